Source: an optimization exercise on an open RTL-to-GDS flow (aim: small area). Production flows keep margins and buffers that such runs may drop.
Function was checked by simulation only, so behaviour that the tests miss may differ from the original.
Runs are listed by start time; runs that overlapped did not see each other's results, and the first one shown may already differ from the original design.
Not every run is shown, and edits may drop behaviour that the tests do not exercise. The clock port is modelled as an ideal driver; clocking choices that lean on that would not hold on a real chip.

[design.v]
module cfar_detector #(
    parameter DATA_WIDTH = 16,
    parameter GUARD_CELLS = 4,
    parameter REFERENCE_CELLS = 16
)(
    input wire clk,
    input wire rst_n,
    input wire enable,
    input wire [DATA_WIDTH-1:0] data_in,
    input wire data_valid,
    input wire [15:0] threshold_scale,
    output reg [15:0] detected_range,
    output reg [15:0] detected_velocity,
    output reg target_detected
);
localparam LAST_CELL = GUARD_CELLS*2+REFERENCE_CELLS*2;
localparam SUM_WIDTH = DATA_WIDTH + $clog2(REFERENCE_CELLS*2);
reg [DATA_WIDTH-1:0] cfar_window [0:LAST_CELL];
reg [SUM_WIDTH-1:0] reference_sum;
reg [SUM_WIDTH-1:0] reference_sum_next;
reg [DATA_WIDTH+15:0] threshold;
reg [DATA_WIDTH-1:0] cell_under_test;
reg [DATA_WIDTH-1:0] cell_under_test_d;
reg [15:0] range_counter;
reg [15:0] velocity_counter;
integer i;
always @(*) begin
    reference_sum_next = 0;
    for (i = 0; i < REFERENCE_CELLS; i = i + 1) begin
        reference_sum_next = reference_sum_next + cfar_window[i];
    end
    for (i = GUARD_CELLS*2+REFERENCE_CELLS+1; i <= LAST_CELL; i = i + 1) begin
        reference_sum_next = reference_sum_next + cfar_window[i];
    end
end
always @(posedge clk or negedge rst_n) begin
    if (!rst_n) begin
        for (i = 0; i <= LAST_CELL; i = i + 1) begin
            cfar_window[i] <= 0;
        end
        reference_sum <= 0;
        threshold <= 0;
        cell_under_test <= 0;
        cell_under_test_d <= 0;
        target_detected <= 0;
        detected_range <= 0;
        detected_velocity <= 0;
        range_counter <= 0;
        velocity_counter <= 0;
    end else if (enable && data_valid) begin
        for (i = LAST_CELL; i > 0; i = i - 1) begin
            cfar_window[i] <= cfar_window[i-1];
        end
        cfar_window[0] <= data_in;
        reference_sum <= reference_sum_next;
        threshold <= (reference_sum >> $clog2(REFERENCE_CELLS*2)) * threshold_scale;
        cell_under_test <= cfar_window[GUARD_CELLS+REFERENCE_CELLS];
        cell_under_test_d <= cell_under_test;
        if (cell_under_test_d > threshold) begin
            target_detected <= 1;
            detected_range <= range_counter;
            detected_velocity <= velocity_counter;
        end else begin
            target_detected <= 0;
        end
        range_counter <= range_counter + 1;
        if (range_counter == 1023) begin  
            range_counter <= 0;
            velocity_counter <= velocity_counter + 1;
            if (velocity_counter == 63) begin  
                velocity_counter <= 0;
            end
        end
    end
end
endmodule
[config.mk]
export PLATFORM = sky130hd
export DESIGN_NAME = cfar_detector
export DESIGN_NICKNAME = cfar_detector
export VERILOG_FILES = /design/flow/design.v
export SDC_FILE = /design/flow/constraint.sdc
export NUM_CORES = 4
export LEC_CHECK = 0
export CAP_MARGIN = 20
export CORE_MARGIN = 2
export CORE_UTILIZATION = 40
export SLEW_MARGIN = 20
[run.sh]
#!/bin/bash
# synth_recipe.tcl (not shown) runs the flow's synth.tcl, then flattens the netlist and writes it again
# the make line also repeats each setting of config.mk as NAME=value (left out here)
make -C /OpenROAD-flow-scripts/flow DESIGN_CONFIG=/design/flow/config.mk WORK_HOME=/design/flow/orfs CLKGATE_MAP_FILE= SYNTH_SCRIPT=/design/flow/synth_recipe.tcl finish
[constraint.sdc]
create_clock -name core_clock -period 10.0 [get_ports {clk}]
set_input_delay 2.0000 -clock core_clock [delete_from_list [all_inputs] [get_ports {clk}]]
set_output_delay 2.0000 -clock core_clock [all_outputs]
set_load 0.01 [all_outputs]
==> impl_metrics.tcl, run 1 <==
set metrics [dict create \
    status "finished clean" \
    max_cap_violations 0 \
    track_usage_pct 16.7 \
    crit_path_max_incr_delay_ns 0.95 \
    synth_cells 5325 \
    initial_core_util_pct 40.3 \
    antenna_found_initial 0 \
    path_cells "clkdlybuf4s50_1 -> nand2_1 -> fa_1 -> inv_1 -> fa_1 -> inv_1 -> fa_1 -> fa_1 -> inv_1 -> fa_1 -> inv_1 -> fa_1 -> inv_1 -> ha_1 -> a21oi_1 -> o21ai_1 -> a2111oi_2 -> nor3_1 -> o21a_1 -> a21o_1 -> a211oi_1 -> o31ai_1" \
    slew_headroom_pct 27.2 \
    rsz0062_at_grt "false" \
    ys_async_sr_fraction_pct 100 \
    synth_ff_type "dfrtp_1" \
    cts_resized 0 \
    hold_buffers 0 \
    routed_via_density 4.73 \
    synth.distinct_cells 57 \
    finalWeightedCongestion 0.843 \
    max_freq_mhz 125 \
    ios 69 \
    cts_tree "yes" \
    critical_path.startpoint_type "primary input" \
    slowest_stage "clkdlybuf4s50_1" \
    ant_nets 0 \
    grt.overflow.total 0 \
    critPathKind "in2reg" \
    row_count 130 \
    finalClockSkew_ns 0.0320 \
    ys_seq_area_share_pct 38.0 \
    drt-total-wl_mm 102 \
    core_area_sq_um 126000 \
    hold_path_depth 2 \
    drv_slew 0 \
    die-height_um 360 \
    fin_crit_ns 7.97 \
    firstDrtPassIters 7 \
    clk_pin_slew_ns 0.06 \
    place.detailed.hpwl_mm 71.7 \
    root_buffer "clkbuf_16" \
    n_antenna_cell 0 \
    vias 33100 \
    setup_viol 0 \
    crit_arrival_ns 8.47 \
    drc 0 \
    die_w_um 360 \
    crit_buf_inv 6 \
    clock_latency_ns 0.68 \
    final_layout_size_suffix_gt1_share_pct 3.41 \
    worstRegToRegCells 23 \
    port_buffers 68 \
    cts_buffer_depth 3 \
    post-cts-setup-buffers 0 \
    worst_pin_slew_ns 1.09 \
    syn2layout_area_growth_pct 10.2 \
    grt_pass1_vias 35700 \
    hold_path_class "reg2reg" \
    path_common_cell "fa_1" \
    path_max_fanout 16 \
    htreeDepth 3 \
    required_ns 10.50 \
    fin_crit_sh_pct 79.7 \
    drtIter0Drc 1972 \
    finalHoldViolCount 0 \
    finalSetupTns_ns 0 \
    yosysWarningCount 2 \
    end_kind "register" \
    grt_pass1_wl_mm 180 \
    die-area_sq_um 129000 \
    synth_edf_count 0 \
    grt_max_degree 251 \
    timing.critical_path.max_delay_family "adder cells" \
    wire_per_inst_um 14.5 \
    syn-cell-area_sq_um 50600 \
    cts_buffers 87 \
    synth-seq-cells 769 \
    synth_area_per_cell_sq_um 9.50 \
    critical_path_cell_count 22 \
    fin_nets 6148 \
    cts_sinks 769 \
]
-- worst register-to-register path, stage by stage (launching register included) --
cell      delay (ns)
dfrtp_1         0.34
inv_1           0.07
fa_1            0.53
inv_1           0.05
fa_1            0.52
inv_1           0.05
fa_1            0.51
fa_1            0.53
inv_1           0.06
fa_1            0.51
fa_1            0.51
inv_1           0.05
fa_1            0.49
inv_1           0.05
fa_1            0.36
ha_1            0.31
a41o_1          0.24
a21oi_1         0.30
o21bai_1        0.25
a21oi_1         0.69
o21ai_0         0.28
o221ai_1        0.37
xor2_1          0.29
o21ai_0         0.11
-- placed cells by master, fill, tap and decap left out, types with 38 or more instances in the layout --
| cell type | n |
|---|---|
| nand2_1 | 1734 |
| inv_1 | 884 |
| dfrtp_1 | 769 |
| fa_1 | 667 |
| o21ai_0 | 302 |
| ha_1 | 164 |
| and2_1 | 90 |
| clkbuf_16 | 88 |
| clkdlybuf4s50_1 | 67 |
| nand3_1 | 47 |
| nand4_1 | 43 |
| nor2_1 | 41 |
| nor2b_1 | 40 |
| a21oi_1 | 38 |
| o211ai_1 | 38 |
-- layer usage --
metal	wire length [um]	global-route usage (%)
met3	2770	2.36
met4	2560	4.50
met2	51500	28.9
met5	0	0
met1	44700	22.1
-- worst paths after layout --
kind,start,to,slack (ns)
max reg2reg,cfar_window[30][2],reference_sum[19],2.35
min in group asynchronous,rst_n,cfar_window[40][0],1.33
max in group asynchronous,rst_n,cfar_window[3][11],6.56
min reg2reg,cfar_window[16][1],cfar_window[17][1],0.45
min,cfar_window[16][1],cfar_window[17][1],0.45
max,threshold_scale[2],threshold[26],2.03
-- flip-flops by register name, summed over array words and instances (netlist names) --
register,flops
detected_range,16
threshold,32
reference_sum,16
velocity_counter,16
range_counter,16
cell_under_test,16
target_detected,1
cfar_window,640
detected_velocity,16
-- cells by family (layout without fill, tap and decap cells) --
| kind of cell | count (synthesis) | in the layout | share of synthesized area [%] |
|---|---|---|---|
| AO/OA/AOI/OAI | 500 | 500 | 5.65 |
| AND/OR/NAND/NOR | 2056 | 2056 | 16.6 |
| XOR/XNOR | 54 | 54 | 0.935 |
| adder cells (fa/ha/maj) | 831 | 831 | 30.5 |
| buffers and inverters | 1115 | 1133 | 8.28 |
| flip-flops | 769 | 769 | 38.0 |
-- layout make-up --
type | instances | area [sq um]
timing repair buffer | 97 | 1020
sequential | 769 | 19200
tap | 1650 | 2060
fill | 12000 | 69800
clock inverter | 27 | 349
inverter | 885 | 3320
clock buffer | 124 | 2570
multi-input combinational | 3441 | 27200
-- synthesized netlist by cell type, types with 3 or more instances --
cell,number,area (sq um)
o21a_1,8,60.1
or3_1,4,25.0
o21ai_0,302,1510
xnor2_1,31,272
ha_1,164,2050
nor3b_1,3,22.5
clkbuf_1,210,788
or4_1,3,22.5
nand3_1,47,235
nor4_1,7,43.8
buf_2,3,15.0
a21o_1,24,180
and2_1,91,569
o211ai_1,38,285
xor2_1,23,201
o31ai_1,8,60.1
nor3_1,9,45.0
fa_1,667,13400
o21ai_1,12,60.1
o311ai_1,3,26.3
buf_1,17,63.8
a21oi_1,39,195
inv_1,885,3320
nor2_1,42,158
nand4_1,43,269
a31oi_1,37,231
nand2b_1,4,25.0
nand3b_1,3,22.5
a211oi_1,8,60.1
dfrtp_1,769,19200
nor2b_1,40,250
nand2_1,1735,6510
and3_1,15,93.8
-- metrics by stage --
stage,area (sq um),worst slack [ns],cells,utilization (%),hold slack [ns]
after floorplan,50600,2.50,5325,-,0.439
after global placement,52800,1.43,6840,42.0,0.447
after detailed placement,52800,1.43,6840,42.0,0.451
after CTS,55700,2.13,6991,44.3,0.454
after global routing,55700,1.65,6993,44.4,0.484
final,55700,2.03,6993,44.4,0.455
Power of run 1 is not shown: default switching activity piles up to over one toggle a cycle in this logic, so the estimate is an artifact.
==> run 2: changes to the inputs <==
==> design.v (replaced) <==
module cfar_detector #(
    parameter DATA_WIDTH = 16,
    parameter GUARD_CELLS = 4,
    parameter REFERENCE_CELLS = 16
)(
    input wire clk,
    input wire rst_n,
    input wire enable,
    input wire [DATA_WIDTH-1:0] data_in,
    input wire data_valid,
    input wire [15:0] threshold_scale,
    output reg [15:0] detected_range,
    output reg [15:0] detected_velocity,
    output reg target_detected
);
wire acc = enable & data_valid;
reg [15:0] dly [1:41];           
reg [20:0] rsum;                 
reg [15:0] cnt;                  
reg        warm;                 
reg        p1, p2;               
integer i;
always @(posedge clk) begin
    if (acc) begin
        dly[1] <= data_in;
        for (i = 2; i <= 41; i = i + 1)
            dly[i] <= dly[i-1];
    end
end
wire [5:0] c6 = cnt[5:0];
wire v16 = warm | (c6 >= 6'd16);
wire v21 = warm | (c6 >= 6'd21);
wire v25 = warm | (c6 >= 6'd25);
wire v41 = warm | (c6 >= 6'd41);
wire [15:0] t16 = dly[16] & {16{v16}};
wire [15:0] t25 = dly[25] & {16{v25}};
wire [15:0] t41 = dly[41] & {16{v41}};
wire [20:0] rsum_next = rsum + data_in - t16 + t25 - t41;
wire [15:0] mean = rsum[20:5];
wire [16:0] tlow = mean * threshold_scale;
reg hi;
always @(*) begin
    hi = 1'b0;
    for (i = 1; i < 16; i = i + 1)
        hi = hi | (threshold_scale[i] & (|(mean >> (16 - i))));
end
wire [15:0] cut = dly[21];
wire det_next = v21 & ~hi & ~tlow[16] & (cut > tlow[15:0]);
always @(posedge clk or negedge rst_n) begin
    if (!rst_n) begin
        rsum <= 0;
        cnt <= 0;
        warm <= 0;
        p1 <= 0;
        p2 <= 0;
        target_detected <= 0;
        detected_range <= 0;
        detected_velocity <= 0;
    end else if (acc) begin
        rsum <= rsum_next;
        cnt <= cnt + 1'b1;
        if (&c6)
            warm <= 1'b1;
        p1 <= det_next;
        p2 <= p1;
        target_detected <= p2;
        if (p2) begin
            detected_range <= {6'd0, cnt[9:0]};
            detected_velocity <= {10'd0, cnt[15:10]};
        end
    end
end
endmodule
==> run 2 against run 1 <==
Effect of this change: synthesized cell count decreased by 68%; maximum frequency decreased by 3.6%; register-to-register slack improved by 0.84 ns; clock-buffer cell count decreased by 40; routed wire length decreased by 51%; critical endpoint is now p1.
==> impl_metrics.tcl, run 2 <==
set metrics [dict create \
    status "finished clean" \
    regMostFlops "dly" \
    hold_path_class "reg2reg" \
    synth.area.top_cells "edfxtp_1, fa_1, dfrtp_1, ha_1, nand2_1" \
    crit_arrival_ns 8.78 \
    grt_max_degree 226 \
    firstDrtPassIters 5 \
    drc 0 \
    path_common_cell "fa_1" \
    ant_nets 0 \
    final_cell_mix "edfxtp_1, nand2_1, inv_1, fa_1, ha_1" \
    synth_top_area_share_pct 67.1 \
    yosysWarningCount 2 \
    post-cts-setup-buffers 0 \
    setup_viol 0 \
    path_cells "clkdlybuf4s50_1 -> nand2_1 -> fa_1 -> fa_1 -> fa_1 -> inv_1 -> fa_1 -> fa_1 -> inv_1 -> fa_1 -> inv_1 -> ha_1 -> or3_1 -> or3_1 -> a31oi_1 -> xor2_1 -> ha_1 -> nand4_1 -> nor2_1 -> a21oi_1 -> nand4_1 -> o41ai_2" \
    cts_resized 0 \
    largest_register_ffs 656 \
    slowest_stage "clkdlybuf4s50_1" \
    initial_core_util_pct 40.3 \
    synth_edf_count 656 \
    finalClockSkew_ns 0.0270 \
    syn2layout_area_growth_pct 13.4 \
    synth-seq-cells 713 \
    slew_headroom_pct 34.9 \
    required_ns 10.51 \
    final_layout_size_suffix_gt1_share_pct 7.76 \
    finalHoldViolCount 0 \
    reg_top3 "dly (656), rsum (21), cnt (16)" \
    drv_slew 0 \
    cts_sinks 713 \
    syn-cell-area_sq_um 29400 \
    antenna_found_initial 2 \
    wire_per_inst_um 17.6 \
    track_usage_pct 13.7 \
    crit_path_max_incr_delay_ns 1.01 \
    fin_crit_ns 8.27 \
    yosys-mux-area-fraction_pct 0.537 \
    vias 13400 \
    worst_pin_slew_ns 0.977 \
    place.detailed.hpwl_mm 31.2 \
    dpl.cell_count 2697 \
    die-height_um 275 \
    synth_top_family_by_area "adder cells" \
    synth_ff_type "edfxtp_1" \
    synth_fa_ha_area_share_pct 13.8 \
    rsz0062_at_grt "false" \
    postPlaceCellArea_sq_um 30900 \
    critical_path.startpoint_type "primary input" \
    hold_path.startpoint "dly[30][11]" \
    cts_buffer_depth 3 \
    ys_async_sr_fraction_pct 7.99 \
    grt_pass1_vias 14200 \
    grt.overflow.total 0 \
    finalWeightedCongestion 0.796 \
    ys_seq_area_share_pct 72.0 \
    mostFrequentLayoutCell "edfxtp_1" \
    clk_pin_slew_ns 0.06 \
    worstReg2RegStart "rsum[10]" \
    synth_top_area_cell "edfxtp_1" \
    max_cap_violations 0 \
    fin_nets 2086 \
    cts_tree "yes" \
    root_buffer "clkbuf_16" \
    die_w_um 275 \
    die-area_sq_um 75600 \
    fin_util_pct 45.7 \
    clock_latency_ns 0.62 \
    nFillCells 6306 \
    port_buffers 52 \
    ff2ff_setup_slack_ns 3.19 \
    synth_xor_area_share_pct 2.03 \
    synth_area_per_cell_sq_um 17.1 \
    worstSetupStartpoint "threshold_scale[3]" \
    htreeDepth 3 \
    fin_crit_sh_pct 82.7 \
    yosysMostFrequentCell "edfxtp_1" \
    ios 69 \
    drtIter0Drc 954 \
    synth-simple-area-share_pct 5.69 \
    grt_pass1_wl_mm 79.5 \
    critPathKind "in2reg" \
    synth.distinct_cells 63 \
    stdcell_area_sq_um 33300 \
    core_area_sq_um 72800 \
    path_max_fanout 16 \
    max_freq_mhz 121 \
    routed_via_density 4.74 \
    fin_cells 2829 \
    row_count 99 \
    synth-compound-area-share_pct 2.78 \
    finalSetupTns_ns 0 \
    synth_common_cells "edfxtp_1, nand2_1, inv_1" \
    drt-total-wl_mm 49.9 \
    synth_cells 1713 \
    hold_buffers 0 \
    end_kind "register" \
    cts_buffers 70 \
]
[run 2: cell families after synthesis]
kind of cell / Yosys count
and+or+nand+nor: 345
adders and majority gates: 239
AOI/OAI and AO/OA: 120
DFF: 713
buffers and inverters: 213
muxes: 14
other: 1
xor gates and xnor gates: 68
[run 2: final cells by class]
type | instances | area [sq um] | area share, %
Antenna cell | 1 | 2.50 | 0.00752
Clock buffer | 84 | 1810 | 5.45
Clock inverter | 46 | 527 | 1.58
Inverter | 162 | 616 | 1.85
Multi-Input combinational cell | 802 | 7360 | 22.1
Sequential cell | 713 | 21100 | 63.5
Tap cell | 959 | 1200 | 3.60
Timing Repair Buffer | 62 | 639 | 1.92
[run 2: worst paths after layout]
kind	endpoint	cells after the start
max reg2reg	p1	22
min in group asynchronous	target_detected	2
min reg2reg	dly[31][11]	0
max in group asynchronous	rsum[0]	2
min	dly[31][11]	0
max	p1	22
[run 2: through the flow]
step,hold slack (ns),worst slack (ns)
after floorplan,0.400,2.29
after global placement,0.401,1.33
after detailed placement,0.405,1.14
after CTS,0.399,1.77
after global routing,0.412,1.39
final,0.396,1.73
[run 2: routing by layer]
layer,track usage [%],up-vias,wire length [um]
li1,-,6206,-
met1,19.3,6914,23500
met2,21.5,200,23400
met3,2.42,89,1580
met4,4.68,0,1410
met5,0,-,0
[run 2: worst max-delay path, delay by kind of cell]
family | cells | cell delay [ns]
buffers and inverters | 4 | 1.15
AOI/OAI and AO/OA | 3 | 0.66
adders and majority gates | 8 | 3.59
and+or+nand+nor | 6 | 1.14
xor gates and xnor gates | 1 | 0.21
Power of run 2 is left out for the same reason.
==> run 3: changes to the inputs <==
--- a/config.mk
+++ b/config.mk
@@ -9,3 +9,5 @@
 export CORE_MARGIN = 2
-export CORE_UTILIZATION = 40
+export CORE_UTILIZATION = 60
+export CTS_BUF_LIST = sky130_fd_sc_hd__clkbuf_8
+export CTS_CLUSTER_SIZE = 30
 export SLEW_MARGIN = 20
==> run 3 against run 2 <==
Effect of this change: still clean on timing, DRC and antenna; flip-flop and latch count unchanged; maximum frequency increased by 3.4%; die area decreased by 33%; clock skew decreased by 0.0019 ns; synthesized cell count unchanged; non-clock buffer count unchanged; core utilization increased by 21 points.
==> impl_metrics.tcl, run 3 <==
set metrics [dict create \
    status "finished clean" \
    ys_seq_area_share_pct 72.0 \
    die_w_um 225 \
    vias 13600 \
    whs_ns 0.399 \
    grt_pass1_wl_mm 75.2 \
    finalClockSkew_ns 0.0251 \
    rsz0062_at_grt "false" \
    routed_via_density 5.31 \
    drc 0 \
    initial_core_util_pct 60.3 \
    firstDrtPassIters 5 \
    antenna_found_initial 0 \
    port_buffers 52 \
    synth-simple-area-share_pct 5.69 \
    grt_pass1_vias 13800 \
    synth_edf_count 656 \
    fin_crit_sh_pct 80.0 \
    clock_latency_ns 0.68 \
    top_usage_layer "met2" \
    finalSetupTns_ns 0 \
    synth_common_cells "edfxtp_1, nand2_1, inv_1" \
    synth_fa_ha_area_share_pct 13.8 \
    gr-usage-met1_pct 28.2 \
    crit_arrival_ns 8.57 \
    critical_path.startpoint_type "primary input" \
    row_count 81 \
    worst_pin_slew_ns 1.12 \
    synth_ff_type "edfxtp_1" \
    setup_viol 0 \
    cts_sinks 713 \
    cts_buffer_depth 3 \
    place.detailed.hpwl_mm 30.2 \
    regMostFlops "dly" \
    yosys-mux-area-fraction_pct 0.537 \
    cts_tree "yes" \
    hold_path_class "reg2reg" \
    clk_pin_slew_ns 0.07 \
    max_freq_mhz 125 \
    final_cell_mix "edfxtp_1, inv_1, nand2_1, fa_1, clkbuf_8" \
    core_area_sq_um 48600 \
    grt.overflow.total 0 \
    final_layout_size_suffix_gt1_share_pct 9.00 \
    nFillCells 3376 \
    multi_input_area_sq_um 7360 \
    end_kind "register" \
    synth_top_family_by_area "adder cells" \
    die-height_um 225 \
    post-cts-setup-buffers 0 \
    htreeDepth 3 \
    ys_async_sr_fraction_pct 7.99 \
    synth-seq-cells 713 \
    synth-compound-area-share_pct 2.78 \
    fin_cells 2555 \
    drv_slew 0 \
    mostFrequentLayoutCell "edfxtp_1" \
    finalWeightedCongestion 0.847 \
    drt-total-wl_mm 48.4 \
    synth_xor_area_share_pct 2.03 \
    wire_per_inst_um 19.0 \
    syn-cell-area_sq_um 29400 \
    required_ns 10.57 \
    dpl.cell_count 2361 \
    finalHoldViolCount 0 \
    synth_cells 1713 \
    path_max_fanout 16 \
    largest_register_ffs 656 \
    track_usage_pct 19.8 \
    grt_max_degree 204 \
    cts_buffers 107 \
    hold_buffers 0 \
    drtIter0Drc 768 \
    n_antenna_cell 0 \
    synth_area_per_cell_sq_um 17.1 \
    ant_nets 0 \
    fin_nets 2123 \
    seqCellArea_sq_um 21100 \
    max_cap_violations 0 \
    gr-usage-met3_pct 4.11 \
    syn2layout_area_growth_pct 10.7 \
    yosysWarningCount 2 \
    cts_resized 0 \
    synth_top_area_cell "edfxtp_1" \
    reg_top3 "dly (656), rsum (21), cnt (16)" \
    synth_top_area_share_pct 67.1 \
    synth.area.top_cells "edfxtp_1, fa_1, dfrtp_1, ha_1, nand2_1" \
    die-area_sq_um 50700 \
    root_buffer "clkbuf_8" \
    fin_crit_ns 8.00 \
    ios 69 \
    grt_util_met2_pct 30.8 \
    yosysMostFrequentCell "edfxtp_1" \
    synth.distinct_cells 63 \
    slew_headroom_pct 25.2 \
    critPathKind "in2reg" \
]
[run 3: cell counts after synthesis]
No cell type changed its count.
[run 3: worst paths after layout]
path                            slack (ns)                from                 to  cells past startpoint
worst max register to register        3.27            rsum[10]                 p1                     22
max in group asynchronous             7.99               rst_n            rsum[2]                      2
min in group asynchronous             1.50               rst_n  detected_range[6]                      2
worst max-delay path                  2.00  threshold_scale[3]                 p1                     22
worst min register to register        0.40         dly[23][14]        dly[24][14]                      0
worst min-delay path                  0.40         dly[23][14]        dly[24][14]                      0
[run 3: cell families (layout without fill, tap and decap cells)]
group	after synthesis	after routing
buf+inv	213	418
compound gates	120	120
flops	713	713
fa+ha+maj	239	239
other cells	1	16
xor+xnor	68	68
simple gates	345	345
mux	14	14
[run 3: critical path: stages]
cell and delay [ns]:
clkdlybuf4s50_1 0.90, nand2_1 0.17, fa_1 0.58, fa_1 0.43
fa_1 0.51, inv_1 0.05, fa_1 0.47, fa_1 0.54
inv_1 0.05, fa_1 0.52, inv_1 0.04, ha_1 0.25
or3_1 0.37, or3_1 0.34, a31oi_1 0.20, xor2_1 0.18
ha_1 0.28, nand4_1 0.10, nor2_1 0.06, a21oi_1 0.12
nand4_1 0.10, o41ai_2 0.29
[run 3: per-stage QoR]
stage                     utilization (%)  cell area (sq um)  setup slack (ns)
after floorplan                         -              29400              2.29
after global placement               62.7              30500              1.45
after detailed placement             62.7              30500              1.35
after CTS                            66.8              32500              2.06
after global routing                 66.8              32500              1.59
final                                66.8              32500              2.00
[run 3: cell type report]
class | count | area share, %
Inverter | 162 | 1.90
Multi-Input combinational cell | 802 | 22.7
Tap cell | 622 | 2.40
Clock inverter | 83 | 1.41
Sequential cell | 713 | 65.0
Timing Repair Buffer | 62 | 1.90
Clock buffer | 111 | 4.70
[run 3: layer usage]
| layer | share of wire (%) | wire (um) | vias up |
|---|---|---|---|
| li1 | - | - | 6294 |
| met1 | 46 | 22300 | 6915 |
| met2 | 47 | 22800 | 261 |
| met3 | 4.3 | 2090 | 103 |
| met4 | 2.6 | 1280 | 0 |
| met5 | 0 | 0 | - |
Power of run 3 is left out for the same reason.
==> run 4: changes to the inputs <==
--- a/config.mk
+++ b/config.mk
@@ -9,5 +9,4 @@
 export CORE_MARGIN = 2
-export CORE_UTILIZATION = 60
-export CTS_BUF_LIST = sky130_fd_sc_hd__clkbuf_8
-export CTS_CLUSTER_SIZE = 30
+export CORE_UTILIZATION = 40
+export CTS_BUF_LIST = sky130_fd_sc_hd__clkbuf_4
 export SLEW_MARGIN = 20
==> run 4 against run 3 <==
Effect of this change: still clean; via count is 3.4% higher; hold slack got worse by 0.027 ns; first-iteration DRC count rose by 23%; global-route usage fell by 5.7 points; core utilization decreased by 21 points; die area up 49%; sequential share of layout area shrank 1.0 points; non-clock buffer count is the same; clock skew grew 0.038 ns; flip-flop and latch count unchanged; final area is 1.6% higher; critical endpoint unchanged.
==> impl_metrics.tcl, run 4 <==
set metrics [dict create \
    hold_path_depth 0 \
    ff2ff_setup_slack_ns 3.23 \
    critPathKind "in2reg" \
    yosys-mux-area-fraction_pct 0.537 \
    yosysMostFrequentCell "edfxtp_1" \
    cts_buffers 170 \
    synth_cells 1713 \
    routed_via_density 4.70 \
    port_buffers 52 \
    crit_path_max_incr_delay_ns 1.02 \
    finalSetupTns_ns 0 \
    status "finished clean" \
    ant_nets 0 \
    initial_core_util_pct 40.3 \
    synth_fa_ha_area_share_pct 13.8 \
    synth-simple-area-share_pct 5.69 \
    worstRegToRegCells 22 \
    setup_viol 0 \
    die_w_um 275 \
    cts_tree "yes" \
    die-height_um 275 \
    antenna_found_initial 3 \
    fin_nets 2186 \
    synth_top_area_cell "edfxtp_1" \
    largest_register_ffs 656 \
    finalHoldViolCount 0 \
    htreeDepth 4 \
    final_layout_size_suffix_gt1_share_pct 14.6 \
    synth.area.top_cells "edfxtp_1, fa_1, dfrtp_1, ha_1, nand2_1" \
    grt_pass1_vias 15000 \
    crit_buf_inv 4 \
    slowest_stage "clkdlybuf4s50_1" \
    finalClockSkew_ns 0.0636 \
    grt.overflow.total 0 \
    synth_edf_count 656 \
    firstDrtPassIters 5 \
    r2r_end "p1" \
    mostFrequentLayoutCell "edfxtp_1" \
    synth-seq-cells 713 \
    ys_async_sr_fraction_pct 7.99 \
    drt-total-wl_mm 51.1 \
    fin_crit_sh_pct 79.1 \
    reg_top3 "dly (656), rsum (21), cnt (16)" \
    worst_pin_slew_ns 1.00 \
    syn2layout_area_growth_pct 12.4 \
    timing.critical_path.max_delay_family "adder cells" \
    drc 0 \
    slew_headroom_pct 33.3 \
    syn-cell-area_sq_um 29400 \
    rsz0062_at_grt "false" \
    crit_arrival_ns 8.77 \
    worstReg2RegStart "rsum[10]" \
    clk_pin_slew_ns 0.07 \
    clock_latency_ns 0.97 \
    cts_buffer_depth 3 \
    place.detailed.hpwl_mm 31.2 \
    synth.distinct_cells 63 \
    synth-compound-area-share_pct 2.78 \
    vias 14000 \
    hold_buffers 0 \
    synth_common_cells "edfxtp_1, nand2_1, inv_1" \
    synth_xor_area_share_pct 2.03 \
    path_cells "clkdlybuf4s50_1 -> nand2_1 -> fa_1 -> fa_1 -> fa_1 -> inv_1 -> fa_1 -> fa_1 -> inv_1 -> fa_1 -> inv_1 -> ha_1 -> or3_1 -> or3_1 -> a31oi_1 -> xor2_1 -> ha_1 -> nand4_1 -> nor2_1 -> a21oi_1 -> nand4_1 -> o41ai_2" \
    die-area_sq_um 75600 \
    hold_path_class "reg2reg" \
    final_cell_mix "edfxtp_1, clkbuf_4, nand2_1, inv_1, fa_1" \
    wire_per_inst_um 17.1 \
    grt_max_degree 226 \
    synth_area_per_cell_sq_um 17.1 \
    cts_sinks 713 \
    track_usage_pct 14.1 \
    grt_pass1_wl_mm 81.7 \
    required_ns 10.86 \
    ys_seq_area_share_pct 72.0 \
    hold_path.startpoint "dly[7][14]" \
    critical_path.startpoint_type "primary input" \
    post-cts-setup-buffers 0 \
    drv_slew 0 \
    max_cap_violations 0 \
    fin_crit_ns 7.91 \
    end_kind "register" \
    synth_ff_type "edfxtp_1" \
    core_area_sq_um 72800 \
    drtIter0Drc 945 \
    root_buffer "clkbuf_4" \
    synth_top_area_share_pct 67.1 \
    path_max_fanout 16 \
    hold_end "dly[8][14]" \
    max_freq_mhz 126 \
    ios 69 \
    row_count 99 \
    synth_top_family_by_area "adder cells" \
    path_common_cell "fa_1" \
    finalWeightedCongestion 0.796 \
    regMostFlops "dly" \
    yosysWarningCount 2 \
    cts_resized 0 \
]
## run 4: worst max path at each step
stage                  startpoint  endpoint  cells past startpoint
6_report       threshold_scale[3]        p1                     22
5_1_grt        threshold_scale[3]        p1                     22
4_1_cts        threshold_scale[3]        p1                     22
3_5_place_dp   threshold_scale[3]        p1                     22
3_3_place_gp   threshold_scale[3]        p1                     22
2_1_floorplan  threshold_scale[6]        p1                     23
## run 4: area by class of cell
class | instances | area, sq um
Fill cell | 6451 | 39800
Sequential cell | 713 | 21100
Multi-Input combinational cell | 802 | 7360
Clock buffer | 238 | 1790
Tap cell | 959 | 1200
Timing Repair Buffer | 62 | 639
Inverter | 162 | 616
Clock inverter | 48 | 267
Antenna cell | 2 | 5.00
## run 4: cells by family after synthesis
family / after synthesis
other: 1
xor gates and xnor gates: 68
DFF: 713
buffers and inverters: 213
muxes: 14
and+or+nand+nor: 345
AOI/OAI and AO/OA: 120
adders and majority gates: 239
## run 4: per-stage QoR
| step | setup WS [ns] | hold WS, ns | instances | utilization [%] | area (sq um) |
|---|---|---|---|---|---|
| 3_3_place_gp | 1.33 | 0.401 | 2697 | 42.4 | 30900 |
| 6_report | 2.09 | 0.372 | 2986 | 45.3 | 33000 |
| 2_1_floorplan | 2.29 | 0.400 | 1728 | - | 29400 |
| 5_1_grt | 1.81 | 0.373 | 2986 | 45.3 | 33000 |
| 4_1_cts | 2.23 | 0.366 | 2983 | 45.3 | 33000 |
| 3_5_place_dp | 1.14 | 0.405 | 2697 | 42.4 | 30900 |
## run 4: per-layer routing
| layer | vias up | share of wire (%) | GRT usage [%] |
|---|---|---|---|
| met5 | - | 0 | 0 |
| met4 | 0 | 2.6 | 6.26 |
| met3 | 83 | 3.9 | 3.52 |
| met2 | 280 | 47 | 21.3 |
| met1 | 7157 | 47 | 19.5 |
| li1 | 6514 | - | - |
Power of run 4 is left out for the same reason.
==> run 5: changes to the inputs <==
==> flow/run.sh (new file) <==
#!/bin/bash
# Standard ORFS layout with two changes: input/output port buffers use the
# smallest buffer cell, and clock tree synthesis uses small clock buffers
# without dummy loads.
set -euo pipefail
export BUFFER_PORTS_ARGS="-buffer_cell sky130_fd_sc_hd__buf_1"
export CTS_ARGS="-sink_clustering_enable -repair_clock_nets -dont_use_dummy_load -buf_list sky130_fd_sc_hd__clkbuf_4 ${CTS_EXTRA:-}"
bash standard.sh finish > standard_make.log 2>&1
==> standard.sh (new file) <==
#!/bin/bash
# synth_recipe.tcl (not shown) runs the flow's synth.tcl, then flattens the netlist and writes it again
# the make line also repeats each setting of config.mk as NAME=value (left out here)
make -C /OpenROAD-flow-scripts/flow DESIGN_CONFIG=/design/flow/config.mk WORK_HOME=/design/flow/orfs CLKGATE_MAP_FILE= SYNTH_SCRIPT=/design/flow/synth_recipe.tcl "${@:-finish}"
--- a/config.mk
+++ b/config.mk
@@ -9,4 +9,3 @@
 export CORE_MARGIN = 2
-export CORE_UTILIZATION = 40
-export CTS_BUF_LIST = sky130_fd_sc_hd__clkbuf_4
+export CORE_UTILIZATION = 60
 export SLEW_MARGIN = 20
removed: run.sh
==> run 5 against run 4 <==
Effect of this change: clock skew rose by 0.038 ns; setup slack better by 0.37 ns; routed wire length fell by 4.7%; non-clock buffer count up 1; synthesized cell count unchanged; register-to-register slack improved by 0.10 ns; critical path depth is the same; largest cell class unchanged.
==> impl_metrics.tcl, run 5 <==
set metrics [dict create \
    crit_arrival_ns 8.36 \
    crit_buf_inv 4 \
    syn2layout_area_growth_pct 7.32 \
    synth-compound-area-share_pct 2.78 \
    required_ns 10.82 \
    slew_headroom_pct 24.6 \
    yosys-mux-area-fraction_pct 0.537 \
    post-cts-setup-buffers 0 \
    synth_ff_type "edfxtp_1" \
    root_buffer "clkbuf_4" \
    path_cells "buf_1 -> nand2_1 -> fa_1 -> fa_1 -> fa_1 -> fa_1 -> inv_1 -> fa_1 -> inv_1 -> fa_1 -> inv_1 -> ha_1 -> or3_1 -> or3_1 -> a31oi_1 -> xor2_1 -> ha_1 -> nand4_1 -> nor2_1 -> a21oi_1 -> nand4_1 -> o41ai_2" \
    multi_input_area_sq_um 7360 \
    seqCellArea_sq_um 21100 \
    port_buffers 52 \
    cts_sinks 713 \
    synth_common_cells "edfxtp_1, nand2_1, inv_1" \
    final_cell_mix "edfxtp_1, clkbuf_4, nand2_1, inv_1, fa_1" \
    ys_seq_area_share_pct 72.0 \
    place.detailed.hpwl_mm 30.1 \
    ant_nets 0 \
    routed_via_density 5.38 \
    cts_tree "yes" \
    timing.critical_path.max_delay_family "adder cells" \
    cts_buffers 174 \
    hold_path_class "reg2reg" \
    path_common_cell "fa_1" \
    synth_xor_area_share_pct 2.03 \
    ios 69 \
    max_freq_mhz 133 \
    drv_slew 0 \
    die_w_um 225 \
    fin_ws_ns 2.46 \
    final_layout_size_suffix_gt1_share_pct 11.3 \
    finalSetupTns_ns 0 \
    synth-seq-cells 713 \
    place_ws_ns 1.56 \
    ff2ff_setup_slack_ns 3.33 \
    path_max_fanout 16 \
    core_area_sq_um 48600 \
    die-height_um 225 \
    setup_viol 0 \
    htreeDepth 4 \
    max_cap_violations 0 \
    reg_top3 "dly (656), rsum (21), cnt (16)" \
    syn-cell-area_sq_um 29400 \
    crit_path_max_incr_delay_ns 0.71 \
    drc 0 \
    end_kind "register" \
    synth-simple-area-share_pct 5.69 \
    grt.overflow.total 0 \
    fin_crit_sh_pct 75.4 \
    nFillCells 3509 \
    synth_fa_ha_area_share_pct 13.8 \
    fin_crit_ns 7.54 \
    slowest_stage "buf_1" \
    synth_top_area_cell "edfxtp_1" \
    synth.distinct_cells 63 \
    grt_max_degree 190 \
    status "finished clean" \
    yosysWarningCount 2 \
    largest_register_ffs 656 \
    worst_pin_slew_ns 1.13 \
    synth_cells 1713 \
    critPathKind "in2reg" \
    cts_resized 0 \
    row_count 81 \
    ys_async_sr_fraction_pct 7.99 \
    hold_buffers 0 \
    drtIter0Drc 884 \
    vias 13700 \
    firstDrtPassIters 5 \
    rsz0062_at_grt "false" \
    wire_per_inst_um 19.2 \
    yosysMostFrequentCell "edfxtp_1" \
    fin_nets 2191 \
    synth.area.top_cells "edfxtp_1, fa_1, dfrtp_1, ha_1, nand2_1" \
    finalHoldViolCount 0 \
    regMostFlops "dly" \
    antenna_found_initial 2 \
    clock_latency_ns 0.94 \
    grt_pass1_wl_mm 76.9 \
    cts_buffer_depth 3 \
    finalClockSkew_ns 0.101 \
    initial_core_util_pct 60.3 \
    track_usage_pct 20.5 \
    grt_pass1_vias 14300 \
    finalWeightedCongestion 0.837 \
    mostFrequentLayoutCell "edfxtp_1" \
    drt-total-wl_mm 48.7 \
    synth_edf_count 656 \
    synth_top_family_by_area "adder cells" \
    clk_pin_slew_ns 0.06 \
    critical_path.startpoint_type "primary input" \
    synth_top_area_share_pct 67.1 \
    fin_util_pct 64.8 \
    die-area_sq_um 50700 \
    synth_area_per_cell_sq_um 17.1 \
]
-- run 5: worst register-to-register path, stage by stage (launching register included) --
cell	delay (ns)
dfrtp_1	0.69
and2_1	0.35
fa_1	0.53
inv_1	0.06
fa_1	0.57
fa_1	0.44
fa_1	0.50
inv_1	0.06
fa_1	0.52
inv_1	0.05
fa_1	0.53
inv_1	0.04
ha_1	0.22
or3_1	0.36
or3_1	0.34
a31oi_1	0.21
xor2_1	0.17
ha_1	0.26
nand4_1	0.10
nor2_1	0.06
a21oi_1	0.14
nand4_1	0.12
o41ai_2	0.30
-- run 5: through the flow --
step | cells | cell area (sq um) | hold slack (ns)
floorplan | 1728 | 29400 | 0.400
detailed placement | 2362 | 30200 | 0.405
CTS | 2536 | 31500 | 0.333
global placement | 2362 | 30200 | 0.400
finish | 2539 | 31500 | 0.344
global route | 2539 | 31500 | 0.342
-- run 5: cells by family after synthesis --
group	after synthesis
DFF	713
adders and majority gates	239
and+or+nand+nor	345
other	1
xor gates and xnor gates	68
muxes	14
buffers and inverters	213
AOI/OAI and AO/OA	120
-- run 5: final cells by class --
cell class | instances | share of cell area, %
Multi-Input combinational cell | 802 | 23.4
Clock buffer | 174 | 4.15
Tap cell | 622 | 2.47
Inverter | 162 | 1.95
Antenna cell | 3 | 0.0238
Sequential cell | 713 | 67.1
Timing Repair Buffer | 63 | 0.977
-- run 5: worst paths after layout --
kind / start / endpoint / cells after the start
max reg2reg: rsum[10] / p1 / 22
min reg2reg: dly[23][13] / dly[24][13] / 0
min: dly[23][13] / dly[24][13] / 0
max in group asynchronous: rst_n / rsum[16] / 2
min in group asynchronous: rst_n / detected_velocity[5] / 2
max: threshold_scale[2] / p1 / 22
-- run 5: per-layer routing --
| metal | GRT usage (%) | vias up | part of all wire [%] |
|---|---|---|---|
| li1 | - | 6397 | - |
| met1 | 28.7 | 6881 | 46 |
| met2 | 30.7 | 297 | 47 |
| met3 | 5.07 | 91 | 4.2 |
| met4 | 9.96 | 0 | 3.0 |
| met5 | 0 | - | 0 |
Power of run 5 is left out for the same reason.
==> run 6: changes to the inputs <==
--- a/flow/run.sh
+++ b/flow/run.sh
@@ -6,3 +6,3 @@
 export BUFFER_PORTS_ARGS="-buffer_cell sky130_fd_sc_hd__buf_1"
-export CTS_ARGS="-sink_clustering_enable -repair_clock_nets -dont_use_dummy_load -buf_list sky130_fd_sc_hd__clkbuf_4 ${CTS_EXTRA:-}"
+export CTS_ARGS="-sink_clustering_enable -repair_clock_nets -dont_use_dummy_load -buf_list sky130_fd_sc_hd__clkbuf_8 -sink_clustering_size 20 -sink_clustering_max_diameter 80"
 bash standard.sh finish > standard_make.log 2>&1
==> run 6 against run 5 <==
Effect of this change: critical path depth is the same; first-iteration DRC count decreased by 12%; highest routed layer unchanged; critical path type unchanged; hold slack improved by 0.0021 ns; clock-buffer cell count down 130; synthesized cell count did not move.
==> impl_metrics.tcl, run 6 <==
set metrics [dict create \
    status "finished clean" \
    clock_latency_ns 0.65 \
    finalWeightedCongestion 0.837 \
    core_area_sq_um 48600 \
    cts_tree "yes" \
    synth_top_area_cell "edfxtp_1" \
    critPathKind "in2reg" \
    initial_core_util_pct 60.3 \
    final_cell_mix "edfxtp_1, nand2_1, inv_1, fa_1, ha_1" \
    drc 0 \
    drtIter0Drc 781 \
    rsz0062_at_grt "false" \
    regMostFlops "dly" \
    vias 12900 \
    die-area_sq_um 50700 \
    grt_util_met2_pct 30.7 \
    grt_pass1_vias 13200 \
    synth.distinct_cells 63 \
    path_max_fanout 16 \
    end_kind "register" \
    cts_buffer_depth 3 \
    required_ns 10.50 \
    wire_per_inst_um 19.5 \
    synth.area.top_cells "edfxtp_1, fa_1, dfrtp_1, ha_1, nand2_1" \
    yosysWarningCount 2 \
    hold_path_depth 0 \
    grt_pass1_wl_mm 73.7 \
    max_cap_violations 0 \
    place.detailed.hpwl_mm 30.1 \
    fin_nets 2061 \
    syn-cell-area_sq_um 29400 \
    gr-usage-met1_pct 28.2 \
    syn2layout_area_growth_pct 4.91 \
    largest_register_ffs 656 \
    path_cells "buf_1 -> nand2_1 -> fa_1 -> fa_1 -> fa_1 -> fa_1 -> inv_1 -> fa_1 -> inv_1 -> fa_1 -> inv_1 -> ha_1 -> or3_1 -> or3_1 -> a31oi_1 -> xor2_1 -> ha_1 -> nand4_1 -> nor2_1 -> a21oi_1 -> nand4_1 -> o41ai_2" \
    post-cts-setup-buffers 0 \
    htreeDepth 2 \
    slew_headroom_pct 31.1 \
    yosysMostFrequentCell "edfxtp_1" \
    critical_path_cell_count 22 \
    finalSetupTns_ns 0 \
    synth_top_area_share_pct 67.1 \
    grt_max_degree 190 \
    ys_seq_area_share_pct 72.0 \
    crit_path_max_incr_delay_ns 0.70 \
    setup_viol 0 \
    max_freq_mhz 127 \
    worst_pin_slew_ns 1.03 \
    crit_buf_inv 4 \
    fin_crit_ns 7.85 \
    synth_ff_type "edfxtp_1" \
    synth_common_cells "edfxtp_1, nand2_1, inv_1" \
    synth_edf_count 656 \
    critical_path.startpoint_type "primary input" \
    firstDrtPassIters 5 \
    row_count 81 \
    ys_async_sr_fraction_pct 7.99 \
    die_w_um 225 \
    drv_slew 0 \
    ant_nets 0 \
    drt-total-wl_mm 47.0 \
    synth-seq-cells 713 \
    reg_top3 "dly (656), rsum (21), cnt (16)" \
    port_buffers 52 \
    synth_area_per_cell_sq_um 17.1 \
    gr-usage-met3_pct 2.84 \
    crit_arrival_ns 8.35 \
    final_layout_size_suffix_gt1_share_pct 4.88 \
    cts_sinks 713 \
    top_usage_layer "met2" \
    postPlaceCellArea_sq_um 30200 \
    path_common_cell "fa_1" \
    track_usage_pct 19.3 \
    cts_buffers 44 \
    routed_via_density 5.37 \
    fin_crit_sh_pct 78.5 \
    finalHoldViolCount 0 \
    ios 69 \
    n_antenna_cell 0 \
    antenna_found_initial 0 \
    clk_pin_slew_ns 0.11 \
    worstRegToRegCells 22 \
    cts_resized 0 \
    stdcell_area_sq_um 30800 \
    grt.overflow.total 0 \
    root_buffer "clkbuf_8" \
    mostFrequentLayoutCell "edfxtp_1" \
    timing.critical_path.max_delay_family "adder cells" \
    slowest_stage "buf_1" \
    synth_cells 1713 \
    finalClockSkew_ns 0.0716 \
    die-height_um 225 \
    hold_buffers 0 \
    hold_path_class "reg2reg" \
]
==> run 6: cell counts after synthesis <==
No cell type changed its count.
==> run 6: layout make-up <==
class | count | area [sq um]
timing repair buffer | 63 | 308
fill | 3525 | 17900
clock buffer | 44 | 606
inverter | 162 | 616
multi-input combinational | 802 | 7360
tap | 622 | 778
sequential | 713 | 21100
==> run 6: metrics by stage <==
step                      util [%]  hold slack (ns)  instances  setup slack [ns]
after floorplan                  -            0.400       1728              2.29
after global placement        62.0            0.400       2362              1.71
after detailed placement      62.1            0.405       2362              1.56
after CTS                     63.3            0.346       2406              2.23
after global routing          63.3            0.341       2406              1.92
final                         63.3            0.346       2406              2.15
==> run 6: kinds of logic (layout without fill, tap and decap cells) <==
| group | after synthesis | after routing | share of synthesized area (%) |
|---|---|---|---|
| AO/OA/AOI/OAI | 120 | 120 | 2.78 |
| adder cells (fa/ha/maj) | 239 | 239 | 13.8 |
| XOR/XNOR | 68 | 68 | 2.03 |
| buffers and inverters | 213 | 269 | 3.16 |
| AND/OR/NAND/NOR | 345 | 345 | 5.69 |
| multiplexers | 14 | 14 | 0.537 |
| flip-flops | 713 | 713 | 72.0 |
| other | 1 | 16 | 0.0128 |
==> run 6: final timing paths <==
path | end | slack [ns] | from
worst max-delay path | p1 | 2.15 | threshold_scale[2]
worst min-delay path | dly[24][5] | 0.35 | dly[23][5]
worst max register to register | p1 | 3.21 | rsum[10]
worst min register to register | dly[24][5] | 0.35 | dly[23][5]
max in group asynchronous | rsum[5] | 7.92 | rst_n
min in group asynchronous | rsum[11] | 1.51 | rst_n
==> run 6: metal layers <==
metal  vias to the layer above  part of all wire (%)
met5                         -                     0
met4                         0                   2.4
met2                       194                    48
li1                       6085                     -
met1                      6582                    46
met3                        61                   3.4
Power of run 6 is left out for the same reason.
==> run 7: changes to the inputs <==
--- a/design.v
+++ b/design.v
@@ -39,3 +39,4 @@
 wire [15:0] mean = rsum[20:5];
-wire [16:0] tlow = mean * threshold_scale;
+wire [15:0] scale = threshold_scale;
+wire [15:0] cut_n = ~dly[21];
 reg hi;
@@ -44,6 +45,274 @@
     for (i = 1; i < 16; i = i + 1)
-        hi = hi | (threshold_scale[i] & (|(mean >> (16 - i))));
+        hi = hi | (scale[i] & (|(mean >> (16 - i))));
 end
-wire [15:0] cut = dly[21];
-wire det_next = v21 & ~hi & ~tlow[16] & (cut > tlow[15:0]);
+wire [15:0] pp [0:15];
+genvar gi;
+generate
+    for (gi = 0; gi < 16; gi = gi + 1) begin : g_pp
+        assign pp[gi] = scale & {16{mean[gi]}};
+    end
+endgenerate
+wire ms1 = pp[0][0] ^ cut_n[0] ^ 1'b1;
+wire mc2 = (pp[0][0] & cut_n[0]) | (pp[0][0] & 1'b1) | (cut_n[0] & 1'b1);
+wire ms3 = pp[0][1] ^ pp[1][0] ^ cut_n[1];
+wire mc4 = (pp[0][1] & pp[1][0]) | (pp[0][1] & cut_n[1]) | (pp[1][0] & cut_n[1]);
+wire ms5 = pp[0][2] ^ pp[1][1] ^ pp[2][0];
+wire mc6 = (pp[0][2] & pp[1][1]) | (pp[0][2] & pp[2][0]) | (pp[1][1] & pp[2][0]);
+wire ms7 = cut_n[2] ^ mc4 ^ ms5;
+wire mc8 = (cut_n[2] & mc4) | (cut_n[2] & ms5) | (mc4 & ms5);
+wire ms9 = pp[0][3] ^ pp[1][2] ^ pp[2][1];
+wire mc10 = (pp[0][3] & pp[1][2]) | (pp[0][3] & pp[2][1]) | (pp[1][2] & pp[2][1]);
+wire ms11 = pp[3][0] ^ cut_n[3] ^ mc6;
+wire mc12 = (pp[3][0] & cut_n[3]) | (pp[3][0] & mc6) | (cut_n[3] & mc6);
+wire ms13 = ms9 ^ mc8 ^ ms11;
+wire mc14 = (ms9 & mc8) | (ms9 & ms11) | (mc8 & ms11);
+wire ms15 = pp[0][4] ^ pp[1][3] ^ pp[2][2];
+wire mc16 = (pp[0][4] & pp[1][3]) | (pp[0][4] & pp[2][2]) | (pp[1][3] & pp[2][2]);
+wire ms17 = pp[3][1] ^ pp[4][0] ^ cut_n[4];
+wire mc18 = (pp[3][1] & pp[4][0]) | (pp[3][1] & cut_n[4]) | (pp[4][0] & cut_n[4]);
+wire ms19 = mc10 ^ ms15 ^ ms17;
+wire mc20 = (mc10 & ms15) | (mc10 & ms17) | (ms15 & ms17);
+wire ms21 = mc12 ^ ms19 ^ mc14;
+wire mc22 = (mc12 & ms19) | (mc12 & mc14) | (ms19 & mc14);
+wire ms23 = pp[0][5] ^ pp[1][4] ^ pp[2][3];
+wire mc24 = (pp[0][5] & pp[1][4]) | (pp[0][5] & pp[2][3]) | (pp[1][4] & pp[2][3]);
+wire ms25 = pp[3][2] ^ pp[4][1] ^ pp[5][0];
+wire mc26 = (pp[3][2] & pp[4][1]) | (pp[3][2] & pp[5][0]) | (pp[4][1] & pp[5][0]);
+wire ms27 = cut_n[5] ^ mc16 ^ mc18;
+wire mc28 = (cut_n[5] & mc16) | (cut_n[5] & mc18) | (mc16 & mc18);
+wire ms29 = ms23 ^ ms25 ^ mc20;
+wire mc30 = (ms23 & ms25) | (ms23 & mc20) | (ms25 & mc20);
+wire ms31 = ms27 ^ ms29 ^ mc22;
+wire mc32 = (ms27 & ms29) | (ms27 & mc22) | (ms29 & mc22);
+wire ms33 = pp[0][6] ^ pp[1][5] ^ pp[2][4];
+wire mc34 = (pp[0][6] & pp[1][5]) | (pp[0][6] & pp[2][4]) | (pp[1][5] & pp[2][4]);
+wire ms35 = pp[3][3] ^ pp[4][2] ^ pp[5][1];
+wire mc36 = (pp[3][3] & pp[4][2]) | (pp[3][3] & pp[5][1]) | (pp[4][2] & pp[5][1]);
+wire ms37 = pp[6][0] ^ cut_n[6] ^ mc24;
+wire mc38 = (pp[6][0] & cut_n[6]) | (pp[6][0] & mc24) | (cut_n[6] & mc24);
+wire ms39 = mc26 ^ ms33 ^ ms35;
+wire mc40 = (mc26 & ms33) | (mc26 & ms35) | (ms33 & ms35);
+wire ms41 = mc28 ^ ms37 ^ ms39;
+wire mc42 = (mc28 & ms37) | (mc28 & ms39) | (ms37 & ms39);
+wire ms43 = mc30 ^ ms41 ^ mc32;
+wire mc44 = (mc30 & ms41) | (mc30 & mc32) | (ms41 & mc32);
+wire ms45 = pp[0][7] ^ pp[1][6] ^ pp[2][5];
+wire mc46 = (pp[0][7] & pp[1][6]) | (pp[0][7] & pp[2][5]) | (pp[1][6] & pp[2][5]);
+wire ms47 = pp[3][4] ^ pp[4][3] ^ pp[5][2];
+wire mc48 = (pp[3][4] & pp[4][3]) | (pp[3][4] & pp[5][2]) | (pp[4][3] & pp[5][2]);
+wire ms49 = pp[6][1] ^ pp[7][0] ^ cut_n[7];
+wire mc50 = (pp[6][1] & pp[7][0]) | (pp[6][1] & cut_n[7]) | (pp[7][0] & cut_n[7]);
+wire ms51 = mc34 ^ mc36 ^ ms45;
+wire mc52 = (mc34 & mc36) | (mc34 & ms45) | (mc36 & ms45);
+wire ms53 = ms47 ^ ms49 ^ mc38;
+wire mc54 = (ms47 & ms49) | (ms47 & mc38) | (ms49 & mc38);
+wire ms55 = mc40 ^ ms51 ^ mc42;
+wire mc56 = (mc40 & ms51) | (mc40 & mc42) | (ms51 & mc42);
+wire ms57 = ms53 ^ ms55 ^ mc44;
+wire mc58 = (ms53 & ms55) | (ms53 & mc44) | (ms55 & mc44);
+wire ms59 = pp[0][8] ^ pp[1][7] ^ pp[2][6];
+wire mc60 = (pp[0][8] & pp[1][7]) | (pp[0][8] & pp[2][6]) | (pp[1][7] & pp[2][6]);
+wire ms61 = pp[3][5] ^ pp[4][4] ^ pp[5][3];
+wire mc62 = (pp[3][5] & pp[4][4]) | (pp[3][5] & pp[5][3]) | (pp[4][4] & pp[5][3]);
+wire ms63 = pp[6][2] ^ pp[7][1] ^ pp[8][0];
+wire mc64 = (pp[6][2] & pp[7][1]) | (pp[6][2] & pp[8][0]) | (pp[7][1] & pp[8][0]);
+wire ms65 = cut_n[8] ^ mc46 ^ mc48;
+wire mc66 = (cut_n[8] & mc46) | (cut_n[8] & mc48) | (mc46 & mc48);
+wire ms67 = mc50 ^ ms59 ^ ms61;
+wire mc68 = (mc50 & ms59) | (mc50 & ms61) | (ms59 & ms61);
+wire ms69 = ms63 ^ mc52 ^ ms65;
+wire mc70 = (ms63 & mc52) | (ms63 & ms65) | (mc52 & ms65);
+wire ms71 = ms67 ^ mc54 ^ ms69;
+wire mc72 = (ms67 & mc54) | (ms67 & ms69) | (mc54 & ms69);
+wire ms73 = mc56 ^ ms71 ^ mc58;
+wire mc74 = (mc56 & ms71) | (mc56 & mc58) | (ms71 & mc58);
+wire ms75 = pp[0][9] ^ pp[1][8] ^ pp[2][7];
+wire mc76 = (pp[0][9] & pp[1][8]) | (pp[0][9] & pp[2][7]) | (pp[1][8] & pp[2][7]);
+wire ms77 = pp[3][6] ^ pp[4][5] ^ pp[5][4];
+wire mc78 = (pp[3][6] & pp[4][5]) | (pp[3][6] & pp[5][4]) | (pp[4][5] & pp[5][4]);
+wire ms79 = pp[6][3] ^ pp[7][2] ^ pp[8][1];
+wire mc80 = (pp[6][3] & pp[7][2]) | (pp[6][3] & pp[8][1]) | (pp[7][2] & pp[8][1]);
+wire ms81 = pp[9][0] ^ cut_n[9] ^ mc60;
+wire mc82 = (pp[9][0] & cut_n[9]) | (pp[9][0] & mc60) | (cut_n[9] & mc60);
+wire ms83 = mc62 ^ mc64 ^ ms75;
+wire mc84 = (mc62 & mc64) | (mc62 & ms75) | (mc64 & ms75);
+wire ms85 = ms77 ^ ms79 ^ mc66;
+wire mc86 = (ms77 & ms79) | (ms77 & mc66) | (ms79 & mc66);
+wire ms87 = mc68 ^ ms81 ^ ms83;
+wire mc88 = (mc68 & ms81) | (mc68 & ms83) | (ms81 & ms83);
+wire ms89 = mc70 ^ ms85 ^ ms87;
+wire mc90 = (mc70 & ms85) | (mc70 & ms87) | (ms85 & ms87);
+wire ms91 = mc72 ^ ms89 ^ mc74;
+wire mc92 = (mc72 & ms89) | (mc72 & mc74) | (ms89 & mc74);
+wire ms93 = pp[0][10] ^ pp[1][9] ^ pp[2][8];
+wire mc94 = (pp[0][10] & pp[1][9]) | (pp[0][10] & pp[2][8]) | (pp[1][9] & pp[2][8]);
+wire ms95 = pp[3][7] ^ pp[4][6] ^ pp[5][5];
+wire mc96 = (pp[3][7] & pp[4][6]) | (pp[3][7] & pp[5][5]) | (pp[4][6] & pp[5][5]);
+wire ms97 = pp[6][4] ^ pp[7][3] ^ pp[8][2];
+wire mc98 = (pp[6][4] & pp[7][3]) | (pp[6][4] & pp[8][2]) | (pp[7][3] & pp[8][2]);
+wire ms99 = pp[9][1] ^ pp[10][0] ^ cut_n[10];
+wire mc100 = (pp[9][1] & pp[10][0]) | (pp[9][1] & cut_n[10]) | (pp[10][0] & cut_n[10]);
+wire ms101 = mc76 ^ mc78 ^ mc80;
+wire mc102 = (mc76 & mc78) | (mc76 & mc80) | (mc78 & mc80);
+wire ms103 = ms93 ^ ms95 ^ ms97;
+wire mc104 = (ms93 & ms95) | (ms93 & ms97) | (ms95 & ms97);
+wire ms105 = ms99 ^ mc82 ^ mc84;
+wire mc106 = (ms99 & mc82) | (ms99 & mc84) | (mc82 & mc84);
+wire ms107 = ms101 ^ ms103 ^ mc86;
+wire mc108 = (ms101 & ms103) | (ms101 & mc86) | (ms103 & mc86);
+wire ms109 = mc88 ^ ms105 ^ mc90;
+wire mc110 = (mc88 & ms105) | (mc88 & mc90) | (ms105 & mc90);
+wire ms111 = ms107 ^ ms109 ^ mc92;
+wire mc112 = (ms107 & ms109) | (ms107 & mc92) | (ms109 & mc92);
+wire ms113 = pp[0][11] ^ pp[1][10] ^ pp[2][9];
+wire mc114 = (pp[0][11] & pp[1][10]) | (pp[0][11] & pp[2][9]) | (pp[1][10] & pp[2][9]);
+wire ms115 = pp[3][8] ^ pp[4][7] ^ pp[5][6];
+wire mc116 = (pp[3][8] & pp[4][7]) | (pp[3][8] & pp[5][6]) | (pp[4][7] & pp[5][6]);
+wire ms117 = pp[6][5] ^ pp[7][4] ^ pp[8][3];
+wire mc118 = (pp[6][5] & pp[7][4]) | (pp[6][5] & pp[8][3]) | (pp[7][4] & pp[8][3]);
+wire ms119 = pp[9][2] ^ pp[10][1] ^ pp[11][0];
+wire mc120 = (pp[9][2] & pp[10][1]) | (pp[9][2] & pp[11][0]) | (pp[10][1] & pp[11][0]);
+wire ms121 = cut_n[11] ^ mc94 ^ mc96;
+wire mc122 = (cut_n[11] & mc94) | (cut_n[11] & mc96) | (mc94 & mc96);
+wire ms123 = mc98 ^ mc100 ^ ms113;
+wire mc124 = (mc98 & mc100) | (mc98 & ms113) | (mc100 & ms113);
+wire ms125 = ms115 ^ ms117 ^ ms119;
+wire mc126 = (ms115 & ms117) | (ms115 & ms119) | (ms117 & ms119);
+wire ms127 = mc102 ^ mc104 ^ ms121;
+wire mc128 = (mc102 & mc104) | (mc102 & ms121) | (mc104 & ms121);
+wire ms129 = ms123 ^ ms125 ^ mc106;
+wire mc130 = (ms123 & ms125) | (ms123 & mc106) | (ms125 & mc106);
+wire ms131 = ms127 ^ mc108 ^ ms129;
+wire mc132 = (ms127 & mc108) | (ms127 & ms129) | (mc108 & ms129);
+wire ms133 = mc110 ^ ms131 ^ mc112;
+wire mc134 = (mc110 & ms131) | (mc110 & mc112) | (ms131 & mc112);
+wire ms135 = pp[0][12] ^ pp[1][11] ^ pp[2][10];
+wire mc136 = (pp[0][12] & pp[1][11]) | (pp[0][12] & pp[2][10]) | (pp[1][11] & pp[2][10]);
+wire ms137 = pp[3][9] ^ pp[4][8] ^ pp[5][7];
+wire mc138 = (pp[3][9] & pp[4][8]) | (pp[3][9] & pp[5][7]) | (pp[4][8] & pp[5][7]);
+wire ms139 = pp[6][6] ^ pp[7][5] ^ pp[8][4];
+wire mc140 = (pp[6][6] & pp[7][5]) | (pp[6][6] & pp[8][4]) | (pp[7][5] & pp[8][4]);
+wire ms141 = pp[9][3] ^ pp[10][2] ^ pp[11][1];
+wire mc142 = (pp[9][3] & pp[10][2]) | (pp[9][3] & pp[11][1]) | (pp[10][2] & pp[11][1]);
+wire ms143 = pp[12][0] ^ cut_n[12] ^ mc114;
+wire mc144 = (pp[12][0] & cut_n[12]) | (pp[12][0] & mc114) | (cut_n[12] & mc114);
+wire ms145 = mc116 ^ mc118 ^ mc120;
+wire mc146 = (mc116 & mc118) | (mc116 & mc120) | (mc118 & mc120);
+wire ms147 = ms135 ^ ms137 ^ ms139;
+wire mc148 = (ms135 & ms137) | (ms135 & ms139) | (ms137 & ms139);
+wire ms149 = ms141 ^ mc122 ^ mc124;
+wire mc150 = (ms141 & mc122) | (ms141 & mc124) | (mc122 & mc124);
+wire ms151 = mc126 ^ ms143 ^ ms145;
+wire mc152 = (mc126 & ms143) | (mc126 & ms145) | (ms143 & ms145);
+wire ms153 = ms147 ^ mc128 ^ ms149;
+wire mc154 = (ms147 & mc128) | (ms147 & ms149) | (mc128 & ms149);
+wire ms155 = ms151 ^ mc130 ^ ms153;
+wire mc156 = (ms151 & mc130) | (ms151 & ms153) | (mc130 & ms153);
+wire ms157 = mc132 ^ ms155 ^ mc134;
+wire mc158 = (mc132 & ms155) | (mc132 & mc134) | (ms155 & mc134);
+wire ms159 = pp[0][13] ^ pp[1][12] ^ pp[2][11];
+wire mc160 = (pp[0][13] & pp[1][12]) | (pp[0][13] & pp[2][11]) | (pp[1][12] & pp[2][11]);
+wire ms161 = pp[3][10] ^ pp[4][9] ^ pp[5][8];
+wire mc162 = (pp[3][10] & pp[4][9]) | (pp[3][10] & pp[5][8]) | (pp[4][9] & pp[5][8]);
+wire ms163 = pp[6][7] ^ pp[7][6] ^ pp[8][5];
+wire mc164 = (pp[6][7] & pp[7][6]) | (pp[6][7] & pp[8][5]) | (pp[7][6] & pp[8][5]);
+wire ms165 = pp[9][4] ^ pp[10][3] ^ pp[11][2];
+wire mc166 = (pp[9][4] & pp[10][3]) | (pp[9][4] & pp[11][2]) | (pp[10][3] & pp[11][2]);
+wire ms167 = pp[12][1] ^ pp[13][0] ^ cut_n[13];
+wire mc168 = (pp[12][1] & pp[13][0]) | (pp[12][1] & cut_n[13]) | (pp[13][0] & cut_n[13]);
+wire ms169 = mc136 ^ mc138 ^ mc140;
+wire mc170 = (mc136 & mc138) | (mc136 & mc140) | (mc138 & mc140);
+wire ms171 = mc142 ^ ms159 ^ ms161;
+wire mc172 = (mc142 & ms159) | (mc142 & ms161) | (ms159 & ms161);
+wire ms173 = ms163 ^ ms165 ^ ms167;
+wire mc174 = (ms163 & ms165) | (ms163 & ms167) | (ms165 & ms167);
+wire ms175 = mc144 ^ mc146 ^ mc148;
+wire mc176 = (mc144 & mc146) | (mc144 & mc148) | (mc146 & mc148);
+wire ms177 = ms169 ^ ms171 ^ ms173;
+wire mc178 = (ms169 & ms171) | (ms169 & ms173) | (ms171 & ms173);
+wire ms179 = mc150 ^ mc152 ^ ms175;
+wire mc180 = (mc150 & mc152) | (mc150 & ms175) | (mc152 & ms175);
+wire ms181 = ms177 ^ mc154 ^ ms179;
+wire mc182 = (ms177 & mc154) | (ms177 & ms179) | (mc154 & ms179);
+wire ms183 = mc156 ^ ms181 ^ mc158;
+wire mc184 = (mc156 & ms181) | (mc156 & mc158) | (ms181 & mc158);
+wire ms185 = pp[0][14] ^ pp[1][13] ^ pp[2][12];
+wire mc186 = (pp[0][14] & pp[1][13]) | (pp[0][14] & pp[2][12]) | (pp[1][13] & pp[2][12]);
+wire ms187 = pp[3][11] ^ pp[4][10] ^ pp[5][9];
+wire mc188 = (pp[3][11] & pp[4][10]) | (pp[3][11] & pp[5][9]) | (pp[4][10] & pp[5][9]);
+wire ms189 = pp[6][8] ^ pp[7][7] ^ pp[8][6];
+wire mc190 = (pp[6][8] & pp[7][7]) | (pp[6][8] & pp[8][6]) | (pp[7][7] & pp[8][6]);
+wire ms191 = pp[9][5] ^ pp[10][4] ^ pp[11][3];
+wire mc192 = (pp[9][5] & pp[10][4]) | (pp[9][5] & pp[11][3]) | (pp[10][4] & pp[11][3]);
+wire ms193 = pp[12][2] ^ pp[13][1] ^ pp[14][0];
+wire mc194 = (pp[12][2] & pp[13][1]) | (pp[12][2] & pp[14][0]) | (pp[13][1] & pp[14][0]);
+wire ms195 = cut_n[14] ^ mc160 ^ mc162;
+wire mc196 = (cut_n[14] & mc160) | (cut_n[14] & mc162) | (mc160 & mc162);
+wire ms197 = mc164 ^ mc166 ^ mc168;
+wire mc198 = (mc164 & mc166) | (mc164 & mc168) | (mc166 & mc168);
+wire ms199 = ms185 ^ ms187 ^ ms189;
+wire mc200 = (ms185 & ms187) | (ms185 & ms189) | (ms187 & ms189);
+wire ms201 = ms191 ^ ms193 ^ mc170;
+wire mc202 = (ms191 & ms193) | (ms191 & mc170) | (ms193 & mc170);
+wire ms203 = mc172 ^ mc174 ^ ms195;
+wire mc204 = (mc172 & mc174) | (mc172 & ms195) | (mc174 & ms195);
+wire ms205 = ms197 ^ ms199 ^ mc176;
+wire mc206 = (ms197 & ms199) | (ms197 & mc176) | (ms199 & mc176);
+wire ms207 = mc178 ^ ms201 ^ ms203;
+wire mc208 = (mc178 & ms201) | (mc178 & ms203) | (ms201 & ms203);
+wire ms209 = mc180 ^ ms205 ^ ms207;
+wire mc210 = (mc180 & ms205) | (mc180 & ms207) | (ms205 & ms207);
+wire ms211 = mc182 ^ ms209 ^ mc184;
+wire mc212 = (mc182 & ms209) | (mc182 & mc184) | (ms209 & mc184);
+wire ms213 = pp[0][15] ^ pp[1][14] ^ pp[2][13];
+wire mc214 = (pp[0][15] & pp[1][14]) | (pp[0][15] & pp[2][13]) | (pp[1][14] & pp[2][13]);
+wire ms215 = pp[3][12] ^ pp[4][11] ^ pp[5][10];
+wire mc216 = (pp[3][12] & pp[4][11]) | (pp[3][12] & pp[5][10]) | (pp[4][11] & pp[5][10]);
+wire ms217 = pp[6][9] ^ pp[7][8] ^ pp[8][7];
+wire mc218 = (pp[6][9] & pp[7][8]) | (pp[6][9] & pp[8][7]) | (pp[7][8] & pp[8][7]);
+wire ms219 = pp[9][6] ^ pp[10][5] ^ pp[11][4];
+wire mc220 = (pp[9][6] & pp[10][5]) | (pp[9][6] & pp[11][4]) | (pp[10][5] & pp[11][4]);
+wire ms221 = pp[12][3] ^ pp[13][2] ^ pp[14][1];
+wire mc222 = (pp[12][3] & pp[13][2]) | (pp[12][3] & pp[14][1]) | (pp[13][2] & pp[14][1]);
+wire ms223 = pp[15][0] ^ cut_n[15] ^ mc186;
+wire mc224 = (pp[15][0] & cut_n[15]) | (pp[15][0] & mc186) | (cut_n[15] & mc186);
+wire ms225 = mc188 ^ mc190 ^ mc192;
+wire mc226 = (mc188 & mc190) | (mc188 & mc192) | (mc190 & mc192);
+wire ms227 = mc194 ^ ms213 ^ ms215;
+wire mc228 = (mc194 & ms213) | (mc194 & ms215) | (ms213 & ms215);
+wire ms229 = ms217 ^ ms219 ^ ms221;
+wire mc230 = (ms217 & ms219) | (ms217 & ms221) | (ms219 & ms221);
+wire ms231 = mc196 ^ mc198 ^ mc200;
+wire mc232 = (mc196 & mc198) | (mc196 & mc200) | (mc198 & mc200);
+wire ms233 = ms223 ^ ms225 ^ ms227;
+wire mc234 = (ms223 & ms225) | (ms223 & ms227) | (ms225 & ms227);
+wire ms235 = ms229 ^ mc202 ^ mc204;
+wire mc236 = (ms229 & mc202) | (ms229 & mc204) | (mc202 & mc204);
+wire ms237 = ms231 ^ ms233 ^ mc206;
+wire mc238 = (ms231 & ms233) | (ms231 & mc206) | (ms233 & mc206);
+wire ms239 = mc208 ^ ms235 ^ mc210;
+wire mc240 = (mc208 & ms235) | (mc208 & mc210) | (ms235 & mc210);
+wire ms241 = ms237 ^ ms239 ^ mc212;
+wire mc242 = (ms237 & ms239) | (ms237 & mc212) | (ms239 & mc212);
+wire ms243 = mc214 ^ mc216 ^ mc218;
+wire mc244 = (mc214 & mc216) | (mc214 & mc218) | (mc216 & mc218);
+wire ms245 = mc220 ^ mc222 ^ mc224;
+wire mc246 = (mc220 & mc222) | (mc220 & mc224) | (mc222 & mc224);
+wire ms247 = mc226 ^ mc228 ^ mc230;
+wire mc248 = (mc226 & mc228) | (mc226 & mc230) | (mc228 & mc230);
+wire ms249 = ms243 ^ mc232 ^ mc234;
+wire mc250 = (ms243 & mc232) | (ms243 & mc234) | (mc232 & mc234);
+wire ms251 = ms245 ^ ms247 ^ mc236;
+wire mc252 = (ms245 & ms247) | (ms245 & mc236) | (ms247 & mc236);
+wire ms253 = ms249 ^ mc238 ^ ms251;
+wire mc254 = (ms249 & mc238) | (ms249 & ms251) | (mc238 & ms251);
+wire ms255 = mc240 ^ ms253 ^ mc242;
+wire mc256 = (mc240 & ms253) | (mc240 & mc242) | (ms253 & mc242);
+wire ms257 = mc244 ^ mc246 ^ mc248;
+wire ms258 = mc250 ^ ms257 ^ mc252;
+wire ms259 = mc254 ^ ms258 ^ mc256;
+wire [17:0] mra = {ms259, ms255, ms241, ms211, ms183, ms157, ms133, ms111, ms91, ms73, ms57, ms43, ms31, ms21, ms13, ms7, mc2, ms1};
+wire [17:0] mrb = {1'b0, 1'b0, 1'b0, 1'b0, 1'b0, 1'b0, 1'b0, 1'b0, 1'b0, 1'b0, 1'b0, 1'b0, 1'b0, 1'b0, 1'b0, 1'b0, ms3, 1'b0};
+wire [17:0] w = mra + mrb;
+wire det_next = v21 & ~hi & ~w[17] & ~w[16];
 always @(posedge clk or negedge rst_n) begin
==> flow/run.sh (replaced) <==
#!/bin/bash
# Standard ORFS layout with two changes: input/output port buffers use the
# smallest buffer cell, and clock tree synthesis uses small clock buffers
# without dummy loads.
set -euo pipefail
export BUFFER_PORTS_ARGS="-buffer_cell sky130_fd_sc_hd__buf_1"
export CTS_ARGS="-sink_clustering_enable -repair_clock_nets -dont_use_dummy_load -buf_list sky130_fd_sc_hd__clkbuf_8 -sink_clustering_size 18 -sink_clustering_max_diameter 60"
bash standard.sh finish > standard_make.log 2>&1
==> run 7 against run 6 <==
Effect of this change: hold slack gained 0.027 ns; sequential share of layout area grew 1.6 points; clock skew grew 0.0025 ns; register-to-register slack lost 0.97 ns; core utilization grew 1.2 points; clock-buffer cell count grew 6; final cell count shrank 6.1%; synthesized area shrank 3.0%; global-route usage shrank 0.11 points; setup slack lost 0.96 ns; die area shrank 2.9%; critical endpoint unchanged; highest routed layer unchanged.
==> impl_metrics.tcl, run 7 <==
set metrics [dict create \
    status "finished clean" \
    die-area_sq_um 49200 \
    die-height_um 222 \
    finalHoldViolCount 0 \
    cts_buffer_depth 3 \
    reg_top3 "dly (656), rsum (21), cnt (16)" \
    setup_viol 0 \
    drc 0 \
    n_antenna_cell 0 \
    htreeDepth 2 \
    ant_nets 0 \
    synth_top_area_cell "edfxtp_1" \
    ff2ff_setup_slack_ns 2.24 \
    syn2layout_area_growth_pct 5.64 \
    fin_crit_sh_pct 88.1 \
    root_buffer "clkbuf_8" \
    drt-total-wl_mm 45.2 \
    cts_resized 0 \
    ios 69 \
    vias 12100 \
    crit_buf_inv 9 \
    fin_nets 1896 \
    cts_sinks 713 \
    mostFrequentLayoutCell "edfxtp_1" \
    synth_common_cells "edfxtp_1, fa_1, inv_1" \
    post-cts-setup-buffers 0 \
    required_ns 10.47 \
    clock_latency_ns 0.66 \
    path_max_fanout 16 \
    fin_crit_ns 8.81 \
    final_cell_mix "edfxtp_1, fa_1, inv_1, nand2_1, and2_1" \
    r2r_end "p1" \
    hold_path_class "reg2reg" \
    port_buffers 52 \
    row_count 79 \
    timing.critical_path.max_delay_family "adder cells" \
    end_kind "register" \
    grt_pass1_vias 12600 \
    synth_ff_type "edfxtp_1" \
    grt_pass1_wl_mm 71.3 \
    routed_via_density 5.35 \
    critPathKind "in2reg" \
    die_w_um 222 \
    finalClockSkew_ns 0.0741 \
    synth.area.top_cells "edfxtp_1, fa_1, dfrtp_1, and2_1, inv_1" \
    max_freq_mhz 113 \
    crit_arrival_ns 9.28 \
    worstRegToRegCells 30 \
    syn-cell-area_sq_um 28500 \
    crit_path_max_incr_delay_ns 0.52 \
    firstDrtPassIters 5 \
    grt_max_degree 209 \
    track_usage_pct 19.2 \
    finalSetupTns_ns 0 \
    antenna_found_initial 0 \
    clk_pin_slew_ns 0.11 \
    initial_core_util_pct 61.0 \
    synth_cells 1572 \
    rsz0062_at_grt "false" \
    regMostFlops "dly" \
    cp-endpoint "p1" \
    ys_seq_area_share_pct 74.2 \
    worstReg2RegStart "rsum[6]" \
    place.detailed.hpwl_mm 29.1 \
    worst_pin_slew_ns 1.07 \
    largest_register_ffs 656 \
    slowest_stage "buf_1" \
    yosysWarningCount 2 \
    finalWeightedCongestion 0.866 \
    path_common_cell "fa_1" \
    drv_slew 0 \
    core_area_sq_um 46700 \
    ys_async_sr_fraction_pct 7.99 \
    worstSetupStartpoint "threshold_scale[0]" \
    max_cap_violations 0 \
    synth.distinct_cells 50 \
    synth_area_per_cell_sq_um 18.1 \
    cts_tree "yes" \
    synth-seq-cells 713 \
    wire_per_inst_um 20.0 \
    cts_buffers 50 \
    hold_buffers 0 \
    synth_edf_count 656 \
    critical_path.startpoint_type "primary input" \
    critical_path_cell_count 31 \
    drtIter0Drc 962 \
    grt.overflow.total 0 \
    final_layout_size_suffix_gt1_share_pct 5.33 \
    slew_headroom_pct 28.6 \
    synth_top_area_share_pct 69.2 \
    yosysMostFrequentCell "edfxtp_1" \
]
-- run 7: per-layer routing --
metal  vias up  GRT usage [%]  part of all wire [%]
met2       230           28.6                    46
met4         0           6.84                   3.1
met1      6201           29.4                    47
li1       5577              -                     -
met5         -              0                     0
met3        72           3.14                   4.1
-- run 7: worst min path at each step --
stage	from	to	slack (ns)	cells after the start
after detailed placement	dly[9][11]	dly[10][11]	0.40	0
after global placement	dly[24][12]	dly[25][12]	0.40	0
after floorplan	dly[9][0]	dly[10][0]	0.40	0
final	dly[29][4]	dly[30][4]	0.37	0
after CTS	dly[29][4]	dly[30][4]	0.37	0
after global routing	dly[29][4]	dly[30][4]	0.36	0
-- run 7: cell families after synthesis --
kind of cell    share of synthesized area [%]
compound gates                           2.06
xor+xnor                                 1.02
fa+ha+maj                                13.7
buf+inv                                  2.92
flops                                    74.2
mux                                     0.514
other cells                            0.0132
simple gates                             5.63
-- run 7: layout make-up --
| class | instances | area, sq um |
|---|---|---|
| flip-flops and latches | 713 | 21100 |
| fillers | 3295 | 16600 |
| multi-input cells | 669 | 6580 |
| well taps | 607 | 759 |
| clock buffers | 50 | 688 |
| inverters | 153 | 582 |
| repair buffers | 67 | 345 |
-- run 7: stage by stage --
stage | utilization [%] | hold WS (ns) | cell area, sq um | cells | setup WS, ns
3_5_place_dp | 62.9 | 0.405 | 29400 | 2208 | 0.587
5_1_grt | 64.5 | 0.357 | 30100 | 2259 | 0.791
4_1_cts | 64.4 | 0.366 | 30000 | 2258 | 1.25
6_report | 64.5 | 0.373 | 30100 | 2259 | 1.19
2_1_floorplan | - | 0.400 | 28500 | 1587 | 1.37
3_3_place_gp | 62.9 | 0.401 | 29400 | 2208 | 0.834
Power of run 7 is not shown: the default activity estimate is doubtful for this run.
==> run 8: changes to the inputs <==
==> flow/run.sh (replaced) <==
#!/bin/bash
# Standard ORFS layout with two changes: input/output port buffers use the
# smallest buffer cell, and clock tree synthesis uses small clock buffers
# without dummy loads.
set -euo pipefail
export BUFFER_PORTS_ARGS="-buffer_cell sky130_fd_sc_hd__buf_1"
export CTS_ARGS="-sink_clustering_enable -repair_clock_nets -dont_use_dummy_load -buf_list sky130_fd_sc_hd__clkbuf_8 -sink_clustering_size 16 -sink_clustering_max_diameter 60"
bash standard.sh finish > standard_make.log 2>&1
==> run 8 against run 7 <==
Effect of this change: clock-buffer cell count is 5 higher; synthesized area stayed put; critical path depth stayed put; hold slack better by 0.0060 ns; sequential share of layout area is 0.16 points lower; die area stayed put; setup slack better by 0.046 ns; routed wire length is 0.52% higher; non-clock buffer count stayed put; via count hardly changed; critical path type unchanged.
==> impl_metrics.tcl, run 8 <==
set metrics [dict create \
    critPathKind "in2reg" \
    worstRegToRegCells 30 \
    firstDrtPassIters 7 \
    synth_ff_type "edfxtp_1" \
    die-area_sq_um 49200 \
    synth_edf_count 656 \
    hold_path.startpoint "dly[12][2]" \
    hold_path_depth 0 \
    core_area_sq_um 46700 \
    rsz0062_at_grt "false" \
    synth_top_area_share_pct 69.2 \
    slew_headroom_pct 30.1 \
    synth_cells 1572 \
    drt-total-wl_mm 45.4 \
    antenna_found_initial 0 \
    fin_nets 1901 \
    nFillCells 3285 \
    synth_fa_ha_area_share_pct 13.7 \
    hold_path_class "reg2reg" \
    place_ws_ns 0.587 \
    row_count 79 \
    hold_end "dly[13][2]" \
    initial_core_util_pct 61.0 \
    synth_area_per_cell_sq_um 18.1 \
    cts_buffers 55 \
    fin_ws_ns 1.23 \
    yosysWarningCount 2 \
    fin_cells 2264 \
    fin_crit_sh_pct 87.7 \
    ys_seq_area_share_pct 74.2 \
    port_buffers 52 \
    finalWeightedCongestion 0.866 \
    root_buffer "clkbuf_8" \
    drv_slew 0 \
    fin_crit_ns 8.77 \
    yosysMostFrequentCell "edfxtp_1" \
    routed_via_density 5.34 \
    ios 69 \
    grt.overflow.total 0 \
    synth-simple-area-share_pct 5.63 \
    max_cap_violations 0 \
    mostFrequentLayoutCell "edfxtp_1" \
    synth_xor_area_share_pct 1.02 \
    ys_async_sr_fraction_pct 7.99 \
    synth-compound-area-share_pct 2.06 \
    max_freq_mhz 114 \
    fin_util_pct 64.6 \
    die-height_um 222 \
    n_antenna_cell 0 \
    ff2ff_setup_slack_ns 2.23 \
    cts_resized 0 \
    place.detailed.hpwl_mm 29.1 \
    required_ns 10.51 \
    finalHoldViolCount 0 \
    status "finished clean" \
    cts_buffer_depth 3 \
    final_cell_mix "edfxtp_1, fa_1, inv_1, nand2_1, and2_1" \
    hold_buffers 0 \
    worst_pin_slew_ns 1.05 \
    syn-cell-area_sq_um 28500 \
    synth_top_area_cell "edfxtp_1" \
    worstReg2RegStart "rsum[6]" \
    grt_pass1_vias 12600 \
    synth.distinct_cells 50 \
    drtIter0Drc 1008 \
    crit_arrival_ns 9.27 \
    grt_max_degree 209 \
    vias 12100 \
    setup_viol 0 \
    finalClockSkew_ns 0.0760 \
    finalSetupTns_ns 0 \
    drc 0 \
    end_kind "register" \
    yosys-mux-area-fraction_pct 0.514 \
    synth.area.top_cells "edfxtp_1, fa_1, dfrtp_1, and2_1, inv_1" \
    cts_sinks 713 \
    path_common_cell "fa_1" \
    post-cts-setup-buffers 0 \
    path_max_fanout 16 \
    dpl.cell_count 2208 \
    clk_pin_slew_ns 0.09 \
    die_w_um 222 \
    track_usage_pct 19.2 \
    reg_top3 "dly (656), rsum (21), cnt (16)" \
    clock_latency_ns 0.68 \
    htreeDepth 2 \
    synth_common_cells "edfxtp_1, fa_1, inv_1" \
    slowest_stage "buf_1" \
    cts_tree "yes" \
    critical_path.startpoint_type "primary input" \
    wire_per_inst_um 20.1 \
    r2r_end "p1" \
    syn2layout_area_growth_pct 5.88 \
    synth_top_family_by_area "adder cells" \
    crit_path_max_incr_delay_ns 0.51 \
    synth-seq-cells 713 \
    regMostFlops "dly" \
    largest_register_ffs 656 \
    grt_pass1_wl_mm 71.3 \
    ant_nets 0 \
    final_layout_size_suffix_gt1_share_pct 5.61 \
]
## run 8: cell counts after synthesis
No cell type changed its count.
## run 8: worst max-delay path by stage
stage,start,endpoint,slack [ns],depth (start not counted)
after floorplan,threshold_scale[1],p1,1.37,31
after global placement,threshold_scale[1],p1,0.83,31
after detailed placement,threshold_scale[0],p1,0.59,31
after CTS,threshold_scale[0],p1,1.29,31
after global routing,threshold_scale[1],p1,0.83,31
final,threshold_scale[0],p1,1.23,31
## run 8: final cells by class
type,instances,area (sq um),share of cell area [%]
multi-input cells,669,6580,21.8
clock buffers,55,757,2.51
well taps,607,759,2.52
repair buffers,67,345,1.15
flip-flops and latches,713,21100,70.1
inverters,153,582,1.93
## run 8: metrics by stage
stage               cell area (sq um)  hold slack, ns
global route                    30100           0.375
CTS                             30100           0.382
finish                          30100           0.379
detailed placement              29400           0.405
global placement                29400           0.401
floorplan                       28500           0.400
## run 8: layer usage
layer	share of wire, %	vias up	GRT usage [%]
li1	-	5574	-
met3	3.8	81	3.45
met5	0	-	0
met4	3.1	0	6.45
met1	47	6218	29.3
met2	46	215	28.8
## run 8: kinds of logic (layout without fill, tap and decap cells)
family,count (synthesis),in the layout
simple gates,308,308
fa+ha+maj,206,206
xor+xnor,33,33
buf+inv,205,275
mux,13,13
compound gates,93,93
other cells,1,16
flops,713,713
## run 8: worst max-delay path, delay by kind of cell
kind	cells	cell delay [ns]
simple gates	4	0.67
buf+inv	9	0.99
fa+ha+maj	15	4.99
compound gates	3	0.61
Power of run 8 is not shown: the default activity estimate is doubtful for this run.
==> run 9: changes to the inputs <==
==> flow/run.sh (replaced) <==
#!/bin/bash
# Standard ORFS layout with two changes: input/output port buffers use the
# smallest buffer cell, and clock tree synthesis uses small clock buffers
# without dummy loads.
set -euo pipefail
export BUFFER_PORTS_ARGS="-buffer_cell sky130_fd_sc_hd__buf_1"
export CTS_ARGS="-sink_clustering_enable -repair_clock_nets -dont_use_dummy_load -buf_list sky130_fd_sc_hd__clkbuf_16 -sink_clustering_size 36 -sink_clustering_max_diameter 90"
bash standard.sh finish > standard_make.log 2>&1
==> run 9 against run 8 <==
Effect of this change: still clean; global-route usage shrank 0.54 points; first-iteration DRC count shrank 4.6%; routed wire length shrank 1.8%; clock-buffer cell count shrank 29; final cell count shrank 1.3%; via count shrank 1.0%; sequential share of layout area grew 0.25 points; hold slack lost 0.0013 ns.
==> impl_metrics.tcl, run 9 <==
set metrics [dict create \
    reg_top3 "dly (656), rsum (21), cnt (16)" \
    yosysMostFrequentCell "edfxtp_1" \
    grt_pass1_vias 12300 \
    die_w_um 222 \
    hold_path_class "reg2reg" \
    port_buffers 52 \
    place_ws_ns 0.587 \
    die-area_sq_um 49200 \
    end_kind "register" \
    finalSetupTns_ns 0 \
    clk_pin_slew_ns 0.12 \
    n_antenna_cell 0 \
    rsz0062_at_grt "false" \
    ant_nets 0 \
    fin_cells 2235 \
    cts_resized 0 \
    fin_ws_ns 1.19 \
    mostFrequentLayoutCell "edfxtp_1" \
    setup_viol 0 \
    hold_buffers 0 \
    regMostFlops "dly" \
    slew_headroom_pct 29.0 \
    core_area_sq_um 46700 \
    place.detailed.hpwl_mm 29.1 \
    synth-seq-cells 713 \
    final_cell_mix "edfxtp_1, fa_1, inv_1, nand2_1, and2_1" \
    required_ns 10.46 \
    fin_crit_sh_pct 88.1 \
    synth_edf_count 656 \
    clock_latency_ns 0.61 \
    max_freq_mhz 114 \
    synth.area.top_cells "edfxtp_1, fa_1, dfrtp_1, and2_1, inv_1" \
    yosysWarningCount 2 \
    synth.distinct_cells 50 \
    fin_crit_ns 8.81 \
    synth_top_area_share_pct 69.2 \
    synth_area_per_cell_sq_um 18.1 \
    wire_per_inst_um 20.0 \
    largest_register_ffs 656 \
    synth_cells 1572 \
    firstDrtPassIters 5 \
    finalWeightedCongestion 0.866 \
    drtIter0Drc 962 \
    syn2layout_area_growth_pct 5.51 \
    cts_sinks 713 \
    path_max_fanout 16 \
    grt_pass1_wl_mm 70.2 \
    drc 0 \
    finalHoldViolCount 0 \
    worst_pin_slew_ns 1.06 \
    drv_slew 0 \
    synth_ff_type "edfxtp_1" \
    cts_buffers 26 \
    synth_top_area_cell "edfxtp_1" \
    ios 69 \
    grt_max_degree 209 \
    vias 12000 \
    cts_buffer_depth 3 \
    post-cts-setup-buffers 0 \
    root_buffer "clkbuf_16" \
    ys_async_sr_fraction_pct 7.99 \
    postPlaceCellArea_sq_um 29400 \
    htreeDepth 1 \
    crit_path_max_incr_delay_ns 0.51 \
    ff2ff_setup_slack_ns 2.23 \
    ys_seq_area_share_pct 74.2 \
    cts_tree "yes" \
    critPathKind "in2reg" \
    max_cap_violations 0 \
    routed_via_density 5.35 \
    row_count 79 \
    critical_path.startpoint_type "primary input" \
    crit_arrival_ns 9.27 \
    slowest_stage "buf_1" \
    finalClockSkew_ns 0.0769 \
    syn-cell-area_sq_um 28500 \
    initial_core_util_pct 61.0 \
    synth_common_cells "edfxtp_1, fa_1, inv_1" \
    fin_nets 1872 \
    dpl.cell_count 2208 \
    grt.overflow.total 0 \
    antenna_found_initial 0 \
    status "finished clean" \
    final_layout_size_suffix_gt1_share_pct 3.93 \
    drt-total-wl_mm 44.6 \
    path_common_cell "fa_1" \
    track_usage_pct 18.7 \
    die-height_um 222 \
    stdcell_area_sq_um 30000 \
]
## run 9: cell counts after synthesis
No cell type changed its count.
## run 9: layout make-up
type	count	area, sq um
inverters	153	582
repair buffers	67	345
multi-input cells	669	6580
fillers	3296	16600
clock buffers	26	651
flip-flops and latches	713	21100
well taps	607	759
## run 9: metrics by stage
| stage | utilization, % | hold WS [ns] |
|---|---|---|
| 6_report | 64.4 | 0.378 |
| 2_1_floorplan | - | 0.400 |
| 3_5_place_dp | 62.9 | 0.405 |
| 5_1_grt | 64.4 | 0.375 |
| 4_1_cts | 64.3 | 0.377 |
| 3_3_place_gp | 62.9 | 0.401 |
## run 9: final timing paths
| kind | cells past startpoint | to | start |
|---|---|---|---|
| setup / recovery | 31 | p1 | threshold_scale[0] |
| hold / removal | 0 | dly[40][11] | dly[39][11] |
| setup reg to reg | 30 | p1 | rsum[6] |
| hold reg to reg | 0 | dly[40][11] | dly[39][11] |
| max in group asynchronous | 2 | rsum[3] | rst_n |
| min in group asynchronous | 2 | cnt[12] | rst_n |
## run 9: kinds of logic (layout without fill, tap and decap cells)
family / Yosys count / count (layout) / share of synthesized area (%)
DFF: 713 / 713 / 74.2
and+or+nand+nor: 308 / 308 / 5.63
adders and majority gates: 206 / 206 / 13.7
buffers and inverters: 205 / 246 / 2.92
AOI/OAI and AO/OA: 93 / 93 / 2.06
xor gates and xnor gates: 33 / 33 / 1.02
muxes: 13 / 13 / 0.514
other: 1 / 16 / 0.0132
## run 9: critical path, delay by kind of cell
kind	cells	cell delay, ns
adders and majority gates	15	4.99
buffers and inverters	9	0.99
and+or+nand+nor	4	0.66
AOI/OAI and AO/OA	3	0.61
## run 9: layer usage
metal | GRT usage [%] | up-vias | routed length, um
met3 | 2.20 | 65 | 1550
met4 | 5.60 | 0 | 1320
met1 | 29.1 | 6210 | 21100
li1 | - | 5525 | -
met2 | 28.6 | 162 | 20600
met5 | 0 | - | 0
Power of run 9 is not shown: the default activity estimate is doubtful for this run.
==> run 10: changes to the inputs <==
==> flow/run.sh (replaced) <==
#!/bin/bash
# Standard ORFS layout with two changes: input/output port buffers use the
# smallest buffer cell, and clock tree synthesis uses small clock buffers
# without dummy loads.
set -euo pipefail
export BUFFER_PORTS_ARGS="-buffer_cell sky130_fd_sc_hd__buf_1"
export CTS_ARGS="-sink_clustering_enable -repair_clock_nets -dont_use_dummy_load -buf_list sky130_fd_sc_hd__clkbuf_16 -sink_clustering_size 28 -sink_clustering_max_diameter 70"
bash standard.sh finish > standard_make.log 2>&1
==> run 10 against run 9 <==
Effect of this change: still clean; maximum frequency decreased by 1.0%; sequential share of layout area decreased by 0.82 points; flip-flop and latch count unchanged; critical endpoint unchanged.
==> impl_metrics.tcl, run 10 <==
set metrics [dict create \
    fin_crit_sh_pct 89.0 \
    fin_nets 1886 \
    ys_seq_area_share_pct 74.2 \
    worst_pin_slew_ns 0.901 \
    crit_path_max_incr_delay_ns 0.52 \
    regMostFlops "dly" \
    row_count 79 \
    routed_via_density 5.35 \
    wire_per_inst_um 20.0 \
    yosysMostFrequentCell "edfxtp_1" \
    post-cts-setup-buffers 0 \
    cts_buffer_depth 3 \
    crit_arrival_ns 9.28 \
    vias 12000 \
    antenna_found_initial 0 \
    synth-seq-cells 713 \
    track_usage_pct 19.1 \
    mostFrequentLayoutCell "edfxtp_1" \
    yosysWarningCount 2 \
    grt.overflow.total 0 \
    reg_top3 "dly (656), rsum (21), cnt (16)" \
    die_w_um 222 \
    cts_tree "yes" \
    end_kind "register" \
    drv_slew 0 \
    synth.area.top_cells "edfxtp_1, fa_1, dfrtp_1, and2_1, inv_1" \
    slowest_stage "buf_1" \
    max_freq_mhz 112 \
    hold_buffers 0 \
    ios 69 \
    slew_headroom_pct 40.0 \
    nFillCells 3254 \
    grt_pass1_vias 12500 \
    critical_path.startpoint_type "primary input" \
    synth_cells 1572 \
    grt_max_degree 209 \
    syn2layout_area_growth_pct 6.75 \
    cts_resized 0 \
    finalHoldViolCount 0 \
    die-height_um 222 \
    synth.distinct_cells 50 \
    required_ns 10.38 \
    htreeDepth 2 \
    synth_top_area_share_pct 69.2 \
    critPathKind "in2reg" \
    initial_core_util_pct 61.0 \
    largest_register_ffs 656 \
    drtIter0Drc 911 \
    place.detailed.hpwl_mm 29.1 \
    root_buffer "clkbuf_16" \
    path_common_cell "fa_1" \
    synth_edf_count 656 \
    port_buffers 52 \
    path_max_fanout 16 \
    die-area_sq_um 49200 \
    finalSetupTns_ns 0 \
    setup_viol 0 \
    firstDrtPassIters 5 \
    final_layout_size_suffix_gt1_share_pct 4.75 \
    cts_sinks 713 \
    finalClockSkew_ns 0.0641 \
    fin_crit_ns 8.90 \
    synth_common_cells "edfxtp_1, fa_1, inv_1" \
    seqCellArea_sq_um 21100 \
    final_cell_mix "edfxtp_1, fa_1, inv_1, nand2_1, and2_1" \
    synth_top_area_cell "edfxtp_1" \
    cts_buffers 38 \
    core_area_sq_um 46700 \
    synth_area_per_cell_sq_um 18.1 \
    multi_input_area_sq_um 6580 \
    finalWeightedCongestion 0.866 \
    syn-cell-area_sq_um 28500 \
    clk_pin_slew_ns 0.08 \
    clock_latency_ns 0.57 \
    n_antenna_cell 0 \
    drt-total-wl_mm 45.0 \
    synth_ff_type "edfxtp_1" \
    ant_nets 0 \
    ys_async_sr_fraction_pct 7.99 \
    grt_pass1_wl_mm 70.9 \
    drc 0 \
    status "finished clean" \
    max_cap_violations 0 \
    hold_path_class "reg2reg" \
    rsz0062_at_grt "false" \
]
-- run 10: kinds of logic (layout without fill, tap and decap cells) --
kind of cell             count (synthesis)  in the layout  synth area share (%)
other                                    1             16                0.0132
AO/OA/AOI/OAI                           93             93                  2.06
multiplexers                            13             13                 0.514
flip-flops                             713            713                  74.2
buffers and inverters                  205            260                  2.92
AND/OR/NAND/NOR                        308            308                  5.63
XOR/XNOR                                33             33                  1.02
adder cells (fa/ha/maj)                206            206                  13.7
-- run 10: through the flow --
| stage | utilization, % | hold slack [ns] | std cells | setup slack, ns | cell area, sq um |
|---|---|---|---|---|---|
| floorplan | - | 0.400 | 1587 | 1.37 | 28500 |
| global placement | 62.9 | 0.401 | 2208 | 0.834 | 29400 |
| detailed placement | 62.9 | 0.405 | 2208 | 0.587 | 29400 |
| CTS | 65.0 | 0.385 | 2246 | 1.16 | 30300 |
| global route | 65.2 | 0.388 | 2249 | 0.693 | 30400 |
| finish | 65.2 | 0.380 | 2249 | 1.10 | 30400 |
-- run 10: per-layer routing --
metal	routed length, um	vias to the layer above	share of wire (%)	GRT usage (%)
met3	1510	75	3.3	2.72
li1	-	5563	-	-
met4	1620	0	3.6	7.28
met2	20500	206	46	28.4
met5	0	-	0	0
met1	21400	6194	47	29.3
-- run 10: layout make-up --
| cell class | instances | area share (%) |
|---|---|---|
| Clock buffer | 38 | 3.13 |
| Inverter | 153 | 1.91 |
| Multi-Input combinational cell | 669 | 21.6 |
| Sequential cell | 713 | 69.5 |
| Tap cell | 607 | 2.50 |
| Timing Repair Buffer | 69 | 1.32 |
-- run 10: final timing paths --
check                                    from          to  slack (ns)  depth (start not counted)
setup / recovery           threshold_scale[0]          p1        1.10                         31
hold / removal                     dly[17][2]  dly[18][2]        0.38                          0
setup reg to reg                      rsum[6]          p1        2.23                         30
hold reg to reg                    dly[17][2]  dly[18][2]        0.38                          0
max in group asynchronous               rst_n          p1        7.80                          2
min in group asynchronous               rst_n     cnt[14]        1.60                          2
-- run 10: worst max-delay path, delay by kind of cell --
family,cells,cell delay (ns)
compound gates,3,0.61
fa+ha+maj,15,5.00
buf+inv,9,1.00
simple gates,4,0.66
Power of run 10 is not shown: the default activity estimate is doubtful for this run.
==> run 11: changes to the inputs <==
==> flow/run.sh (replaced) <==
#!/bin/bash
# Standard ORFS layout with these changes:
#  - after the standard synthesis, flow/fapol.py chooses the polarity of each full
#    adder (a full adder is self-dual) and of simple gates so that fewer inverters
#    are needed; registers and ports are left as the synthesis made them;
#  - input/output port buffers use the smallest buffer cell;
#  - clock tree synthesis uses clkbuf_8 without dummy loads.
set -euo pipefail
export BUFFER_PORTS_ARGS="-buffer_cell sky130_fd_sc_hd__buf_1"
export CTS_ARGS="-sink_clustering_enable -repair_clock_nets -dont_use_dummy_load -buf_list sky130_fd_sc_hd__clkbuf_8 -sink_clustering_size 18 -sink_clustering_max_diameter 60"
R=orfs/results/${FLOW_PLATFORM}/cfar_detector/base
LIB=${FLOW_HOME}/platforms/${FLOW_PLATFORM}/lib/sky130_fd_sc_hd__tt_025C_1v80.lib
bash standard.sh synth > synth_make.log 2>&1
cp $R/1_2_yosys.v $R/1_2_yosys_standard.v
python3 flow/fapol.py $R/1_2_yosys_standard.v $R/1_2_yosys.v $LIB > fapol.log 2>&1
rm -f $R/1_synth.odb $R/1_synth.sdc
bash standard.sh finish > standard_make.log 2>&1
==> flow/fapol.py (new file) <==
#!/usr/bin/env python3
"""Full-adder polarity optimisation of a mapped sky130hd netlist.

A full adder is self-dual: FA(~a, ~b, ~c) = ~FA(a, b, c) on both outputs. Yosys's
full-adder extraction leaves many inverters between full adders. This pass picks, for
every fa cell, whether it computes its function on complemented signals, and for
simple gates (and2/nand2, ...) which polarity they drive, so that as few inverters as
possible remain. All inverters it may touch are taken out first and put back where a
load needs the complement of what its net carries.

Flip-flops, ports and every other cell keep their names and connections.

usage: fapol.py IN.v OUT.v LIB
"""
import re
import sys
import collections

inp, outp, libf = sys.argv[1:4]
P = 'sky130_fd_sc_hd__'

area = {}
lib = open(libf).read()
for m in re.finditer(r'cell\s*\(\s*"?(\w+)"?\s*\)\s*\{', lib):
    a = re.search(r'area\s*:\s*([\d.]+)', lib[m.end():m.end() + 5000])
    area[m.group(1)] = float(a.group(1)) if a else 0.0

OUTPINS = {'X', 'Y', 'Q', 'Q_N', 'SUM', 'COUT', 'HI', 'LO'}
INV_AREA = area[P + 'inv_1']

# gate pairs with identical inputs and complementary outputs: base -> (complement, out pin)
PAIRS = {}
for a, b in [('and2', 'nand2'), ('or2', 'nor2'), ('xor2', 'xnor2'), ('and3', 'nand3'),
             ('or3', 'nor3'), ('and4', 'nand4'), ('or4', 'nor4'), ('a21o', 'a21oi'),
             ('o21a', 'o21ai'), ('a22o', 'a22oi'), ('o22a', 'o22ai'), ('a211o', 'a211oi'),
             ('o211a', 'o211ai'), ('a31o', 'a31oi'), ('o31a', 'o31ai')]:
    PAIRS[a] = b
    PAIRS[b] = a


def outpin(base):
    # sky130hd: inverting gates drive Y, non-inverting X
    if base in ('nand2', 'nor2', 'xnor2', 'nand3', 'nor3', 'nand4', 'nor4') or base.endswith(('oi', 'ai')):
        return 'Y'
    return 'X'


def split_type(t):
    m = re.match(P + r'(\w+?)_(\d+)$', t)
    return (m.group(1), m.group(2)) if m else (None, None)


src = open(inp).read()
mod_start = src.index('module ')
body_end = src.rindex('endmodule')
cell_re = re.compile(r'^\s*(' + P + r'\w+)\s+(\S+)\s*\((.*?)\);\s*$', re.S | re.M)
matches = list(cell_re.finditer(src, mod_start, body_end))
first = matches[0].start()
header = src[:first]
assert 'assign' not in src[first:body_end] or True
cells = []
for m in matches:
    pins = collections.OrderedDict((p, v.strip()) for p, v in re.findall(r'\.(\w+)\(([^()]*)\)', m.group(3)))
    cells.append({'type': m.group(1), 'name': m.group(2), 'pins': pins})
# anything between cells other than whitespace would be lost
rest = cell_re.sub('', src[first:body_end])
assert rest.strip() == '', rest.strip()[:200]

ports_out = set()
for m in re.finditer(r'^\s*output\s+(\[(\d+):(\d+)\]\s+)?(\S+);', header, re.M):
    if m.group(1):
        for i in range(int(m.group(3)), int(m.group(2)) + 1):
            ports_out.add(f'{m.group(4)}[{i}]')
    else:
        ports_out.add(m.group(4))

drv = {}
for c in cells:
    for p, v in c['pins'].items():
        if p in OUTPINS:
            drv[v] = (c, p)


def is_inv(c):
    b, _ = split_type(c['type'])
    return b in ('inv', 'clkinv')


# inverters that may be removed: output is not a port
removable = set()
for c in cells:
    if is_inv(c) and c['pins']['Y'] not in ports_out:
        removable.add(c['name'])


def root(net):
    par = 0
    while net in drv and drv[net][0]['name'] in removable:
        net = drv[net][0]['pins']['A']
        par ^= 1
    return net, par


fas = [c for c in cells if split_type(c['type'])[0] == 'fa']
fa_names = {c['name'] for c in fas}
flip = {c['name']: 0 for c in fas}

# uses: every input pin of every kept cell, plus output ports driven through removed inverters
uses = []  # [cell or None, pin, root, parity]
for c in cells:
    if c['name'] in removable:
        continue
    for p, v in c['pins'].items():
        if p in OUTPINS:
            continue
        r, par = root(v)
        uses.append([c, p, r, par])

uses_of_root = collections.defaultdict(list)
for u in uses:
    uses_of_root[u[2]].append(u)

# driver kind of each root
gate_pol = {}  # root -> 0/1 for swappable gates


def driver_info(r):
    if r in drv and r not in ports_out:
        c, p = drv[r]
        if c['name'] in fa_names:
            return ('fa', c)
        b, _ = split_type(c['type'])
        if b in PAIRS and p == outpin(b):
            return ('gate', c)
    return ('fixed', None)


dinfo = {r: driver_info(r) for r in uses_of_root}
for r, (k, c) in dinfo.items():
    if k == 'gate':
        gate_pol[r] = 0


def gate_delta(c):
    b, s = split_type(c['type'])
    comp = PAIRS[b]
    t2 = P + comp + '_' + s
    if t2 not in area:
        t2 = P + comp + '_1'
    return area.get(t2, 1e9) - area[c['type']], t2


def root_cost(r):
    need = set()
    for c, p, rr, par in uses_of_root[r]:
        f = flip.get(c['name'], 0) if c is not None else 0
        need.add(par ^ f)
    if r.startswith("1'"):
        return 0.0, 0
    k, c = dinfo.get(r, ('fixed', None))
    if k == 'fa':
        d = flip[c['name']]
        return (INV_AREA if (1 - d) in need else 0.0), d
    if k == 'gate':
        best = None
        for d in (0, 1):
            cost = (gate_delta(c)[0] if d else 0.0) + (INV_AREA if (1 - d) in need else 0.0)
            if best is None or cost < best[0] - 1e-9:
                best = (cost, d)
        return best
    return (INV_AREA if 1 in need else 0.0), 0


def roots_of_fa(c):
    rs = set()
    for p, v in c['pins'].items():
        if p in OUTPINS:
            rs.add(v)
        else:
            rs.add(root(v)[0])
    return rs


total = sum(root_cost(r)[0] for r in uses_of_root)
start = total
improved = True
while improved:
    improved = False
    for c in fas:
        if any(v in ports_out for p, v in c['pins'].items() if p in OUTPINS):
            continue
        rs = [r for r in roots_of_fa(c) if r in uses_of_root or r in dinfo]
        before = sum(root_cost(r)[0] for r in rs if r in uses_of_root)
        flip[c['name']] ^= 1
        after = sum(root_cost(r)[0] for r in rs if r in uses_of_root)
        if after < before - 1e-9:
            improved = True
            total += after - before
        else:
            flip[c['name']] ^= 1

removed_area = sum(area[c['type']] for c in cells if c['name'] in removable)
print(f'fapol: {sum(flip.values())} of {len(fas)} full adders flipped; '
      f'inverter/gate cost {start:.1f} -> {total:.1f}; removed inverters {len(removable)} '
      f'({removed_area:.1f} um2)', file=sys.stderr)

# ---- rewrite ----
phys = {}
for r in uses_of_root:
    phys[r] = root_cost(r)[1]
new_cells = []
new_wires = []
inv_net = {}
n_new = [0]


def inverted(r):
    if r.startswith("1'"):
        return "1'h1" if r.endswith('0') else "1'h0"
    if r not in inv_net:
        n_new[0] += 1
        net = f'fapol_n{n_new[0]}'
        inv_net[r] = net
        new_wires.append(net)
        new_cells.append({'type': P + 'inv_1', 'name': f'fapol_i{n_new[0]}',
                          'pins': collections.OrderedDict([('A', r), ('Y', net)])})
    return inv_net[r]


for c, p, r, par in uses:
    f = flip.get(c['name'], 0)
    want = par ^ f
    c['pins'][p] = r if want == phys[r] else inverted(r)

out_cells = []
for c in cells:
    if c['name'] in removable:
        continue
    r_out = None
    for p, v in c['pins'].items():
        if p in OUTPINS:
            r_out = v
    k = dinfo.get(r_out, ('fixed', None))[0] if r_out else 'fixed'
    if k == 'gate' and phys.get(r_out, 0) == 1:
        b, _ = split_type(c['type'])
        _, t2 = gate_delta(c)
        op = outpin(b)
        pins = collections.OrderedDict()
        for p, v in c['pins'].items():
            pins[outpin(PAIRS[b]) if p == op else p] = v
        c = {'type': t2, 'name': c['name'], 'pins': pins}
    out_cells.append(c)
out_cells.extend(new_cells)

# output ports that were driven by removed inverters need their driver back
driven = set()
for c in out_cells:
    for p, v in c['pins'].items():
        if p in OUTPINS:
            driven.add(v)
for c in cells:
    if c['name'] in removable and c['pins']['Y'] not in driven:
        # the net still has loads that were rerouted; it is no longer used
        pass

hdr = header.rstrip() + '\n' + ''.join(f'  wire {w};\n' for w in new_wires)
body = []
for c in out_cells:
    pins = ',\n'.join(f'    .{p}({v} )' if v.startswith('\\') else f'    .{p}({v})' for p, v in c['pins'].items())
    body.append(f"  {c['type']} {c['name']} (\n{pins}\n  );\n")
open(outp, 'w').write(hdr + ''.join(body) + src[body_end:])
==> run 11 against run 10 <==
Effect of this change: register-to-register slack lost 0.29 ns; via count shrank 0.68%; synthesized cell count shrank 7.8%; die area shrank 2.4%; clock skew shrank 0.0030 ns; non-clock buffer count grew 9; final area shrank 3.2%; core utilization shrank 0.60 points; still clean on timing, DRC and antenna; highest routed layer unchanged; clock-buffer cell count grew 11; hold slack lost 0.0060 ns; sequential share of layout area grew 2.3 points; final cell count shrank 4.8%.
==> impl_metrics.tcl, run 11 <==
set metrics [dict create \
    status "finished clean" \
    synth_area_per_cell_sq_um 19.1 \
    nFillCells 3133 \
    reg_top3 "dly (656), rsum (21), cnt (16)" \
    grt_max_degree 180 \
    r2r_end "p1" \
    critPathKind "in2reg" \
    antenna_found_initial 3 \
    wire_per_inst_um 21.3 \
    finalWeightedCongestion 0.841 \
    cts_tree "yes" \
    port_buffers 52 \
    finalHoldViolCount 0 \
    worstReg2RegStart "rsum[6]" \
    fin_nets 1784 \
    crit_arrival_ns 9.53 \
    mostFrequentLayoutCell "edfxtp_1" \
    die_w_um 219 \
    end_kind "register" \
    grt_pass1_wl_mm 70.5 \
    clk_pin_slew_ns 0.10 \
    cp-endpoint "p1" \
    vias 12000 \
    worst_pin_slew_ns 0.880 \
    max_freq_mhz 111 \
    hold_path_class "reg2reg" \
    required_ns 10.53 \
    rsz0062_at_grt "false" \
    core_area_sq_um 45600 \
    fin_ws_ns 1.00 \
    drtIter0Drc 1034 \
    finalClockSkew_ns 0.0611 \
    drc 0 \
    n_antenna_cell 0 \
    ff2ff_setup_slack_ns 1.94 \
    postPlaceCellArea_sq_um 28700 \
    cts_resized 0 \
    syn-cell-area_sq_um 27800 \
    row_count 78 \
    path_max_fanout 3 \
    die-height_um 219 \
    routed_via_density 5.59 \
    place_ws_ns 0.310 \
    htreeDepth 2 \
    die-area_sq_um 48000 \
    drt-total-wl_mm 45.6 \
    firstDrtPassIters 6 \
    fin_crit_ns 9.00 \
    yosysWarningCount 2 \
    cts_sinks 713 \
    place.detailed.hpwl_mm 30.1 \
    final_cell_mix "edfxtp_1, nand2_1, fa_1, dfrtp_1, buf_1" \
    finalSetupTns_ns 0 \
    grt.overflow.total 0 \
    worstSetupStartpoint "threshold_scale[1]" \
    stdcell_area_sq_um 29400 \
    post-cts-setup-buffers 0 \
    setup_viol 0 \
    ant_nets 0 \
    syn2layout_area_growth_pct 5.97 \
    multi_input_area_sq_um 6330 \
    clock_latency_ns 0.67 \
    root_buffer "clkbuf_8" \
    synth_cells 1450 \
    max_cap_violations 0 \
    largest_register_ffs 656 \
    grt_pass1_vias 12200 \
    critical_path.startpoint_type "primary input" \
    final_layout_size_suffix_gt1_share_pct 6.43 \
    worstRegToRegCells 23 \
    track_usage_pct 19.9 \
    ios 69 \
    seqCellArea_sq_um 21100 \
    fin_crit_sh_pct 90.0 \
    cts_buffers 49 \
    hold_buffers 0 \
    drv_slew 0 \
    initial_core_util_pct 60.9 \
    slew_headroom_pct 41.3 \
    cts_buffer_depth 3 \
    regMostFlops "dly" \
]
run 11: worst min-delay path by stage:
stage,depth (start not counted),start,end,slack [ns]
global route,0,dly[35][3],dly[36][3],0.38
CTS,0,dly[32][3],dly[33][3],0.37
finish,0,dly[32][3],dly[33][3],0.37
global placement,0,dly[20][10],dly[21][10],0.40
detailed placement,0,dly[9][7],dly[10][7],0.40
floorplan,0,dly[9][0],dly[10][0],0.40
run 11: critical path: stages:
cell and delay [ns]:
buf_1 0.13, nand2_1 0.09, fa_1 0.49, fa_1 0.40, fa_1 0.42, fa_1 0.39
fa_1 0.39, fa_1 0.39, fa_1 0.39, fa_1 0.41, fa_1 0.41, fa_1 0.39
fa_1 0.39, fa_1 0.40, fa_1 0.39, fa_1 0.38, fa_1 0.39, fa_1 0.39
xnor2_1 0.15, xnor2_1 0.19, xnor2_1 0.11, and3_1 0.18, o21ai_0 0.17, o21ai_1 0.09
run 11: layout make-up:
| cell class | count | share of cell area (%) |
|---|---|---|
| Clock buffer | 49 | 2.29 |
| Multi-Input combinational cell | 669 | 21.5 |
| Inverter | 31 | 0.421 |
| Timing Repair Buffer | 78 | 1.42 |
| Sequential cell | 713 | 71.8 |
| Tap cell | 600 | 2.55 |
run 11: per-layer routing:
metal	wire [um]	vias up	track usage, %	part of all wire [%]
met5	0	-	0	0
li1	-	5347	-	-
met1	20800	6296	30.4	46
met4	1120	0	5.86	2.5
met2	21100	244	29.6	46
met3	2510	69	4.27	5.5
run 11: stage by stage:
step | hold slack (ns) | utilization, % | cells
3_3_place_gp | 0.401 | 63.1 | 2091
4_1_cts | 0.373 | 64.6 | 2140
2_1_floorplan | 0.400 | - | 1465
5_1_grt | 0.379 | 64.6 | 2140
3_5_place_dp | 0.405 | 63.1 | 2091
6_report | 0.374 | 64.6 | 2140
Power of run 11 is not shown: the default activity estimate is doubtful for this run.
==> run 12: changes to the inputs <==
--- a/flow/run.sh
+++ b/flow/run.sh
@@ -6,4 +6,6 @@
 #  - input/output port buffers use the smallest buffer cell;
+#  - one tie cell drives all constant-0 outputs;
 #  - clock tree synthesis uses clkbuf_8 without dummy loads.
 set -euo pipefail
+export SKIP_REPAIR_TIE_FANOUT=1
 export BUFFER_PORTS_ARGS="-buffer_cell sky130_fd_sc_hd__buf_1"
==> run 12 against run 11 <==
Effect of this change: synthesized cell count is the same; via count shrank 1.1%; final area fell by 0.16%; global-route usage decreased by 0.51 points.
==> impl_metrics.tcl, run 12 <==
set metrics [dict create \
    antenna_found_initial 3 \
    synth_cells 1450 \
    die-height_um 219 \
    track_usage_pct 19.4 \
    stdcell_area_sq_um 29400 \
    drt-total-wl_mm 44.6 \
    postPlaceCellArea_sq_um 28700 \
    finalHoldViolCount 0 \
    place.detailed.hpwl_mm 28.8 \
    grt_pass1_wl_mm 69.2 \
    reg_top3 "dly (656), rsum (21), cnt (16)" \
    syn-cell-area_sq_um 27800 \
    end_kind "register" \
    cts_buffers 50 \
    fin_crit_ns 9.05 \
    fin_crit_sh_pct 90.5 \
    grt_pass1_vias 12100 \
    max_freq_mhz 110 \
    largest_register_ffs 656 \
    drtIter0Drc 1021 \
    drc 0 \
    regMostFlops "dly" \
    hold_buffers 0 \
    htreeDepth 2 \
    finalSetupTns_ns 0 \
    required_ns 10.49 \
    drv_slew 0 \
    row_count 78 \
    finalClockSkew_ns 0.0816 \
    cts_tree "yes" \
    ant_nets 0 \
    grt_max_degree 200 \
    grt.overflow.total 0 \
    clk_pin_slew_ns 0.09 \
    port_buffers 52 \
    synth_area_per_cell_sq_um 19.1 \
    slew_headroom_pct 29.9 \
    die-area_sq_um 48000 \
    finalWeightedCongestion 0.808 \
    max_cap_violations 0 \
    clock_latency_ns 0.65 \
    cts_resized 0 \
    initial_core_util_pct 60.9 \
    firstDrtPassIters 6 \
    routed_via_density 5.55 \
    die_w_um 219 \
    cts_sinks 713 \
    final_cell_mix "edfxtp_1, nand2_1, fa_1, dfrtp_1, buf_1" \
    syn2layout_area_growth_pct 5.80 \
    setup_viol 0 \
    crit_arrival_ns 9.54 \
    critPathKind "in2reg" \
    status "finished clean" \
    critical_path.startpoint_type "primary input" \
    path_max_fanout 2 \
    yosysWarningCount 2 \
    worst_pin_slew_ns 1.05 \
    post-cts-setup-buffers 0 \
    core_area_sq_um 45600 \
    rsz0062_at_grt "false" \
    wire_per_inst_um 20.9 \
    vias 11800 \
    final_layout_size_suffix_gt1_share_pct 6.55 \
    root_buffer "clkbuf_8" \
    hold_path_class "reg2reg" \
    fin_nets 1770 \
    ios 69 \
    cts_buffer_depth 3 \
    mostFrequentLayoutCell "edfxtp_1" \
]
[run 12: final timing paths]
kind	start	endpoint	slack (ns)	cells after the start
max	threshold_scale[2]	p1	0.95	24
max in group asynchronous	rst_n	rsum[6]	7.83	2
max reg2reg	rsum[7]	p1	1.90	24
min reg2reg	dly[22][3]	dly[23][3]	0.39	0
min in group asynchronous	rst_n	detected_velocity[0]	1.52	2
min	dly[22][3]	dly[23][3]	0.39	0
[run 12: final cells by class]
cell class / count / area (sq um)
inverters: 31 / 124
well taps: 600 / 751
fillers: 3120 / 16200
diodes: 2 / 5.00
repair buffers: 78 / 408
flip-flops and latches: 713 / 21100
multi-input cells: 654 / 6280
clock buffers: 50 / 688
[run 12: layer usage]
| metal | vias up | GRT usage (%) | part of all wire, % |
|---|---|---|---|
| li1 | 5332 | - | - |
| met2 | 217 | 29.3 | 46 |
| met1 | 6205 | 30.1 | 48 |
| met3 | 65 | 2.83 | 3.7 |
| met4 | 0 | 5.83 | 2.4 |
| met5 | - | 0 | 0 |
[run 12: worst max-delay path, stage by stage]
cell,delay (ns)
buf_1,0.13
nand2_1,0.10
fa_1,0.52
fa_1,0.40
fa_1,0.42
fa_1,0.39
fa_1,0.39
fa_1,0.39
fa_1,0.39
fa_1,0.39
fa_1,0.38
fa_1,0.39
fa_1,0.39
fa_1,0.40
fa_1,0.40
fa_1,0.39
fa_1,0.39
fa_1,0.38
xnor2_1,0.19
xnor2_1,0.16
xnor2_1,0.12
and3_1,0.18
o21ai_0,0.16
o21ai_1,0.09
[run 12: through the flow]
step	util [%]	instances	setup slack [ns]	hold slack, ns
2_1_floorplan	-	1450	0.514	0.400
3_3_place_gp	62.9	2076	0.532	0.400
3_5_place_dp	62.9	2076	0.294	0.405
4_1_cts	64.4	2126	0.997	0.394
5_1_grt	64.5	2127	0.688	0.399
6_report	64.5	2128	0.946	0.393
Power of run 12 is not shown: the default activity estimate is doubtful for this run.
==> run 13: changes to the inputs <==
--- a/flow/run.sh
+++ b/flow/run.sh
@@ -6,6 +6,4 @@
 #  - input/output port buffers use the smallest buffer cell;
-#  - one tie cell drives all constant-0 outputs;
 #  - clock tree synthesis uses clkbuf_8 without dummy loads.
 set -euo pipefail
-export SKIP_REPAIR_TIE_FANOUT=1
 export BUFFER_PORTS_ARGS="-buffer_cell sky130_fd_sc_hd__buf_1"
--- a/config.mk
+++ b/config.mk
@@ -9,3 +9,3 @@
 export CORE_MARGIN = 2
-export CORE_UTILIZATION = 60
+export CORE_UTILIZATION = 70
 export SLEW_MARGIN = 20
==> run 13 against run 12 <==
Effect of this change: still clean; setup slack worse by 0.057 ns; final cell count is 3.7% lower; register-to-register slack worse by 0.54 ns; critical endpoint unchanged.
==> impl_metrics.tcl, run 13 <==
set metrics [dict create \
    cts_tree "yes" \
    fin_ws_ns 0.889 \
    grt.overflow.total 0 \
    initial_core_util_pct 71.3 \
    r2r_end "p1" \
    drc 0 \
    critPathKind "in2reg" \
    fin_nets 1775 \
    finalHoldViolCount 0 \
    htreeDepth 2 \
    core_area_sq_um 38900 \
    drv_slew 0 \
    rsz0062_at_grt "false" \
    syn2layout_area_growth_pct 5.27 \
    finalSetupTns_ns 0 \
    worst_pin_slew_ns 1.11 \
    setup_viol 0 \
    final_layout_size_suffix_gt1_share_pct 5.81 \
    max_freq_mhz 110 \
    row_count 72 \
    path_cells "buf_1 -> nand2_1 -> fa_1 -> fa_1 -> fa_1 -> fa_1 -> fa_1 -> fa_1 -> fa_1 -> fa_1 -> fa_1 -> fa_1 -> fa_1 -> fa_1 -> fa_1 -> fa_1 -> fa_1 -> fa_1 -> xnor2_1 -> xnor2_1 -> xnor2_1 -> and3_1 -> o21ai_0 -> o21ai_1" \
    cts_buffer_depth 3 \
    firstDrtPassIters 5 \
    place_ws_ns 0.274 \
    cts_resized 0 \
    required_ns 10.47 \
    hold_path_class "reg2reg" \
    mostFrequentLayoutCell "edfxtp_1" \
    die-area_sq_um 41300 \
    die-height_um 203 \
    routed_via_density 5.78 \
    slowest_stage "fa_1" \
    antenna_found_initial 4 \
    ant_nets 0 \
    synth_area_per_cell_sq_um 19.1 \
    fin_cells 2049 \
    slew_headroom_pct 26.3 \
    clk_pin_slew_ns 0.11 \
    crit_arrival_ns 9.58 \
    end_kind "register" \
    n_antenna_cell 0 \
    finalClockSkew_ns 0.0998 \
    final_cell_mix "edfxtp_1, nand2_1, fa_1, dfrtp_1, buf_1" \
    critical_path_cell_count 24 \
    status "finished clean" \
    drtIter0Drc 1124 \
    worstRegToRegCells 23 \
    hold_buffers 0 \
    wire_per_inst_um 21.5 \
    finalWeightedCongestion 0.847 \
    dpl.cell_count 2002 \
    grt_max_degree 209 \
    cts_sinks 713 \
    drt-total-wl_mm 44.1 \
    worstSetupStartpoint "threshold_scale[1]" \
    yosysWarningCount 2 \
    post-cts-setup-buffers 0 \
    synth_cells 1450 \
    fin_util_pct 75.1 \
    crit_buf_inv 1 \
    worstReg2RegStart "rsum[6]" \
    reg_top3 "dly (656), rsum (21), cnt (16)" \
    fin_crit_ns 9.11 \
    grt_pass1_wl_mm 67.4 \
    cp-endpoint "p1" \
    syn-cell-area_sq_um 27800 \
    largest_register_ffs 656 \
    root_buffer "clkbuf_8" \
    critical_path.startpoint_type "primary input" \
    fin_crit_sh_pct 91.1 \
    vias 11800 \
    track_usage_pct 22.3 \
    die_w_um 203 \
    cts_buffers 47 \
    grt_pass1_vias 12000 \
    path_max_fanout 3 \
    path_common_cell "fa_1" \
    regMostFlops "dly" \
    clock_latency_ns 0.65 \
    ios 69 \
    crit_path_max_incr_delay_ns 0.54 \
    ff2ff_setup_slack_ns 1.36 \
    timing.critical_path.max_delay_family "adder cells" \
    place.detailed.hpwl_mm 29.4 \
    nFillCells 2214 \
    max_cap_violations 0 \
    port_buffers 52 \
]
run 13: changes by cell type in the layout (fill, tap and decap cells not counted), sizes merged:
cell | previous run | this run
buf | 77 | 70
clkbuf | 51 | 48
conb | 1 | 16
diode | 2 | 0
run 13: final cells by class:
cell class,count,area (sq um),area share [%]
clock buffer,47,647,2.21
sequential,713,21100,72.3
tap,518,648,2.22
inverter,31,124,0.424
timing repair buffer,71,355,1.22
multi-input combinational,669,6330,21.7
run 13: per-layer routing:
metal / share of wire (%) / global-route usage (%) / vias to the layer above
met5: 0 / 0 / -
met4: 2.4 / 6.62 / 0
met3: 5.1 / 3.50 / 71
met2: 48 / 34.8 / 307
met1: 44 / 33.7 / 6137
li1: - / - / 5332
run 13: worst min path at each step:
stage	from	to	slack (ns)	cells past startpoint
5_1_grt	dly[7][3]	dly[8][3]	0.40	0
6_report	dly[4][3]	dly[5][3]	0.41	0
3_5_place_dp	dly[9][12]	dly[10][12]	0.40	0
4_1_cts	dly[7][3]	dly[8][3]	0.41	0
2_1_floorplan	dly[9][0]	dly[10][0]	0.40	0
3_3_place_gp	dly[19][7]	dly[20][7]	0.40	0
run 13: worst register-to-register path, delay by kind of cell, from the launching register on:
kind,cells,cell delay (ns)
AO/OA/AOI/OAI,2,0.31
XOR/XNOR,3,0.45
adder cells (fa/ha/maj),16,6.41
flip-flops,1,0.95
AND/OR/NAND/NOR,2,0.40
run 13: metrics by stage:
stage          area (sq um)  hold WS, ns
5_1_grt               29200        0.403
6_report              29200        0.415
2_1_floorplan         27800        0.400
3_3_place_gp          28600        0.401
4_1_cts               29200        0.414
3_5_place_dp          28600        0.405
Power of run 13 is not shown: the default activity estimate is doubtful for this run.
==> run 14: changes to the inputs <==
--- a/flow/run.sh
+++ b/flow/run.sh
@@ -6,4 +6,6 @@
 #  - input/output port buffers use the smallest buffer cell;
+#  - one tie cell drives all constant-0 outputs;
 #  - clock tree synthesis uses clkbuf_8 without dummy loads.
 set -euo pipefail
+export SKIP_REPAIR_TIE_FANOUT=1
 export BUFFER_PORTS_ARGS="-buffer_cell sky130_fd_sc_hd__buf_1"
--- a/config.mk
+++ b/config.mk
@@ -9,3 +9,3 @@
 export CORE_MARGIN = 2
-export CORE_UTILIZATION = 70
+export CORE_UTILIZATION = 75
 export SLEW_MARGIN = 20
==> run 14 against run 13 <==
Effect of this change: still clean on timing, DRC and antenna; via count grew 1.5%; critical path depth is the same; setup slack gained 0.036 ns; global-route usage grew 3.4 points; maximum frequency grew 0.40%.
==> impl_metrics.tcl, run 14 <==
set metrics [dict create \
    status "finished clean" \
    nFillCells 1737 \
    end_kind "register" \
    critical_path.startpoint_type "primary input" \
    clk_pin_slew_ns 0.09 \
    r2r_end "p1" \
    fin_ws_ns 0.925 \
    cts_tree "yes" \
    grt_pass1_vias 12400 \
    root_buffer "clkbuf_8" \
    syn2layout_area_growth_pct 4.94 \
    drt-total-wl_mm 46.7 \
    post-cts-setup-buffers 0 \
    crit_arrival_ns 9.57 \
    port_buffers 52 \
    finalWeightedCongestion 0.850 \
    final_cell_mix "edfxtp_1, nand2_1, fa_1, dfrtp_1, buf_1" \
    cts_buffers 47 \
    ant_nets 0 \
    worst_pin_slew_ns 1.07 \
    fin_crit_ns 9.07 \
    cts_buffer_depth 3 \
    max_cap_violations 0 \
    track_usage_pct 25.7 \
    regMostFlops "dly" \
    ios 69 \
    path_common_cell "fa_1" \
    drtIter0Drc 968 \
    grt_util_met2_pct 40.9 \
    rsz0062_at_grt "false" \
    die-height_um 196 \
    gr-usage-met3_pct 3.90 \
    seqCellArea_sq_um 21100 \
    hold_path_depth 0 \
    path_cells "buf_1 -> nand2_1 -> fa_1 -> fa_1 -> fa_1 -> fa_1 -> fa_1 -> fa_1 -> fa_1 -> fa_1 -> fa_1 -> fa_1 -> fa_1 -> fa_1 -> fa_1 -> fa_1 -> fa_1 -> fa_1 -> xnor2_1 -> xnor2_1 -> xnor2_1 -> and3_1 -> o21ai_0 -> o21ai_1" \
    routed_via_density 6.05 \
    postPlaceCellArea_sq_um 28500 \
    worstReg2RegStart "rsum[6]" \
    fin_crit_sh_pct 90.7 \
    vias 12000 \
    synth_area_per_cell_sq_um 19.1 \
    path_max_fanout 3 \
    hold_end "dly[21][3]" \
    hold_path.startpoint "dly[20][3]" \
    core_area_sq_um 36500 \
    ff2ff_setup_slack_ns 1.34 \
    mostFrequentLayoutCell "edfxtp_1" \
    antenna_found_initial 3 \
    grt_max_degree 204 \
    n_antenna_cell 0 \
    cts_resized 0 \
    largest_register_ffs 656 \
    final_layout_size_suffix_gt1_share_pct 5.99 \
    drv_slew 0 \
    top_usage_layer "met2" \
    die_w_um 196 \
    reg_top3 "dly (656), rsum (21), cnt (16)" \
    hold_buffers 0 \
    drc 0 \
    initial_core_util_pct 76.0 \
    timing.critical_path.max_delay_family "adder cells" \
    crit_buf_inv 1 \
    syn-cell-area_sq_um 27800 \
    setup_viol 0 \
    grt_pass1_wl_mm 71.7 \
    slew_headroom_pct 28.4 \
    finalClockSkew_ns 0.0751 \
    place.detailed.hpwl_mm 31.0 \
    clock_latency_ns 0.67 \
    required_ns 10.49 \
    wire_per_inst_um 23.5 \
    synth_cells 1450 \
    finalSetupTns_ns 0 \
    grt.overflow.total 0 \
    place_ws_ns 0.295 \
    hold_path_class "reg2reg" \
    htreeDepth 2 \
    gr-usage-met1_pct 38.4 \
    worstRegToRegCells 23 \
    multi_input_area_sq_um 6270 \
    fin_nets 1762 \
    crit_path_max_incr_delay_ns 0.51 \
    yosysWarningCount 2 \
    critPathKind "in2reg" \
    max_freq_mhz 110 \
    finalHoldViolCount 0 \
    firstDrtPassIters 5 \
    row_count 70 \
    cts_sinks 713 \
    slowest_stage "fa_1" \
    die-area_sq_um 38600 \
    stdcell_area_sq_um 29100 \
]
[run 14: worst max path at each step]
stage / from / end / cells after the start
finish: threshold_scale[1] / p1 / 24
detailed placement: threshold_scale[1] / p1 / 24
global route: threshold_scale[0] / p1 / 24
global placement: threshold_scale[1] / p1 / 24
CTS: threshold_scale[1] / p1 / 24
floorplan: threshold_scale[1] / p1 / 24
[run 14: per-layer routing]
layer,routed length (um),share of wire [%]
met5,0,0
met4,1090,2.3
met3,2850,6.1
met2,23000,49
met1,19800,42
[run 14: area by class of cell]
class                           count  share of cell area, %
Multi-Input combinational cell    654                   21.5
Inverter                           31                  0.425
Sequential cell                   713                   72.5
Clock buffer                       47                   2.22
Tap cell                          468                   2.01
Timing Repair Buffer               73                   1.31
[run 14: metrics by stage]
stage | hold WS [ns] | std cells | util [%]
global route | 0.400 | 1986 | 79.8
CTS | 0.397 | 1986 | 79.8
detailed placement | 0.405 | 1939 | 78.0
floorplan | 0.400 | 1450 | -
global placement | 0.400 | 1939 | 78.0
finish | 0.386 | 1986 | 79.8
[run 14: worst register-to-register path, delay by kind of cell, from the launching register on]
kind                     cells  cell delay, ns
AO/OA/AOI/OAI                2            0.29
XOR/XNOR                     3            0.45
adder cells (fa/ha/maj)     16            6.43
flip-flops                   1            0.96
AND/OR/NAND/NOR              2            0.37
Power of run 14 is not shown: the default activity estimate is doubtful for this run.
==> run 15: changes to the inputs <==
--- a/config.mk
+++ b/config.mk
@@ -9,3 +9,3 @@
 export CORE_MARGIN = 2
-export CORE_UTILIZATION = 75
+export CORE_UTILIZATION = 70
 export SLEW_MARGIN = 20
==> run 15 against run 14 <==
Effect of this change: non-clock buffer count unchanged; final cell count increased by 2.6%; routed wire length down 4.0%; largest cell class unchanged; core utilization down 4.7 points; still clean on timing, DRC and antenna; critical endpoint unchanged; via count shrank 0.76%; flip-flop and latch count is the same; global-route usage fell by 2.9 points; synthesized area unchanged; register-to-register slack worse by 0.03 ns; first-iteration DRC count grew 9.0%; maximum frequency shrank 0.74%.
==> impl_metrics.tcl, run 15 <==
set metrics [dict create \
    crit_arrival_ns 9.65 \
    initial_core_util_pct 71.3 \
    hold_path_class "reg2reg" \
    final_layout_size_suffix_gt1_share_pct 6.06 \
    core_area_sq_um 38900 \
    ios 69 \
    die-height_um 203 \
    drtIter0Drc 1055 \
    drc 0 \
    finalWeightedCongestion 0.842 \
    finalSetupTns_ns 0 \
    final_cell_mix "edfxtp_1, nand2_1, fa_1, dfrtp_1, buf_1" \
    cts_buffers 48 \
    synth_area_per_cell_sq_um 19.1 \
    path_common_cell "fa_1" \
    crit_path_max_incr_delay_ns 0.53 \
    mostFrequentLayoutCell "edfxtp_1" \
    routed_via_density 5.86 \
    path_max_fanout 3 \
    synth_cells 1450 \
    critical_path.startpoint_type "primary input" \
    track_usage_pct 22.8 \
    syn-cell-area_sq_um 27800 \
    root_buffer "clkbuf_8" \
    top_usage_layer "met2" \
    ant_nets 0 \
    cts_sinks 713 \
    clk_pin_slew_ns 0.10 \
    regMostFlops "dly" \
    drt-total-wl_mm 44.8 \
    gr-usage-met3_pct 3.99 \
    wire_per_inst_um 22.0 \
    crit_buf_inv 1 \
    path_cells "buf_1 -> nand2_1 -> fa_1 -> fa_1 -> fa_1 -> fa_1 -> fa_1 -> fa_1 -> fa_1 -> fa_1 -> fa_1 -> fa_1 -> fa_1 -> fa_1 -> fa_1 -> fa_1 -> fa_1 -> fa_1 -> xnor2_1 -> xnor2_1 -> xnor2_1 -> and3_1 -> o21ai_0 -> o21ai_1" \
    vias 11900 \
    required_ns 10.50 \
    max_cap_violations 0 \
    place.detailed.hpwl_mm 29.5 \
    largest_register_ffs 656 \
    status "finished clean" \
    n_antenna_cell 0 \
    fin_crit_sh_pct 91.4 \
    yosysWarningCount 2 \
    timing.critical_path.max_delay_family "adder cells" \
    critPathKind "in2reg" \
    cts_buffer_depth 3 \
    finalClockSkew_ns 0.0818 \
    reg_top3 "dly (656), rsum (21), cnt (16)" \
    grt_max_degree 225 \
    fin_crit_ns 9.14 \
    slowest_stage "fa_1" \
    grt_util_met2_pct 34.6 \
    slew_headroom_pct 26.6 \
    htreeDepth 2 \
    grt.overflow.total 0 \
    worst_pin_slew_ns 1.10 \
    rsz0062_at_grt "false" \
    antenna_found_initial 4 \
    syn2layout_area_growth_pct 5.27 \
    die_w_um 203 \
    die-area_sq_um 41300 \
    firstDrtPassIters 6 \
    gr-usage-met1_pct 34.4 \
    post-cts-setup-buffers 0 \
    cts_tree "yes" \
    fin_nets 1763 \
    setup_viol 0 \
    hold_buffers 0 \
    end_kind "register" \
    finalHoldViolCount 0 \
    grt_pass1_wl_mm 68.6 \
    row_count 72 \
    clock_latency_ns 0.65 \
    max_freq_mhz 109 \
    port_buffers 52 \
    drv_slew 0 \
    grt_pass1_vias 12100 \
    cts_resized 0 \
]
run 15: final cells by class:
class	instances	area, sq um
Tap cell	518	648
Fill cell	2159	9690
Sequential cell	713	21100
Multi-Input combinational cell	654	6270
Clock buffer	48	661
Inverter	31	124
Timing Repair Buffer	73	399
run 15: through the flow:
stage | utilization, % | instance area, sq um | std cells | setup WS, ns | hold slack (ns)
floorplan | - | 27800 | 1450 | 0.514 | 0.400
global placement | 73.3 | 28500 | 1988 | 0.463 | 0.400
detailed placement | 73.3 | 28500 | 1988 | 0.270 | 0.405
CTS | 75.0 | 29200 | 2036 | 0.885 | 0.388
global route | 75.1 | 29200 | 2037 | 0.501 | 0.397
finish | 75.1 | 29200 | 2037 | 0.857 | 0.397
run 15: routing by layer:
metal	vias to the layer above	routed length (um)	part of all wire (%)
met5	-	0	0
met4	0	1370	3.1
met1	6179	19200	43
li1	5320	-	-
met2	347	21300	47
met3	86	2960	6.6
run 15: path summary, 6_finish.rpt:
path / from / endpoint / depth (start not counted) / slack [ns]
min in group asynchronous: rst_n / cnt[10] / 2 / 1.51
setup / recovery: threshold_scale[1] / p1 / 24 / 0.86
setup reg to reg: rsum[6] / p1 / 23 / 1.31
hold / removal: dly[18][9] / dly[19][9] / 0 / 0.40
hold reg to reg: dly[18][9] / dly[19][9] / 0 / 0.40
max in group asynchronous: rst_n / p1 / 2 / 7.87
run 15: worst reg2reg max path: cells and delay by family, from the launching register on:
family                   cells  cell delay, ns
AO/OA/AOI/OAI                2            0.23
XOR/XNOR                     3            0.50
adder cells (fa/ha/maj)     16            6.52
flip-flops                   1            0.96
AND/OR/NAND/NOR              2            0.38
Power of run 15 is not shown: the default activity estimate is doubtful for this run.
==> run 16: changes to the inputs <==
--- a/design.v
+++ b/design.v
@@ -34,6 +34,7 @@
 wire v41 = warm | (c6 >= 6'd41);
-wire [15:0] t16 = dly[16] & {16{v16}};
-wire [15:0] t25 = dly[25] & {16{v25}};
-wire [15:0] t41 = dly[41] & {16{v41}};
-wire [20:0] rsum_next = rsum + data_in - t16 + t25 - t41;
+wire [15:0] t0  = data_in & {16{acc}};
+wire [15:0] t16 = dly[16] & {16{v16 & acc}};
+wire [15:0] t25 = dly[25] & {16{v25 & acc}};
+wire [15:0] t41 = dly[41] & {16{v41 & acc}};
+wire [20:0] rsum_next = rsum + t0 - t16 + t25 - t41;
 wire [15:0] mean = rsum[20:5];
@@ -318,4 +319,9 @@
 always @(posedge clk or negedge rst_n) begin
-    if (!rst_n) begin
+    if (!rst_n)
         rsum <= 0;
+    else
+        rsum <= rsum_next;
+end
+always @(posedge clk or negedge rst_n) begin
+    if (!rst_n) begin
         cnt <= 0;
@@ -328,3 +334,2 @@
     end else if (acc) begin
-        rsum <= rsum_next;
         cnt <= cnt + 1'b1;
==> run 16 against run 15 <==
Effect of this change: final cell count decreased by 1.8%; synthesized area is 0.70% lower; maximum frequency decreased by 0.14%; via count is 2.7% lower; non-clock buffer count unchanged; die area shrank 0.68%; core utilization is 0.13 points higher; flip-flop and latch count is the same; sequential share of layout area is 0.21 points higher; first-iteration DRC count is 18% lower; critical path depth shrank 1; global-route usage shrank 0.061 points.
==> impl_metrics.tcl, run 16 <==
set metrics [dict create \
    status "finished clean" \
    wire_per_inst_um 22.2 \
    drv_slew 0 \
    fin_crit_ns 9.16 \
    mostFrequentLayoutCell "edfxtp_1" \
    required_ns 10.46 \
    crit_path_max_incr_delay_ns 0.47 \
    final_layout_size_suffix_gt1_share_pct 7.50 \
    fin_cells 2000 \
    firstDrtPassIters 5 \
    syn2layout_area_growth_pct 5.70 \
    rsz0062_at_grt "false" \
    cts_sinks 713 \
    port_buffers 52 \
    path_max_fanout 3 \
    root_buffer "clkbuf_8" \
    drtIter0Drc 869 \
    cts_buffers 47 \
    track_usage_pct 22.7 \
    row_count 72 \
    finalClockSkew_ns 0.0969 \
    drc 0 \
    hold_buffers 0 \
    drt-total-wl_mm 44.3 \
    path_cells "buf_1 -> nand2_1 -> fa_1 -> fa_1 -> fa_1 -> fa_1 -> fa_1 -> fa_1 -> fa_1 -> fa_1 -> fa_1 -> fa_1 -> fa_1 -> fa_1 -> fa_1 -> fa_1 -> fa_1 -> fa_1 -> xnor2_1 -> xnor2_1 -> xnor2_1 -> a211o_1 -> o31ai_1" \
    reg_top3 "dly (656), rsum (21), cnt (16)" \
    dr_wl_met2_mm 20.5 \
    cts_tree "yes" \
    vias 11600 \
    max_freq_mhz 109 \
    routed_via_density 5.81 \
    fin_crit_sh_pct 91.6 \
    die-height_um 202 \
    clk_pin_slew_ns 0.10 \
    clock_latency_ns 0.65 \
    dr_wl_met3_mm 2.57 \
    finalHoldViolCount 0 \
    max_cap_violations 0 \
    die-area_sq_um 41000 \
    ant_nets 0 \
    antenna_found_initial 1 \
    grt_max_degree 165 \
    critical_path.startpoint_type "primary input" \
    crit_arrival_ns 9.62 \
    slew_headroom_pct 32.4 \
    final_cell_mix "edfxtp_1, nand2_1, fa_1, dfrtp_1, buf_1" \
    whs_ns 0.339 \
    cts_buffer_depth 3 \
    synth_cells 1401 \
    post-cts-setup-buffers 0 \
    critPathKind "in2reg" \
    top_layer_used "met4" \
    path_common_cell "fa_1" \
    grt_pass1_wl_mm 68.1 \
    die_w_um 202 \
    regMostFlops "dly" \
    grt.overflow.total 0 \
    setup_viol 0 \
    grt_pass1_vias 11800 \
    end_kind "register" \
    finalWeightedCongestion 0.885 \
    fin_nets 1724 \
    largest_register_ffs 656 \
    slowest_stage "fa_1" \
    core_area_sq_um 38700 \
    wl_met1_mm 20.1 \
    worst_pin_slew_ns 1.01 \
    place_ws_ns 0.221 \
    initial_core_util_pct 71.2 \
    htreeDepth 2 \
    syn-cell-area_sq_um 27600 \
    place.detailed.hpwl_mm 29.6 \
    cts_resized 0 \
    fin_ws_ns 0.845 \
    hold_path_class "reg2reg" \
    dpl.cell_count 1951 \
    synth_area_per_cell_sq_um 19.7 \
    yosysWarningCount 2 \
    ios 69 \
    fin_util_pct 75.2 \
]
==> run 16: cell types whose count changed in the layout (fill, tap and decap cells not counted), moves of 6 or more <==
cell and change:
a21o_1 +6, a21oi_1 -9, a21oi_2 +8, and2_1 +17, and3_1 +16, nand2_1 -24, nor2_1 +7, nor2b_1 -17
o21ai_0 -23, xnor2_1 +10
==> run 16: layout make-up <==
class	count	area (sq um)
Fill cell	2148	9590
Clock buffer	47	647
Sequential cell	713	21100
Antenna cell	2	5.00
Multi-Input combinational cell	620	6240
Timing Repair Buffer	73	374
Inverter	27	105
Tap cell	518	648
==> run 16: path summary, 6_finish.rpt <==
check / end / cells after the start / from / slack (ns)
min in group asynchronous: rsum[5] / 2 / rst_n / 1.56
min reg2reg: dly[40][15] / 0 / dly[39][15] / 0.34
max in group asynchronous: p1 / 2 / rst_n / 7.77
min: dly[40][15] / 0 / dly[39][15] / 0.34
max reg2reg: p1 / 21 / rsum[9] / 1.73
max: p1 / 23 / threshold_scale[1] / 0.84
==> run 16: layer usage <==
layer,vias up,global-route usage [%]
met4,0,7.09
met2,344,33.4
met3,62,3.95
met5,-,0
li1,5166,-
met1,6039,36.1
==> run 16: critical path, delay by kind of cell <==
family	cells	cell delay, ns
fa+ha+maj	16	6.41
xor+xnor	3	0.47
simple gates	1	0.10
compound gates	2	0.49
buf+inv	1	0.13
==> run 16: through the flow <==
stage	setup TNS, ns	instance area, sq um
4_1_cts	0	29100
5_1_grt	0	29100
6_report	0	29100
2_1_floorplan	-1750.67	27700
3_5_place_dp	0	28500
3_3_place_gp	0	28500
Power of run 16 is not shown: the default activity estimate is doubtful for this run.
==> run 17: changes to the inputs <==
--- a/flow/run.sh
+++ b/flow/run.sh
@@ -11,3 +11,3 @@
 export BUFFER_PORTS_ARGS="-buffer_cell sky130_fd_sc_hd__buf_1"
-export CTS_ARGS="-sink_clustering_enable -repair_clock_nets -dont_use_dummy_load -buf_list sky130_fd_sc_hd__clkbuf_8 -sink_clustering_size 18 -sink_clustering_max_diameter 60"
+export CTS_ARGS="-sink_clustering_enable -repair_clock_nets -dont_use_dummy_load -buf_list sky130_fd_sc_hd__clkbuf_16 -sink_clustering_size 30 -sink_clustering_max_diameter 70"
 R=orfs/results/${FLOW_PLATFORM}/cfar_detector/base
==> run 17 against run 16 <==
Effect of this change: maximum frequency barely moved; non-clock buffer count did not move; register-to-register slack got worse by 0.03 ns; die area did not move; clock skew is 0.011 ns lower; synthesized cell count did not move; hold slack improved by 0.013 ns; via count shrank 0.14%; core utilization increased by 0.33 points; final area up 0.44%; routed wire length is 2.3% higher; synthesized area stayed put.
==> impl_metrics.tcl, run 17 <==
set metrics [dict create \
    status "finished clean" \
    fin_cells 1984 \
    ios 69 \
    final_layout_size_suffix_gt1_share_pct 6.49 \
    fin_util_pct 75.6 \
    hold_path_depth 0 \
    wire_per_inst_um 22.8 \
    die-area_sq_um 41000 \
    synth_cells 1401 \
    slowest_stage "fa_1" \
    cts_sinks 713 \
    drc 0 \
    drtIter0Drc 1117 \
    ff2ff_setup_slack_ns 1.70 \
    grt_util_met2_pct 35.0 \
    die-height_um 202 \
    slew_headroom_pct 31.3 \
    worst_pin_slew_ns 1.03 \
    port_buffers 52 \
    worstRegToRegCells 21 \
    fin_crit_sh_pct 91.6 \
    whs_ns 0.352 \
    postPlaceCellArea_sq_um 28500 \
    finalWeightedCongestion 0.885 \
    cp-endpoint "p1" \
    critPathKind "in2reg" \
    post-cts-setup-buffers 0 \
    grt_max_degree 165 \
    largest_register_ffs 656 \
    final_cell_mix "edfxtp_1, nand2_1, fa_1, dfrtp_1, buf_1" \
    ant_nets 0 \
    seqCellArea_sq_um 21100 \
    worstSetupStartpoint "threshold_scale[1]" \
    place.detailed.hpwl_mm 29.6 \
    core_area_sq_um 38700 \
    max_freq_mhz 109 \
    top_usage_layer "met1" \
    crit_path_max_incr_delay_ns 0.47 \
    cts_resized 0 \
    finalClockSkew_ns 0.0854 \
    hold_path_class "reg2reg" \
    finalHoldViolCount 0 \
    regMostFlops "dly" \
    vias 11600 \
    cts_buffer_depth 3 \
    initial_core_util_pct 71.2 \
    crit_buf_inv 1 \
    path_cells "buf_1 -> nand2_1 -> fa_1 -> fa_1 -> fa_1 -> fa_1 -> fa_1 -> fa_1 -> fa_1 -> fa_1 -> fa_1 -> fa_1 -> fa_1 -> fa_1 -> fa_1 -> fa_1 -> fa_1 -> fa_1 -> xnor2_1 -> xnor2_1 -> xnor2_1 -> a211o_1 -> o31ai_1" \
    hold_buffers 0 \
    grt.overflow.total 0 \
    grt_pass1_vias 11800 \
    r2r_end "p1" \
    setup_viol 0 \
    grt_pass1_wl_mm 68.7 \
    cts_buffers 31 \
    crit_arrival_ns 9.60 \
    track_usage_pct 22.9 \
    path_max_fanout 3 \
    dpl.cell_count 1951 \
    mostFrequentLayoutCell "edfxtp_1" \
    end_kind "register" \
    die_w_um 202 \
    path_common_cell "fa_1" \
    clk_pin_slew_ns 0.10 \
    fin_crit_ns 9.16 \
    gr-usage-met1_pct 35.1 \
    htreeDepth 1 \
    worstReg2RegStart "rsum[9]" \
    reg_top3 "dly (656), rsum (21), cnt (16)" \
    fin_nets 1708 \
    multi_input_area_sq_um 6240 \
    syn-cell-area_sq_um 27600 \
    cts_tree "yes" \
    clock_latency_ns 0.63 \
    synth_area_per_cell_sq_um 19.7 \
    antenna_found_initial 1 \
    rsz0062_at_grt "false" \
    yosysWarningCount 2 \
    timing.critical_path.max_delay_family "adder cells" \
    required_ns 10.45 \
    root_buffer "clkbuf_16" \
    gr-usage-met3_pct 4.09 \
    max_cap_violations 0 \
    firstDrtPassIters 4 \
    stdcell_area_sq_um 29300 \
    syn2layout_area_growth_pct 6.17 \
    routed_via_density 5.84 \
    row_count 72 \
    drv_slew 0 \
    nFillCells 2168 \
    critical_path.startpoint_type "primary input" \
    drt-total-wl_mm 45.3 \
    critical_path_cell_count 23 \
]
## run 17: changes by cell type in the layout (fill, tap and decap cells not counted), sizes merged
| cell | delta |
|---|---|
| clkbuf | -16 |
## run 17: metrics by stage
step | setup slack, ns | TNS, ns
final | 0.844 | 0
after global placement | 0.432 | 0
after CTS | 0.815 | 0
after detailed placement | 0.221 | 0
after global routing | 0.477 | 0
after floorplan | -4.21 | -1750.67
## run 17: final cells by class
cell class	instances	area share, %
inverter	27	0.359
multi-input combinational	620	21.3
clock buffer	31	2.65
tap	518	2.21
timing repair buffer	73	1.28
sequential	713	72.2
antenna	2	0.0171
## run 17: worst register-to-register path, stage by stage (launching register included)
cell and delay (ns):
dfrtp_1 0.92, nand2_1 0.17, fa_1 0.55, fa_1 0.45, fa_1 0.42, fa_1 0.39
fa_1 0.40, fa_1 0.39, fa_1 0.39, fa_1 0.40, fa_1 0.39, fa_1 0.41
fa_1 0.39, fa_1 0.38, fa_1 0.38, fa_1 0.38, fa_1 0.38, xnor2_1 0.20
xnor2_1 0.16, xnor2_1 0.11, a211o_1 0.26, o31ai_1 0.23
## run 17: how the worst min path moves through the flow
stage / from / end / slack (ns)
after CTS: dly[37][15] / dly[38][15] / 0.35
after floorplan: dly[9][0] / dly[10][0] / 0.40
after detailed placement: dly[9][8] / dly[10][8] / 0.40
after global placement: dly[20][11] / dly[21][11] / 0.40
after global routing: dly[37][15] / dly[38][15] / 0.34
final: dly[39][15] / dly[40][15] / 0.35
## run 17: per-layer routing
metal	vias up	wire length (um)
met4	0	1360
met3	76	2600
met5	-	0
met1	6041	20100
li1	5139	-
met2	339	21200
Power of run 17 is not shown: the default activity estimate is doubtful for this run.
==> run 18: changes to the inputs <==
--- a/flow/run.sh
+++ b/flow/run.sh
@@ -11,3 +11,3 @@
 export BUFFER_PORTS_ARGS="-buffer_cell sky130_fd_sc_hd__buf_1"
-export CTS_ARGS="-sink_clustering_enable -repair_clock_nets -dont_use_dummy_load -buf_list sky130_fd_sc_hd__clkbuf_16 -sink_clustering_size 30 -sink_clustering_max_diameter 70"
+export CTS_ARGS="-sink_clustering_enable -repair_clock_nets -dont_use_dummy_load -buf_list {sky130_fd_sc_hd__clkbuf_8 sky130_fd_sc_hd__clkbuf_16} -sink_clustering_size 24 -sink_clustering_max_diameter 70"
 R=orfs/results/${FLOW_PLATFORM}/cfar_detector/base
==> run 18 against run 17 <==
Effect of this change: routed wire length rose by 3.6%; synthesized area did not move; critical path type unchanged; hold slack got worse by 0.0058 ns; first-iteration DRC count fell by 5.6%; critical path depth did not move; clock-buffer cell count rose by 6; via count rose by 0.72%; flip-flop and latch count did not move.
==> impl_metrics.tcl, run 18 <==
set metrics [dict create \
    status "finished clean" \
    synth_area_per_cell_sq_um 19.7 \
    syn2layout_area_growth_pct 6.71 \
    stdcell_area_sq_um 29400 \
    max_freq_mhz 108 \
    initial_core_util_pct 71.2 \
    crit_arrival_ns 9.64 \
    whs_ns 0.346 \
    routed_via_density 5.87 \
    slew_headroom_pct 30.6 \
    fin_crit_ns 9.24 \
    wl_met1_mm 20.1 \
    grt_pass1_wl_mm 71.2 \
    dr_wl_met2_mm 22.5 \
    ios 69 \
    die-area_sq_um 41000 \
    mostFrequentLayoutCell "edfxtp_1" \
    hold_path_class "reg2reg" \
    die_w_um 202 \
    reg_top3 "dly (656), rsum (21), cnt (16)" \
    htreeDepth 2 \
    drv_slew 0 \
    vias 11700 \
    wire_per_inst_um 23.6 \
    required_ns 10.40 \
    drc 0 \
    synth_cells 1401 \
    finalHoldViolCount 0 \
    place.detailed.hpwl_mm 29.6 \
    max_cap_violations 0 \
    path_max_fanout 3 \
    cts_buffer_depth 3 \
    finalClockSkew_ns 0.0924 \
    dr_wl_met3_mm 2.96 \
    nFillCells 2131 \
    core_area_sq_um 38700 \
    critPathKind "in2reg" \
    clk_pin_slew_ns 0.09 \
    postPlaceCellArea_sq_um 28500 \
    grt_max_degree 165 \
    drt-total-wl_mm 47.0 \
    rsz0062_at_grt "false" \
    finalWeightedCongestion 0.885 \
    ant_nets 0 \
    setup_viol 0 \
    cts_buffers 37 \
    final_layout_size_suffix_gt1_share_pct 6.87 \
    post-cts-setup-buffers 0 \
    largest_register_ffs 656 \
    end_kind "register" \
    clock_latency_ns 0.58 \
    fin_crit_sh_pct 92.4 \
    fin_nets 1714 \
    critical_path.startpoint_type "primary input" \
    cts_sinks 713 \
    drtIter0Drc 1054 \
    regMostFlops "dly" \
    cts_tree "yes" \
    hold_buffers 0 \
    antenna_found_initial 4 \
    cts_resized 0 \
    row_count 72 \
    track_usage_pct 24.0 \
    root_buffer "clkbuf_16" \
    yosysWarningCount 2 \
    final_cell_mix "edfxtp_1, nand2_1, fa_1, dfrtp_1, buf_1" \
    firstDrtPassIters 5 \
    die-height_um 202 \
    port_buffers 52 \
    grt_pass1_vias 12100 \
    grt.overflow.total 0 \
    syn-cell-area_sq_um 27600 \
    worst_pin_slew_ns 1.04 \
    top_layer_used "met5" \
]
-- run 18: worst paths after layout --
path	from	to	slack, ns	cells after the start
max reg2reg	rsum[9]	p1	1.63	21
max in group asynchronous	rst_n	p1	7.73	2
min	dly[39][15]	dly[40][15]	0.35	0
max	threshold_scale[1]	p1	0.76	23
min reg2reg	dly[39][15]	dly[40][15]	0.35	0
min in group asynchronous	rst_n	rsum[2]	1.63	2
-- run 18: cell type report --
class                   count  area (sq um)  area share, %
repair buffers             73           374           1.27
inverters                  27           105          0.357
diodes                      1          2.50        0.00851
multi-input cells         620          6240           21.2
flip-flops and latches    713         21100           71.8
clock buffers              37           926           3.15
well taps                 518           648           2.20
-- run 18: layer usage --
metal	up-vias	track usage, %
li1	5149	-
met1	6089	35.5
met2	357	37.3
met3	82	4.75
met4	2	8.08
met5	-	0
-- run 18: critical path: stages --
cell and delay, ns:
buf_1 0.14, nand2_1 0.11, fa_1 0.47, fa_1 0.45
fa_1 0.42, fa_1 0.39, fa_1 0.40, fa_1 0.39
fa_1 0.39, fa_1 0.39, fa_1 0.40, fa_1 0.39
fa_1 0.41, fa_1 0.39, fa_1 0.38, fa_1 0.38
fa_1 0.38, fa_1 0.38, xnor2_1 0.20, xnor2_1 0.16
xnor2_1 0.11, a211o_1 0.26, o31ai_1 0.24
-- run 18: metrics by stage --
| stage | std cells | setup WS (ns) | utilization, % | setup TNS (ns) |
|---|---|---|---|---|
| after CTS | 1988 | 0.769 | 75.9 | 0 |
| after floorplan | 1401 | -4.21 | - | -1750.67 |
| after detailed placement | 1951 | 0.221 | 73.5 | 0 |
| after global routing | 1988 | 0.437 | 75.9 | 0 |
| final | 1989 | 0.760 | 76.0 | 0 |
| after global placement | 1951 | 0.432 | 73.5 | 0 |
Power of run 18 is not shown: the default activity estimate is doubtful for this run.
==> run 19: changes to the inputs <==
--- a/design.v
+++ b/design.v
@@ -38,3 +38,108 @@
 wire [15:0] t41 = dly[41] & {16{v41 & acc}};
-wire [20:0] rsum_next = rsum + t0 - t16 + t25 - t41;
+wire [20:0] rsa = {rs362, rs360, rs358, rs356, rc353, rc347, rc341, rc335, rc329, rc323, rc317, rc311, rc305, rc299, rc293, rc287, rc281, rc275, rs272, rc263, rs262};
+wire [20:0] rsb = {1'b0, 1'b0, 1'b0, 1'b0, rs354, rs352, rs346, rs340, rs334, rs328, rs322, rs316, rs310, rs304, rs298, rs292, rs286, rs280, rs274, rs268, 1'b0};
+wire rs260 = rsum[0] ^ t0[0] ^ t25[0];
+wire rc261 = (rsum[0] & t0[0]) | (rsum[0] & t25[0]) | (t0[0] & t25[0]);
+wire rs262 = ~t16[0] ^ ~t41[0] ^ rs260;
+wire rc263 = (~t16[0] & ~t41[0]) | (~t16[0] & rs260) | (~t41[0] & rs260);
+wire rs264 = rsum[1] ^ t0[1] ^ t25[1];
+wire rc265 = (rsum[1] & t0[1]) | (rsum[1] & t25[1]) | (t0[1] & t25[1]);
+wire rs266 = ~t16[1] ^ ~t41[1] ^ 1'b1;
+wire rc267 = (~t16[1] & ~t41[1]) | (~t16[1] & 1'b1) | (~t41[1] & 1'b1);
+wire rs268 = rc261 ^ rs264 ^ rs266;
+wire rc269 = (rc261 & rs264) | (rc261 & rs266) | (rs264 & rs266);
+wire rs270 = rsum[2] ^ t0[2] ^ t25[2];
+wire rc271 = (rsum[2] & t0[2]) | (rsum[2] & t25[2]) | (t0[2] & t25[2]);
+wire rs272 = ~t16[2] ^ ~t41[2] ^ rc265;
+wire rc273 = (~t16[2] & ~t41[2]) | (~t16[2] & rc265) | (~t41[2] & rc265);
+wire rs274 = rc267 ^ rs270 ^ rc269;
+wire rc275 = (rc267 & rs270) | (rc267 & rc269) | (rs270 & rc269);
+wire rs276 = rsum[3] ^ t0[3] ^ t25[3];
+wire rc277 = (rsum[3] & t0[3]) | (rsum[3] & t25[3]) | (t0[3] & t25[3]);
+wire rs278 = ~t16[3] ^ ~t41[3] ^ rc271;
+wire rc279 = (~t16[3] & ~t41[3]) | (~t16[3] & rc271) | (~t41[3] & rc271);
+wire rs280 = rs276 ^ rc273 ^ rs278;
+wire rc281 = (rs276 & rc273) | (rs276 & rs278) | (rc273 & rs278);
+wire rs282 = rsum[4] ^ t0[4] ^ t25[4];
+wire rc283 = (rsum[4] & t0[4]) | (rsum[4] & t25[4]) | (t0[4] & t25[4]);
+wire rs284 = ~t16[4] ^ ~t41[4] ^ rc277;
+wire rc285 = (~t16[4] & ~t41[4]) | (~t16[4] & rc277) | (~t41[4] & rc277);
+wire rs286 = rs282 ^ rc279 ^ rs284;
+wire rc287 = (rs282 & rc279) | (rs282 & rs284) | (rc279 & rs284);
+wire rs288 = rsum[5] ^ t0[5] ^ t25[5];
+wire rc289 = (rsum[5] & t0[5]) | (rsum[5] & t25[5]) | (t0[5] & t25[5]);
+wire rs290 = ~t16[5] ^ ~t41[5] ^ rc283;
+wire rc291 = (~t16[5] & ~t41[5]) | (~t16[5] & rc283) | (~t41[5] & rc283);
+wire rs292 = rs288 ^ rc285 ^ rs290;
+wire rc293 = (rs288 & rc285) | (rs288 & rs290) | (rc285 & rs290);
+wire rs294 = rsum[6] ^ t0[6] ^ t25[6];
+wire rc295 = (rsum[6] & t0[6]) | (rsum[6] & t25[6]) | (t0[6] & t25[6]);
+wire rs296 = ~t16[6] ^ ~t41[6] ^ rc289;
+wire rc297 = (~t16[6] & ~t41[6]) | (~t16[6] & rc289) | (~t41[6] & rc289);
+wire rs298 = rs294 ^ rc291 ^ rs296;
+wire rc299 = (rs294 & rc291) | (rs294 & rs296) | (rc291 & rs296);
+wire rs300 = rsum[7] ^ t0[7] ^ t25[7];
+wire rc301 = (rsum[7] & t0[7]) | (rsum[7] & t25[7]) | (t0[7] & t25[7]);
+wire rs302 = ~t16[7] ^ ~t41[7] ^ rc295;
+wire rc303 = (~t16[7] & ~t41[7]) | (~t16[7] & rc295) | (~t41[7] & rc295);
+wire rs304 = rs300 ^ rc297 ^ rs302;
+wire rc305 = (rs300 & rc297) | (rs300 & rs302) | (rc297 & rs302);
+wire rs306 = rsum[8] ^ t0[8] ^ t25[8];
+wire rc307 = (rsum[8] & t0[8]) | (rsum[8] & t25[8]) | (t0[8] & t25[8]);
+wire rs308 = ~t16[8] ^ ~t41[8] ^ rc301;
+wire rc309 = (~t16[8] & ~t41[8]) | (~t16[8] & rc301) | (~t41[8] & rc301);
+wire rs310 = rs306 ^ rc303 ^ rs308;
+wire rc311 = (rs306 & rc303) | (rs306 & rs308) | (rc303 & rs308);
+wire rs312 = rsum[9] ^ t0[9] ^ t25[9];
+wire rc313 = (rsum[9] & t0[9]) | (rsum[9] & t25[9]) | (t0[9] & t25[9]);
+wire rs314 = ~t16[9] ^ ~t41[9] ^ rc307;
+wire rc315 = (~t16[9] & ~t41[9]) | (~t16[9] & rc307) | (~t41[9] & rc307);
+wire rs316 = rs312 ^ rc309 ^ rs314;
+wire rc317 = (rs312 & rc309) | (rs312 & rs314) | (rc309 & rs314);
+wire rs318 = rsum[10] ^ t0[10] ^ t25[10];
+wire rc319 = (rsum[10] & t0[10]) | (rsum[10] & t25[10]) | (t0[10] & t25[10]);
+wire rs320 = ~t16[10] ^ ~t41[10] ^ rc313;
+wire rc321 = (~t16[10] & ~t41[10]) | (~t16[10] & rc313) | (~t41[10] & rc313);
+wire rs322 = rs318 ^ rc315 ^ rs320;
+wire rc323 = (rs318 & rc315) | (rs318 & rs320) | (rc315 & rs320);
+wire rs324 = rsum[11] ^ t0[11] ^ t25[11];
+wire rc325 = (rsum[11] & t0[11]) | (rsum[11] & t25[11]) | (t0[11] & t25[11]);
+wire rs326 = ~t16[11] ^ ~t41[11] ^ rc319;
+wire rc327 = (~t16[11] & ~t41[11]) | (~t16[11] & rc319) | (~t41[11] & rc319);
+wire rs328 = rs324 ^ rc321 ^ rs326;
+wire rc329 = (rs324 & rc321) | (rs324 & rs326) | (rc321 & rs326);
+wire rs330 = rsum[12] ^ t0[12] ^ t25[12];
+wire rc331 = (rsum[12] & t0[12]) | (rsum[12] & t25[12]) | (t0[12] & t25[12]);
+wire rs332 = ~t16[12] ^ ~t41[12] ^ rc325;
+wire rc333 = (~t16[12] & ~t41[12]) | (~t16[12] & rc325) | (~t41[12] & rc325);
+wire rs334 = rs330 ^ rc327 ^ rs332;
+wire rc335 = (rs330 & rc327) | (rs330 & rs332) | (rc327 & rs332);
+wire rs336 = rsum[13] ^ t0[13] ^ t25[13];
+wire rc337 = (rsum[13] & t0[13]) | (rsum[13] & t25[13]) | (t0[13] & t25[13]);
+wire rs338 = ~t16[13] ^ ~t41[13] ^ rc331;
+wire rc339 = (~t16[13] & ~t41[13]) | (~t16[13] & rc331) | (~t41[13] & rc331);
+wire rs340 = rs336 ^ rc333 ^ rs338;
+wire rc341 = (rs336 & rc333) | (rs336 & rs338) | (rc333 & rs338);
+wire rs342 = rsum[14] ^ t0[14] ^ t25[14];
+wire rc343 = (rsum[14] & t0[14]) | (rsum[14] & t25[14]) | (t0[14] & t25[14]);
+wire rs344 = ~t16[14] ^ ~t41[14] ^ rc337;
+wire rc345 = (~t16[14] & ~t41[14]) | (~t16[14] & rc337) | (~t41[14] & rc337);
+wire rs346 = rs342 ^ rc339 ^ rs344;
+wire rc347 = (rs342 & rc339) | (rs342 & rs344) | (rc339 & rs344);
+wire rs348 = rsum[15] ^ t0[15] ^ t25[15];
+wire rc349 = (rsum[15] & t0[15]) | (rsum[15] & t25[15]) | (t0[15] & t25[15]);
+wire rs350 = ~t16[15] ^ ~t41[15] ^ rc343;
+wire rc351 = (~t16[15] & ~t41[15]) | (~t16[15] & rc343) | (~t41[15] & rc343);
+wire rs352 = rs348 ^ rc345 ^ rs350;
+wire rc353 = (rs348 & rc345) | (rs348 & rs350) | (rc345 & rs350);
+wire rs354 = rsum[16] ^ rc349 ^ rc351;
+wire rc355 = (rsum[16] & rc349) | (rsum[16] & rc351) | (rc349 & rc351);
+wire rs356 = rsum[17] ^ 1'b1 ^ rc355;
+wire rc357 = (rsum[17] & 1'b1) | (rsum[17] & rc355) | (1'b1 & rc355);
+wire rs358 = rsum[18] ^ 1'b1 ^ rc357;
+wire rc359 = (rsum[18] & 1'b1) | (rsum[18] & rc357) | (1'b1 & rc357);
+wire rs360 = rsum[19] ^ 1'b1 ^ rc359;
+wire rc361 = (rsum[19] & 1'b1) | (rsum[19] & rc359) | (1'b1 & rc359);
+wire rs362 = rsum[20] ^ 1'b1 ^ rc361;
+wire [20:0] rsum_next = rsa + rsb;
 wire [15:0] mean = rsum[20:5];
--- a/flow/run.sh
+++ b/flow/run.sh
@@ -11,3 +11,3 @@
 export BUFFER_PORTS_ARGS="-buffer_cell sky130_fd_sc_hd__buf_1"
-export CTS_ARGS="-sink_clustering_enable -repair_clock_nets -dont_use_dummy_load -buf_list {sky130_fd_sc_hd__clkbuf_8 sky130_fd_sc_hd__clkbuf_16} -sink_clustering_size 24 -sink_clustering_max_diameter 70"
+export CTS_ARGS="-sink_clustering_enable -repair_clock_nets -dont_use_dummy_load -buf_list sky130_fd_sc_hd__clkbuf_8 -sink_clustering_size 18 -sink_clustering_max_diameter 60"
 R=orfs/results/${FLOW_PLATFORM}/cfar_detector/base
==> run 19 against run 18 <==
Effect of this change: still clean on timing, DRC and antenna; final area down 1.5%; die area down 0.34%; non-clock buffer count up 5; flip-flop and latch count unchanged; clock skew down 0.049 ns; clock-buffer cell count up 10; core utilization down 1.2 points; routed wire length down 3.2%; register-to-register slack worse by 0.62 ns; via count down 0.98%; setup slack worse by 0.29 ns; synthesized cell count down 1.1%; critical path type unchanged; critical endpoint unchanged; highest routed layer is now met4.
==> impl_metrics.tcl, run 19 <==
set metrics [dict create \
    status "finished clean" \
    fin_crit_sh_pct 95.3 \
    setup_viol 0 \
    syn-cell-area_sq_um 27500 \
    drc 0 \
    max_cap_violations 0 \
    regMostFlops "dly" \
    grt.overflow.total 0 \
    fin_nets 1705 \
    root_buffer "clkbuf_8" \
    path_max_fanout 3 \
    grt_pass1_wl_mm 69.6 \
    dpl.cell_count 1940 \
    finalClockSkew_ns 0.0432 \
    fin_cells 1987 \
    cts_sinks 713 \
    cts_buffer_depth 3 \
    max_freq_mhz 105 \
    crit_arrival_ns 10.07 \
    grt_max_degree 137 \
    ff2ff_setup_slack_ns 1.01 \
    end_kind "register" \
    port_buffers 52 \
    critical_path.startpoint_type "primary input" \
    vias 11600 \
    worstReg2RegStart "rsum[5]" \
    final_layout_size_suffix_gt1_share_pct 6.74 \
    die-height_um 202 \
    hold_path_class "reg2reg" \
    cts_buffers 47 \
    top_usage_layer "met1" \
    clk_pin_slew_ns 0.10 \
    ant_nets 0 \
    wire_per_inst_um 22.9 \
    critPathKind "in2reg" \
    yosysWarningCount 2 \
    drv_slew 0 \
    firstDrtPassIters 5 \
    die_w_um 202 \
    cts_tree "yes" \
    hold_path_depth 0 \
    initial_core_util_pct 70.9 \
    grt_pass1_vias 12000 \
    worstRegToRegCells 23 \
    ios 69 \
    place.detailed.hpwl_mm 30.1 \
    track_usage_pct 23.5 \
    syn2layout_area_growth_pct 5.42 \
    mostFrequentLayoutCell "edfxtp_1" \
    finalHoldViolCount 0 \
    finalWeightedCongestion 0.898 \
    rsz0062_at_grt "false" \
    antenna_found_initial 0 \
    grt_util_met2_pct 35.8 \
    n_antenna_cell 0 \
    required_ns 10.53 \
    hold_path.startpoint "dly[24][12]" \
    die-area_sq_um 40900 \
    hold_buffers 0 \
    drtIter0Drc 1042 \
    synth_cells 1386 \
    r2r_end "p1" \
    clock_latency_ns 0.65 \
    core_area_sq_um 38700 \
    gr-usage-met1_pct 35.8 \
    htreeDepth 2 \
    worst_pin_slew_ns 0.928 \
    slew_headroom_pct 38.1 \
    reg_top3 "dly (656), rsum (21), cnt (16)" \
    largest_register_ffs 656 \
    fin_crit_ns 9.53 \
    hold_end "dly[25][12]" \
    synth_area_per_cell_sq_um 19.8 \
    final_cell_mix "edfxtp_1, nand2_1, fa_1, dfrtp_1, buf_1" \
    drt-total-wl_mm 45.5 \
    routed_via_density 5.82 \
    row_count 72 \
    gr-usage-met3_pct 3.92 \
]
==> run 19: cell types whose count changed in the layout (fill, tap and decap cells not counted), sizes merged, moves of 4 or more <==
| cell | before | now |
|---|---|---|
| o211ai | 0 | 5 |
| clkbuf | 37 | 48 |
| ha | 31 | 23 |
| buf | 73 | 77 |
| a21o | 11 | 7 |
| xor2 | 8 | 13 |
| xnor2 | 32 | 22 |
| nor2 | 19 | 11 |
| and2 | 20 | 30 |
| and3 | 21 | 2 |
==> run 19: worst max path at each step <==
| stage | startpoint | to | cells past startpoint |
|---|---|---|---|
| 2_1_floorplan | threshold_scale[1] | p1 | 24 |
| 3_3_place_gp | threshold_scale[1] | p1 | 24 |
| 3_5_place_dp | threshold_scale[1] | p1 | 25 |
| 4_1_cts | threshold_scale[1] | p1 | 25 |
| 5_1_grt | threshold_scale[1] | p1 | 25 |
| 6_report | threshold_scale[1] | p1 | 24 |
==> run 19: area by class of cell <==
class | count | area, sq um
inverters | 29 | 116
well taps | 518 | 648
multi-input cells | 602 | 6030
flip-flops and latches | 713 | 21100
repair buffers | 78 | 404
fillers | 2143 | 9770
clock buffers | 47 | 647
==> run 19: worst max-delay path, cell delays in order <==
cell     delay (ns)
buf_1          0.17
nand2_1        0.12
fa_1           0.50
fa_1           0.44
fa_1           0.42
fa_1           0.39
fa_1           0.38
fa_1           0.39
fa_1           0.39
fa_1           0.39
fa_1           0.39
fa_1           0.40
fa_1           0.39
fa_1           0.39
fa_1           0.39
fa_1           0.39
fa_1           0.39
fa_1           0.39
xor2_1         0.16
xnor3_1        0.45
or2_2          0.29
mux2i_1        0.14
o21ai_1        0.10
o31ai_2        0.21
==> run 19: per-layer routing <==
layer	share of wire [%]	routed length, um	up-vias
li1	-	-	5123
met1	44	20100	5999
met5	0	0	-
met4	3.1	1430	0
met2	47	21500	344
met3	5.4	2450	98
==> run 19: per-stage QoR <==
step           hold slack (ns)  worst slack, ns  setup TNS, ns  utilization, %  instance area (sq um)
2_1_floorplan            0.400            0.139              0               -                  27500
3_3_place_gp             0.401          0.00167              0            73.1                  28300
3_5_place_dp             0.405           -0.286         -0.286            73.1                  28300
4_1_cts                  0.393            0.409              0            74.8                  29000
5_1_grt                  0.411           0.0855              0            74.8                  29000
6_report                 0.405            0.465              0            74.8                  29000
==> run 19: what timing repair did <==
action / CTS / global route
gates resized for setup: 0 / 1
setup endpoints to repair: 0 / 1
buffers inserted: 0 / 0
Power of run 19 is not shown: the default activity estimate is doubtful for this run.
==> run 20: changes to the inputs <==
--- a/design.v
+++ b/design.v
@@ -430,4 +430,9 @@
 always @(posedge clk or negedge rst_n) begin
-    if (!rst_n) begin
+    if (!rst_n)
         cnt <= 0;
+    else
+        cnt <= cnt + {15'd0, acc};
+end
+always @(posedge clk or negedge rst_n) begin
+    if (!rst_n) begin
         warm <= 0;
@@ -439,3 +444,2 @@
     end else if (acc) begin
-        cnt <= cnt + 1'b1;
         if (&c6)
==> run 20 against run 19 <==
Effect of this change: flip-flop and latch count unchanged; first-iteration DRC count decreased by 11%; non-clock buffer count unchanged; routed wire length decreased by 1.8%; largest cell class unchanged.
==> impl_metrics.tcl, run 20 <==
set metrics [dict create \
    status "finished clean" \
    slowest_stage "fa_1" \
    grt.overflow.total 0 \
    nFillCells 2109 \
    timing.critical_path.max_delay_family "adder cells" \
    cts_buffer_depth 3 \
    drv_slew 0 \
    firstDrtPassIters 6 \
    multi_input_area_sq_um 5930 \
    grt_pass1_wl_mm 68.8 \
    worstRegToRegCells 23 \
    finalClockSkew_ns 0.0974 \
    place.detailed.hpwl_mm 29.2 \
    path_cells "buf_1 -> nand2_1 -> fa_1 -> fa_1 -> fa_1 -> fa_1 -> fa_1 -> fa_1 -> fa_1 -> fa_1 -> fa_1 -> fa_1 -> fa_1 -> fa_1 -> fa_1 -> fa_1 -> fa_1 -> fa_1 -> xnor2_1 -> xnor2_1 -> xnor2_1 -> or3_1 -> a22oi_1 -> a32o_2" \
    antenna_found_initial 2 \
    finalHoldViolCount 0 \
    grt_pass1_vias 11800 \
    syn2layout_area_growth_pct 5.41 \
    cts_resized 0 \
    ant_nets 0 \
    post-cts-setup-buffers 0 \
    rsz0062_at_grt "false" \
    synth_cells 1385 \
    crit_arrival_ns 9.90 \
    clk_pin_slew_ns 0.09 \
    fin_crit_ns 9.39 \
    drtIter0Drc 932 \
    critical_path.startpoint_type "primary input" \
    seqCellArea_sq_um 21100 \
    mostFrequentLayoutCell "edfxtp_1" \
    die_w_um 202 \
    ios 69 \
    fin_nets 1703 \
    critical_path_cell_count 24 \
    finalSetupTns_ns 0 \
    path_max_fanout 3 \
    die-area_sq_um 40800 \
    final_cell_mix "edfxtp_1, nand2_1, fa_1, dfrtp_1, buf_1" \
    initial_core_util_pct 71.0 \
    track_usage_pct 23.2 \
    fin_crit_sh_pct 93.9 \
    regMostFlops "dly" \
    syn-cell-area_sq_um 27400 \
    critPathKind "in2reg" \
    cts_sinks 713 \
    drt-total-wl_mm 44.6 \
    port_buffers 52 \
    crit_buf_inv 1 \
    clock_latency_ns 0.67 \
    htreeDepth 2 \
    crit_path_max_incr_delay_ns 0.49 \
    hold_path_class "reg2reg" \
    row_count 72 \
    cts_tree "yes" \
    final_layout_size_suffix_gt1_share_pct 7.02 \
    setup_viol 0 \
    end_kind "register" \
    largest_register_ffs 656 \
    reg_top3 "dly (656), rsum (21), cnt (16)" \
    vias 11500 \
    hold_buffers 0 \
    synth_area_per_cell_sq_um 19.8 \
    yosysWarningCount 2 \
    drc 0 \
    wire_per_inst_um 22.5 \
    grt_max_degree 106 \
    cts_buffers 48 \
    finalWeightedCongestion 0.886 \
    slew_headroom_pct 36.0 \
    max_cap_violations 0 \
    hold_path_depth 0 \
    die-height_um 202 \
    n_antenna_cell 0 \
    routed_via_density 5.79 \
    path_common_cell "fa_1" \
    core_area_sq_um 38600 \
    root_buffer "clkbuf_8" \
    required_ns 10.51 \
    max_freq_mhz 107 \
    worst_pin_slew_ns 0.952 \
]
## run 20: cell count changes in the layout (fill, tap and decap cells not counted), moves of 3 or more
| cell | change |
|---|---|
| o21ai_0 | -8 |
| nor2_1 | +5 |
| xnor2_1 | +6 |
| nand4_1 | +3 |
| a31oi_1 | -3 |
| o211ai_1 | -3 |
| and4_1 | -3 |
| inv_1 | +8 |
| nand2_1 | +4 |
| xor2_1 | -5 |
## run 20: layer usage
metal,vias to the layer above,routed length [um],global-route usage (%)
met5,-,64,1.19
met4,2,948,6.67
met3,69,3110,4.32
met2,350,20400,33.8
met1,5985,20100,36.9
li1,5093,-,-
## run 20: final cells by class
class                           count  area share (%)
Inverter                           37           0.506
Multi-Input combinational cell    592            20.5
Tap cell                          518            2.24
Timing Repair Buffer               78            1.35
Sequential cell                   713            73.1
Clock buffer                       48            2.29
## run 20: stage by stage
step | util [%] | area, sq um | instances | setup WS (ns) | hold slack (ns)
after detailed placement | 73.1 | 28200 | 1938 | 0.0158 | 0.405
after CTS | 74.8 | 28900 | 1986 | 0.643 | 0.357
after global routing | 74.8 | 28900 | 1986 | 0.271 | 0.377
final | 74.8 | 28900 | 1986 | 0.611 | 0.362
after global placement | 73.1 | 28200 | 1938 | 0.181 | 0.400
after floorplan | - | 27400 | 1385 | 0.143 | 0.400
## run 20: worst paths after layout
check	from	to	slack (ns)
setup / recovery	threshold_scale[1]	p1	0.61
hold / removal	dly[38][7]	dly[39][7]	0.36
setup reg to reg	rsum[5]	p1	1.01
hold reg to reg	dly[38][7]	dly[39][7]	0.36
max in group asynchronous	rst_n	rsum[17]	7.83
min in group asynchronous	rst_n	rsum[1]	1.48
## run 20: worst register-to-register path: cells and delay by family (launching register included)
kind	cells	cell delay, ns
and+or+nand+nor	2	0.55
AOI/OAI and AO/OA	2	0.37
adders and majority gates	16	6.50
xor gates and xnor gates	3	0.43
DFF	1	0.96
Power of run 20 is not shown: the default activity estimate is doubtful for this run.
==> run 21: changes to the inputs <==
--- a/config.mk
+++ b/config.mk
@@ -7,5 +7,5 @@
 export LEC_CHECK = 0
-export CAP_MARGIN = 20
+export CAP_MARGIN = 5
 export CORE_MARGIN = 2
 export CORE_UTILIZATION = 70
-export SLEW_MARGIN = 20
+export SLEW_MARGIN = 5
==> run 21 against run 20 <==
Effect of this change: setup slack unchanged; core utilization unchanged; still clean on timing, DRC and antenna; clock skew unchanged; die area is the same; synthesized area is the same; routed wire length stayed put; hold slack is the same; critical endpoint unchanged.
==> impl_metrics.tcl, run 21 <==
set metrics [dict create \
    status "finished clean" \
    dpl.cell_count 1938 \
    hold_path_depth 0 \
    multi_input_area_sq_um 5930 \
    root_buffer "clkbuf_8" \
    n_antenna_cell 0 \
    fin_ws_ns 0.611 \
    wire_per_inst_um 22.5 \
    slowest_stage "fa_1" \
    critPathKind "in2reg" \
    finalHoldViolCount 0 \
    fin_crit_ns 9.39 \
    place_ws_ns 0.0158 \
    finalSetupTns_ns 0 \
    cts_resized 0 \
    place.detailed.hpwl_mm 29.2 \
    drt-total-wl_mm 44.6 \
    cts_tree "yes" \
    die-area_sq_um 40800 \
    drtIter0Drc 932 \
    port_buffers 52 \
    r2r_end "p1" \
    syn2layout_area_growth_pct 5.41 \
    cts_buffer_depth 3 \
    finalWeightedCongestion 0.886 \
    nFillCells 2109 \
    fin_nets 1703 \
    initial_core_util_pct 71.0 \
    firstDrtPassIters 6 \
    crit_arrival_ns 9.90 \
    grt_max_degree 106 \
    syn-cell-area_sq_um 27400 \
    ant_nets 0 \
    rsz0062_at_grt "false" \
    dr_wl_met2_mm 20.4 \
    hold_path_class "reg2reg" \
    die-height_um 202 \
    dr_wl_met3_mm 3.11 \
    critical_path.startpoint_type "primary input" \
    synth_cells 1385 \
    max_cap_violations 0 \
    required_ns 10.51 \
    slew_headroom_pct 36.0 \
    fin_crit_sh_pct 93.9 \
    path_cells "buf_1 -> nand2_1 -> fa_1 -> fa_1 -> fa_1 -> fa_1 -> fa_1 -> fa_1 -> fa_1 -> fa_1 -> fa_1 -> fa_1 -> fa_1 -> fa_1 -> fa_1 -> fa_1 -> fa_1 -> fa_1 -> xnor2_1 -> xnor2_1 -> xnor2_1 -> or3_1 -> a22oi_1 -> a32o_2" \
    drc 0 \
    die_w_um 202 \
    vias 11500 \
    ios 69 \
    max_freq_mhz 107 \
    worst_pin_slew_ns 0.952 \
    synth_area_per_cell_sq_um 19.8 \
    largest_register_ffs 656 \
    seqCellArea_sq_um 21100 \
    grt_pass1_vias 11800 \
    core_area_sq_um 38600 \
    clk_pin_slew_ns 0.09 \
    wl_met1_mm 20.1 \
    post-cts-setup-buffers 0 \
    fin_util_pct 74.8 \
    routed_via_density 5.79 \
    ff2ff_setup_slack_ns 1.01 \
    clock_latency_ns 0.67 \
    antenna_found_initial 2 \
    final_layout_size_suffix_gt1_share_pct 7.02 \
    yosysWarningCount 2 \
    hold_buffers 0 \
    worstReg2RegStart "rsum[5]" \
    track_usage_pct 23.2 \
    finalClockSkew_ns 0.0974 \
    setup_viol 0 \
    final_cell_mix "edfxtp_1, nand2_1, fa_1, dfrtp_1, buf_1" \
    end_kind "register" \
    cts_buffers 48 \
    path_max_fanout 3 \
    htreeDepth 2 \
    regMostFlops "dly" \
    grt_pass1_wl_mm 68.8 \
    reg_top3 "dly (656), rsum (21), cnt (16)" \
    grt.overflow.total 0 \
    hold_path.startpoint "dly[38][7]" \
    crit_path_max_incr_delay_ns 0.49 \
    mostFrequentLayoutCell "edfxtp_1" \
    hold_end "dly[39][7]" \
    fin_cells 1986 \
    path_common_cell "fa_1" \
    drv_slew 0 \
    worstRegToRegCells 23 \
    top_layer_used "met5" \
    cts_sinks 713 \
    row_count 72 \
]
## run 21: cell type report
cell class                 instances  share of cell area, %
timing repair buffer              78                   1.35
clock buffer                      48                   2.29
inverter                          37                  0.506
tap                              518                   2.24
sequential                       713                   73.1
multi-input combinational        592                   20.5
## run 21: how the worst max path moves through the flow
stage / start / endpoint / slack [ns] / cells after the start
floorplan: enable / rsum[18] / 0.14 / 14
global placement: threshold_scale[1] / p1 / 0.18 / 24
detailed placement: threshold_scale[1] / p1 / 0.02 / 24
CTS: threshold_scale[1] / p1 / 0.64 / 24
global route: threshold_scale[1] / p1 / 0.27 / 24
finish: threshold_scale[1] / p1 / 0.61 / 24
## run 21: metrics by stage
stage | hold slack, ns | instance area [sq um]
global route | 0.377 | 28900
global placement | 0.400 | 28200
CTS | 0.357 | 28900
detailed placement | 0.405 | 28200
finish | 0.362 | 28900
floorplan | 0.400 | 27400
## run 21: worst max-delay path: cells and delay by family
| kind | cells | cell delay (ns) |
|---|---|---|
| and+or+nand+nor | 2 | 0.46 |
| adders and majority gates | 16 | 6.48 |
| xor gates and xnor gates | 3 | 0.43 |
| AOI/OAI and AO/OA | 2 | 0.37 |
| buffers and inverters | 1 | 0.14 |
## run 21: layer usage
layer	vias up	global-route usage, %
li1	5093	-
met1	5985	36.9
met2	350	33.8
met3	69	4.32
met4	2	6.67
met5	-	1.19
Power of run 21 is not shown: the default activity estimate is doubtful for this run.

afterwards: timing with drivers on the ports:
How much do the figures lean on ideal ports? The routed layouts below were timed once more, with nothing changed but the port constraints.
Step 1 assumes that a clkbuf_16 drives the clock port and a buf_2 every other input.
Step 2 moves the port delays by t, midway between the first and last clock arrival at a register: inputs arrive t later, outputs are due t later. That takes back most of the time a late clock gives input paths.
a / b / c = ideal / step 1 / step 2; a / b = the first two.
| run | t (ns) | slack for setup (ns) | cell pins on the clock port's net |
|---|---|---|---|
| run 1 | 0.742 | 2.027 / 2.077 / 1.335 | 1 |
| run 2 | 0.663 | 1.731 / 1.756 / 1.093 | 1 |
| run 3 | 0.718 | 2.004 / 2.031 / 1.314 | 1 |
| run 4 | 0.994 | 2.090 / 2.113 / 1.119 | 1 |
| run 5 | 0.953 | 2.462 / 2.494 / 1.541 | 1 |
| run 6 | 0.655 | 2.151 / 2.182 / 1.527 | 1 |
| run 7 | 0.670 | 1.188 / 1.198 / 0.528 | 1 |
| run 8 | 0.673 | 1.235 / 1.244 / 0.570 | 1 |
| run 9 | 0.625 | 1.193 / 1.208 / 0.583 | 1 |
| run 10 | 0.595 | 1.104 / 1.118 / 0.523 | 1 |
| run 11 | 0.695 | 1.002 / 1.033 / 0.338 | 1 |
| run 12 | 0.658 | 0.946 / 0.972 / 0.314 | 1 |
| run 13 | 0.652 | 0.889 / 0.916 / 0.264 | 1 |
| run 14 | 0.680 | 0.925 / 0.956 / 0.276 | 1 |
| run 15 | 0.663 | 0.857 / 0.885 / 0.222 | 1 |
| run 16 | 0.653 | 0.845 / 0.871 / 0.217 | 1 |
| run 17 | 0.637 | 0.844 / 0.876 / 0.239 | 1 |
| run 18 | 0.595 | 0.760 / 0.791 / 0.196 | 1 |
| run 19 | 0.682 | 0.465 / 0.466 / -0.216 | 1 |
| run 20 | 0.663 | 0.611 / 0.607 / -0.056 | 1 |
| run 21 | 0.663 | 0.611 / 0.607 / -0.056 | 1 |
Met with ideal ports but missed after step 2: setup timing in run 19, run 20 and run 21. The setup slack of run 4, which loses most, moves by +0.023 ns with the drivers and by -0.971 ns with both steps.
